From an optimization exercise on the open Yosys and OpenROAD flow, aimed at small area; shortcuts taken in it are not production practice.
At most, simulation tests tie the RTL to the original design; equivalence was not proved.
Runs are listed by start time; runs that overlapped did not see each other's results, and the first one shown may already differ from the original design.
The series may have gaps, and a smaller design here may also do less where the tests do not look.
Only the layout flow was run in runs 3 to 6, 13 to 15 and 25; the RTL was not checked for function there.

[design/flow/config.mk]
export PLATFORM = sky130hd
export DESIGN_NAME = snake_top
export DESIGN_NICKNAME = snake_top
export VERILOG_FILES = /design/flow/design.v
export SDC_FILE = /design/flow/constraint.sdc
export NUM_CORES = 4
export LEC_CHECK = 0
export CAP_MARGIN = 20
export CORE_MARGIN = 2
export CORE_UTILIZATION = 40
export SLEW_MARGIN = 20
[design/flow/constraint.sdc]
create_clock -name core_clock -period 20.0 [get_ports {CLOCK_50}]
set_input_delay 4.0000 -clock core_clock [delete_from_list [all_inputs] [get_ports {CLOCK_50}]]
set_output_delay 4.0000 -clock core_clock [all_outputs]
set_load 0.01 [all_outputs]
[design/flow/design.v]
module snake_top(
	input CLOCK_50,
	input [4:0] KEY,            
	output [3:0] VGA_R,
	output [3:0] VGA_G,
	output [3:0] VGA_B,
	output VGA_HS,
	output VGA_VS,
	output [6:0] HEX0,
	output [6:0] HEX1,
	output [6:0] HEX2,
	output [6:0] HEX3,
	output [6:0] HEX4,
	output [6:0] HEX5
);
wire reset = ~KEY[4];
reg clk25;
always @(posedge CLOCK_50 or posedge reset) begin
	if (reset)
		clk25 <= 0;
	else
		clk25 <= ~clk25;
end
reg [11:0] slowcnt;
reg move_tick;
always @(posedge CLOCK_50 or posedge reset) begin
	if (reset) begin
		slowcnt <= 0;
		move_tick <= 0;
	end else begin
		slowcnt <= slowcnt + 1;
		move_tick <= (slowcnt == 0);
	end
end
reg [1:0] direction;
always @(posedge CLOCK_50 or posedge reset) begin
	if (reset)
		direction <= 2'b01;  
	else begin
		if (KEY[0] && direction != 2'b10) direction <= 2'b00;  
		else if (KEY[1] && direction != 2'b11) direction <= 2'b01;  
		else if (KEY[2] && direction != 2'b00) direction <= 2'b10;  
		else if (KEY[3] && direction != 2'b01) direction <= 2'b11;  
	end
end
wire [639:0] snake_x;
wire [639:0] snake_y;
wire [6:0] snake_length;
wire [9:0] apple_x;
wire [9:0] apple_y;
wire game_over;
snake_engine ENGINE (
	.clk(CLOCK_50),
	.reset(reset),
	.move_tick(move_tick),
	.direction(direction),
	.snake_x(snake_x),
	.snake_y(snake_y),
	.snake_length(snake_length),
	.apple_x(apple_x),
	.apple_y(apple_y),
	.game_over(game_over)
);
wire [9:0] px, py;
wire display_on;
vga_sync VGA (
	.clk(CLOCK_50),
	.reset(reset),
	.ce(~clk25),
	.px(px),
	.py(py),
	.hsync(VGA_HS),
	.vsync(VGA_VS),
	.display_on(display_on)
);
wire [3:0] r, g, b;
game_render RENDER (
	.px(px),
	.py(py),
	.snake_x(snake_x),
	.snake_y(snake_y),
	.snake_length(snake_length),
	.apple_x(apple_x),
	.apple_y(apple_y),
	.game_over(game_over),
	.red(r),
	.green(g),
	.blue(b)
);
assign VGA_R = display_on ? r : 0;
assign VGA_G = display_on ? g : 0;
assign VGA_B = display_on ? b : 0;
wire [3:0] score_tens = (snake_length) / 10;
wire [3:0] score_ones = (snake_length) % 10;
hex_decoder H0 (score_ones, HEX0);
hex_decoder H1 (score_tens, HEX1);
assign HEX2 = 7'b1111111;
assign HEX3 = 7'b1111111;
assign HEX4 = 7'b1111111;
assign HEX5 = 7'b1111111;
endmodule
module snake_engine #(
	parameter SNAKE_MAX = 64
)(
	input clk,
	input reset,
	input move_tick,           
	input [1:0] direction,     
	output reg [10*SNAKE_MAX-1:0] snake_x,  
	output reg [10*SNAKE_MAX-1:0] snake_y,
	output reg [6:0] snake_length,
	output reg [9:0] apple_x,
	output reg [9:0] apple_y,
	output reg game_over
);
reg [9:0] head_x;
reg [9:0] head_y;
reg [9:0] food_x;
reg [9:0] food_y;
reg [5:0] lfsr_x;   
reg [4:0] lfsr_y;   
integer i, j;
reg collision;
reg [SNAKE_MAX-1:0] body_segment_on;
wire eat_food = (head_x == apple_x) && (head_y == apple_y);
always @(posedge clk or posedge reset) begin
	if (reset) begin
		game_over <= 0;
		lfsr_x <= 6'b101001;
		lfsr_y <= 5'b11011;
		apple_x <= 40/4;  
		apple_y <= 30/4;
		head_x <= 20;
		head_y <= 15;
		body_segment_on <= 64'b0000000000000000000000000000000000000000000000000000001111111111;
		snake_length <= 10;
		for (i=0; i<SNAKE_MAX; i=i+1) begin
			snake_x[i*10 +: 10] <= 20;
			snake_y[i*10 +: 10] <= 15 + i;
		end
	end else if (game_over);
	else if (move_tick) begin
		lfsr_x <= {lfsr_x[4:0], lfsr_x[5] ^ lfsr_x[2]};
		lfsr_y <= {lfsr_y[3:0], lfsr_y[4] ^ lfsr_y[2]};
		if(lfsr_x <= 1 || lfsr_x >= 39) lfsr_x <= 5;
		if(lfsr_y <= 1 || lfsr_y >= 29) lfsr_y <= 5;
		case(direction)
			2'b00: head_y <= head_y - 1;
			2'b01: head_x <= head_x + 1;
			2'b10: head_y <= head_y + 1;
			2'b11: head_x <= head_x - 1;
		endcase
		collision = 0;
		for (j=1; j<SNAKE_MAX; j=j+1) begin
			if (snake_x[j*10 +:10] == head_x && snake_y[j*10 +:10] == head_y && body_segment_on[j]) begin
				collision = 1;
			end
		end
		if(collision) begin
			game_over <= 1;
		end
		else if (head_x >= 39 || head_y >= 29 || head_x <= 1 || head_y < 1) begin
			game_over <= 1;
		end else begin
			if (eat_food) begin
				snake_length <= snake_length + 1;
				body_segment_on[snake_length] <= 1;
				apple_x <= lfsr_x % 40;
				apple_y <= lfsr_y % 30;
			end
			for (i=SNAKE_MAX-1; i>0; i=i-1) begin
				snake_x[i*10 +:10] <= snake_x[(i-1)*10 +:10];
				snake_y[i*10 +:10] <= snake_y[(i-1)*10 +:10];
			end
			snake_x[0*10 +:10] <= head_x;
			snake_y[0*10 +:10] <= head_y;
		end
	end
end
endmodule
module vga_sync(
	input clk,
	input reset,
	input ce,          
	output [9:0] px,
	output [9:0] py,
	output reg hsync,
	output reg vsync,
	output display_on
);
parameter H_VISIBLE = 640;
parameter H_FP = 16;
parameter H_SYNC = 96;
parameter H_BP = 48;
parameter H_TOTAL = 800;
parameter V_VISIBLE = 480;
parameter V_FP = 10;
parameter V_SYNC = 2;
parameter V_BP = 33;
parameter V_TOTAL = 525;
reg [9:0] hcount;
reg [9:0] vcount;
always @(posedge clk or posedge reset) begin
	if (reset) begin
		hcount <= 0;
		vcount <= 0;
	end else if (!ce) begin
	end else if (hcount == H_TOTAL-1) begin
		hcount <= 0;
		if (vcount == V_TOTAL-1)
			vcount <= 0;
		else
			vcount <= vcount + 1;
	end else begin
		hcount <= hcount + 1;
	end
end
always @(*) begin
	hsync = ~((hcount >= H_VISIBLE + H_FP) && (hcount <  H_VISIBLE + H_FP + H_SYNC));
	vsync = ~((vcount >= V_VISIBLE + V_FP) && (vcount <  V_VISIBLE + V_FP + V_SYNC));
end
assign display_on = (hcount < H_VISIBLE) && (vcount < V_VISIBLE);
assign px = hcount;
assign py = vcount;
endmodule
module game_render #(
	parameter SNAKE_MAX = 64
)(
	input [9:0] px,     
	input [9:0] py,     
	input [10*SNAKE_MAX-1:0] snake_x,
	input [10*SNAKE_MAX-1:0] snake_y,
	input [6:0] snake_length,
	input [9:0] apple_x,
	input [9:0] apple_y,
	input game_over,
	output reg [3:0] red,
	output reg [3:0] green,
	output reg [3:0] blue
);
integer i;
reg hit_snake;
reg hit_apple;
wire [9:0] cell_x = px >> 4;    
wire [9:0] cell_y = py >> 4;
always @(*) begin
	hit_snake = 0;
	hit_apple = 0;
	for (i = 0; i < 64; i = i + 1) begin
		if (i < snake_length) begin
			if (cell_x == snake_x[i*10 +: 10] &&
				cell_y == snake_y[i*10 +: 10])
				hit_snake = 1;
		end
	end
	if(cell_x == apple_x && cell_y == apple_y)
		hit_apple = 1;
	if (game_over) begin
		red = 4'hF;
		green = 4'h0;
		blue = 4'h0;
		if (px > 200 && px <= 250) begin
			if (py > 200 && py <=210) begin
				red = 4'hF;
				green = 4'hF;
				blue = 4'hF;
			end else if (py > 210 && py <= 230 && px > 200 && px <= 210) begin
				red = 4'hF;
				green = 4'hF;
				blue = 4'hF;
			end else if (py > 230 && py <= 240 && ((px > 200 && px <= 210) || (px > 230 && px <= 250))) begin
				red = 4'hF;
				green = 4'hF;
				blue = 4'hF;
			end else if (py > 240 && py <= 260 && ((px > 200 && px <= 210) || (px > 240 && px <= 250))) begin
					red = 4'hF;
					green = 4'hF;
					blue = 4'hF;
			end else if (py > 260 && py <= 270) begin
				red = 4'hF;
				green = 4'hF;
				blue = 4'hF;
			end else if (py > 280 && py <= 290) begin
				red = 4'hF;
				green = 4'hF;
				blue = 4'hF;
			end else if (py > 290 && py <= 340 && ((px > 200 && px <= 210) || (px > 240 && px <= 250))) begin
				red = 4'hF;
				green = 4'hF;
				blue = 4'hF;
			end else if (py > 340 && py <= 350) begin
				red = 4'hF;
				green = 4'hF;
				blue = 4'hF;
			end
		end else if (px > 260 && px <= 310) begin
			if (py > 200 && py <=210) begin
				red = 4'hF;
				green = 4'hF;
				blue = 4'hF;
			end else if (py > 210 && py <= 230 && ((px > 260 && px <= 270) || (px > 300 && px <= 310))) begin
				red = 4'hF;
				green = 4'hF;
				blue = 4'hF;
			end else if (py > 230 && py <=240) begin
				red = 4'hF;
				green = 4'hF;
				blue = 4'hF;
			end else if (py > 240 && py <= 270 && ((px > 260 && px <= 270) || (px > 300 && px <= 310))) begin
				red = 4'hF;
				green = 4'hF;
				blue = 4'hF;
			end else if (py > 280 && py <= 320 && ((px > 260 && px <= 270) || (px > 300 && px <= 310))) begin
				red = 4'hF;
				green = 4'hF;
				blue = 4'hF;
			end else if (py > 320 && py <= 340 && ((px > 270 && px <= 280) || (px > 290 && px <= 300))) begin
				red = 4'hF;
				green = 4'hF;
				blue = 4'hF;
			end else if (py > 340 && py <= 350 && px > 280 && px <= 290) begin
				red = 4'hF;
				green = 4'hF;
				blue = 4'hF;
			end
		end else if (px > 320 && px <= 370) begin
			if (py > 200 && py <=220 && ((px > 320 && px <= 330) || (px > 360 && px <= 370))) begin
				red = 4'hF;
				green = 4'hF;
				blue = 4'hF;
			end else if (py > 220 && py <= 230 && ((px > 320 && px <= 340) || (px > 350 && px <= 370))) begin
				red = 4'hF;
				green = 4'hF;
				blue = 4'hF;
			end else if (py > 230 && py <= 240 && ((px > 320 && px <= 330) || (px > 360 && px <= 370) || (px > 340 && px <= 350))) begin
				red = 4'hF;
				green = 4'hF;
				blue = 4'hF;
			end else if (py > 240 && py <= 270 && ((px > 320 && px <= 330) || (px > 360 && px <= 370))) begin
				red = 4'hF;
				green = 4'hF;
				blue = 4'hF;
			end else if (py > 280 && py <= 290) begin
				red = 4'hF;
				green = 4'hF;
				blue = 4'hF;
			end else if (py > 290 && py <= 310 && px > 320 && px <= 330) begin
				red = 4'hF;
				green = 4'hF;
				blue = 4'hF;
			end else if (py > 310 && py <= 320 && px > 320 && px <= 350) begin
				red = 4'hF;
				green = 4'hF;
				blue = 4'hF;
			end else if (py > 320 && py <= 340 && px > 320 && px <= 330) begin
				red = 4'hF;
				green = 4'hF;
				blue = 4'hF;
			end else if (py > 340 && py <= 350) begin
				red = 4'hF;
				green = 4'hF;
				blue = 4'hF;
			end  
		end else if (px > 380 && px <= 430) begin
			if (py > 200 && py <=210) begin
				red = 4'hF;
				green = 4'hF;
				blue = 4'hF;
			end else if (py > 210 && py <= 230 && px > 380 && px <= 390) begin
				red = 4'hF;
				green = 4'hF;
				blue = 4'hF;
			end else if (py > 230 && py <= 240 && px > 380 && px <= 410) begin
				red = 4'hF;
				green = 4'hF;
				blue = 4'hF;
			end else if (py > 240 && py <= 260 && px > 380 && px <= 390) begin
				red = 4'hF;
				green = 4'hF;
				blue = 4'hF;
			end else if (py > 260 && py <= 270) begin
				red = 4'hF;
				green = 4'hF;
				blue = 4'hF;
			end else if (py > 280 && py <= 290 && px > 380 && px <= 420  ) begin
				red = 4'hF;
				green = 4'hF;
				blue = 4'hF;
			end else if (py > 290 && py <= 310 && ((px > 380 && px <= 390) || (px > 420 && px <= 430))) begin
				red = 4'hF;
				green = 4'hF;
				blue = 4'hF;
			end else if (py > 310 && py <= 320 && px > 380 && px <= 420  ) begin
				red = 4'hF;
				green = 4'hF;
				blue = 4'hF;
			end else if (py > 320 && py <= 330 && ((px > 380 && px <= 390) || (px > 400 && px <= 410))) begin
				red = 4'hF;
				green = 4'hF;
				blue = 4'hF;
			end else if (py > 330 && py <= 340 && ((px > 380 && px <= 390) || (px > 410 && px <= 420))) begin
				red = 4'hF;
				green = 4'hF;
				blue = 4'hF;
			end else if (py > 340 && py <= 350 && ((px > 380 && px <= 390) || (px > 420 && px <= 430))) begin
				red = 4'hF;
				green = 4'hF;
				blue = 4'hF;
			end  
		end else begin
			red = 4'hF;
			green = 4'h0;
			blue = 4'h0;
		end
   end else if (hit_snake) begin
		red   = 4'h0;
		green = 4'hF;
		blue  = 4'h0;
	end else if (hit_apple) begin
		red   = 4'hF;
		green = 4'h0;
		blue  = 4'h0;
	end else if(px < 16+13 || px >= (40-1)*16 || py < 16 || py >= (30-1)*16) begin
		red = 4'h0;
		green = 4'hA;
		blue = 4'hA;
	end else begin
		red   = 4'h0;
		green = 4'h0;
		blue  = 4'h0;
	end
end
endmodule
module hex_decoder(
	input [3:0] value,
	output reg [6:0] seg       
);
always @(*) begin
	case(value)
		4'h0: seg = 7'b1000000;
		4'h1: seg = 7'b1111001;
		4'h2: seg = 7'b0100100;
		4'h3: seg = 7'b0110000;
		4'h4: seg = 7'b0011001;
		4'h5: seg = 7'b0010010;
		4'h6: seg = 7'b0000010;
		4'h7: seg = 7'b1111000;
		4'h8: seg = 7'b0000000;
		4'h9: seg = 7'b0010000;
		4'hA: seg = 7'b0001000;
		4'hB: seg = 7'b0000011;
		4'hC: seg = 7'b1000110;
		4'hD: seg = 7'b0100001;
		4'hE: seg = 7'b0000110;
		4'hF: seg = 7'b0001110;
	endcase
end
endmodule
[design/flow/run.sh]
#!/bin/bash
# synth_recipe.tcl (not shown) runs the flow's synth.tcl, then flattens the netlist and writes it again
# the make line also repeats each setting of config.mk as NAME=value (left out here)
make -C /OpenROAD-flow-scripts/flow DESIGN_CONFIG=/design/flow/config.mk WORK_HOME=/design/flow/orfs CLKGATE_MAP_FILE= SYNTH_SCRIPT=/design/flow/synth_recipe.tcl finish
==> results of run 1 <==
layout make-up:
| type | instances | area (sq um) | share of cell area, % |
|---|---|---|---|
| multi-input combinational | 5229 | 44500 | 48.5 |
| sequential | 1436 | 36500 | 39.8 |
| clock buffer | 247 | 4880 | 5.32 |
| tap | 2805 | 3510 | 3.82 |
| timing repair buffer | 152 | 1420 | 1.55 |
| clock inverter | 60 | 772 | 0.841 |
| inverter | 37 | 139 | 0.151 |
| antenna | 2 | 5.00 | 0.00545 |
critical path, delay by kind of cell (launching register included):
family                     cells  cell delay (ps)
DFF                            1              760
and+or+nand+nor                7             1890
adders and majority gates      2              660
AOI/OAI and AO/OA              5             1720
xor gates and xnor gates       1              120
buffers and inverters          1              570
registers in the layout, indices dropped and copies added, names as in the netlist:
| register | cells |
|---|---|
| direction | 2 |
| ENGINE.apple_x | 10 |
| ENGINE.snake_length | 7 |
| ENGINE.game_over | 1 |
| VGA.vcount | 10 |
| ENGINE.head_y | 10 |
| ENGINE.lfsr_y | 5 |
| slowcnt | 12 |
| ENGINE.head_x | 10 |
| clk25 | 1 |
| move_tick | 1 |
| ENGINE.snake_x | 640 |
| ENGINE.snake_y | 640 |
| ENGINE.body_segment_on | 63 |
| ENGINE.lfsr_x | 6 |
| ENGINE.apple_y | 8 |
| VGA.hcount | 10 |
per-layer routing:
metal,global-route usage [%],vias up,routed length (um)
met5,0,-,120
met4,13.5,20,16300
met3,5.84,706,25100
met2,41.4,2661,133000
met1,37.6,30900,128000
li1,-,24900,-
cell families (layout without fill, tap and decap cells):
family	count (synthesis)	in the layout	share of synthesized area, %
compound gates	369	369	2.97
xor+xnor	2114	2114	21.9
fa+ha+maj	40	40	0.587
buf+inv	533	496	4.33
flops	1436	1436	43.1
mux	1287	1287	17.7
other cells	1	30	0.00444
simple gates	1391	1391	9.36
synthesized netlist by cell type (all sizes together) (6+ instances only):
cell     instances  area, sq um
a31oi           22          138
inv             37          139
clkbuf          43          161
or3             12         75.1
or2             11         68.8
or4             17          128
dfrtp         1071        26800
and3            16          100
nand2b          20          125
nor2           114          435
o2111ai         12          105
a41oi            6         52.6
nand3          142          711
ha              38          475
nor4bb           6         60.1
a211oi          10         75.1
and2            24          150
a2111oi          8         70.1
a22oi            7         57.6
nor4           455         2850
mux2          1275        14800
o22ai           30          188
dfstp          365         9590
mux2i           11          110
xnor2         1046         9160
nand4          315         1970
o21bai          40          300
buf            453         3360
a21o            29          218
a21oi           54          270
nor3            78          390
nand2          141          537
o21ai           77          385
o31ai           11         82.6
o211ai          10         75.1
xor2          1068         9350
nor2b           17          106
per-stage QoR:
stage	setup slack (ps)	cells	hold WS, ps	utilization (%)
2_1_floorplan	12220	7198	427	-
6_report	9430	9968	432	43.7
4_1_cts	9290	9964	429	43.7
3_3_place_gp	10230	9657	419	41.0
3_5_place_dp	10200	9657	413	41.0
5_1_grt	9100	9967	446	43.7
worst max path at each step:
stage / startpoint / end / slack, ps / cells past startpoint
global route: ENGINE.snake_length[5]$_DFFE_PN0P_ / HEX0[6] / 9100 / 16
CTS: ENGINE.snake_length[5]$_DFFE_PN0P_ / HEX0[6] / 9290 / 16
floorplan: ENGINE.snake_length[4]$_DFFE_PN0P_ / HEX0[6] / 12220 / 18
global placement: ENGINE.snake_length[5]$_DFFE_PN0P_ / HEX0[6] / 10230 / 17
finish: ENGINE.snake_length[5]$_DFFE_PN0P_ / HEX0[6] / 9430 / 16
detailed placement: ENGINE.snake_length[5]$_DFFE_PN0P_ / HEX0[6] / 10200 / 16
==> results.json, run 1 <==
{
  "dr.pass1.iters": 7,
  "postRouteAntennaNets": 0,
  "cts_tree": "built",
  "layout_commonest_cell": "mux2_1",
  "dr.first_iter.drc_count": 6297,
  "area_delta_synth_final_pct": 8.70,
  "relSlewSlack_pct": 17.8,
  "layout_min_cycle_time_ps": 10570,
  "grt_max_degree": 181,
  "gp_congestion": 0.970,
  "fin_crit_sh_pct": 52.9,
  "holdPathEnd": "ENGINE.apple_x[8]$_DFFE_PN0P_",
  "r2r_start": "ENGINE.head_y[9]$_DFFE_PN0P_",
  "cts_max_path_buffers": 3,
  "pin_count": 62,
  "n_fill_cell": 19500,
  "worst_slew_pin_slew_ps": 1230,
  "grt_overflow_total": 0,
  "setup_tns_ps": 0,
  "max_freq_mhz": 94.6,
  "outcome": "complete, no violations",
  "root_buffer": "clkbuf_16",
  "finalSetupViolCount": 0,
  "fin_worst_skew_ps": 43.1,
  "ff2ff_path_depth": 14,
  "cp-start-kind": "flip-flop",
  "cts_sinks": 1436,
  "hp-class": "reg -> reg",
  "vias_per_cell": 5.94,
  "final_cell_mix": "mux2_1, xor2_1, xnor2_1",
  "cts_resized": 0,
  "slew_violations": 0,
  "hold_viol_final": 0,
  "slowest_delay_ps": 760,
  "grt_usage_pct": 27.6,
  "yosysWarnings": 5,
  "initial_utilization_pct": 40.2,
  "synth_edf_count": 0,
  "ys_ff_latch": 1436,
  "cpMostUsedCell": "ha_1",
  "antenna_found_initial": 16,
  "drc": 0,
  "rsz0062_at_grt": "no",
  "nets": 7063,
  "ff2ff_setup_slack_ps": 11260,
  "holdPathStages": 0,
  "die_area_sq_um": 215000,
  "port_buffers": 33,
  "grt_pass1_wl_um": 440000,
  "cts_buffers": 163,
  "cts.htree.levels": 4,
  "netlist_area_sq_um": 84400,
  "vias": 59200,
  "post-cts-setup-buffer-count": 0,
  "ys_async_sr_fraction_pct": 100,
  "endpoint_kind": "primary output",
  "dpl_cell_area_sq_um": 86000,
  "maxCapViolCount": 0,
  "first_global_vias": 59900,
  "clk_pin_slew_ps": 60,
  "drive_gt1_share_pct": 13.8,
  "crit_type": "reg -> out",
  "syn-instance-count": 7171,
  "rr_endpoint": "ENGINE.snake_y[592]$_DFFE_PN0P_",
  "ys_seq_area_share_pct": 43.1,
  "ys_types": 84,
  "die_y_um": 463,
  "postCtsHoldBufs": 0,
  "num_rows": 168,
  "arrival_ps": 6570,
  "hpwl_um": 202000,
  "wire_per_inst_um": 30.3,
  "final_area_sq_um": 91800,
  "worstPathMaxFanout": 20,
  "finalWirelength_um": 302000,
  "postSynthAreaPerCell_sq_um": 11.8,
  "core_sq_um": 210000,
  "required_ps": 16000,
  "hold_start": "ENGINE.apple_x[8]$_DFFE_PN0P_",
  "dieWidth_um": 463,
  "cpMaxStageDelayCell": "dfrtp_1",
  "synth_ff_type": "dfrtp_1",
  "critical_path.cell_chain": "or2_1 > ha_1 > nand3b_1 > a22oi_2 > or2_2 > a21oi_1 > nor2_1 > xnor2_1 > ha_1 > nand3_1 > a31oi_1 > nor3_1 > a311oi_4 > or3b_2 > o21ai_0 > clkdlybuf4s50_1",
  "worstSkewPairLatency_ps": 850
}
Power of run 1 is not shown: the default activity estimate is doubtful for this run.
==> run 2: changes to the inputs <==
==> design/flow/design.v (replaced) <==
module snake_top(
	input CLOCK_50,
	input [4:0] KEY,            
	output [3:0] VGA_R,
	output [3:0] VGA_G,
	output [3:0] VGA_B,
	output VGA_HS,
	output VGA_VS,
	output [6:0] HEX0,
	output [6:0] HEX1,
	output [6:0] HEX2,
	output [6:0] HEX3,
	output [6:0] HEX4,
	output [6:0] HEX5
);
wire reset = ~KEY[4];
reg clk25;
reg [9:0] hcount;
reg [9:0] vcount;
always @(posedge CLOCK_50 or posedge reset) begin
	if (reset) begin
		clk25 <= 0;
		hcount <= 0;
		vcount <= 0;
	end else begin
		clk25 <= ~clk25;
		if (!clk25) begin
			if (hcount == 799) begin
				hcount <= 0;
				vcount <= (vcount == 524) ? 10'd0 : vcount + 10'd1;
			end else
				hcount <= hcount + 10'd1;
		end
	end
end
assign VGA_HS = ~((hcount >= 656) && (hcount < 752));
assign VGA_VS = ~((vcount >= 490) && (vcount < 492));
wire display_on = (hcount < 640) && (vcount < 480);
reg [6:0] q;
reg [5:0] w;
reg f;
wire ld = q[6];
wire [5:0] j = q[5:0];
wire tick = ld && (w == 0) && !f;
always @(posedge CLOCK_50 or posedge reset) begin
	if (reset) begin
		q <= 0;
		w <= 62;
		f <= 0;
	end else begin
		f <= tick;
		if (q == 0) begin
			q <= 64;
			w <= (w == 62) ? 6'd0 : w + 6'd1;
		end else if (!tick)
			q <= q - 7'd1;
	end
end
reg [1:0] direction;
always @(posedge CLOCK_50 or posedge reset) begin
	if (reset)
		direction <= 2'b01;
	else begin
		if (KEY[0] && direction != 2'b10) direction <= 2'b00;
		else if (KEY[1] && direction != 2'b11) direction <= 2'b01;
		else if (KEY[2] && direction != 2'b00) direction <= 2'b10;
		else if (KEY[3] && direction != 2'b01) direction <= 2'b11;
	end
end
reg game_over;
reg [5:0] hx;
reg [4:0] hy;
reg [5:0] ax;
reg [4:0] ay;
reg [5:0] lfsr_x;
reg [4:0] lfsr_y;
reg [6:0] len;
reg sat;               
reg [6:0] zc;          
reg [5:0] tx;          
reg [4:0] ty;
reg [1:0] tlink;       
reg tzero;
reg coll;              
reg [5:0] clr_x;       
reg clr_f;
reg [1:0] ring_lo [0:8];
reg [1:0] ring_hi [9:64];
wire [1:0] tap = ring_hi[64];
wire wall = (hx >= 39) || (hy >= 29) || (hx <= 1) || (hy == 0);
wire eat = (hx == ax) && (hy == ay);
wire go_tick = tick && !game_over;
wire move = go_tick && !coll && !wall;
wire grow_vis = eat && !len[6];
wire [6:0] len_new = len + {6'd0, eat};
reg [5:0] px_w;
reg [4:0] py_w;
wire [6:0] j7 = {1'b0, j};
wire vis = j7 < len;
wire cvis = vis || sat;
wire zero_j = (zc == j7);
wire last_vis = (j == 63) || !(j7 + 7'd1 < len);
wire last_cvis = (j == 63) || (!(j7 + 7'd1 < len) && !sat);
always @(posedge CLOCK_50) begin : ring_rot
	integer p;
	for (p = 10; p <= 64; p = p + 1)
		ring_hi[p] <= ring_hi[p-1];
	ring_hi[9] <= ring_lo[8];
end
always @(posedge CLOCK_50 or posedge reset) begin : ring_rst
	integer p;
	if (reset) begin
		for (p = 0; p <= 8; p = p + 1)
			ring_lo[p] <= 2'b00;
	end else begin
		for (p = 1; p <= 8; p = p + 1)
			ring_lo[p] <= ring_lo[p-1];
		ring_lo[0] <= move ? direction : tap;
	end
end
always @(posedge CLOCK_50) begin
	if (ld || !cvis) begin
		px_w <= tx;
		py_w <= ty;
	end else if (!zero_j) begin
		case (tap)
			2'b00: py_w <= py_w - 5'd1;
			2'b01: px_w <= px_w + 6'd1;
			2'b10: py_w <= py_w + 5'd1;
			2'b11: px_w <= px_w - 6'd1;
		endcase
	end
end
reg [38:2] mask;
reg [4:0] mask_row;
reg bld;
wire [9:0] vnext = vcount + 10'd1;
wire [4:0] target_row = vnext[8:4];
wire start = ld && !tick && (hcount >= 640) && (mask_row != target_row);
always @(posedge CLOCK_50 or posedge reset) begin : mask_blk
	integer x;
	if (reset) begin
		mask <= 0;
		mask_row <= 0;
		bld <= 0;
	end else begin
		if (ld)
			bld <= start;
		if (start) begin
			mask <= 0;
			mask_row <= target_row;
		end else if (!ld) begin
			if (bld && vis && py_w == mask_row)
				for (x = 2; x <= 38; x = x + 1)
					if (px_w == x) mask[x] <= 1'b1;
		end else if (move) begin
			if (len_new == 0)
				mask <= 0;
			else
				for (x = 2; x <= 38; x = x + 1) begin
					if (hy == mask_row && hx == x)
						mask[x] <= 1'b1;
					else if (!grow_vis && clr_f && clr_x == x)
						mask[x] <= 1'b0;
				end
		end
	end
end
always @(posedge CLOCK_50 or posedge reset) begin
	if (reset) begin
		game_over <= 0;
		lfsr_x <= 6'b101001;
		lfsr_y <= 5'b11011;
		ax <= 10;
		ay <= 7;
		hx <= 20;
		hy <= 15;
		len <= 10;
		sat <= 0;
		zc <= 0;
		tx <= 20;
		ty <= 24;
		tlink <= 2'b00;
		tzero <= 0;
		coll <= 0;
		clr_x <= 0;
		clr_f <= 0;
	end else begin
		sat <= sat | len[6];
		if (ld)
			coll <= 0;
		else begin
			if (cvis && j != 0 && px_w == hx && py_w == hy)
				coll <= 1;
			if (last_vis) begin
				clr_x <= px_w;
				clr_f <= (py_w == mask_row) && !zero_j;
			end
			if (last_cvis) begin
				tlink <= tap;
				tzero <= zero_j;
			end
		end
		if (go_tick) begin
			lfsr_x <= {lfsr_x[4:0], lfsr_x[5] ^ lfsr_x[2]};
			lfsr_y <= {lfsr_y[3:0], lfsr_y[4] ^ lfsr_y[2]};
			if (lfsr_x <= 1 || lfsr_x >= 39) lfsr_x <= 5;
			if (lfsr_y <= 1 || lfsr_y >= 29) lfsr_y <= 5;
			case (direction)
				2'b00: hy <= hy - 5'd1;
				2'b01: hx <= hx + 6'd1;
				2'b10: hy <= hy + 5'd1;
				2'b11: hx <= hx - 6'd1;
			endcase
			if (coll || wall)
				game_over <= 1;
		end
		if (move) begin
			if (!zc[6]) zc <= zc + 7'd1;
			if (eat) begin
				len <= len_new;
				ax <= lfsr_x % 40;
				ay <= lfsr_y % 30;
			end
			if (!(eat && !len[6] && !sat) && !tzero) begin
				case (tlink)
					2'b00: ty <= ty - 5'd1;
					2'b01: tx <= tx + 6'd1;
					2'b10: ty <= ty + 5'd1;
					2'b11: tx <= tx - 6'd1;
				endcase
			end
		end
	end
end
wire [5:0] cell_x = hcount[9:4];
wire [4:0] cell_y = vcount[8:4];
wire hit_snake = (cell_x >= 2 && cell_x <= 38) ? mask[cell_x] : 1'b0;
wire hit_apple = (cell_x == ax) && (cell_y == ay);
wire border = (hcount < 29) || (hcount >= 624) || (vcount < 16) || (vcount >= 464);
wire [9:0] px = hcount;
wire [9:0] py = vcount;
reg text;
always @(*) begin
	text = 0;
	if (px > 200 && px <= 250) begin
		if (py > 200 && py <=210) text = 1;
		else if (py > 210 && py <= 230 && px > 200 && px <= 210) text = 1;
		else if (py > 230 && py <= 240 && ((px > 200 && px <= 210) || (px > 230 && px <= 250))) text = 1;
		else if (py > 240 && py <= 260 && ((px > 200 && px <= 210) || (px > 240 && px <= 250))) text = 1;
		else if (py > 260 && py <= 270) text = 1;
		else if (py > 280 && py <= 290) text = 1;
		else if (py > 290 && py <= 340 && ((px > 200 && px <= 210) || (px > 240 && px <= 250))) text = 1;
		else if (py > 340 && py <= 350) text = 1;
	end else if (px > 260 && px <= 310) begin
		if (py > 200 && py <=210) text = 1;
		else if (py > 210 && py <= 230 && ((px > 260 && px <= 270) || (px > 300 && px <= 310))) text = 1;
		else if (py > 230 && py <=240) text = 1;
		else if (py > 240 && py <= 270 && ((px > 260 && px <= 270) || (px > 300 && px <= 310))) text = 1;
		else if (py > 280 && py <= 320 && ((px > 260 && px <= 270) || (px > 300 && px <= 310))) text = 1;
		else if (py > 320 && py <= 340 && ((px > 270 && px <= 280) || (px > 290 && px <= 300))) text = 1;
		else if (py > 340 && py <= 350 && px > 280 && px <= 290) text = 1;
	end else if (px > 320 && px <= 370) begin
		if (py > 200 && py <=220 && ((px > 320 && px <= 330) || (px > 360 && px <= 370))) text = 1;
		else if (py > 220 && py <= 230 && ((px > 320 && px <= 340) || (px > 350 && px <= 370))) text = 1;
		else if (py > 230 && py <= 240 && ((px > 320 && px <= 330) || (px > 360 && px <= 370) || (px > 340 && px <= 350))) text = 1;
		else if (py > 240 && py <= 270 && ((px > 320 && px <= 330) || (px > 360 && px <= 370))) text = 1;
		else if (py > 280 && py <= 290) text = 1;
		else if (py > 290 && py <= 310 && px > 320 && px <= 330) text = 1;
		else if (py > 310 && py <= 320 && px > 320 && px <= 350) text = 1;
		else if (py > 320 && py <= 340 && px > 320 && px <= 330) text = 1;
		else if (py > 340 && py <= 350) text = 1;
	end else if (px > 380 && px <= 430) begin
		if (py > 200 && py <=210) text = 1;
		else if (py > 210 && py <= 230 && px > 380 && px <= 390) text = 1;
		else if (py > 230 && py <= 240 && px > 380 && px <= 410) text = 1;
		else if (py > 240 && py <= 260 && px > 380 && px <= 390) text = 1;
		else if (py > 260 && py <= 270) text = 1;
		else if (py > 280 && py <= 290 && px > 380 && px <= 420) text = 1;
		else if (py > 290 && py <= 310 && ((px > 380 && px <= 390) || (px > 420 && px <= 430))) text = 1;
		else if (py > 310 && py <= 320 && px > 380 && px <= 420) text = 1;
		else if (py > 320 && py <= 330 && ((px > 380 && px <= 390) || (px > 400 && px <= 410))) text = 1;
		else if (py > 330 && py <= 340 && ((px > 380 && px <= 390) || (px > 410 && px <= 420))) text = 1;
		else if (py > 340 && py <= 350 && ((px > 380 && px <= 390) || (px > 420 && px <= 430))) text = 1;
	end
end
reg [3:0] r, g, b;
always @(*) begin
	if (game_over) begin
		r = 4'hF;
		g = text ? 4'hF : 4'h0;
		b = text ? 4'hF : 4'h0;
	end else if (hit_snake) begin
		r = 4'h0; g = 4'hF; b = 4'h0;
	end else if (hit_apple) begin
		r = 4'hF; g = 4'h0; b = 4'h0;
	end else if (border) begin
		r = 4'h0; g = 4'hA; b = 4'hA;
	end else begin
		r = 4'h0; g = 4'h0; b = 4'h0;
	end
end
assign VGA_R = display_on ? r : 4'h0;
assign VGA_G = display_on ? g : 4'h0;
assign VGA_B = display_on ? b : 4'h0;
wire [3:0] score_tens = len / 10;
wire [3:0] score_ones = len % 10;
function [6:0] seg7;
	input [3:0] value;
	case (value)
		4'h0: seg7 = 7'b1000000;
		4'h1: seg7 = 7'b1111001;
		4'h2: seg7 = 7'b0100100;
		4'h3: seg7 = 7'b0110000;
		4'h4: seg7 = 7'b0011001;
		4'h5: seg7 = 7'b0010010;
		4'h6: seg7 = 7'b0000010;
		4'h7: seg7 = 7'b1111000;
		4'h8: seg7 = 7'b0000000;
		4'h9: seg7 = 7'b0010000;
		4'hA: seg7 = 7'b0001000;
		4'hB: seg7 = 7'b0000011;
		4'hC: seg7 = 7'b1000110;
		4'hD: seg7 = 7'b0100001;
		4'hE: seg7 = 7'b0000110;
		4'hF: seg7 = 7'b0001110;
	endcase
endfunction
assign HEX0 = seg7(score_ones);
assign HEX1 = seg7(score_tens);
assign HEX2 = 7'b1111111;
assign HEX3 = 7'b1111111;
assign HEX4 = 7'b1111111;
assign HEX5 = 7'b1111111;
endmodule
==> run 2 against run 1 <==
  * Register-to-register slack gained 4200 ps
  * Flip-flop and latch count shrank 1144
  * Count of clock-buffer cells in the layout shrank 203
  * Worst setup slack gained 620 ps
  * Maximum frequency grew 6.2%
  * Critical path depth grew 1
  * Global-route usage shrank 8.4 points
  * Die area shrank 80%
  * Non-clock buffer count shrank 109
  * Clock skew shrank 11 ps
  * Critical path type unchanged
  * Critical endpoint is now HEX0[0]
==> results.json, run 2 <==
{
  "postSynthAreaPerCell_sq_um": 9.33,
  "synth_ff_type": "dfrtp_1",
  "vias": 13500,
  "top_layer": "met5",
  "final_cell_mix": "nand2_1, a21oi_1, dfrtp_1",
  "finalWirelength_um": 42500,
  "grt_pass1_wl_um": 69500,
  "setup_tns_ps": 0,
  "ff2ff_setup_slack_ps": 15480,
  "drc": 0,
  "outcome": "complete, no violations",
  "required_ps": 16000,
  "port_buffers": 33,
  "regMostFlops": "ring_hi",
  "n_fill_cell": 4021,
  "cts.htree.levels": 1,
  "hold_viol_final": 0,
  "worstSkewPairLatency_ps": 590,
  "rsz0062_at_grt": "no",
  "largest_registers": "ring_hi: 112 flops, mask: 37 flops, ring_lo: 18 flops",
  "netlist_area_sq_um": 16900,
  "cts_max_path_buffers": 3,
  "synth_top_area_cell": "dfrtp_1",
  "fin_worst_skew_ps": 31.7,
  "clk_pin_slew_ps": 60,
  "postRouteAntennaNets": 0,
  "slew_violations": 0,
  "num_rows": 75,
  "arrival_ps": 5960,
  "gp_congestion": 0.903,
  "antenna_found_initial": 3,
  "die_area_sq_um": 44000,
  "worst_slew_pin_slew_ps": 1180,
  "maxCapViolCount": 0,
  "finalSetupViolCount": 0,
  "synth_commonest_cells": "a21oi_1, nand2_1, dfrtp_1, nor2_1, dfxtp_1",
  "first_global_vias": 12900,
  "wl_met3_um": 2750,
  "relSlewSlack_pct": 21.5,
  "cts_tree": "built",
  "pin_count": 62,
  "yosysWarnings": 3,
  "core_sq_um": 41900,
  "grt_usage_pct": 19.1,
  "grt_max_degree": 91,
  "post-cts-setup-buffer-count": 0,
  "max_freq_mhz": 100,
  "initial_utilization_pct": 40.4,
  "drive_gt1_share_pct": 10.6,
  "die_y_um": 210,
  "endpoint_kind": "primary output",
  "root_buffer": "clkbuf_16",
  "hpwl_um": 29200,
  "ys_async_sr_fraction_pct": 57.9,
  "layout_min_cycle_time_ps": 9960,
  "ys_types": 98,
  "netlist.area_leader.share_pct": 20.5,
  "routed-wl-met2_um": 19700,
  "route.layer.met1.wl_um": 19200,
  "nets": 1841,
  "hp-class": "reg -> reg",
  "dr.pass1.iters": 6,
  "vias_per_cell": 5.80,
  "synth_edf_count": 11,
  "ys_seq_area_share_pct": 40.4,
  "grt_overflow_total": 0,
  "crit_type": "reg -> out",
  "cts_resized": 0,
  "dr.first_iter.drc_count": 1189,
  "worstPathMaxFanout": 17,
  "cts_sinks": 292,
  "cts_buffers": 31,
  "fin_crit_sh_pct": 49.8,
  "postCtsHoldBufs": 0,
  "ys_ff_latch": 292,
  "cp-start-kind": "flip-flop",
  "syn-instance-count": 1814,
  "largest_reg_flops": 112,
  "dieWidth_um": 210,
  "area_delta_synth_final_pct": 8.77,
  "synth_area_leaders": "dfrtp_1, dfxtp_1, ha_1",
  "wire_per_inst_um": 18.3
}
## run 2: changes by cell type after synthesis, sizes merged, moves of 335 or more
cell,before,now
buf,453,75
dfrtp,1071,139
dfstp,365,30
mux2,1275,64
nor4,455,17
xnor2,1046,71
xor2,1068,55
## run 2: per-layer routing
metal / up-vias / global-route usage, %
met3: 76 / 2.27
met2: 507 / 30.9
met5: - / 0
met1: 6544 / 27.0
li1: 6346 / -
met4: 2 / 5.60
## run 2: path summary, 6_finish.rpt
path                                   startpoint                endpoint  cells after the start
max in group asynchronous                  KEY[4]        q[6]$_DFFE_PN0P_                      2
setup reg to reg                hx[3]$_DFFE_PN0P_     mask[7]$_DFFE_PN0P_                     14
hold reg to reg            ring_hi[33][1]$_DFF_P_  ring_hi[34][1]$_DFF_P_                      0
min in group asynchronous                  KEY[4]   hcount[3]$_DFFE_PN0N_                      1
hold / removal             ring_hi[33][1]$_DFF_P_  ring_hi[34][1]$_DFF_P_                      0
setup / recovery               len[5]$_DFFE_PN0P_                 HEX0[0]                     17
## run 2: layout make-up
class | instances | area (sq um) | area share, %
multi-input cells | 1329 | 9200 | 49.9
flip-flops and latches | 292 | 6840 | 37.1
clock buffers | 44 | 887 | 4.82
well taps | 539 | 674 | 3.66
repair buffers | 43 | 410 | 2.23
inverters | 62 | 233 | 1.26
clock inverters | 14 | 168 | 0.911
diodes | 2 | 5.00 | 0.0272
## run 2: worst max-delay path, stage by stage (launching register included)
cell,delay [ps]
dfrtp_1,710
nor2_1,170
inv_1,110
ha_1,290
nor2b_1,400
a221o_1,220
o31ai_1,90
o22ai_1,720
o21ai_0,510
xnor2_1,470
inv_1,170
ha_1,290
nand2_1,130
nor3_1,50
o21ai_0,180
nand4_1,140
a211o_1,240
clkdlybuf4s50_1,480
## run 2: per-stage QoR
step	util (%)	cell area [sq um]	setup slack, ps	hold slack [ps]	cells
final	44.0	18400	10040	324	2325
after global placement	41.4	17300	10790	311	2265
after global routing	44.0	18400	9520	330	2323
after floorplan	-	17000	11990	310	1841
after CTS	43.9	18400	10010	323	2323
after detailed placement	41.4	17300	10650	312	2265
## run 2: kinds of logic after synthesis
kind of cell	Yosys count	share of synthesized area, %
simple gates	560	16.9
buf+inv	220	5.95
mux	90	6.70
fa+ha+maj	77	5.90
other cells	1	0.0222
flops	292	40.4
compound gates	447	17.5
xor+xnor	127	6.65
Power of run 2 is not shown: the default activity estimate is doubtful for this run.
==> run 3: changes to the inputs <==
==> design/flow/design.v (replaced) <==
module snake_top(
	input CLOCK_50,
	input [4:0] KEY,            
	output [3:0] VGA_R,
	output [3:0] VGA_G,
	output [3:0] VGA_B,
	output VGA_HS,
	output VGA_VS,
	output [6:0] HEX0,
	output [6:0] HEX1,
	output [6:0] HEX2,
	output [6:0] HEX3,
	output [6:0] HEX4,
	output [6:0] HEX5
);
wire reset = ~KEY[4];
reg clk25;
reg [9:0] hcount;
reg [9:0] vcount;
always @(posedge CLOCK_50 or posedge reset) begin
	if (reset) begin
		clk25 <= 0;
		hcount <= 0;
		vcount <= 0;
	end else begin
		clk25 <= ~clk25;
		if (!clk25) begin
			if (hcount == 799) begin
				hcount <= 0;
				vcount <= (vcount == 524) ? 10'd0 : vcount + 10'd1;
			end else
				hcount <= hcount + 10'd1;
		end
	end
end
assign VGA_HS = ~((hcount >= 656) && (hcount < 752));
assign VGA_VS = ~((vcount >= 490) && (vcount < 492));
wire display_on = (hcount < 640) && (vcount < 480);
reg ld;
reg [2:0] qt;          
reg [3:0] qo;          
reg [5:0] w;
reg f;
wire j0 = (qt == 0) && (qo == 0);
wire tick = ld && (w == 0) && !f;
always @(posedge CLOCK_50 or posedge reset) begin
	if (reset) begin
		ld <= 0;
		qt <= 0;
		qo <= 0;
		w <= 62;
		f <= 0;
	end else begin
		f <= tick;
		if (ld) begin
			if (!tick) begin
				ld <= 0;
				qt <= 6;
				qo <= 3;
			end
		end else if (j0) begin
			ld <= 1;
			w <= (w == 62) ? 6'd0 : w + 6'd1;
		end else if (qo == 0) begin
			qo <= 9;
			qt <= qt - 3'd1;
		end else
			qo <= qo - 4'd1;
	end
end
reg [1:0] direction;
always @(posedge CLOCK_50 or posedge reset) begin
	if (reset)
		direction <= 2'b01;
	else begin
		if (KEY[0] && direction != 2'b10) direction <= 2'b00;
		else if (KEY[1] && direction != 2'b11) direction <= 2'b01;
		else if (KEY[2] && direction != 2'b00) direction <= 2'b10;
		else if (KEY[3] && direction != 2'b01) direction <= 2'b11;
	end
end
reg game_over;
reg [5:0] hx;
reg [4:0] hy;
reg [5:0] ax;
reg [4:0] ay;
reg [5:0] lfsr_x;
reg [4:0] lfsr_y;
reg [3:0] lt;          
reg [3:0] lo;          
reg sat;               
reg [2:0] zt;          
reg [3:0] zo;          
reg [5:0] tx;          
reg [4:0] ty;
reg [1:0] tlink;       
reg tzero;
reg coll;              
reg [5:0] clr_x;       
reg clr_f;
reg [1:0] ring_lo [0:8];
reg [1:0] ring_hi [9:64];
wire [1:0] tap = ring_hi[64];
wire wall = (hx >= 39) || (hy >= 29) || (hx <= 1) || (hy == 0);
wire eat = (hx == ax) && (hy == ay);
wire go_tick = tick && !game_over;
wire move = go_tick && !coll && !wall;
wire len64 = (lt > 6) || (lt == 6 && lo >= 4);
wire grow_vis = eat && !len64;
wire len_wrap = eat && (lt == 12) && (lo == 7);
reg [5:0] px_w;
reg [4:0] py_w;
reg vis;               
reg vprev;             
wire cvis = vis || sat;
wire zero_j = (zt == qt) && (zo == qo);
wire last_vis = !vprev;
wire last_cvis = !(vprev || sat) || (qt == 6 && qo == 3);
always @(posedge CLOCK_50 or posedge reset) begin
	if (reset) begin
		vprev <= 1;
		vis <= 1;
	end else begin
		vprev <= ld ? 1'b0 : vis;
		vis <= ld ? len64 : (vis || ({1'b0, qt} == lt && qo == lo));
	end
end
always @(posedge CLOCK_50) begin : ring_rot
	integer p;
	for (p = 10; p <= 64; p = p + 1)
		ring_hi[p] <= ring_hi[p-1];
	ring_hi[9] <= ring_lo[8];
end
always @(posedge CLOCK_50 or posedge reset) begin : ring_rst
	integer p;
	if (reset) begin
		for (p = 0; p <= 8; p = p + 1)
			ring_lo[p] <= 2'b00;
	end else begin
		for (p = 1; p <= 8; p = p + 1)
			ring_lo[p] <= ring_lo[p-1];
		ring_lo[0] <= move ? direction : tap;
	end
end
always @(posedge CLOCK_50 or posedge reset) begin
	if (reset) begin
		px_w <= 20;
		py_w <= 15;
	end else if (ld || !cvis) begin
		px_w <= tx;
		py_w <= ty;
	end else if (!zero_j) begin
		case (tap)
			2'b00: py_w <= py_w - 5'd1;
			2'b01: px_w <= px_w + 6'd1;
			2'b10: py_w <= py_w + 5'd1;
			2'b11: px_w <= px_w - 6'd1;
		endcase
	end
end
reg [38:2] mask;
reg [4:0] mask_row;
reg bld;
wire [9:0] vnext = vcount + 10'd1;
wire [4:0] target_row = vnext[8:4];
wire start = ld && !tick && (hcount >= 640) && (mask_row != target_row);
always @(posedge CLOCK_50 or posedge reset) begin : mask_blk
	integer x;
	if (reset) begin
		mask <= 0;
		mask_row <= 0;
		bld <= 0;
	end else begin
		if (ld)
			bld <= start;
		if (start) begin
			mask <= 0;
			mask_row <= target_row;
		end else if (move && len_wrap) begin
			mask <= 0;
		end else begin
			for (x = 2; x <= 38; x = x + 1) begin
				if ((ld ? move : bld && vis) && py_w == mask_row && px_w == x)
					mask[x] <= 1'b1;
				else if (move && !grow_vis && clr_f && clr_x == x)
					mask[x] <= 1'b0;
			end
		end
	end
end
always @(posedge CLOCK_50 or posedge reset) begin
	if (reset) begin
		game_over <= 0;
		lfsr_x <= 6'b101001;
		lfsr_y <= 5'b11011;
		ax <= 10;
		ay <= 7;
		hx <= 20;
		hy <= 15;
		lt <= 1;
		lo <= 0;
		sat <= 0;
		zt <= 0;
		zo <= 0;
		tx <= 20;
		ty <= 24;
		tlink <= 2'b00;
		tzero <= 0;
		coll <= 0;
		clr_x <= 0;
		clr_f <= 0;
	end else begin
		sat <= sat | len64;
		if (ld)
			coll <= 0;
		else begin
			if (cvis && !j0 && px_w == hx && py_w == hy)
				coll <= 1;
			if (last_vis) begin
				clr_x <= px_w;
				clr_f <= (py_w == mask_row) && !zero_j;
			end
			if (last_cvis) begin
				tlink <= tap;
				tzero <= zero_j;
			end
		end
		if (go_tick) begin
			lfsr_x <= {lfsr_x[4:0], lfsr_x[5] ^ lfsr_x[2]};
			lfsr_y <= {lfsr_y[3:0], lfsr_y[4] ^ lfsr_y[2]};
			if (lfsr_x <= 1 || lfsr_x >= 39) lfsr_x <= 5;
			if (lfsr_y <= 1 || lfsr_y >= 29) lfsr_y <= 5;
			case (direction)
				2'b00: hy <= hy - 5'd1;
				2'b01: hx <= hx + 6'd1;
				2'b10: hy <= hy + 5'd1;
				2'b11: hx <= hx - 6'd1;
			endcase
			if (coll || wall)
				game_over <= 1;
		end
		if (move) begin
			if (!(zt == 6 && zo == 4)) begin
				if (zo == 9) begin
					zo <= 0;
					zt <= zt + 3'd1;
				end else
					zo <= zo + 4'd1;
			end
			if (eat) begin
				if (len_wrap) begin
					lt <= 0;
					lo <= 0;
				end else if (lo == 9) begin
					lo <= 0;
					lt <= lt + 4'd1;
				end else
					lo <= lo + 4'd1;
				ax <= lfsr_x % 40;
				ay <= lfsr_y % 30;
			end
			if (!(grow_vis && !sat) && !tzero) begin
				case (tlink)
					2'b00: ty <= ty - 5'd1;
					2'b01: tx <= tx + 6'd1;
					2'b10: ty <= ty + 5'd1;
					2'b11: tx <= tx - 6'd1;
				endcase
			end
		end
	end
end
wire [5:0] cell_x = hcount[9:4];
wire [4:0] cell_y = vcount[8:4];
wire hit_snake = (cell_x >= 2 && cell_x <= 38) ? mask[cell_x] : 1'b0;
wire hit_apple = (cell_x == ax) && (cell_y == ay);
wire border = (hcount < 29) || (hcount >= 624) || (vcount < 16) || (vcount >= 464);
reg [3:0] hsub;        
reg [2:0] tc;          
reg [2:0] tl;          
reg [3:0] vsub;        
reg [3:0] tr;          
always @(posedge CLOCK_50 or posedge reset) begin
	if (reset)
		tr <= 15;
	else if (!clk25 && hcount == 799) begin
		if (vcount == 200)
			tr <= 0;
		else if (vsub == 9 && tr != 15)
			tr <= tr + 4'd1;
	end
end
always @(posedge CLOCK_50) begin
	if (!clk25) begin
		if (hcount == 200) begin
			hsub <= 0;
			tc <= 0;
			tl <= 0;
		end else if (hsub == 9) begin
			hsub <= 0;
			if (tc == 5) begin
				tc <= 0;
				if (!tl[2]) tl <= tl + 3'd1;
			end else
				tc <= tc + 3'd1;
		end else
			hsub <= hsub + 4'd1;
		if (hcount == 799) begin
			if (vcount == 200 || vsub == 9)
				vsub <= 0;
			else
				vsub <= vsub + 4'd1;
		end
	end
end
reg [4:0] grow;
always @(*) begin
	case ({tr[3], tl[1:0], tr[2:0]})
		6'b000000: grow = 5'b11111;
		6'b000001: grow = 5'b00001;
		6'b000010: grow = 5'b00001;
		6'b000011: grow = 5'b11001;
		6'b000100: grow = 5'b10001;
		6'b000101: grow = 5'b10001;
		6'b000110: grow = 5'b11111;
		6'b001000: grow = 5'b11111;
		6'b001001: grow = 5'b10001;
		6'b001010: grow = 5'b10001;
		6'b001011: grow = 5'b11111;
		6'b001100: grow = 5'b10001;
		6'b001101: grow = 5'b10001;
		6'b001110: grow = 5'b10001;
		6'b010000: grow = 5'b10001;
		6'b010001: grow = 5'b10001;
		6'b010010: grow = 5'b11011;
		6'b010011: grow = 5'b10101;
		6'b010100: grow = 5'b10001;
		6'b010101: grow = 5'b10001;
		6'b010110: grow = 5'b10001;
		6'b011000: grow = 5'b11111;
		6'b011001: grow = 5'b00001;
		6'b011010: grow = 5'b00001;
		6'b011011: grow = 5'b00111;
		6'b011100: grow = 5'b00001;
		6'b011101: grow = 5'b00001;
		6'b011110: grow = 5'b11111;
		6'b100000: grow = 5'b11111;
		6'b100001: grow = 5'b10001;
		6'b100010: grow = 5'b10001;
		6'b100011: grow = 5'b10001;
		6'b100100: grow = 5'b10001;
		6'b100101: grow = 5'b10001;
		6'b100110: grow = 5'b11111;
		6'b101000: grow = 5'b10001;
		6'b101001: grow = 5'b10001;
		6'b101010: grow = 5'b10001;
		6'b101011: grow = 5'b10001;
		6'b101100: grow = 5'b01010;
		6'b101101: grow = 5'b01010;
		6'b101110: grow = 5'b00100;
		6'b110000: grow = 5'b11111;
		6'b110001: grow = 5'b00001;
		6'b110010: grow = 5'b00001;
		6'b110011: grow = 5'b00111;
		6'b110100: grow = 5'b00001;
		6'b110101: grow = 5'b00001;
		6'b110110: grow = 5'b11111;
		6'b111000: grow = 5'b01111;
		6'b111001: grow = 5'b10001;
		6'b111010: grow = 5'b10001;
		6'b111011: grow = 5'b01111;
		6'b111100: grow = 5'b00101;
		6'b111101: grow = 5'b01001;
		6'b111110: grow = 5'b10001;
		default: grow = 5'b00000;
	endcase
end
wire text = !tl[2] && (tr != 15) && (tr != 7) && (tc != 5) && grow[tc];
reg [3:0] r, g, b;
always @(*) begin
	if (game_over) begin
		r = 4'hF;
		g = text ? 4'hF : 4'h0;
		b = text ? 4'hF : 4'h0;
	end else if (hit_snake) begin
		r = 4'h0; g = 4'hF; b = 4'h0;
	end else if (hit_apple) begin
		r = 4'hF; g = 4'h0; b = 4'h0;
	end else if (border) begin
		r = 4'h0; g = 4'hA; b = 4'hA;
	end else begin
		r = 4'h0; g = 4'h0; b = 4'h0;
	end
end
assign VGA_R = display_on ? r : 4'h0;
assign VGA_G = display_on ? g : 4'h0;
assign VGA_B = display_on ? b : 4'h0;
function [6:0] seg7;
	input [3:0] value;
	case (value)
		4'h0: seg7 = 7'b1000000;
		4'h1: seg7 = 7'b1111001;
		4'h2: seg7 = 7'b0100100;
		4'h3: seg7 = 7'b0110000;
		4'h4: seg7 = 7'b0011001;
		4'h5: seg7 = 7'b0010010;
		4'h6: seg7 = 7'b0000010;
		4'h7: seg7 = 7'b1111000;
		4'h8: seg7 = 7'b0000000;
		4'h9: seg7 = 7'b0010000;
		4'hA: seg7 = 7'b0001000;
		4'hB: seg7 = 7'b0000011;
		4'hC: seg7 = 7'b1000110;
		4'hD: seg7 = 7'b0100001;
		4'hE: seg7 = 7'b0000110;
		4'hF: seg7 = 7'b0001110;
	endcase
endfunction
assign HEX0 = seg7(lo);
assign HEX1 = seg7(lt);
assign HEX2 = 7'b1111111;
assign HEX3 = 7'b1111111;
assign HEX4 = 7'b1111111;
assign HEX5 = 7'b1111111;
endmodule
--- a/design/flow/config.mk
+++ b/design/flow/config.mk
@@ -8,4 +8,5 @@
 export CAP_MARGIN = 20
 export CORE_MARGIN = 2
 export CORE_UTILIZATION = 40
+export CTS_BUF_LIST = sky130_fd_sc_hd__clkbuf_2 sky130_fd_sc_hd__clkbuf_4 sky130_fd_sc_hd__clkbuf_8
 export SLEW_MARGIN = 20
==> run 3 against run 2 <==
  * Critical path depth is 7 lower
  * Via count decreased by 21%
  * Register-to-register slack improved by 430 ps
  * First-iteration DRC count down 37%
  * Maximum frequency rose by 16%
  * Wire length fell by 25%
  * Flip-flop and latch count rose by 22
  * Non-clock buffer count fell by 6
  * Final cell count down 13%
  * Sequential share of layout area up 7.1 points
  * Clock skew shrank 5.8 ps
  * Critical path type unchanged
  * Critical endpoint is now VGA_G[3]
==> results.json, run 3 <==
{
  "ff2ff_setup_slack_ps": 15910,
  "drive_gt1_share_pct": 12.2,
  "cts_resized": 0,
  "finalSetupViolCount": 0,
  "finalWirelength_um": 31800,
  "rr_endpoint": "mask[26]$_DFFE_PN0P_",
  "root_buffer": "clkbuf_8",
  "largest_reg_flops": 112,
  "relSlewSlack_pct": 30.8,
  "synth_commonest_cells": "nand2_1, dfrtp_1, o21ai_0, dfxtp_1, nor2_1",
  "maxCapViolCount": 0,
  "wire_per_inst_um": 15.7,
  "synth_ff_type": "dfrtp_1",
  "endpoint_kind": "primary output",
  "cts_sinks": 314,
  "ys_types": 77,
  "outcome": "complete, no violations",
  "worstSkewPairLatency_ps": 610,
  "hpwl_um": 21600,
  "rsz0062_at_grt": "no",
  "dr.pass1.iters": 5,
  "cts_buffers": 54,
  "regMostFlops": "ring_hi",
  "grt_overflow_total": 0,
  "largest_registers": "ring_hi: 112 flops, mask: 37 flops, ring_lo: 18 flops",
  "port_buffers": 33,
  "worstPathMaxFanout": 18,
  "final_cell_mix": "nand2_1, dfrtp_1, o21ai_0",
  "cts_tree": "built",
  "setup_tns_ps": 0,
  "synth_edf_count": 14,
  "cp-start-kind": "flip-flop",
  "cts.htree.levels": 2,
  "synth_area_leaders": "dfrtp_1, dfxtp_1, dfstp_2",
  "core_sq_um": 36700,
  "syn-instance-count": 1508,
  "synth_most_common_cell": "nand2_1",
  "holdPathEnd": "ring_hi[17][0]$_DFF_P_",
  "cts_max_path_buffers": 3,
  "synth_top_area_cell": "dfrtp_1",
  "r2r_start": "w[3]$_DFFE_PN1P_",
  "fin_worst_skew_ps": 25.9,
  "ys_seq_area_share_pct": 49.6,
  "clk_pin_slew_ps": 70,
  "yosysWarnings": 3,
  "grt_pass1_wl_um": 53600,
  "dieWidth_um": 197,
  "max_freq_mhz": 116,
  "n_antenna_cell": 0,
  "vias_per_cell": 5.27,
  "netlist.area_leader.share_pct": 24.6,
  "die_area_sq_um": 38900,
  "n_fill_cell": 3454,
  "arrival_ps": 4610,
  "first_global_vias": 10400,
  "initial_utilization_pct": 40.7,
  "die_y_um": 197,
  "holdPathStages": 0,
  "postRouteAntennaNets": 0,
  "layout_commonest_cell": "nand2_1",
  "area_delta_synth_final_pct": 12.2,
  "layout_min_cycle_time_ps": 8610,
  "worst_slew_pin_slew_ps": 1030,
  "nets": 1592,
  "route.layer.met1.wl_um": 15100,
  "slew_violations": 0,
  "ys_async_sr_fraction_pct": 59.9,
  "drc": 0,
  "grt_usage_pct": 16.7,
  "hold_viol_final": 0,
  "dr.first_iter.drc_count": 755,
  "postSynthAreaPerCell_sq_um": 9.91,
  "num_rows": 70,
  "netlist_area_sq_um": 14900,
  "gp_congestion": 0.859,
  "wl_met3_um": 1300,
  "ys_ff_latch": 314,
  "crit_type": "reg -> out",
  "top_layer": "met4",
  "hp-class": "reg -> reg",
  "ff2ff_path_depth": 8,
  "fin_crit_sh_pct": 43.1,
  "grt_max_degree": 118,
  "required_ps": 16000,
  "antenna_found_initial": 0,
  "postCtsHoldBufs": 0,
  "hold_start": "ring_hi[16][0]$_DFF_P_",
  "pin_count": 62,
  "routed-wl-met2_um": 14700,
  "post-cts-setup-buffer-count": 0,
  "vias": 10700
}
run 3: cell types whose count changed after synthesis, sizes merged, moves of 16 or more:
cell	change
mux2	-48
nor3	-30
a211oi	-16
buf	-32
a21oi	-65
o21ai	+45
nand2	+26
run 3: cells by family (layout without fill, tap and decap cells):
family,Yosys count,in the layout,synth area share [%]
AO/OA/AOI/OAI,322,322,13.1
XOR/XNOR,114,114,6.86
adder cells (fa/ha/maj),70,70,6.11
buffers and inverters,168,194,5.17
flip-flops,314,314,49.6
multiplexers,42,42,3.70
other,1,28,0.0251
AND/OR/NAND/NOR,477,477,15.4
run 3: layout make-up:
class,count,area (sq um),share of cell area [%]
flip-flops and latches,314,7420,44.2
multi-input cells,1053,6860,40.9
clock buffers,79,1020,6.11
well taps,468,586,3.49
repair buffers,37,364,2.17
clock inverters,22,304,1.81
inverters,56,210,1.25
run 3: critical path, cell delays in order, from the launching register on:
cell and delay, ps:
dfrtp_1 740, inv_1 250, ha_1 320, xor2_1 540, mux2_2 310, a21oi_1 70
o32a_1 360, a211oi_1 500, nor2_1 130, a22oi_1 210, clkdlybuf4s50_1 580
run 3: per-stage QoR:
stage                     cells  setup slack (ps)  cell area, sq um  utilization [%]  hold WS, ps
after CTS                  2029             11290             16800             45.7          315
after detailed placement   1928             11960             15400             42.1          312
final                      2029             11390             16800             45.7          322
after floorplan            1535             13040             15000                -          310
after global routing       2029             11050             16800             45.7          326
after global placement     1928             12150             15400             42.1          311
run 3: worst max-delay path by stage:
stage / from / to / slack [ps] / cells after the start
after floorplan: hcount[5]$_DFFE_PN0N_ / VGA_G[3] / 13040 / 11
after global placement: hcount[5]$_DFFE_PN0N_ / VGA_G[3] / 12150 / 10
after detailed placement: hcount[5]$_DFFE_PN0N_ / VGA_G[3] / 11960 / 10
after CTS: hcount[5]$_DFFE_PN0N_ / VGA_G[3] / 11290 / 10
after global routing: hcount[5]$_DFFE_PN0N_ / VGA_G[3] / 11050 / 10
final: hcount[5]$_DFFE_PN0N_ / VGA_G[3] / 11390 / 10
run 3: layer usage:
metal	global-route usage, %	vias up
met3	2.73	59
li1	-	5193
met4	5.99	0
met1	23.4	5190
met2	26.2	250
met5	0	-
Power of run 3 is not shown: the default activity estimate is doubtful for this run.
==> run 4: changes to the inputs <==
--- a/design/flow/config.mk
+++ b/design/flow/config.mk
@@ -8,5 +8,5 @@
 export CAP_MARGIN = 20
 export CORE_MARGIN = 2
 export CORE_UTILIZATION = 40
-export CTS_BUF_LIST = sky130_fd_sc_hd__clkbuf_2 sky130_fd_sc_hd__clkbuf_4 sky130_fd_sc_hd__clkbuf_8
+export CTS_BUF_LIST = sky130_fd_sc_hd__clkbuf_4
 export SLEW_MARGIN = 20
==> run 4 against run 3 <==
  * Synthesized area unchanged
  * First-iteration DRC count fell by 5.7%
  * Final cell count increased by 2.9%
  * Critical path depth unchanged
  * Count of clock-buffer cells in the layout rose by 45
  * Maximum frequency is 1.9% lower
  * Cell area shrank 1.3%
  * Non-clock buffer count unchanged
  * Wire length is 1.3% higher
==> results.json, run 4 <==
{
  "dr.pass1.iters": 5,
  "drive_gt1_share_pct": 13.9,
  "holdPathStages": 0,
  "fin_crit_sh_pct": 43.9,
  "cts_max_path_buffers": 3,
  "die_y_um": 197,
  "r2r_start": "w[3]$_DFFE_PN1P_",
  "root_buffer": "clkbuf_4",
  "ff2ff_path_depth": 8,
  "slowest_delay_ps": 740,
  "synth_commonest_cells": "nand2_1, dfrtp_1, o21ai_0, dfxtp_1, nor2_1",
  "grt_pass1_wl_um": 54300,
  "first_global_vias": 10700,
  "finalWirelength_um": 32200,
  "worst_slew_pin_slew_ps": 1040,
  "cpMaxStageDelayCell": "dfrtp_1",
  "rr_endpoint": "mask[14]$_DFFE_PN0P_",
  "vias": 10900,
  "grt_max_degree": 118,
  "crit_type": "reg -> out",
  "cts_buffers": 85,
  "layout_min_cycle_time_ps": 8780,
  "n_fill_cell": 3502,
  "syn-instance-count": 1508,
  "initial_utilization_pct": 40.7,
  "grt_usage_pct": 17.1,
  "fin_worst_skew_ps": 38.1,
  "layout_commonest_cell": "nand2_1",
  "arrival_ps": 4780,
  "largest_reg_flops": 112,
  "antenna_found_initial": 2,
  "hold_start": "ring_hi[57][0]$_DFF_P_",
  "final_cell_mix": "nand2_1, dfrtp_1, clkbuf_4",
  "hpwl_um": 21600,
  "largest_registers": "ring_hi: 112 flops, mask: 37 flops, ring_lo: 18 flops",
  "nets": 1623,
  "ys_seq_area_share_pct": 49.6,
  "slew_violations": 0,
  "post-cts-setup-buffer-count": 0,
  "netlist_area_sq_um": 14900,
  "relSlewSlack_pct": 30.1,
  "setup_tns_ps": 0,
  "gp_congestion": 0.859,
  "rsz0062_at_grt": "no",
  "synth_top_area_cell": "dfrtp_1",
  "synth_ff_type": "dfrtp_1",
  "synth_most_common_cell": "nand2_1",
  "holdPathEnd": "ring_hi[58][0]$_DFF_P_",
  "dieWidth_um": 197,
  "wire_per_inst_um": 15.4,
  "pin_count": 62,
  "ys_ff_latch": 314,
  "vias_per_cell": 5.22,
  "finalSetupViolCount": 0,
  "worstPathMaxFanout": 18,
  "fin_ws_ps": 11220,
  "regMostFlops": "ring_hi",
  "worstSkewPairLatency_ps": 730,
  "ff2ff_setup_slack_ps": 15880,
  "dpl_cell_area_sq_um": 15400,
  "netlist.area_leader.share_pct": 24.6,
  "cp-start-kind": "flip-flop",
  "hold_viol_final": 0,
  "yosysWarnings": 3,
  "critical_path.cell_chain": "inv_1 > ha_1 > xor2_1 > mux2_2 > a21oi_1 > o32a_1 > a211oi_1 > nor2_1 > a22oi_1 > clkdlybuf4s50_1",
  "required_ps": 16000,
  "hp-class": "reg -> reg",
  "die_area_sq_um": 38900,
  "postRouteAntennaNets": 0,
  "endpoint_kind": "primary output",
  "postCtsHoldBufs": 0,
  "maxCapViolCount": 0,
  "cts.htree.levels": 3,
  "outcome": "complete, no violations",
  "synth_area_leaders": "dfrtp_1, dfxtp_1, dfstp_2",
  "postSynthAreaPerCell_sq_um": 9.91,
  "area_delta_synth_final_pct": 10.8,
  "grt_overflow_total": 0,
  "dp_slack_ps": 11960,
  "clk_pin_slew_ps": 70,
  "synth_edf_count": 14,
  "num_rows": 70,
  "ys_async_sr_fraction_pct": 59.9,
  "ys_types": 77,
  "dr.first_iter.drc_count": 712,
  "final_area_sq_um": 16600,
  "cts_sinks": 314,
  "core_sq_um": 36700,
  "cts_resized": 0,
  "max_freq_mhz": 114,
  "port_buffers": 33,
  "drc": 0,
  "cts_tree": "built"
}
## run 4: cell counts after synthesis
No cell type changed its count.
## run 4: how the worst max path moves through the flow
stage	start	to	slack (ps)	cells past startpoint
global placement	hcount[5]$_DFFE_PN0N_	VGA_G[3]	12150	10
detailed placement	hcount[5]$_DFFE_PN0N_	VGA_G[3]	11960	10
floorplan	hcount[5]$_DFFE_PN0N_	VGA_G[3]	13040	11
CTS	hcount[5]$_DFFE_PN0N_	VGA_G[3]	11130	10
global route	hcount[5]$_DFFE_PN0N_	VGA_G[3]	10890	10
finish	hcount[5]$_DFFE_PN0N_	VGA_G[3]	11220	10
## run 4: stage by stage
step | hold WS [ps] | cells | util [%]
finish | 317 | 2087 | 45.1
global route | 328 | 2087 | 45.1
CTS | 320 | 2085 | 45.1
detailed placement | 312 | 1928 | 42.1
global placement | 311 | 1928 | 42.1
floorplan | 310 | 1535 | -
## run 4: layout make-up
cell class	count	area (sq um)	area share, %
Sequential cell	314	7420	44.8
Antenna cell	2	5.00	0.0302
Clock buffer	124	931	5.62
Multi-Input combinational cell	1053	6860	41.4
Clock inverter	33	183	1.10
Timing Repair Buffer	37	364	2.20
Tap cell	468	586	3.54
Inverter	56	210	1.27
## run 4: cells by family (layout without fill, tap and decap cells)
family          count (synthesis)  after routing  share of synthesized area [%]
buf+inv                       168            250                           5.17
fa+ha+maj                      70             70                           6.11
compound gates                322            322                           13.1
simple gates                  477            477                           15.4
other cells                     1             30                         0.0251
flops                         314            314                           49.6
mux                            42             42                           3.70
xor+xnor                      114            114                           6.86
## run 4: worst max-delay path: cells and delay by family, from the launching register on
kind                     cells  cell delay [ps]
flip-flops                   1              740
XOR/XNOR                     1              550
AND/OR/NAND/NOR              1              130
buffers and inverters        2              830
multiplexers                 1              310
adder cells (fa/ha/maj)      1              310
AO/OA/AOI/OAI                4             1160
## run 4: per-layer routing
| metal | vias up | wire length (um) | global-route usage (%) |
|---|---|---|---|
| met5 | - | 0 | 0 |
| met4 | 0 | 747 | 7.46 |
| met3 | 66 | 1450 | 3.76 |
| met2 | 257 | 14900 | 26.4 |
| met1 | 5264 | 15100 | 23.1 |
| li1 | 5304 | - | - |
Power of run 4 is not shown: the default activity estimate is doubtful for this run.
==> run 5: changes to the inputs <==
--- a/design/flow/design.v
+++ b/design/flow/design.v
@@ -108,6 +108,7 @@
 wire len64 = (lt > 6) || (lt == 6 && lo >= 4);
 wire grow_vis = eat && !len64;
 wire len_wrap = eat && (lt == 12) && (lo == 7);
+wire len0 = (lt == 0) && (lo == 0);
 reg [5:0] px_w;
 reg [4:0] py_w;
 reg vis;               
@@ -117,14 +118,13 @@
 wire last_vis = !vprev;
 wire last_cvis = !(vprev || sat) || (qt == 6 && qo == 3);
 always @(posedge CLOCK_50 or posedge reset) begin
-	if (reset) begin
+	if (reset)
 		vprev <= 1;
-		vis <= 1;
-	end else begin
+	else
 		vprev <= ld ? 1'b0 : vis;
-		vis <= ld ? len64 : (vis || ({1'b0, qt} == lt && qo == lo));
-	end
 end
+always @(posedge CLOCK_50)
+	vis <= ld ? len64 : (vis || ({1'b0, qt} == lt && qo == lo));
 always @(posedge CLOCK_50) begin : ring_rot
 	integer p;
 	for (p = 10; p <= 64; p = p + 1)
@@ -142,11 +142,8 @@
 		ring_lo[0] <= move ? direction : tap;
 	end
 end
-always @(posedge CLOCK_50 or posedge reset) begin
-	if (reset) begin
-		px_w <= 20;
-		py_w <= 15;
-	end else if (ld || !cvis) begin
+always @(posedge CLOCK_50) begin
+	if (ld || !cvis) begin
 		px_w <= tx;
 		py_w <= ty;
 	end else if (!zero_j) begin
@@ -164,30 +161,36 @@
 wire [9:0] vnext = vcount + 10'd1;
 wire [4:0] target_row = vnext[8:4];
 wire start = ld && !tick && (hcount >= 640) && (mask_row != target_row);
-always @(posedge CLOCK_50 or posedge reset) begin : mask_blk
-	integer x;
+reg pend;
+wire first_move = (zt == 0) && (zo == 0);
+wire set_en = ld ? (move && !(len0 && !eat) && !first_move) : (bld && vis);
+wire mhit = pend || (set_en && py_w == mask_row);
+wire [5:0] maddr = pend ? clr_x : px_w;
+always @(posedge CLOCK_50 or posedge reset) begin
 	if (reset) begin
-		mask <= 0;
 		mask_row <= 0;
 		bld <= 0;
+		pend <= 0;
 	end else begin
 		if (ld)
 			bld <= start;
-		if (start) begin
-			mask <= 0;
+		if (start)
 			mask_row <= target_row;
-		end else if (move && len_wrap) begin
-			mask <= 0;
-		end else begin
-			for (x = 2; x <= 38; x = x + 1) begin
-				if ((ld ? move : bld && vis) && py_w == mask_row && px_w == x)
-					mask[x] <= 1'b1;
-				else if (move && !grow_vis && clr_f && clr_x == x)
-					mask[x] <= 1'b0;
-			end
-		end
+		pend <= move && !grow_vis && !len_wrap && clr_f;
 	end
 end
+always @(posedge CLOCK_50) begin : mask_blk
+	integer x;
+	if (start || (move && len_wrap))
+		mask <= 0;
+	else
+		for (x = 2; x <= 38; x = x + 1)
+			if (mhit && maddr == x)
+				mask[x] <= !pend;
+end
+always @(posedge CLOCK_50)
+	if (!ld && last_vis)
+		clr_x <= px_w;
 always @(posedge CLOCK_50 or posedge reset) begin
 	if (reset) begin
 		game_over <= 0;
@@ -207,7 +210,6 @@
 		tlink <= 2'b00;
 		tzero <= 0;
 		coll <= 0;
-		clr_x <= 0;
 		clr_f <= 0;
 	end else begin
 		sat <= sat | len64;
@@ -216,10 +218,8 @@
 		else begin
 			if (cvis && !j0 && px_w == hx && py_w == hy)
 				coll <= 1;
-			if (last_vis) begin
-				clr_x <= px_w;
+			if (last_vis)
 				clr_f <= (py_w == mask_row) && !zero_j;
-			end
 			if (last_cvis) begin
 				tlink <= tap;
 				tzero <= zero_j;
@@ -272,7 +272,7 @@
 end
 wire [5:0] cell_x = hcount[9:4];
 wire [4:0] cell_y = vcount[8:4];
-wire hit_snake = (cell_x >= 2 && cell_x <= 38) ? mask[cell_x] : 1'b0;
+wire hit_snake = (cell_x >= 2 && cell_x <= 38 && mask_row != 0 && !(pend && cell_x == clr_x)) ? mask[cell_x] : 1'b0;
 wire hit_apple = (cell_x == ax) && (cell_y == ay);
 wire border = (hcount < 29) || (hcount >= 624) || (vcount < 16) || (vcount >= 464);
 reg [3:0] hsub;        
--- a/design/flow/config.mk
+++ b/design/flow/config.mk
@@ -8,5 +8,7 @@
 export CAP_MARGIN = 20
 export CORE_MARGIN = 2
 export CORE_UTILIZATION = 40
-export CTS_BUF_LIST = sky130_fd_sc_hd__clkbuf_4
+export CTS_BUF_LIST = sky130_fd_sc_hd__clkbuf_8
+export CTS_CLUSTER_DIAMETER = 50
+export CTS_CLUSTER_SIZE = 12
 export SLEW_MARGIN = 20
==> run 5 against run 4 <==
  * Still clean on timing, DRC and antenna
  * Final cell count fell by 6.7%
  * Sequential share of layout area rose by 0.60 points
  * Global-route usage fell by 0.90 points
  * Maximum frequency rose by 9.4%
  * Non-clock buffer count rose by 2
  * First-iteration DRC count fell by 6.2%
  * Largest cell class unchanged
==> results.json, run 5 <==
{
  "outcome": "complete, no violations",
  "layout_min_cycle_time_ps": 8030,
  "layout_commonest_cell": "dfxtp_1",
  "cts_max_path_buffers": 3,
  "hold_viol_final": 0,
  "largest_registers": "ring_hi: 112 flops, mask: 37 flops, ring_lo: 18 flops",
  "max_freq_mhz": 124,
  "drive_gt1_share_pct": 12.1,
  "area_delta_synth_final_pct": 8.26,
  "postSynthAreaPerCell_sq_um": 10.3,
  "ff2ff_setup_slack_ps": 16880,
  "dr.pass1.iters": 5,
  "ys_types": 88,
  "hold_start": "ring_hi[16][1]$_DFF_P_",
  "die_area_sq_um": 38800,
  "num_rows": 70,
  "final_cell_mix": "dfxtp_1, nor2_1, nand2_1",
  "worstSkewPairLatency_ps": 560,
  "postRouteAntennaNets": 0,
  "wire_per_inst_um": 15.8,
  "cts_tree": "built",
  "synth_area_leaders": "dfxtp_1, dfrtp_1, edfxtp_1",
  "port_buffers": 33,
  "synth_top_area_cell": "dfxtp_1",
  "cts_sinks": 315,
  "rr_endpoint": "mask[23]$_SDFFE_PP0P_",
  "post-cts-setup-buffer-count": 0,
  "dieWidth_um": 197,
  "arrival_ps": 4030,
  "ff2ff_path_depth": 10,
  "holdPathEnd": "ring_hi[17][1]$_DFF_P_",
  "fin_worst_skew_ps": 25.6,
  "holdPathStages": 0,
  "drc": 0,
  "postCtsHoldBufs": 0,
  "final_area_sq_um": 16100,
  "netlist_area_sq_um": 14900,
  "relSlewSlack_pct": 33.2,
  "placed_cells": 1883,
  "fin_crit_sh_pct": 40.2,
  "cts_buffers": 38,
  "required_ps": 16000,
  "setup_tns_ps": 0,
  "synth_edf_count": 31,
  "r2r_start": "vcount[1]$_DFFE_PN0P_",
  "rsz0062_at_grt": "no",
  "ys_ff_latch": 315,
  "fin_util_pct": 44.0,
  "worstPathMaxFanout": 21,
  "regMostFlops": "ring_hi",
  "maxCapViolCount": 0,
  "core_sq_um": 36700,
  "cts.htree.levels": 2,
  "endpoint_kind": "primary output",
  "clk_pin_slew_ps": 80,
  "hpwl_um": 21100,
  "synth_ff_type": "dfxtp_1",
  "grt_pass1_wl_um": 51500,
  "dpl_cell_area_sq_um": 15400,
  "dr.first_iter.drc_count": 668,
  "syn-instance-count": 1453,
  "die_y_um": 197,
  "ys_seq_area_share_pct": 49.2,
  "first_global_vias": 9891,
  "root_buffer": "clkbuf_8",
  "hp-class": "reg -> reg",
  "n_fill_cell": 3509,
  "finalSetupViolCount": 0,
  "vias": 10300,
  "grt_usage_pct": 16.2,
  "finalWirelength_um": 30700,
  "synth_commonest_cells": "dfxtp_1, nor2_1, nand2_1, dfrtp_1, o21ai_0",
  "slew_violations": 0,
  "instances_no_fill": 1947,
  "cts_resized": 0,
  "nets": 1533,
  "initial_utilization_pct": 40.6,
  "synth_most_common_cell": "dfxtp_1",
  "crit_type": "reg -> out",
  "largest_reg_flops": 112,
  "pin_count": 62,
  "n_antenna_cell": 0,
  "ys_async_sr_fraction_pct": 42.5,
  "cp-start-kind": "flip-flop",
  "vias_per_cell": 5.27,
  "grt_max_degree": 77,
  "antenna_found_initial": 0,
  "worst_slew_pin_slew_ps": 991,
  "grt_overflow_total": 0,
  "yosysWarnings": 3,
  "netlist.area_leader.share_pct": 20.1,
  "gp_congestion": 0.809
}
==> run 5: logic make-up (layout without fill, tap and decap cells) <==
kind of cell	Yosys count	after routing	synth area share [%]
muxes	34	34	3.20
other	1	28	0.0251
adders and majority gates	72	72	6.29
xor gates and xnor gates	125	125	7.34
DFF	315	315	49.2
and+or+nand+nor	429	429	14.2
AOI/OAI and AO/OA	302	302	14.0
buffers and inverters	175	174	5.71
==> run 5: how the worst max path moves through the flow <==
stage	to	slack, ps	depth (start not counted)	startpoint
floorplan	VGA_G[3]	13060	13	hcount[5]$_DFFE_PN0N_
global placement	VGA_G[1]	12570	10	hcount[5]$_DFFE_PN0N_
detailed placement	VGA_R[2]	12500	10	hcount[5]$_DFFE_PN0N_
CTS	VGA_R[2]	11870	10	hcount[5]$_DFFE_PN0N_
global route	VGA_R[3]	11560	10	hcount[5]$_DFFE_PN0N_
finish	VGA_R[2]	11970	10	hcount[5]$_DFFE_PN0N_
==> run 5: through the flow <==
stage,worst slack (ps),hold WS (ps)
after detailed placement,12500,312
after floorplan,13060,310
final,11970,318
after CTS,11870,320
after global placement,12570,311
after global routing,11560,323
==> run 5: area by class of cell <==
type,count,area (sq um),share of cell area (%)
sequential,315,7330,45.4
multi-input combinational,990,6830,42.3
tap,468,586,3.63
clock buffer,41,564,3.50
timing repair buffer,39,377,2.33
inverter,71,267,1.65
clock inverter,23,189,1.17
==> run 5: layer usage <==
metal	global-route usage (%)	share of wire, %	vias to the layer above
met4	5.29	2.6	0
met3	2.60	3.8	57
met2	25.5	45	179
met5	0	0	-
met1	22.8	48	4987
li1	-	-	5039
==> run 5: worst max-delay path, cell delays in order, from the launching register on <==
cell             delay, ps
dfrtp_1                940
inv_1                  100
ha_1                   530
mux4_2                 350
mux2i_1                140
mux2i_1                120
a22oi_1                220
a31o_2                 210
a21oi_1                 70
nor2_1                 200
clkdlybuf4s50_1        590
Power of run 5 is not shown: the default activity estimate is doubtful for this run.
==> run 6: changes to the inputs <==
--- a/design/flow/config.mk
+++ b/design/flow/config.mk
@@ -8,7 +8,7 @@
 export CAP_MARGIN = 20
 export CORE_MARGIN = 2
 export CORE_UTILIZATION = 40
-export CTS_BUF_LIST = sky130_fd_sc_hd__clkbuf_8
-export CTS_CLUSTER_DIAMETER = 50
-export CTS_CLUSTER_SIZE = 12
+export CTS_BUF_LIST = sky130_fd_sc_hd__clkbuf_4
+export CTS_CLUSTER_DIAMETER = 40
+export CTS_CLUSTER_SIZE = 8
 export SLEW_MARGIN = 20
==> run 6 against run 5 <==
  * Critical path type unchanged
  * Non-clock buffer count stayed put
  * Critical path depth stayed put
  * Register-to-register slack hardly changed
  * Die area stayed put
  * Still clean
  * Core utilization is 0.16 points higher
  * Count of clock-buffer cells in the layout is 30 higher
  * First-iteration DRC count is 3.6% higher
  * Wire length is 0.61% higher
  * Synthesized cell count stayed put
  * Critical endpoint unchanged
==> results.json, run 6 <==
{
  "arrival_ps": 4210,
  "relSlewSlack_pct": 35.7,
  "finalSetupViolCount": 0,
  "dieWidth_um": 197,
  "regMostFlops": "ring_hi",
  "ys_seq_area_share_pct": 49.2,
  "worstPathMaxFanout": 21,
  "pin_count": 62,
  "critical_path.cell_chain": "inv_1 > ha_1 > mux4_2 > mux2i_1 > mux2i_1 > a22oi_1 > a31o_2 > a21oi_1 > nor2_1 > clkdlybuf4s50_1",
  "crit_type": "reg -> out",
  "worst_slew_pin_slew_ps": 955,
  "largest_registers": "ring_hi: 112 flops, mask: 37 flops, ring_lo: 18 flops",
  "core_sq_um": 36700,
  "postRouteAntennaNets": 0,
  "slowest_delay_ps": 940,
  "grt_overflow_total": 0,
  "dr.pass1.iters": 5,
  "yosysWarnings": 3,
  "cts_resized": 0,
  "holdPathStages": 0,
  "hold_viol_final": 0,
  "rr_endpoint": "mask[29]$_SDFFE_PP0P_",
  "drive_gt1_share_pct": 13.9,
  "clk_pin_slew_ps": 90,
  "cts_buffers": 52,
  "cpMostUsedCell": "mux2i_1",
  "post-cts-setup-buffer-count": 0,
  "ys_types": 88,
  "maxCapViolCount": 0,
  "die_area_sq_um": 38800,
  "cpMaxStageDelayCell": "dfrtp_1",
  "cts_sinks": 315,
  "outcome": "complete, no violations",
  "hp-class": "reg -> reg",
  "hold_start": "ring_hi[52][0]$_DFF_P_",
  "hpwl_um": 21100,
  "ff2ff_setup_slack_ps": 16870,
  "nets": 1547,
  "holdPathEnd": "ring_hi[53][0]$_DFF_P_",
  "port_buffers": 33,
  "setup_tns_ps": 0,
  "required_ps": 16000,
  "grt_max_degree": 77,
  "syn-instance-count": 1453,
  "wire_per_inst_um": 15.7,
  "placed_cells": 1883,
  "instances_no_fill": 1974,
  "dr.first_iter.drc_count": 692,
  "synth_edf_count": 31,
  "area_delta_synth_final_pct": 8.65,
  "initial_utilization_pct": 40.6,
  "fin_crit_sh_pct": 41.0,
  "cp.depth": 10,
  "synth_ff_type": "dfxtp_1",
  "synth_area_leaders": "dfxtp_1, dfrtp_1, edfxtp_1",
  "netlist_area_sq_um": 14900,
  "ys_ff_latch": 315,
  "grt_usage_pct": 16.3,
  "largest_reg_flops": 112,
  "synth_top_area_cell": "dfxtp_1",
  "root_buffer": "clkbuf_4",
  "cts.htree.levels": 2,
  "ff2ff_path_depth": 10,
  "fin_worst_skew_ps": 41.8,
  "endpoint_kind": "primary output",
  "first_global_vias": 10100,
  "ys_async_sr_fraction_pct": 42.5,
  "netlist.area_leader.share_pct": 20.1,
  "die_y_um": 197,
  "cts_tree": "built",
  "vias_per_cell": 5.29,
  "synth_most_common_cell": "dfxtp_1",
  "synth_commonest_cells": "dfxtp_1, nor2_1, nand2_1, dfrtp_1, o21ai_0",
  "postSynthAreaPerCell_sq_um": 10.3,
  "postCtsHoldBufs": 0,
  "grt_pass1_wl_um": 51800,
  "final_cell_mix": "dfxtp_1, nor2_1, nand2_1",
  "drc": 0,
  "slew_violations": 0,
  "cts_max_path_buffers": 3,
  "cp-start-kind": "flip-flop",
  "vias": 10400,
  "antenna_found_initial": 1,
  "num_rows": 70,
  "r2r_start": "vcount[1]$_DFFE_PN0P_",
  "finalWirelength_um": 30900,
  "layout_min_cycle_time_ps": 8210,
  "max_freq_mhz": 122,
  "layout_commonest_cell": "dfxtp_1",
  "worstSkewPairLatency_ps": 730,
  "critPathTopFamily": "flip-flops",
  "worst-path-buf-inv": 2,
  "gp_congestion": 0.809,
  "rsz0062_at_grt": "no"
}
## run 6: changes by cell type in the layout (fill, tap and decap cells not counted)
cell	change
clkinv_4	-2
clkinvlp_4	-1
diode_2	+1
inv_6	-1
inv_1	-7
inv_2	+1
bufinv_16	+5
clkinv_1	+3
clkbuf_8	-41
clkbuf_4	+71
inv_4	-1
inv_8	-1
## run 6: cell type report
class / count / area [sq um]
Inverter: 71 / 267
Tap cell: 468 / 586
Timing Repair Buffer: 39 / 377
Clock inverter: 19 / 277
Multi-Input combinational cell: 990 / 6830
Clock buffer: 71 / 533
Sequential cell: 315 / 7330
Fill cell: 3499 / 20500
Antenna cell: 1 / 2.50
## run 6: worst max-delay path by stage
stage | from | slack [ps] | to
2_1_floorplan | hcount[5]$_DFFE_PN0N_ | 13060 | VGA_G[3]
3_3_place_gp | hcount[5]$_DFFE_PN0N_ | 12570 | VGA_G[1]
3_5_place_dp | hcount[5]$_DFFE_PN0N_ | 12500 | VGA_R[2]
4_1_cts | hcount[5]$_DFFE_PN0N_ | 11670 | VGA_R[2]
5_1_grt | hcount[5]$_DFFE_PN0N_ | 11380 | VGA_R[3]
6_report | hcount[5]$_DFFE_PN0N_ | 11790 | VGA_R[2]
## run 6: per-layer routing
| metal | part of all wire, % | vias up | global-route usage [%] |
|---|---|---|---|
| met5 | 0 | - | 0 |
| met4 | 2.5 | 0 | 5.79 |
| met3 | 4.6 | 61 | 2.68 |
| met2 | 45 | 220 | 25.7 |
| met1 | 48 | 5061 | 22.6 |
| li1 | - | 5100 | - |
## run 6: cells by family (layout without fill, tap and decap cells)
group	Yosys count	after routing	share of synthesized area, %
AOI/OAI and AO/OA	302	302	14.0
xor gates and xnor gates	125	125	7.34
adders and majority gates	72	72	6.29
buffers and inverters	175	200	5.71
DFF	315	315	49.2
muxes	34	34	3.20
other	1	29	0.0251
and+or+nand+nor	429	429	14.2
## run 6: stage by stage
stage	worst slack [ps]	hold slack [ps]	instance area (sq um)	utilization (%)
after floorplan	13060	310	15000	-
after global placement	12570	311	15400	41.9
after detailed placement	12500	312	15400	41.9
after CTS	11670	322	16200	44.1
after global routing	11380	319	16200	44.1
final	11790	319	16200	44.1
Power of run 6 is not shown: the default activity estimate is doubtful for this run.
==> run 7: changes to the inputs <==
--- a/design/flow/design.v
+++ b/design/flow/design.v
@@ -17,6 +17,7 @@
 reg clk25;
 reg [9:0] hcount;
 reg [9:0] vcount;
+wire [9:0] vinc = vcount + 10'd1;
 always @(posedge CLOCK_50 or posedge reset) begin
 	if (reset) begin
 		clk25 <= 0;
@@ -27,7 +28,7 @@
 		if (!clk25) begin
 			if (hcount == 799) begin
 				hcount <= 0;
-				vcount <= (vcount == 524) ? 10'd0 : vcount + 10'd1;
+				vcount <= (vcount == 524) ? 10'd0 : vinc;
 			end else
 				hcount <= hcount + 10'd1;
 		end
@@ -39,19 +40,18 @@
 reg ld;
 reg [2:0] qt;          
 reg [3:0] qo;          
-reg [5:0] w;
-reg f;
+reg [5:0] w;           
 wire j0 = (qt == 0) && (qo == 0);
-wire tick = ld && (w == 0) && !f;
+wire tick = ld && (w == 63);
 always @(posedge CLOCK_50 or posedge reset) begin
 	if (reset) begin
 		ld <= 0;
 		qt <= 0;
 		qo <= 0;
 		w <= 62;
-		f <= 0;
 	end else begin
-		f <= tick;
+		if ((j0 && !ld) || tick)
+			w <= w + 6'd1;
 		if (ld) begin
 			if (!tick) begin
 				ld <= 0;
@@ -60,7 +60,6 @@
 			end
 		end else if (j0) begin
 			ld <= 1;
-			w <= (w == 62) ? 6'd0 : w + 6'd1;
 		end else if (qo == 0) begin
 			qo <= 9;
 			qt <= qt - 3'd1;
@@ -156,11 +155,11 @@
 	end
 end
 reg [38:2] mask;
-reg [4:0] mask_row;
 reg bld;
-wire [9:0] vnext = vcount + 10'd1;
-wire [4:0] target_row = vnext[8:4];
-wire start = ld && !tick && (hcount >= 640) && (mask_row != target_row);
+reg built;
+wire hblank = (hcount >= 640);
+wire [4:0] mask_row = hblank ? vinc[8:4] : vcount[8:4];
+wire start = ld && !tick && hblank && !built;
 reg pend;
 wire first_move = (zt == 0) && (zo == 0);
 wire set_en = ld ? (move && !(len0 && !eat) && !first_move) : (bld && vis);
@@ -168,14 +167,16 @@
 wire [5:0] maddr = pend ? clr_x : px_w;
 always @(posedge CLOCK_50 or posedge reset) begin
 	if (reset) begin
-		mask_row <= 0;
 		bld <= 0;
+		built <= 0;
 		pend <= 0;
 	end else begin
 		if (ld)
 			bld <= start;
 		if (start)
-			mask_row <= target_row;
+			built <= 1;
+		else if (!hblank)
+			built <= 0;
 		pend <= move && !grow_vis && !len_wrap && clr_f;
 	end
 end
==> design/flow/config.mk (replaced) <==
export PLATFORM = sky130hd
export DESIGN_NAME = snake_top
export DESIGN_NICKNAME = snake_top
export VERILOG_FILES = /design/flow/design.v
export SDC_FILE = /design/flow/constraint.sdc
export NUM_CORES = 4
export LEC_CHECK = 0
export CAP_MARGIN = 20
export CORE_MARGIN = 2
export CORE_UTILIZATION = 60
export CTS_BUF_LIST = sky130_fd_sc_hd__clkbuf_8
export CTS_CLUSTER_DIAMETER = 50
export CTS_CLUSTER_SIZE = 20
export SLEW_MARGIN = 20
==> run 7 against run 6 <==
  * Sequential share of layout area grew 0.31 points
  * Final cell count fell by 6.9%
  * Wire length increased by 0.52%
  * Synthesized cell count increased by 3.9%
  * Maximum frequency fell by 3.5%
  * Worst setup slack got worse by 300 ps
  * First-iteration DRC count rose by 19%
  * Core utilization increased by 21 points
  * Flip-flop and latch count decreased by 5
==> results.json, run 7 <==
{
  "synth_top_area_cell": "dfxtp_1",
  "yosysWarnings": 3,
  "cts_tree": "built",
  "drive_gt1_share_pct": 9.52,
  "ff2ff_setup_slack_ps": 16510,
  "cts_buffers": 30,
  "n_antenna_cell": 0,
  "root_buffer": "clkbuf_8",
  "hold_viol_final": 0,
  "slowest_delay_ps": 780,
  "synth_most_common_cell": "dfxtp_1",
  "num_rows": 57,
  "post-cts-setup-buffer-count": 0,
  "postSynthAreaPerCell_sq_um": 9.83,
  "rr_endpoint": "lt[2]$_DFFE_PN0P_",
  "setup_tns_ps": 0,
  "wire_per_inst_um": 16.9,
  "fin_worst_skew_ps": 37.6,
  "finalWirelength_um": 31100,
  "hp-class": "reg -> reg",
  "pin_count": 62,
  "grt_max_degree": 76,
  "dieWidth_um": 161,
  "worstPathMaxFanout": 17,
  "startpoint": "hcount[5]$_DFFE_PN0N_",
  "ys_seq_area_share_pct": 48.6,
  "ff2ff_path_depth": 6,
  "largest_registers": "ring_hi: 112 flops, mask: 37 flops, ring_lo: 18 flops",
  "largest_reg_flops": 112,
  "regMostFlops": "ring_hi",
  "netlist.area_leader.share_pct": 20.2,
  "cts_max_path_buffers": 3,
  "worst-path-buf-inv": 2,
  "placed_cells": 1781,
  "arrival_ps": 4500,
  "syn-instance-count": 1509,
  "rsz0062_at_grt": "no",
  "grt_usage_pct": 24.1,
  "critPathTopFamily": "multiplexers",
  "ys_async_sr_fraction_pct": 41.6,
  "required_ps": 16000,
  "ys_types": 85,
  "n_fill_cell": 2029,
  "fin_crit_sh_pct": 42.5,
  "synth_commonest_cells": "dfxtp_1, nor2_1, nand2_1, o21ai_0, dfrtp_1",
  "instances_no_fill": 1837,
  "vias_per_cell": 5.74,
  "dr.pass1.iters": 5,
  "synth_edf_count": 31,
  "first_global_vias": 9965,
  "area_delta_synth_final_pct": 6.64,
  "grt_overflow_total": 0,
  "drc": 0,
  "postRouteAntennaNets": 0,
  "gp_congestion": 0.890,
  "multi_input_area_sq_um": 6890,
  "regArea_sq_um": 7200,
  "cpMaxStageDelayCell": "dfrtp_1",
  "layout_min_cycle_time_ps": 8500,
  "cts_sinks": 310,
  "grt_pass1_wl_um": 51100,
  "antenna_found_initial": 1,
  "cp.depth": 10,
  "cpMostUsedCell": "nand3_1",
  "cts.htree.levels": 1,
  "cts_resized": 0,
  "holdPathStages": 0,
  "layout_commonest_cell": "dfxtp_1",
  "dr.first_iter.drc_count": 821,
  "initial_utilization_pct": 61.0,
  "core_sq_um": 24300,
  "nets": 1564,
  "critical_path.cell_chain": "inv_1 > ha_1 > mux4_2 > mux2_2 > nand3_1 > o311a_1 > nand3_1 > a31oi_1 > o21a_1 > clkdlybuf4s50_1",
  "crit_type": "reg -> out",
  "relSlewSlack_pct": 27.4,
  "max_freq_mhz": 118,
  "finalSetupViolCount": 0,
  "synth_ff_type": "dfxtp_1",
  "cp-start-kind": "flip-flop",
  "die_area_sq_um": 26000,
  "r2r_start": "ld$_DFF_PN0_",
  "netlist_area_sq_um": 14800,
  "maxCapViolCount": 0,
  "port_buffers": 33,
  "endpoint": "VGA_R[1]",
  "ys_ff_latch": 310,
  "final_cell_mix": "dfxtp_1, nor2_1, nand2_1",
  "vias": 10500,
  "die_y_um": 161,
  "worstSkewPairLatency_ps": 630,
  "postCtsHoldBufs": 0,
  "slew_violations": 0,
  "synth_area_leaders": "dfxtp_1, dfrtp_1, edfxtp_1",
  "outcome": "complete, no violations",
  "hpwl_um": 21400,
  "clk_pin_slew_ps": 110,
  "endpoint_kind": "primary output",
  "worst_slew_pin_slew_ps": 1090
}
==> run 7: cell types whose count changed after synthesis, sizes merged, moves of 8 or more <==
cell and delta:
a31oi +33, clkbuf +9, mux2 +13, nand3 +13, o21ai +36, o221a -37, xnor2 -16, xor2 +8
==> run 7: worst min path at each step <==
stage	startpoint	to	slack, ps
after floorplan	ring_hi[9][0]$_DFF_P_	ring_hi[10][0]$_DFF_P_	310
after global placement	ring_hi[61][0]$_DFF_P_	ring_hi[62][0]$_DFF_P_	310
after detailed placement	ring_hi[11][0]$_DFF_P_	ring_hi[12][0]$_DFF_P_	310
after CTS	ring_hi[34][0]$_DFF_P_	ring_hi[35][0]$_DFF_P_	330
after global routing	ring_hi[20][1]$_DFF_P_	ring_hi[21][1]$_DFF_P_	330
final	ring_hi[44][0]$_DFF_P_	ring_hi[45][0]$_DFF_P_	330
==> run 7: logic make-up after synthesis <==
family	count (synthesis)	synth area share, %
DFF	310	48.6
other	1	0.0253
muxes	42	3.80
xor gates and xnor gates	117	6.91
adders and majority gates	69	6.07
AOI/OAI and AO/OA	330	13.8
buffers and inverters	184	5.77
and+or+nand+nor	456	15.0
==> run 7: worst register-to-register path, stage by stage (launching register included) <==
cell and delay, ps:
dfrtp_1 890, or4b_4 670, nor3_4 270, nand4bb_1 760, a21oi_1 530, a21oi_1 120, a31oi_1 160
==> run 7: routing by layer <==
metal	track usage, %	wire, um	vias up	part of all wire, %
met5	0	12	-	0.039
met4	6.94	802	2	2.6
met3	3.26	1470	63	4.7
met2	39.4	14500	255	47
met1	33.7	14300	5064	46
li1	-	-	5164	-
==> run 7: cell type report <==
class                      instances  area share (%)
clock buffer                      31            2.70
clock inverter                    25            1.80
inverter                          69            1.64
multi-input combinational       1042            43.5
sequential                       310            45.6
tap                              324            2.56
timing repair buffer              36            2.22
==> run 7: through the flow <==
| step | area [sq um] | setup WS, ps | hold WS (ps) | util [%] |
|---|---|---|---|---|
| 5_1_grt | 15800 | 11210 | 328 | 65.0 |
| 3_3_place_gp | 15100 | 12220 | 311 | 62.1 |
| 2_1_floorplan | 14900 | 13090 | 310 | - |
| 6_report | 15800 | 11500 | 329 | 65.0 |
| 3_5_place_dp | 15100 | 12130 | 312 | 62.1 |
| 4_1_cts | 15800 | 11450 | 327 | 65.0 |
Power of run 7 is not shown: the default activity estimate is doubtful for this run.
==> run 8: changes to the inputs <==
==> design/flow/flow/run.sh (new file) <==
#!/bin/bash
# The standard ORFS layout (standard.sh, unchanged) with two settings
# passed through the environment:
#  - the port buffers that buffer_ports inserts use the smallest buffer
#    (every input and output port still gets its own buffer);
#  - clock tree synthesis clusters the flip-flops 16 to a buffer within
#    60 um, uses clkbuf_8 and adds no dummy loads.
# standard.sh's output goes to standard.log; ORFS keeps each tool's log
# under orfs/logs/.
set -o pipefail
export BUFFER_PORTS_ARGS="-buffer_cell sky130_fd_sc_hd__buf_1"
export CTS_ARGS="-sink_clustering_enable -repair_clock_nets -sink_clustering_size 16 -sink_clustering_max_diameter 60 -buf_list sky130_fd_sc_hd__clkbuf_8 -dont_use_dummy_load"
bash standard.sh > standard.log 2>&1
==> design/flow/standard.sh (new file) <==
#!/bin/bash
# synth_recipe.tcl (not shown) runs the flow's synth.tcl, then flattens the netlist and writes it again
# the make line also repeats each setting of config.mk as NAME=value (left out here)
make -C /OpenROAD-flow-scripts/flow DESIGN_CONFIG=/design/flow/config.mk WORK_HOME=/design/flow/orfs CLKGATE_MAP_FILE= SYNTH_SCRIPT=/design/flow/synth_recipe.tcl "${@:-finish}"
--- a/design/flow/config.mk
+++ b/design/flow/config.mk
@@ -8,7 +8,4 @@
 export CAP_MARGIN = 20
 export CORE_MARGIN = 2
 export CORE_UTILIZATION = 60
-export CTS_BUF_LIST = sky130_fd_sc_hd__clkbuf_8
-export CTS_CLUSTER_DIAMETER = 50
-export CTS_CLUSTER_SIZE = 20
 export SLEW_MARGIN = 20
removed: design/flow/run.sh
==> run 8 against run 7 <==
  * Still clean
  * Maximum frequency up 5.7%
  * Critical endpoint is now VGA_R[2]
  * Clock skew up 24 ps
  * Core utilization down 2.3 points
  * Critical path depth unchanged
  * Wire length down 1.9%
  * Final cell count down 1.6%
==> results.json, run 8 <==
{
  "outcome": "complete, no violations",
  "cts_tree": "built",
  "netlist.area_leader.share_pct": 20.2,
  "worstPathMaxFanout": 17,
  "slowest_delay_ps": 760,
  "postSynthAreaPerCell_sq_um": 9.83,
  "dr.first_iter.drc_count": 671,
  "cts_sinks": 310,
  "core_sq_um": 24300,
  "hp-class": "reg -> reg",
  "cts.htree.levels": 1,
  "largest_registers": "ring_hi: 112 flops, mask: 37 flops, ring_lo: 18 flops",
  "ys_seq_area_share_pct": 48.6,
  "synth_commonest_cells": "dfxtp_1, nor2_1, nand2_1, o21ai_0, dfrtp_1",
  "ys_types": 85,
  "crit_type": "reg -> out",
  "area_delta_synth_final_pct": 2.87,
  "nets": 1560,
  "ys_async_sr_fraction_pct": 41.6,
  "worst_slew_pin_slew_ps": 1040,
  "cpMostUsedCell": "nand3_1",
  "setup_tns_ps": 0,
  "vias_per_cell": 5.75,
  "rsz0062_at_grt": "no",
  "grt_usage_pct": 24.0,
  "regMostFlops": "ring_hi",
  "ff2ff_setup_slack_ps": 16390,
  "endpoint": "VGA_R[2]",
  "cpMaxStageDelayCell": "dfrtp_1",
  "synth_most_common_cell": "dfxtp_1",
  "whs_ps": 324,
  "endpoint_kind": "primary output",
  "largest_reg_flops": 112,
  "synth_top_area_cell": "dfxtp_1",
  "startpoint": "hcount[5]$_DFFE_PN0N_",
  "first_global_vias": 9884,
  "clk_pin_slew_ps": 90,
  "arrival_ps": 4050,
  "synth_area_leaders": "dfxtp_1, dfrtp_1, edfxtp_1",
  "finalSetupViolCount": 0,
  "antenna_found_initial": 0,
  "fin_crit_sh_pct": 40.2,
  "root_buffer": "clkbuf_8",
  "max_freq_mhz": 124,
  "finalWirelength_um": 30500,
  "cts_buffers": 25,
  "vias": 10400,
  "hpwl_um": 21400,
  "drive_gt1_share_pct": 7.89,
  "critical_path.cell_chain": "inv_1 > ha_1 > mux4_2 > mux2_2 > nand3_1 > o311a_1 > nand3_1 > a31oi_1 > o21a_1 > buf_1",
  "synth_edf_count": 31,
  "wire_per_inst_um": 16.9,
  "cts_resized": 0,
  "relSlewSlack_pct": 30.3,
  "layout_commonest_cell": "dfxtp_1",
  "syn-instance-count": 1509,
  "yosysWarnings": 3,
  "drc": 0,
  "netlist_area_sq_um": 14800,
  "die_y_um": 161,
  "layout_min_cycle_time_ps": 8050,
  "grt_max_degree": 68,
  "dieWidth_um": 161,
  "required_ps": 16000,
  "grt_overflow_total": 0,
  "grt_pass1_wl_um": 51400,
  "hold_viol_final": 0,
  "final_cell_mix": "dfxtp_1, nor2_1, nand2_1",
  "gp_congestion": 0.846,
  "cp-start-kind": "flip-flop",
  "dr.pass1.iters": 5,
  "ff2ff_path_depth": 6,
  "cts_max_path_buffers": 3,
  "pin_count": 62,
  "port_buffers": 33,
  "ys_ff_latch": 310,
  "rr_endpoint": "lt[2]$_DFFE_PN0P_",
  "synth_ff_type": "dfxtp_1",
  "maxCapViolCount": 0,
  "r2r_start": "ld$_DFF_PN0_",
  "num_rows": 57,
  "postCtsHoldBufs": 0,
  "n_antenna_cell": 0,
  "die_area_sq_um": 26000,
  "post-cts-setup-buffer-count": 0,
  "worstSkewPairLatency_ps": 570,
  "initial_utilization_pct": 61.0,
  "fin_worst_skew_ps": 61.6,
  "postRouteAntennaNets": 0,
  "slew_violations": 0
}
[run 8: cell types whose count changed in the layout (fill, tap and decap cells not counted), sizes merged]
cell	previous run	this run
clkinv	4	2
buf	4	36
clkbuf	31	26
clkdlybuf4s50	32	0
inv	89	67
clkinvlp	1	0
[run 8: area by class of cell]
class / count / area, sq um
Fill cell: 2066 / 9060
Sequential cell: 310 / 7200
Timing Repair Buffer: 37 / 158
Tap cell: 324 / 405
Multi-Input combinational cell: 1042 / 6890
Clock buffer: 25 / 344
Inverter: 69 / 259
[run 8: per-layer routing]
| metal | vias up | track usage [%] | wire length, um |
|---|---|---|---|
| li1 | 5115 | - | - |
| met5 | - | 0 | 0 |
| met3 | 38 | 2.41 | 1210 |
| met2 | 209 | 39.5 | 14300 |
| met1 | 5029 | 34.5 | 14400 |
| met4 | 0 | 5.93 | 617 |
[run 8: cell families (layout without fill, tap and decap cells)]
logic type                 count (synthesis)  in the layout  share of synthesized area (%)
and+or+nand+nor                          456            456                           15.0
AOI/OAI and AO/OA                        330            330                           13.8
DFF                                      310            310                           48.6
buffers and inverters                    184            131                           5.77
xor gates and xnor gates                 117            117                           6.91
adders and majority gates                 69             69                           6.07
muxes                                     42             42                           3.80
other                                      1             28                         0.0253
[run 8: worst max-delay path, delay by kind of cell, from the launching register on]
kind            cells  cell delay, ps
compound gates      3             610
fa+ha+maj           1             690
buf+inv             2             400
flops               1             760
mux                 2             870
simple gates        2             170
[run 8: metrics by stage]
step	worst slack [ps]	area [sq um]	utilization, %	instances
4_1_cts	11870	15300	62.7	1807
2_1_floorplan	13090	14900	-	1536
5_1_grt	11680	15300	62.7	1807
6_report	11950	15300	62.7	1807
3_5_place_dp	12510	14900	61.3	1782
3_3_place_gp	12610	14900	61.3	1782
[run 8: worst min path at each step]
stage	from	end	slack (ps)	cells after the start
2_1_floorplan	ring_hi[9][0]$_DFF_P_	ring_hi[10][0]$_DFF_P_	310	0
3_3_place_gp	ring_hi[16][1]$_DFF_P_	ring_hi[17][1]$_DFF_P_	310	0
3_5_place_dp	ring_hi[62][1]$_DFF_P_	ring_hi[63][1]$_DFF_P_	310	0
4_1_cts	ring_lo[4][1]$_DFF_PN0_	ring_lo[5][1]$_DFF_PN0_	330	0
5_1_grt	ring_hi[19][0]$_DFF_P_	ring_hi[20][0]$_DFF_P_	330	0
6_report	ring_lo[4][1]$_DFF_PN0_	ring_lo[5][1]$_DFF_PN0_	320	0
Power of run 8 is not shown: the default activity estimate is doubtful for this run.
==> run 9: changes to the inputs <==
==> design/flow/run.sh (new file) <==
#!/bin/bash
# synth_recipe.tcl (not shown) runs the flow's synth.tcl, then flattens the netlist and writes it again
# the make line also repeats each setting of config.mk as NAME=value (left out here)
make -C /OpenROAD-flow-scripts/flow DESIGN_CONFIG=/design/flow/config.mk WORK_HOME=/design/flow/orfs CLKGATE_MAP_FILE= SYNTH_SCRIPT=/design/flow/synth_recipe.tcl finish
--- a/design/flow/config.mk
+++ b/design/flow/config.mk
@@ -8,4 +8,7 @@
 export CAP_MARGIN = 20
 export CORE_MARGIN = 2
 export CORE_UTILIZATION = 60
+export CTS_BUF_LIST = sky130_fd_sc_hd__clkbuf_8
+export CTS_CLUSTER_DIAMETER = 60
+export CTS_CLUSTER_SIZE = 16
 export SLEW_MARGIN = 20
removed: design/flow/flow/run.sh
removed: design/flow/standard.sh
==> run 9 against run 8 <==
  * First-iteration DRC count grew 22%
  * Sequential share of layout area is 1.0 points lower
  * Non-clock buffer count is 1 lower
  * Final cell count rose by 1.1%
  * Core utilization increased by 1.4 points
  * Critical path depth is the same
  * Maximum frequency shrank 5.1%
  * Global-route usage is 0.077 points higher
  * Synthesized cell count stayed put
  * Hold slack lost 7.1 ps
  * Critical endpoint is now VGA_R[1]
==> results.json, run 9 <==
{
  "outcome": "complete, no violations",
  "vias": 10500,
  "regMostFlops": "ring_hi",
  "hp-class": "reg -> reg",
  "fin_crit_sh_pct": 42.4,
  "drc": 0,
  "synth_commonest_cells": "dfxtp_1, nor2_1, nand2_1, o21ai_0, dfrtp_1",
  "relSlewSlack_pct": 26.5,
  "die_area_sq_um": 26000,
  "cp-start-kind": "flip-flop",
  "drive_gt1_share_pct": 8.52,
  "gp_congestion": 0.890,
  "first_global_vias": 9931,
  "core_sq_um": 24300,
  "cpMaxStageDelayCell": "dfrtp_1",
  "regArea_sq_um": 7200,
  "fin_ws_ps": 11520,
  "area_delta_synth_final_pct": 5.13,
  "hpwl_um": 21400,
  "n_antenna_cell": 0,
  "postCtsHoldBufs": 0,
  "ys_ff_latch": 310,
  "hold_start": "ring_hi[63][1]$_DFF_P_",
  "final_cell_mix": "dfxtp_1, nor2_1, nand2_1",
  "clk_pin_slew_ps": 100,
  "vias_per_cell": 5.74,
  "maxCapViolCount": 0,
  "largest_registers": "ring_hi: 112 flops, mask: 37 flops, ring_lo: 18 flops",
  "dieWidth_um": 161,
  "endpoint_kind": "primary output",
  "antenna_found_initial": 1,
  "postSynthAreaPerCell_sq_um": 9.83,
  "synth_top_area_cell": "dfxtp_1",
  "setup_tns_ps": 0,
  "fin_worst_skew_ps": 21.7,
  "synth_area_leaders": "dfxtp_1, dfrtp_1, edfxtp_1",
  "critPathTopFamily": "multiplexers",
  "ys_seq_area_share_pct": 48.6,
  "cts_tree": "built",
  "crit_type": "reg -> out",
  "syn-instance-count": 1509,
  "cts_max_path_buffers": 3,
  "cts_buffers": 26,
  "wire_per_inst_um": 16.9,
  "slowest_delay_ps": 780,
  "max_freq_mhz": 118,
  "root_buffer": "clkbuf_8",
  "largest_reg_flops": 112,
  "n_fill_cell": 2070,
  "nets": 1560,
  "critical_path.cell_chain": "inv_1 > ha_1 > mux4_2 > mux2_2 > nand3_1 > o311a_1 > nand3_1 > a31oi_1 > o21a_1 > clkdlybuf4s50_1",
  "die_y_um": 161,
  "grt_max_degree": 76,
  "cpMostUsedCell": "nand3_1",
  "dp_slack_ps": 12130,
  "startpoint": "hcount[5]$_DFFE_PN0N_",
  "yosysWarnings": 3,
  "grt_pass1_wl_um": 51200,
  "layout_min_cycle_time_ps": 8480,
  "cts_sinks": 310,
  "cts_resized": 0,
  "dr.pass1.iters": 7,
  "ys_types": 85,
  "synth_ff_type": "dfxtp_1",
  "rsz0062_at_grt": "no",
  "worstPathMaxFanout": 17,
  "grt_overflow_total": 0,
  "num_rows": 57,
  "worstSkewPairLatency_ps": 580,
  "ys_async_sr_fraction_pct": 41.6,
  "synth_most_common_cell": "dfxtp_1",
  "grt_usage_pct": 24.1,
  "finalWirelength_um": 30800,
  "worst-path-buf-inv": 2,
  "initial_utilization_pct": 61.0,
  "layout_commonest_cell": "dfxtp_1",
  "netlist.area_leader.share_pct": 20.2,
  "pin_count": 62,
  "postRouteAntennaNets": 0,
  "cts.htree.levels": 1,
  "required_ps": 16000,
  "r2r_start": "ld$_DFF_PN0_",
  "finalSetupViolCount": 0,
  "hold_viol_final": 0,
  "port_buffers": 33,
  "post-cts-setup-buffer-count": 0,
  "dr.first_iter.drc_count": 818,
  "multi_input_area_sq_um": 6890,
  "slew_violations": 0,
  "arrival_ps": 4480,
  "worst_slew_pin_slew_ps": 1100,
  "netlist_area_sq_um": 14800,
  "synth_edf_count": 31
}
[run 9: cell counts after synthesis]
Identical to the previous run, type by type.
[run 9: path summary, 6_finish.rpt]
path,endpoint,slack (ps),depth (start not counted)
setup / recovery,VGA_R[1],11520,10
hold / removal,ring_hi[64][1]$_DFF_P_,320,0
setup reg to reg,lt[2]$_DFFE_PN0P_,16510,6
hold reg to reg,ring_hi[64][1]$_DFF_P_,320,0
max in group asynchronous,lt[2]$_DFFE_PN0P_,15150,2
min in group asynchronous,ring_lo[8][1]$_DFF_PN0_,3580,1
[run 9: final cells by class]
cell class / count / share of cell area, %
Inverter: 69 / 1.66
Multi-Input combinational cell: 1042 / 44.2
Tap cell: 324 / 2.60
Clock buffer: 28 / 2.47
Clock inverter: 17 / 0.650
Timing Repair Buffer: 36 / 2.25
Sequential cell: 310 / 46.2
[run 9: kinds of logic (layout without fill, tap and decap cells)]
group                    count (synthesis)  in the layout  share of synthesized area, %
adder cells (fa/ha/maj)                 69             69                          6.07
XOR/XNOR                               117            117                          6.91
AND/OR/NAND/NOR                        456            456                          15.0
other                                    1             28                        0.0253
buffers and inverters                  184            150                          5.77
multiplexers                            42             42                          3.80
flip-flops                             310            310                          48.6
AO/OA/AOI/OAI                          330            330                          13.8
[run 9: metal layers]
metal / vias up / wire length [um] / track usage [%]
met1: 5011 / 14300 / 33.9
met2: 270 / 14300 / 39.3
li1: 5141 / - / -
met4: 2 / 673 / 6.33
met3: 51 / 1460 / 3.49
met5: - / 12 / 0
[run 9: per-stage QoR]
step	hold WS [ps]	utilization (%)	instances	cell area, sq um
2_1_floorplan	310	-	1536	14900
3_3_place_gp	311	62.1	1781	15100
3_5_place_dp	312	62.1	1781	15100
4_1_cts	327	64.1	1826	15600
5_1_grt	329	64.1	1826	15600
6_report	317	64.1	1826	15600
Power of run 9 is not shown: the default activity estimate is doubtful for this run.
==> run 10: changes to the inputs <==
--- a/design/flow/design.v
+++ b/design/flow/design.v
@@ -18,6 +18,7 @@
 reg [9:0] hcount;
 reg [9:0] vcount;
 wire [9:0] vinc = vcount + 10'd1;
+wire hend = hcount[9] && hcount[8] && hcount[4:0] == 5'd31;    
 always @(posedge CLOCK_50 or posedge reset) begin
 	if (reset) begin
 		clk25 <= 0;
@@ -26,9 +27,9 @@
 	end else begin
 		clk25 <= ~clk25;
 		if (!clk25) begin
-			if (hcount == 799) begin
+			if (hend) begin
 				hcount <= 0;
-				vcount <= (vcount == 524) ? 10'd0 : vinc;
+				vcount <= (vcount[9] && vcount[3] && vcount[2]) ? 10'd0 : vinc;    
 			end else
 				hcount <= hcount + 10'd1;
 		end
@@ -273,7 +274,10 @@
 end
 wire [5:0] cell_x = hcount[9:4];
 wire [4:0] cell_y = vcount[8:4];
-wire hit_snake = (cell_x >= 2 && cell_x <= 38 && mask_row != 0 && !(pend && cell_x == clr_x)) ? mask[cell_x] : 1'b0;
+wire [31:0] mlo = {mask[31:2], 2'b00};
+wire [7:0] mhi = {1'b0, mask[38:32]};
+wire mbit = cell_x[5] ? mhi[cell_x[2:0]] : mlo[cell_x[4:0]];
+wire hit_snake = mbit && mask_row != 0 && !(pend && cell_x == clr_x);
 wire hit_apple = (cell_x == ax) && (cell_y == ay);
 wire border = (hcount < 29) || (hcount >= 624) || (vcount < 16) || (vcount >= 464);
 reg [3:0] hsub;        
@@ -284,7 +288,7 @@
 always @(posedge CLOCK_50 or posedge reset) begin
 	if (reset)
 		tr <= 15;
-	else if (!clk25 && hcount == 799) begin
+	else if (!clk25 && hend) begin
 		if (vcount == 200)
 			tr <= 0;
 		else if (vsub == 9 && tr != 15)
@@ -306,7 +310,7 @@
 				tc <= tc + 3'd1;
 		end else
 			hsub <= hsub + 4'd1;
-		if (hcount == 799) begin
+		if (hend) begin
 			if (vcount == 200 || vsub == 9)
 				vsub <= 0;
 			else
@@ -373,10 +377,18 @@
 		6'b111100: grow = 5'b00101;
 		6'b111101: grow = 5'b01001;
 		6'b111110: grow = 5'b10001;
+		6'b000111: grow = 5'b11111;
+		6'b001111: grow = 5'b10001;
+		6'b010111: grow = 5'b10001;
+		6'b011111: grow = 5'b11111;
+		6'b100111: grow = 5'b11111;
+		6'b101111: grow = 5'b00100;
+		6'b110111: grow = 5'b11111;
+		6'b111111: grow = 5'b10001;
 		default: grow = 5'b00000;
 	endcase
 end
-wire text = !tl[2] && (tr != 15) && (tr != 7) && (tc != 5) && grow[tc];
+wire text = !tl[2] && (tr[2:0] != 7) && (tc != 5) && grow[tc];
 reg [3:0] r, g, b;
 always @(*) begin
 	if (game_over) begin
@@ -396,29 +408,20 @@
 assign VGA_R = display_on ? r : 4'h0;
 assign VGA_G = display_on ? g : 4'h0;
 assign VGA_B = display_on ? b : 4'h0;
-function [6:0] seg7;
-	input [3:0] value;
-	case (value)
-		4'h0: seg7 = 7'b1000000;
-		4'h1: seg7 = 7'b1111001;
-		4'h2: seg7 = 7'b0100100;
-		4'h3: seg7 = 7'b0110000;
-		4'h4: seg7 = 7'b0011001;
-		4'h5: seg7 = 7'b0010010;
-		4'h6: seg7 = 7'b0000010;
-		4'h7: seg7 = 7'b1111000;
-		4'h8: seg7 = 7'b0000000;
-		4'h9: seg7 = 7'b0010000;
-		4'hA: seg7 = 7'b0001000;
-		4'hB: seg7 = 7'b0000011;
-		4'hC: seg7 = 7'b1000110;
-		4'hD: seg7 = 7'b0100001;
-		4'hE: seg7 = 7'b0000110;
-		4'hF: seg7 = 7'b0001110;
-	endcase
-endfunction
-assign HEX0 = seg7(lo);
-assign HEX1 = seg7(lt);
+assign HEX0[0] = !((lo[3]) || (!lo[0] && !lo[2]) || (lo[0] && lo[2]) || (lo[1]));
+assign HEX0[1] = !((!lo[2]) || (!lo[0] && !lo[1]) || (lo[0] && lo[1]));
+assign HEX0[2] = (!lo[0] && lo[1] && !lo[2]);
+assign HEX0[3] = (lo[0] && !lo[1] && !lo[2] && !lo[3]) || (!lo[0] && !lo[1] && lo[2]) || (lo[0] && lo[1] && lo[2]);
+assign HEX0[4] = (!lo[1] && lo[2]) || (lo[0]);
+assign HEX0[5] = (lo[0] && !lo[2] && !lo[3]) || (lo[1] && !lo[2]) || (lo[0] && lo[1]);
+assign HEX0[6] = (!lo[1] && !lo[2] && !lo[3]) || (lo[0] && lo[1] && lo[2]);
+assign HEX1[0] = !((lt[1] && !lt[3]) || (!lt[1] && lt[3]) || (!lt[0] && !lt[2]) || (lt[0] && lt[2]));
+assign HEX1[1] = !((!lt[0] && !lt[1] && !lt[3]) || (lt[0] && lt[1] && !lt[3]) || (!lt[1] && !lt[2]) || (!lt[0] && !lt[2]));
+assign HEX1[2] = (!lt[0] && lt[1] && !lt[2] && !lt[3]) || (lt[2] && lt[3]);
+assign HEX1[3] = (lt[0] && !lt[1] && !lt[2] && !lt[3]) || (!lt[0] && !lt[1] && lt[2] && !lt[3]) || (!lt[0] && lt[1] && lt[3]) || (lt[0] && lt[1] && lt[2]);
+assign HEX1[4] = (!lt[1] && lt[2] && !lt[3]) || (lt[0] && !lt[3]) || (lt[0] && !lt[1]);
+assign HEX1[5] = !((lt[3]) || (!lt[1] && lt[2]) || (!lt[0] && lt[2]) || (!lt[0] && !lt[1]));
+assign HEX1[6] = (!lt[1] && !lt[2] && !lt[3]) || (lt[2] && lt[3]) || (lt[0] && lt[1] && lt[2]);
 assign HEX2 = 7'b1111111;
 assign HEX3 = 7'b1111111;
 assign HEX4 = 7'b1111111;
==> design/flow/flow/run.sh (new file) <==
#!/bin/bash
# The standard ORFS layout (standard.sh, unchanged) with two settings
# passed through the environment:
#  - the port buffers that buffer_ports inserts use the smallest buffer
#    (every input and output port still gets its own buffer);
#  - clock tree synthesis clusters the flip-flops 16 to a buffer within
#    60 um, uses clkbuf_8 and adds no dummy loads.
# standard.sh's output goes to standard.log; ORFS keeps each tool's log
# under orfs/logs/.
set -o pipefail
export BUFFER_PORTS_ARGS="-buffer_cell sky130_fd_sc_hd__buf_1"
export CTS_ARGS="-sink_clustering_enable -repair_clock_nets -sink_clustering_size 10 -sink_clustering_max_diameter 40 -buf_list sky130_fd_sc_hd__clkbuf_4 -dont_use_dummy_load"
bash standard.sh > standard.log 2>&1
==> design/flow/standard.sh (new file) <==
#!/bin/bash
# synth_recipe.tcl (not shown) runs the flow's synth.tcl, then flattens the netlist and writes it again
# the make line also repeats each setting of config.mk as NAME=value (left out here)
make -C /OpenROAD-flow-scripts/flow DESIGN_CONFIG=/design/flow/config.mk WORK_HOME=/design/flow/orfs CLKGATE_MAP_FILE= SYNTH_SCRIPT=/design/flow/synth_recipe.tcl "${@:-finish}"
--- a/design/flow/config.mk
+++ b/design/flow/config.mk
@@ -8,7 +8,4 @@
 export CAP_MARGIN = 20
 export CORE_MARGIN = 2
 export CORE_UTILIZATION = 60
-export CTS_BUF_LIST = sky130_fd_sc_hd__clkbuf_8
-export CTS_CLUSTER_DIAMETER = 60
-export CTS_CLUSTER_SIZE = 16
 export SLEW_MARGIN = 20
removed: design/flow/run.sh
==> run 10 against run 9 <==
  * Still clean
  * Hold slack got worse by 30 ps
  * Clock skew grew 56 ps
  * Cell area is 6.0% lower
  * Sequential share of layout area increased by 3.0 points
  * Global-route usage is 0.64 points lower
  * Maximum frequency increased by 12%
  * Final cell count fell by 7.1%
  * Die area is 4.5% lower
==> results.json, run 10 <==
{
  "hold_viol_final": 0,
  "endpoint_kind": "primary output",
  "netlist_area_sq_um": 14100,
  "slew_violations": 0,
  "ys_async_sr_fraction_pct": 41.6,
  "num_rows": 56,
  "cts.htree.levels": 2,
  "nets": 1446,
  "largest_reg_flops": 112,
  "ys_ff_latch": 310,
  "yosysWarnings": 3,
  "gp_congestion": 0.853,
  "grt_overflow_total": 0,
  "dr.first_iter.drc_count": 723,
  "grt_max_degree": 72,
  "postRouteAntennaNets": 0,
  "worstSkewPairLatency_ps": 670,
  "drive_gt1_share_pct": 9.38,
  "ys_seq_area_share_pct": 50.9,
  "dieWidth_um": 158,
  "cts_max_path_buffers": 3,
  "wire_per_inst_um": 16.5,
  "hpwl_um": 19300,
  "synth_area_leaders": "dfxtp_1, dfrtp_1, edfxtp_1",
  "max_freq_mhz": 132,
  "worstPathMaxFanout": 21,
  "maxCapViolCount": 0,
  "crit_type": "reg -> out",
  "area_delta_synth_final_pct": 3.61,
  "synth_commonest_cells": "dfxtp_1, nand2_1, dfrtp_1, nor2_1, o21ai_0",
  "final_cell_mix": "dfxtp_1, nand2_1, dfrtp_1",
  "cp-start-kind": "flip-flop",
  "antenna_found_initial": 2,
  "synth_most_common_cell": "dfxtp_1",
  "grt_util_met2_pct": 36.7,
  "fin_crit_sh_pct": 37.8,
  "setup_tns_ps": 0,
  "arrival_ps": 3560,
  "largest_registers": "ring_hi: 112 flops, mask: 37 flops, ring_lo: 18 flops",
  "die_y_um": 158,
  "layout_min_cycle_time_ps": 7560,
  "vias": 9663,
  "port_buffers": 33,
  "busiest_layer": "met2",
  "rsz0062_at_grt": "no",
  "netlist.area_leader.share_pct": 21.2,
  "grt_pass1_wl_um": 46700,
  "cts_buffers": 45,
  "dr.pass1.iters": 5,
  "fin_worst_skew_ps": 78.2,
  "drc": 0,
  "post-cts-setup-buffer-count": 0,
  "ys_types": 75,
  "n_fill_cell": 1972,
  "vias_per_cell": 5.69,
  "relSlewSlack_pct": 37.7,
  "initial_utilization_pct": 60.6,
  "cts_tree": "built",
  "use_met3_pct": 3.61,
  "pin_count": 62,
  "synth_top_area_cell": "dfxtp_1",
  "die_area_sq_um": 24800,
  "finalWirelength_um": 28100,
  "clk_pin_slew_ps": 90,
  "syn-instance-count": 1364,
  "root_buffer": "clkbuf_4",
  "postSynthAreaPerCell_sq_um": 10.4,
  "cts_sinks": 310,
  "core_sq_um": 23300,
  "grt_usage_pct": 23.4,
  "outcome": "complete, no violations",
  "hp-class": "reg -> reg",
  "synth_edf_count": 31,
  "regMostFlops": "ring_hi",
  "finalSetupViolCount": 0,
  "layout_commonest_cell": "dfxtp_1",
  "synth_ff_type": "dfxtp_1",
  "first_global_vias": 9218,
  "worst_slew_pin_slew_ps": 935,
  "cts_resized": 0,
  "required_ps": 16000,
  "postCtsHoldBufs": 0,
  "met1_usage_pct": 33.8
}
-- run 10: cell types whose count changed after synthesis, sizes merged, moves of 7 or more --
cell,previous run,this run
o21ai,126,93
xor2,68,58
a31oi,48,6
nor2,140,78
nor2b,13,5
xnor2,49,59
inv,67,54
o211ai,8,41
nand3,36,27
buf,57,44
o31ai,17,29
ha,64,57
-- run 10: final timing paths --
| check | to | from | cells after the start | slack, ps |
|---|---|---|---|---|
| worst min register to register | ring_hi[25][1]$_DFF_P_ | ring_hi[24][1]$_DFF_P_ | 0 | 290 |
| min in group asynchronous | ring_lo[7][0]$_DFF_PN0_ | KEY[4] | 1 | 3470 |
| worst max-delay path | VGA_R[2] | hcount[4]$_DFFE_PN0N_ | 8 | 12440 |
| worst max register to register | mask[33]$_SDFFE_PP0P_ | hcount[8]$_DFFE_PN0N_ | 7 | 16070 |
| max in group asynchronous | vcount[4]$_DFFE_PN0P_ | KEY[4] | 2 | 15040 |
| worst min-delay path | ring_hi[25][1]$_DFF_P_ | ring_hi[24][1]$_DFF_P_ | 0 | 290 |
-- run 10: metal layers --
metal / part of all wire [%] / routed length [um]
met1: 49 / 13700
met2: 45 / 12600
met5: 0 / 0
met4: 2.2 / 623
met3: 4.3 / 1200
-- run 10: metrics by stage --
| stage | worst slack (ps) | utilization, % | area [sq um] | instances | hold WS [ps] |
|---|---|---|---|---|---|
| 2_1_floorplan | 13290 | - | 14200 | 1391 | 310 |
| 3_3_place_gp | 13090 | 61.3 | 14300 | 1650 | 310 |
| 3_5_place_dp | 13020 | 61.3 | 14300 | 1650 | 312 |
| 4_1_cts | 12330 | 62.8 | 14600 | 1695 | 285 |
| 5_1_grt | 12100 | 62.8 | 14700 | 1697 | 291 |
| 6_report | 12440 | 62.8 | 14700 | 1697 | 287 |
-- run 10: cells by family (layout without fill, tap and decap cells) --
group,count (synthesis),count (layout),share of synthesized area [%]
buf+inv,154,139,5.09
xor+xnor,119,119,7.56
simple gates,377,377,13.0
flops,310,310,50.9
mux,34,34,3.26
compound gates,307,307,14.4
fa+ha+maj,62,62,5.75
other cells,1,30,0.0265
-- run 10: cell type report --
cell class	count	area (sq um)	share of cell area (%)
sequential	310	7200	49.2
multi-input combinational	927	6320	43.2
tap	319	399	2.72
clock buffer	45	338	2.31
inverter	54	203	1.38
timing repair buffer	40	180	1.23
antenna	2	5.00	0.0342
-- run 10: worst max-delay path, stage by stage (launching register included) --
cell      delay, ps
dfrtp_1         920
mux4_2          590
mux2i_1         170
a221oi_1        100
a311oi_1        460
a311o_1         200
a21oi_1          70
nor2_1          240
buf_1           190
Power of run 10 is not shown: the default activity estimate is doubtful for this run.
==> run 11: changes to the inputs <==
--- a/design/flow/flow/run.sh
+++ b/design/flow/flow/run.sh
@@ -9,5 +9,5 @@
 # under orfs/logs/.
 set -o pipefail
 export BUFFER_PORTS_ARGS="-buffer_cell sky130_fd_sc_hd__buf_1"
-export CTS_ARGS="-sink_clustering_enable -repair_clock_nets -sink_clustering_size 10 -sink_clustering_max_diameter 40 -buf_list sky130_fd_sc_hd__clkbuf_4 -dont_use_dummy_load"
+export CTS_ARGS="-sink_clustering_enable -repair_clock_nets -sink_clustering_size 16 -sink_clustering_max_diameter 60 -buf_list sky130_fd_sc_hd__clkbuf_8 -dont_use_dummy_load"
 bash standard.sh > standard.log 2>&1
==> run 11 against run 10 <==
  * Worst setup slack better by 120 ps
  * Global-route usage is 0.22 points lower
  * Synthesized area stayed put
  * Clock skew is 25 ps lower
  * Via count is 1.5% lower
  * First-iteration DRC count is 3.5% higher
  * Maximum frequency is 1.7% higher
  * Hold slack better by 40 ps
  * Largest cell class unchanged
  * Highest routed layer unchanged
==> results.json, run 11 <==
{
  "fin_worst_skew_ps": 52.9,
  "vias": 9514,
  "relSlewSlack_pct": 38.1,
  "vias_per_cell": 5.66,
  "gp_congestion": 0.853,
  "required_ps": 16000,
  "port_buffers": 33,
  "syn-instance-count": 1364,
  "area_delta_synth_final_pct": 4.11,
  "hpwl_um": 19300,
  "largest_registers": "ring_hi: 112 flops, mask: 37 flops, ring_lo: 18 flops",
  "wire_per_inst_um": 16.6,
  "netlist.area_leader.share_pct": 21.2,
  "die_area_sq_um": 24800,
  "cts_resized": 0,
  "hp-class": "reg -> reg",
  "slew_violations": 0,
  "worstSkewPairLatency_ps": 590,
  "drc": 0,
  "synth_area_leaders": "dfxtp_1, dfrtp_1, edfxtp_1",
  "die_y_um": 158,
  "ys_ff_latch": 310,
  "yosysWarnings": 3,
  "n_antenna_cell": 0,
  "synth_edf_count": 31,
  "synth_ff_type": "dfxtp_1",
  "crit_type": "reg -> out",
  "cts.htree.levels": 1,
  "synth_top_area_cell": "dfxtp_1",
  "postRouteAntennaNets": 0,
  "core_sq_um": 23300,
  "nets": 1431,
  "instances_no_fill": 1680,
  "rsz0062_at_grt": "no",
  "max_freq_mhz": 134,
  "pin_count": 62,
  "synth_commonest_cells": "dfxtp_1, nand2_1, dfrtp_1, nor2_1, o21ai_0",
  "dr.first_iter.drc_count": 748,
  "endpoint_kind": "primary output",
  "cts_buffers": 30,
  "antenna_found_initial": 1,
  "dr.pass1.iters": 5,
  "placed_cells": 1650,
  "grt_pass1_wl_um": 46500,
  "finalWirelength_um": 27800,
  "layout_min_cycle_time_ps": 7440,
  "largest_reg_flops": 112,
  "dieWidth_um": 158,
  "drive_gt1_share_pct": 8.38,
  "post-cts-setup-buffer-count": 0,
  "synth_most_common_cell": "dfxtp_1",
  "netlist_area_sq_um": 14100,
  "worstPathMaxFanout": 21,
  "final_area_sq_um": 14700,
  "outcome": "complete, no violations",
  "clk_pin_slew_ps": 90,
  "initial_utilization_pct": 60.6,
  "grt_usage_pct": 23.2,
  "num_rows": 56,
  "worst_slew_pin_slew_ps": 929,
  "cts_max_path_buffers": 3,
  "regMostFlops": "ring_hi",
  "finalSetupViolCount": 0,
  "first_global_vias": 9096,
  "grt_max_degree": 72,
  "arrival_ps": 3440,
  "dpl_cell_area_sq_um": 14300,
  "setup_tns_ps": 0,
  "n_fill_cell": 1968,
  "fin_crit_sh_pct": 37.2,
  "root_buffer": "clkbuf_8",
  "maxCapViolCount": 0,
  "final_cell_mix": "dfxtp_1, nand2_1, dfrtp_1",
  "cp-start-kind": "flip-flop",
  "ys_types": 75,
  "cts_tree": "built",
  "hold_viol_final": 0,
  "layout_commonest_cell": "dfxtp_1",
  "ys_seq_area_share_pct": 50.9,
  "postCtsHoldBufs": 0,
  "grt_overflow_total": 0,
  "ys_async_sr_fraction_pct": 41.6,
  "postSynthAreaPerCell_sq_um": 10.4,
  "cts_sinks": 310
}
-- run 11: cell count changes in the layout (fill, tap and decap cells not counted), sizes merged --
cell | previous run | this run
diode | 2 | 0
clkbuf | 46 | 31
-- run 11: cells by family (layout without fill, tap and decap cells) --
logic type	count (synthesis)	count (layout)	synth area share, %
compound gates	307	307	14.4
xor+xnor	119	119	7.56
fa+ha+maj	62	62	5.75
buf+inv	154	124	5.09
flops	310	310	50.9
mux	34	34	3.26
other cells	1	28	0.0265
simple gates	377	377	13.0
-- run 11: layout make-up --
type / instances / area, sq um / area share, %
sequential: 310 / 7200 / 48.9
tap: 319 / 399 / 2.71
clock buffer: 30 / 413 / 2.80
multi-input combinational: 927 / 6320 / 43.0
timing repair buffer: 40 / 180 / 1.22
inverter: 54 / 203 / 1.38
-- run 11: worst max-delay path: stages (launching register included) --
cell and delay, ps:
dfrtp_1 910, mux4_2 590, mux2i_1 170, a221oi_1 100
a311oi_1 430, a311o_1 200, nand3b_1 120, a21oi_1 200
buf_1 170
-- run 11: through the flow --
step           hold WS (ps)  utilization, %  worst slack (ps)
4_1_cts                 330            63.1             12430
6_report                328            63.1             12560
2_1_floorplan           310               -             13290
3_3_place_gp            310            61.3             13090
3_5_place_dp            312            61.3             13020
5_1_grt                 333            63.1             12220
-- run 11: worst paths after layout --
kind                       slack [ps]                   start  cells past startpoint                     end
setup / recovery                12560   hcount[4]$_DFFE_PN0N_                      8                VGA_B[3]
hold / removal                    330  ring_hi[42][0]$_DFF_P_                      0  ring_hi[43][0]$_DFF_P_
setup reg to reg                16080   hcount[8]$_DFFE_PN0N_                      7   mask[35]$_SDFFE_PP0P_
hold reg to reg                   330  ring_hi[42][0]$_DFF_P_                      0  ring_hi[43][0]$_DFF_P_
max in group asynchronous       15020                  KEY[4]                      2   vcount[4]$_DFFE_PN0P_
min in group asynchronous        3550                  KEY[4]                      1       tx[0]$_DFFE_PN0P_
-- run 11: per-layer routing --
layer	wire [um]	share of wire, %	track usage [%]
met1	13600	49	33.7
met2	12500	45	37.0
met3	1080	3.9	3.06
met4	590	2.1	5.67
met5	0	0	0
Power of run 11 is not shown: the default activity estimate is doubtful for this run.
==> run 12: changes to the inputs <==
==> design/flow/flow/run.sh (replaced) <==
#!/bin/bash
# The standard ORFS layout (standard.sh, unchanged) with two settings
# passed through the environment:
#  - the port buffers that buffer_ports inserts use the smallest buffer
#    (every input and output port still gets its own buffer);
#  - clock tree synthesis clusters the flip-flops up to 10 to a buffer
#    within 40 um, uses clkbuf_4 and adds no dummy loads.
# standard.sh's output goes to standard.log; ORFS keeps each tool's log
# under orfs/logs/.
set -o pipefail
export BUFFER_PORTS_ARGS="-buffer_cell sky130_fd_sc_hd__buf_1"
export CTS_ARGS="-sink_clustering_enable -repair_clock_nets -sink_clustering_size 10 -sink_clustering_max_diameter 40 -buf_list sky130_fd_sc_hd__clkbuf_4 -dont_use_dummy_load"
bash standard.sh > standard.log 2>&1
==> run 12 against run 11 <==
  * Synthesized cell count is the same
  * Non-clock buffer count unchanged
  * Critical path depth unchanged
  * Critical path type unchanged
  * Largest cell class unchanged
==> results.json, run 12 <==
{
  "final_cell_mix": "dfxtp_1, nand2_1, dfrtp_1",
  "cts_resized": 0,
  "synth_area_leaders": "dfxtp_1, dfrtp_1, edfxtp_1",
  "grt_max_degree": 72,
  "grt_usage_pct": 23.4,
  "post-cts-setup-buffer-count": 0,
  "r2r_start": "hcount[8]$_DFFE_PN0N_",
  "grt_pass1_wl_um": 46700,
  "critical_path.cell_chain": "mux4_2 > mux2i_1 > a221oi_1 > a311oi_1 > a311o_1 > a21oi_1 > nor2_1 > buf_1",
  "grt_overflow_total": 0,
  "synth_ff_type": "dfxtp_1",
  "num_rows": 56,
  "worst_slew_pin_slew_ps": 935,
  "top_layer": "met4",
  "dr.first_iter.drc_count": 723,
  "die_area_sq_um": 24800,
  "netlist_area_sq_um": 14100,
  "wire_per_inst_um": 16.5,
  "hp-class": "reg -> reg",
  "fin_worst_skew_ps": 78.2,
  "largest_reg_flops": 112,
  "critPathTopFamily": "flip-flops",
  "regMostFlops": "ring_hi",
  "ys_types": 75,
  "slowest_delay_ps": 920,
  "initial_utilization_pct": 60.6,
  "area_delta_synth_final_pct": 3.61,
  "cpMaxStageDelayCell": "dfrtp_1",
  "relSlewSlack_pct": 37.7,
  "first_global_vias": 9218,
  "required_ps": 16000,
  "cts.htree.levels": 2,
  "holdPathStages": 0,
  "worstSkewPairLatency_ps": 670,
  "vias_per_cell": 5.69,
  "routed-wl-met2_um": 12600,
  "yosysWarnings": 3,
  "arrival_ps": 3560,
  "route.layer.met1.wl_um": 13700,
  "synth_compound_area_share_pct": 14.4,
  "holdPathEnd": "ring_hi[25][1]$_DFF_P_",
  "fin_crit_sh_pct": 37.8,
  "ys_ff_latch": 310,
  "dr.pass1.iters": 5,
  "hold_viol_final": 0,
  "ys_seq_area_share_pct": 50.9,
  "ys_async_sr_fraction_pct": 41.6,
  "largest_registers": "ring_hi: 112 flops, mask: 37 flops, ring_lo: 18 flops",
  "wl_met3_um": 1200,
  "synth_fa_ha_area_share_pct": 5.75,
  "worst-path-buf-inv": 1,
  "clk_pin_slew_ps": 90,
  "hold_start": "ring_hi[24][1]$_DFF_P_",
  "synth_most_common_cell": "dfxtp_1",
  "netlist.area_leader.share_pct": 21.2,
  "rsz0062_at_grt": "no",
  "cts_sinks": 310,
  "max_freq_mhz": 132,
  "port_buffers": 33,
  "layout_min_cycle_time_ps": 7560,
  "cts_max_path_buffers": 3,
  "yosys.area_share.simple_pct": 13.0,
  "nets": 1446,
  "postSynthAreaPerCell_sq_um": 10.4,
  "endpoint_kind": "primary output",
  "synth-xor-area-share_pct": 7.56,
  "drive_gt1_share_pct": 9.38,
  "ff2ff_path_depth": 7,
  "synth_top_area_cell": "dfxtp_1",
  "synth_commonest_cells": "dfxtp_1, nand2_1, dfrtp_1, nor2_1, o21ai_0",
  "root_buffer": "clkbuf_4",
  "finalSetupViolCount": 0,
  "ff2ff_setup_slack_ps": 16070,
  "core_sq_um": 23300,
  "antenna_found_initial": 2,
  "die_y_um": 158,
  "synth_top_family_by_area": "compound AO/OA/AOI/OAI gates",
  "synthMuxAreaShare_pct": 3.26,
  "setup_tns_ps": 0,
  "drc": 0,
  "syn-instance-count": 1364,
  "pin_count": 62,
  "hpwl_um": 19300,
  "dieWidth_um": 158,
  "cts_tree": "built",
  "synth_edf_count": 31,
  "slew_violations": 0,
  "outcome": "complete, no violations",
  "layout_commonest_cell": "dfxtp_1",
  "cp-start-kind": "flip-flop",
  "postRouteAntennaNets": 0,
  "vias": 9663,
  "maxCapViolCount": 0,
  "worstPathMaxFanout": 21,
  "gp_congestion": 0.853,
  "rr_endpoint": "mask[33]$_SDFFE_PP0P_",
  "cts_buffers": 45,
  "crit_type": "reg -> out",
  "postCtsHoldBufs": 0,
  "finalWirelength_um": 28100
}
-- run 12: cell type report --
class	instances	area, sq um
fill	1972	8680
sequential	310	7200
multi-input combinational	927	6320
tap	319	399
clock buffer	45	338
inverter	54	203
timing repair buffer	40	180
antenna	2	5.00
-- run 12: logic make-up (layout without fill, tap and decap cells) --
kind of cell | Yosys count | in the layout
flops | 310 | 310
mux | 34 | 34
buf+inv | 154 | 139
xor+xnor | 119 | 119
simple gates | 377 | 377
other cells | 1 | 30
compound gates | 307 | 307
fa+ha+maj | 62 | 62
-- run 12: worst max-delay path by stage --
stage / from / endpoint / slack (ps) / depth (start not counted)
floorplan: tr[1]$_DFFE_PN1P_ / VGA_G[3] / 13290 / 10
global placement: hcount[4]$_DFFE_PN0N_ / VGA_R[3] / 13090 / 8
detailed placement: hcount[4]$_DFFE_PN0N_ / VGA_R[2] / 13020 / 8
CTS: hcount[4]$_DFFE_PN0N_ / VGA_R[2] / 12330 / 8
global route: hcount[4]$_DFFE_PN0N_ / VGA_R[1] / 12100 / 8
finish: hcount[4]$_DFFE_PN0N_ / VGA_R[2] / 12440 / 8
-- run 12: per-layer routing --
metal | up-vias | track usage [%]
li1 | 4790 | -
met1 | 4629 | 33.8
met5 | - | 0
met4 | 0 | 6.84
met3 | 48 | 3.61
met2 | 196 | 36.7
-- run 12: stage by stage --
stage / util (%) / instance area, sq um / setup slack [ps] / instances / hold WS [ps]
floorplan: - / 14200 / 13290 / 1391 / 310
global placement: 61.3 / 14300 / 13090 / 1650 / 310
detailed placement: 61.3 / 14300 / 13020 / 1650 / 312
CTS: 62.8 / 14600 / 12330 / 1695 / 285
global route: 62.8 / 14700 / 12100 / 1697 / 291
finish: 62.8 / 14700 / 12440 / 1697 / 287
Power of run 12 is not shown: the default activity estimate is doubtful for this run.
==> run 13: changes to the inputs <==
--- a/design/flow/design.v
+++ b/design/flow/design.v
@@ -93,8 +93,7 @@
 reg [3:0] zo;          
 reg [5:0] tx;          
 reg [4:0] ty;
-reg [1:0] tlink;       
-reg tzero;
+reg lc_d;              
 reg coll;              
 reg [5:0] clr_x;       
 reg clr_f;
@@ -207,10 +206,9 @@
 		sat <= 0;
 		zt <= 0;
 		zo <= 0;
-		tx <= 20;
-		ty <= 24;
-		tlink <= 2'b00;
-		tzero <= 0;
+		tx <= 20;          
+		ty <= 23;          
+		lc_d <= 0;
 		coll <= 0;
 		clr_f <= 0;
 	end else begin
@@ -222,10 +220,11 @@
 				coll <= 1;
 			if (last_vis)
 				clr_f <= (py_w == mask_row) && !zero_j;
-			if (last_cvis) begin
-				tlink <= tap;
-				tzero <= zero_j;
-			end
+		end
+		lc_d <= !ld && last_cvis;
+		if (!ld && lc_d && w == 62 && !(grow_vis && !sat)) begin
+			tx <= px_w;
+			ty <= py_w;
 		end
 		if (go_tick) begin
 			lfsr_x <= {lfsr_x[4:0], lfsr_x[5] ^ lfsr_x[2]};
@@ -261,14 +260,6 @@
 				ax <= lfsr_x % 40;
 				ay <= lfsr_y % 30;
 			end
-			if (!(grow_vis && !sat) && !tzero) begin
-				case (tlink)
-					2'b00: ty <= ty - 5'd1;
-					2'b01: tx <= tx + 6'd1;
-					2'b10: ty <= ty + 5'd1;
-					2'b11: tx <= tx - 6'd1;
-				endcase
-			end
 		end
 	end
 end
==> run 13 against run 12 <==
  * Still clean on timing, DRC and antenna
  * Wire length is 0.15% higher
  * Highest routed layer unchanged
  * Maximum frequency is 2.3% lower
  * First-iteration DRC count is 16% lower
  * Final cell count is 2.8% lower
  * Die area is 1.3% lower
  * Via count is 0.19% lower
  * Clock skew is 31 ps higher
==> results.json, run 13 <==
{
  "outcome": "complete, no violations",
  "hpwl_um": 19400,
  "vias": 9645,
  "die_area_sq_um": 24500,
  "finalWirelength_um": 28100,
  "grt_pass1_wl_um": 46600,
  "cts_max_path_buffers": 3,
  "grt_max_degree": 73,
  "port_buffers": 33,
  "maxCapViolCount": 0,
  "hold_viol_final": 0,
  "worst_slew_pin_slew_ps": 1090,
  "synth_commonest_cells": "dfxtp_1, nand2_1, o21ai_0, dfrtp_1, nor2_1",
  "dieWidth_um": 156,
  "max_freq_mhz": 129,
  "final_cell_mix": "dfxtp_1, nand2_1, o21ai_0",
  "postCtsHoldBufs": 0,
  "fin_worst_skew_ps": 109,
  "synth_ff_type": "dfxtp_1",
  "hp-class": "reg -> reg",
  "ys_async_sr_fraction_pct": 41.2,
  "multi_input_area_sq_um": 6150,
  "netlist_area_sq_um": 13900,
  "cts_sinks": 308,
  "synth_edf_count": 31,
  "cts_resized": 0,
  "required_ps": 16000,
  "die_y_um": 156,
  "crit_type": "reg -> out",
  "initial_utilization_pct": 61.4,
  "rr_endpoint": "mask[17]$_SDFFE_PP0P_",
  "fin_util_pct": 63.3,
  "drive_gt1_share_pct": 9.54,
  "placed_cells": 1604,
  "grt_usage_pct": 23.6,
  "worstPathMaxFanout": 10,
  "synth_most_common_cell": "dfxtp_1",
  "wire_per_inst_um": 17.1,
  "pin_count": 62,
  "n_fill_cell": 1925,
  "endpoint_kind": "primary output",
  "drc": 0,
  "syn-instance-count": 1357,
  "endpoint": "VGA_B[1]",
  "r2r_start": "ld$_DFF_PN0_",
  "cp-start-kind": "flip-flop",
  "rsz0062_at_grt": "no",
  "cts_tree": "built",
  "gp_congestion": 0.887,
  "slew_violations": 0,
  "regMostFlops": "ring_hi",
  "largest_reg_flops": 112,
  "cts.htree.levels": 2,
  "grt_overflow_total": 0,
  "synth_area_leaders": "dfxtp_1, dfrtp_1, dfstp_2",
  "nets": 1425,
  "netlist.area_leader.share_pct": 21.5,
  "startpoint": "tr[1]$_DFFE_PN1P_",
  "finalSetupViolCount": 0,
  "ys_seq_area_share_pct": 51.3,
  "postRouteAntennaNets": 0,
  "relSlewSlack_pct": 27.2,
  "layout_min_cycle_time_ps": 7740,
  "num_rows": 55,
  "instances_no_fill": 1649,
  "synth_top_area_cell": "dfxtp_1",
  "antenna_found_initial": 1,
  "ff2ff_setup_slack_ps": 16620,
  "ff2ff_path_depth": 7,
  "postSynthAreaPerCell_sq_um": 10.3,
  "core_sq_um": 22700,
  "yosysWarnings": 3,
  "first_global_vias": 9087,
  "layout_commonest_cell": "dfxtp_1",
  "largest_registers": "ring_hi: 112 flops, mask: 37 flops, ring_lo: 18 flops",
  "cts_buffers": 44,
  "clk_pin_slew_ps": 90,
  "post-cts-setup-buffer-count": 0,
  "fin_crit_sh_pct": 38.7,
  "hold_start": "ring_hi[14][1]$_DFF_P_",
  "arrival_ps": 3740,
  "vias_per_cell": 5.85,
  "ys_types": 81,
  "dr.pass1.iters": 5,
  "setup_tns_ps": 0,
  "dr.first_iter.drc_count": 606,
  "root_buffer": "clkbuf_4",
  "area_delta_synth_final_pct": 3.09,
  "worstSkewPairLatency_ps": 700,
  "ys_ff_latch": 308,
  "regArea_sq_um": 7160
}
[run 13: cell types whose count changed in the layout (fill, tap and decap cells not counted), moves of 8 or more]
cell / previous run / this run
a31oi_1: 6 / 14
o21ai_0: 75 / 110
nor2b_1: 5 / 13
nand2_1: 132 / 112
o31ai_1: 29 / 11
nand2b_1: 12 / 22
nand4_1: 14 / 22
a21o_1: 17 / 8
xnor2_1: 59 / 47
[run 13: stage by stage]
stage,worst slack [ps],hold slack (ps),instance area [sq um]
2_1_floorplan,13010,310,14100
3_3_place_gp,12980,310,14000
3_5_place_dp,12940,312,14000
4_1_cts,12220,227,14400
5_1_grt,11920,252,14400
6_report,12260,251,14400
[run 13: worst min-delay path by stage]
stage | depth (start not counted) | to
after floorplan | 0 | ring_hi[10][0]$_DFF_P_
after global placement | 0 | ring_hi[10][1]$_DFF_P_
after detailed placement | 0 | ring_hi[14][0]$_DFF_P_
after CTS | 0 | ring_hi[15][1]$_DFF_P_
after global routing | 0 | ring_hi[15][1]$_DFF_P_
final | 0 | ring_hi[15][1]$_DFF_P_
[run 13: cell type report]
type / instances / area share, %
Multi-Input combinational cell: 916 / 42.8
Sequential cell: 308 / 49.8
Antenna cell: 1 / 0.0174
Tap cell: 285 / 2.48
Clock buffer: 44 / 2.30
Timing Repair Buffer: 39 / 1.20
Inverter: 56 / 1.46
[run 13: worst max-delay path, cell delays in order (launching register included)]
cell      delay, ps
dfstp_2         640
inv_1           120
ha_1            400
nor2b_1         120
o21ai_0         240
a221oi_1        120
a311o_1         340
and3_1          180
o311ai_0        580
o41ai_1         210
buf_1           170
[run 13: logic make-up after synthesis]
kind of cell	after synthesis	synth area share, %
adder cells (fa/ha/maj)	54	5.00
multiplexers	35	3.31
AO/OA/AOI/OAI	297	13.7
flip-flops	308	51.3
buffers and inverters	160	5.33
other	1	0.0269
AND/OR/NAND/NOR	391	14.4
XOR/XNOR	111	6.97
[run 13: layer usage]
layer,up-vias,GRT usage (%),wire (um)
li1,4736,-,-
met1,4585,32.8,13000
met2,260,37.9,12800
met3,64,4.13,1520
met4,0,7.51,733
met5,-,0,0
Power of run 13 is not shown: the default activity estimate is doubtful for this run.
==> run 14: changes to the inputs <==
--- a/design/flow/design.v
+++ b/design/flow/design.v
@@ -141,17 +141,26 @@
 		ring_lo[0] <= move ? direction : tap;
 	end
 end
+reg [5:0] nx;
+reg [4:0] ny;
+always @(*) begin
+	nx = px_w;
+	ny = py_w;
+	if (!zero_j)
+		case (tap)
+			2'b00: ny = py_w - 5'd1;
+			2'b01: nx = px_w + 6'd1;
+			2'b10: ny = py_w + 5'd1;
+			2'b11: nx = px_w - 6'd1;
+		endcase
+end
 always @(posedge CLOCK_50) begin
 	if (ld || !cvis) begin
 		px_w <= tx;
 		py_w <= ty;
-	end else if (!zero_j) begin
-		case (tap)
-			2'b00: py_w <= py_w - 5'd1;
-			2'b01: px_w <= px_w + 6'd1;
-			2'b10: py_w <= py_w + 5'd1;
-			2'b11: px_w <= px_w - 6'd1;
-		endcase
+	end else begin
+		px_w <= nx;
+		py_w <= ny;
 	end
 end
 reg [38:2] mask;
@@ -222,6 +231,10 @@
 				clr_f <= (py_w == mask_row) && !zero_j;
 		end
 		lc_d <= !ld && last_cvis;
+		if (!ld && j0 && !first_move) begin
+			hx <= nx;
+			hy <= ny;
+		end
 		if (!ld && lc_d && w == 62 && !(grow_vis && !sat)) begin
 			tx <= px_w;
 			ty <= py_w;
@@ -231,12 +244,6 @@
 			lfsr_y <= {lfsr_y[3:0], lfsr_y[4] ^ lfsr_y[2]};
 			if (lfsr_x <= 1 || lfsr_x >= 39) lfsr_x <= 5;
 			if (lfsr_y <= 1 || lfsr_y >= 29) lfsr_y <= 5;
-			case (direction)
-				2'b00: hy <= hy - 5'd1;
-				2'b01: hx <= hx + 6'd1;
-				2'b10: hy <= hy + 5'd1;
-				2'b11: hx <= hx - 6'd1;
-			endcase
 			if (coll || wall)
 				game_over <= 1;
 		end
==> run 14 against run 13 <==
  * Critical path depth decreased by 4
  * Flip-flop and latch count unchanged
  * Global-route usage increased by 0.65 points
  * Still clean
  * Worst setup slack improved by 110 ps
  * Non-clock buffer count increased by 4
  * Register-to-register slack got worse by 240 ps
  * Cell area increased by 0.60%
  * Die area increased by 0.37%
  * First-iteration DRC count increased by 58%
  * Synthesized area increased by 0.38%
==> results.json, run 14 <==
{
  "gp_congestion": 0.870,
  "drive_gt1_share_pct": 9.52,
  "yosysWarnings": 3,
  "grt_overflow_total": 0,
  "maxCapViolCount": 0,
  "finalSetupViolCount": 0,
  "synth_commonest_cells": "dfxtp_1, nand2_1, nor2_1, dfrtp_1, o21ai_0",
  "wire_per_inst_um": 16.9,
  "yosys.area_share.simple_pct": 15.5,
  "die_y_um": 157,
  "finalWirelength_um": 29000,
  "ff2ff_setup_slack_ps": 16380,
  "synth_area_leaders": "dfxtp_1, dfrtp_1, dfstp_2",
  "synth_compound_area_share_pct": 14.4,
  "ys_types": 82,
  "grt_max_degree": 72,
  "grt_pass1_wl_um": 48000,
  "cts.htree.levels": 2,
  "endpoint_kind": "primary output",
  "dr.first_iter.drc_count": 959,
  "layout_min_cycle_time_ps": 7630,
  "hpwl_um": 19800,
  "core_sq_um": 22800,
  "fin_worst_skew_ps": 97.7,
  "grt_usage_pct": 24.3,
  "initial_utilization_pct": 61.5,
  "netlist_area_sq_um": 14000,
  "regMostFlops": "ring_hi",
  "largest_registers": "ring_hi: 112 flops, mask: 37 flops, ring_lo: 18 flops",
  "pin_count": 62,
  "syn-instance-count": 1400,
  "netlist.area_leader.share_pct": 23.0,
  "cpMaxStageDelayCell": "dfrtp_1",
  "postCtsHoldBufs": 0,
  "postSynthAreaPerCell_sq_um": 10.0,
  "synthMuxAreaShare_pct": 4.05,
  "postRouteAntennaNets": 0,
  "slowest_delay_ps": 930,
  "worst_slew_pin_slew_ps": 1120,
  "dr.pass1.iters": 7,
  "cts_sinks": 308,
  "root_buffer": "clkbuf_4",
  "outcome": "complete, no violations",
  "clk_pin_slew_ps": 100,
  "nets": 1463,
  "slew_violations": 0,
  "ys_async_sr_fraction_pct": 41.2,
  "first_global_vias": 9277,
  "max_freq_mhz": 131,
  "cp-start-kind": "flip-flop",
  "rsz0062_at_grt": "no",
  "num_rows": 55,
  "setup_tns_ps": 0,
  "port_buffers": 33,
  "crit_type": "reg -> out",
  "synth_edf_count": 20,
  "synth_ff_type": "dfxtp_1",
  "ys_ff_latch": 308,
  "required_ps": 16000,
  "layout_commonest_cell": "dfxtp_1",
  "synth_top_area_cell": "dfxtp_1",
  "largest_reg_flops": 112,
  "cts_buffers": 44,
  "cts_max_path_buffers": 3,
  "synth_most_common_cell": "dfxtp_1",
  "fin_crit_sh_pct": 38.1,
  "die_area_sq_um": 24600,
  "hold_viol_final": 0,
  "worstSkewPairLatency_ps": 670,
  "critical_path.cell_chain": "mux4_2 > or4_1 > a21boi_0 > o31ai_1 > a21boi_0 > buf_1",
  "cpMostUsedCell": "a21boi_0",
  "arrival_ps": 3630,
  "worstPathMaxFanout": 21,
  "post-cts-setup-buffer-count": 0,
  "relSlewSlack_pct": 25.5,
  "hp-class": "reg -> reg",
  "antenna_found_initial": 1,
  "cts_tree": "built",
  "synth-xor-area-share_pct": 5.88,
  "cts_resized": 0,
  "vias": 9924,
  "drc": 0,
  "vias_per_cell": 5.76,
  "synth_fa_ha_area_share_pct": 4.31,
  "ys_seq_area_share_pct": 50.3,
  "synth_top_family_by_area": "simple AND/OR/NAND/NOR gates",
  "final_cell_mix": "dfxtp_1, nand2_1, nor2_1",
  "dieWidth_um": 157,
  "area_delta_synth_final_pct": 3.32
}
==> run 14: cell types whose count changed in the layout (fill, tap and decap cells not counted), sizes merged, moves of 11 or more <==
cell / change
a21oi: +28
a22o: +31
dfxtp: +11
edfxtp: -11
nand2: +16
nor2: +22
nor3: +23
o211ai: -35
o21ai: -27
xor2: -26
==> run 14: worst max-delay path: cells and delay by family, from the launching register on <==
family	cells	cell delay (ps)
AO/OA/AOI/OAI	3	920
AND/OR/NAND/NOR	1	390
flip-flops	1	930
multiplexers	1	580
buffers and inverters	1	200
==> run 14: per-layer routing <==
layer	GRT usage (%)	up-vias	wire, um
met4	6.77	0	539
li1	-	4908	-
met5	0	-	0
met3	3.77	49	1560
met1	36.0	4709	14000
met2	36.9	258	12900
==> run 14: area by class of cell <==
cell class / instances / area, sq um
Tap cell: 313 / 392
Fill cell: 1948 / 8310
Clock buffer: 44 / 330
Timing Repair Buffer: 43 / 203
Antenna cell: 1 / 2.50
Inverter: 49 / 184
Sequential cell: 308 / 7050
Multi-Input combinational cell: 964 / 6310
==> run 14: final timing paths <==
kind / start / endpoint / cells after the start
max: hcount[4]$_DFFE_PN0N_ / VGA_R[1] / 6
min: ring_hi[25][0]$_DFF_P_ / ring_hi[26][0]$_DFF_P_ / 0
min reg2reg: ring_hi[25][0]$_DFF_P_ / ring_hi[26][0]$_DFF_P_ / 0
min in group asynchronous: KEY[4] / vcount[5]$_DFFE_PN0P_ / 1
max in group asynchronous: KEY[4] / ld$_DFF_PN0_ / 2
max reg2reg: w[1]$_DFFE_PN1P_ / lt[1]$_DFFE_PN0P_ / 6
==> run 14: logic make-up (layout without fill, tap and decap cells) <==
family | Yosys count | after routing
adders and majority gates | 47 | 47
AOI/OAI and AO/OA | 309 | 309
and+or+nand+nor | 442 | 442
buffers and inverters | 155 | 136
xor gates and xnor gates | 94 | 94
other | 1 | 29
DFF | 308 | 308
muxes | 44 | 44
==> run 14: stage by stage <==
stage / util [%] / hold slack (ps) / setup WS, ps / instance area (sq um) / instances
after floorplan: - / 310 / 13290 / 14100 / 1427
after global placement: 62.0 / 312 / 13040 / 14100 / 1677
after detailed placement: 62.0 / 312 / 12930 / 14100 / 1677
after CTS: 63.5 / 298 / 12250 / 14500 / 1721
after global routing: 63.5 / 295 / 12110 / 14500 / 1722
final: 63.5 / 284 / 12370 / 14500 / 1722
Power of run 14 is not shown: the default activity estimate is doubtful for this run.
==> run 15: changes to the inputs <==
--- a/design/flow/design.v
+++ b/design/flow/design.v
@@ -141,26 +141,17 @@
 		ring_lo[0] <= move ? direction : tap;
 	end
 end
-reg [5:0] nx;
-reg [4:0] ny;
-always @(*) begin
-	nx = px_w;
-	ny = py_w;
-	if (!zero_j)
-		case (tap)
-			2'b00: ny = py_w - 5'd1;
-			2'b01: nx = px_w + 6'd1;
-			2'b10: ny = py_w + 5'd1;
-			2'b11: nx = px_w - 6'd1;
-		endcase
-end
 always @(posedge CLOCK_50) begin
 	if (ld || !cvis) begin
 		px_w <= tx;
 		py_w <= ty;
-	end else begin
-		px_w <= nx;
-		py_w <= ny;
+	end else if (!zero_j) begin
+		case (tap)
+			2'b00: py_w <= py_w - 5'd1;
+			2'b01: px_w <= px_w + 6'd1;
+			2'b10: py_w <= py_w + 5'd1;
+			2'b11: px_w <= px_w - 6'd1;
+		endcase
 	end
 end
 reg [38:2] mask;
@@ -231,10 +222,6 @@
 				clr_f <= (py_w == mask_row) && !zero_j;
 		end
 		lc_d <= !ld && last_cvis;
-		if (!ld && j0 && !first_move) begin
-			hx <= nx;
-			hy <= ny;
-		end
 		if (!ld && lc_d && w == 62 && !(grow_vis && !sat)) begin
 			tx <= px_w;
 			ty <= py_w;
@@ -244,6 +231,12 @@
 			lfsr_y <= {lfsr_y[3:0], lfsr_y[4] ^ lfsr_y[2]};
 			if (lfsr_x <= 1 || lfsr_x >= 39) lfsr_x <= 5;
 			if (lfsr_y <= 1 || lfsr_y >= 29) lfsr_y <= 5;
+			case (direction)
+				2'b00: hy <= hy - 5'd1;
+				2'b01: hx <= hx + 6'd1;
+				2'b10: hy <= hy + 5'd1;
+				2'b11: hx <= hx - 6'd1;
+			endcase
 			if (coll || wall)
 				game_over <= 1;
 		end
@@ -281,17 +274,24 @@
 reg [3:0] hsub;        
 reg [2:0] tc;          
 reg [2:0] tl;          
-reg [3:0] vsub;        
 reg [3:0] tr;          
-always @(posedge CLOCK_50 or posedge reset) begin
-	if (reset)
-		tr <= 15;
-	else if (!clk25 && hend) begin
-		if (vcount == 200)
-			tr <= 0;
-		else if (vsub == 9 && tr != 15)
-			tr <= tr + 4'd1;
-	end
+always @(*) begin
+	tr = 15;
+	if (vcount > 200 && vcount <= 210) tr = 0;
+	if (vcount > 210 && vcount <= 220) tr = 1;
+	if (vcount > 220 && vcount <= 230) tr = 2;
+	if (vcount > 230 && vcount <= 240) tr = 3;
+	if (vcount > 240 && vcount <= 250) tr = 4;
+	if (vcount > 250 && vcount <= 260) tr = 5;
+	if (vcount > 260 && vcount <= 270) tr = 6;
+	if (vcount > 270 && vcount <= 280) tr = 7;
+	if (vcount > 280 && vcount <= 290) tr = 8;
+	if (vcount > 290 && vcount <= 300) tr = 9;
+	if (vcount > 300 && vcount <= 310) tr = 10;
+	if (vcount > 310 && vcount <= 320) tr = 11;
+	if (vcount > 320 && vcount <= 330) tr = 12;
+	if (vcount > 330 && vcount <= 340) tr = 13;
+	if (vcount > 340 && vcount <= 350) tr = 14;
 end
 always @(posedge CLOCK_50) begin
 	if (!clk25) begin
@@ -308,12 +308,6 @@
 				tc <= tc + 3'd1;
 		end else
 			hsub <= hsub + 4'd1;
-		if (hend) begin
-			if (vcount == 200 || vsub == 9)
-				vsub <= 0;
-			else
-				vsub <= vsub + 4'd1;
-		end
 	end
 end
 reg [4:0] grow;
==> run 15 against run 14 <==
  * Still clean
  * Clock skew increased by 15 ps
  * Flip-flop and latch count decreased by 8
  * Cell area increased by 0.19%
  * Non-clock buffer count decreased by 2
  * Critical endpoint is now VGA_G[3]
==> results.json, run 15 <==
{
  "synth_top_area_cell": "dfxtp_1",
  "cts_resized": 0,
  "die_y_um": 157,
  "endpoint_kind": "primary output",
  "largest_reg_flops": 112,
  "area_delta_synth_final_pct": 3.01,
  "wire_per_inst_um": 16.9,
  "first_global_vias": 9514,
  "core_sq_um": 23300,
  "fin_worst_skew_ps": 113,
  "synth_commonest_cells": "dfxtp_1, nor2_1, nand2_1, dfrtp_1, xnor2_1",
  "holdPathStages": 0,
  "finalSetupViolCount": 0,
  "holdPathEnd": "ring_hi[47][0]$_DFF_P_",
  "hold_viol_final": 0,
  "syn-instance-count": 1413,
  "cts_max_path_buffers": 3,
  "postSynthAreaPerCell_sq_um": 9.96,
  "ys_ff_latch": 300,
  "grt_pass1_wl_um": 48200,
  "grt_max_degree": 63,
  "initial_utilization_pct": 60.5,
  "ys_types": 100,
  "vias_per_cell": 5.84,
  "hpwl_um": 20200,
  "fin_ws_ps": 10910,
  "netlist_area_sq_um": 14100,
  "nets": 1468,
  "rsz0062_at_grt": "no",
  "worstPathMaxFanout": 19,
  "clk_pin_slew_ps": 100,
  "hp-class": "reg -> reg",
  "root_buffer": "clkbuf_4",
  "drc": 0,
  "grt_usage_pct": 24.0,
  "yosysWarnings": 3,
  "pin_count": 62,
  "synth_ff_type": "dfxtp_1",
  "netlist.area_leader.share_pct": 21.3,
  "num_rows": 56,
  "layout_commonest_cell": "dfxtp_1",
  "cts_tree": "built",
  "ff2ff_path_depth": 8,
  "layout_min_cycle_time_ps": 9090,
  "max_freq_mhz": 110,
  "slew_violations": 0,
  "antenna_found_initial": 1,
  "setup_tns_ps": 0,
  "finalWirelength_um": 29200,
  "required_ps": 16000,
  "cts_sinks": 300,
  "arrival_ps": 5090,
  "fin_util_pct": 62.3,
  "rr_endpoint": "mask[24]$_SDFFE_PP0P_",
  "vias": 10100,
  "dp_slack_ps": 11660,
  "ys_seq_area_share_pct": 49.3,
  "r2r_start": "vcount[5]$_DFFE_PN0P_",
  "cp-start-kind": "flip-flop",
  "die_area_sq_um": 24700,
  "fin_crit_sh_pct": 45.4,
  "drive_gt1_share_pct": 10.6,
  "post-cts-setup-buffer-count": 0,
  "largest_registers": "ring_hi: 112 flops, mask: 37 flops, ring_lo: 18 flops",
  "hold_start": "ring_hi[46][0]$_DFF_P_",
  "maxCapViolCount": 0,
  "crit_type": "reg -> out",
  "synth_most_common_cell": "dfxtp_1",
  "final_cell_mix": "dfxtp_1, nor2_1, nand2_1",
  "worstSkewPairLatency_ps": 650,
  "worst_slew_pin_slew_ps": 906,
  "cts.htree.levels": 2,
  "dieWidth_um": 157,
  "gp_congestion": 0.877,
  "dr.pass1.iters": 5,
  "postCtsHoldBufs": 0,
  "dr.first_iter.drc_count": 610,
  "postRouteAntennaNets": 0,
  "relSlewSlack_pct": 39.5,
  "grt_overflow_total": 0,
  "synth_edf_count": 27,
  "ff2ff_setup_slack_ps": 16060,
  "cts_buffers": 41,
  "outcome": "complete, no violations",
  "port_buffers": 33,
  "ys_async_sr_fraction_pct": 41.0,
  "regMostFlops": "ring_hi",
  "synth_area_leaders": "dfxtp_1, dfrtp_1, dfstp_2"
}
run 15: changes by cell type in the layout (fill, tap and decap cells not counted), sizes merged, moves of 13 or more:
cell    delta
xnor2     +20
a22o      -35
a21oi     -27
nor2      +48
nand2     +13
nor3      -19
a211oi    +22
run 15: area by class of cell:
class | count | area [sq um]
Timing Repair Buffer | 41 | 188
Antenna cell | 1 | 2.50
Fill cell | 2026 | 8770
Tap cell | 319 | 399
Sequential cell | 300 | 6930
Multi-Input combinational cell | 982 | 6490
Inverter | 46 | 173
Clock buffer | 41 | 308
run 15: metrics by stage:
stage	std cells	cell area (sq um)	hold slack (ps)
floorplan	1440	14200	310
global placement	1688	14200	311
detailed placement	1688	14200	312
CTS	1729	14500	271
global route	1730	14500	254
finish	1730	14500	276
run 15: cell families after synthesis:
group,count (synthesis),share of synthesized area (%)
AND/OR/NAND/NOR,480,16.7
flip-flops,300,49.3
AO/OA/AOI/OAI,287,14.2
buffers and inverters,158,5.32
XOR/XNOR,103,6.41
adder cells (fa/ha/maj),50,4.61
multiplexers,34,3.43
other,1,0.0267
run 15: per-layer routing:
metal,part of all wire [%],GRT usage (%)
met5,0,0
met4,2.0,6.75
met2,47,39.0
met3,4.4,3.39
met1,47,33.9
run 15: worst max-delay path by stage:
stage | to | from | cells past startpoint | slack [ps]
3_3_place_gp | VGA_B[1] | vcount[7]$_DFFE_PN0P_ | 16 | 11670
5_1_grt | VGA_G[0] | vcount[8]$_DFFE_PN0P_ | 16 | 10600
4_1_cts | VGA_B[1] | vcount[7]$_DFFE_PN0P_ | 16 | 10870
2_1_floorplan | VGA_B[3] | vcount[1]$_DFFE_PN0P_ | 19 | 12130
6_report | VGA_G[3] | vcount[8]$_DFFE_PN0P_ | 16 | 10910
3_5_place_dp | VGA_B[1] | vcount[7]$_DFFE_PN0P_ | 16 | 11660
run 15: worst max-delay path, stage by stage, from the launching register on:
cell and delay (ps):
dfrtp_1 770, or4b_1 550, or3_1 390, a21o_1 230
o211a_2 170, and2_1 190, inv_1 80, ha_1 230
nor2b_1 240, nor2_1 90, a21oi_1 190, o41ai_2 110
a311o_1 330, a311o_1 370, and4_4 180, nor2_1 130
buf_1 170
Power of run 15 is not shown: the default activity estimate is doubtful for this run.
==> run 16: changes to the inputs <==
--- a/design/flow/design.v
+++ b/design/flow/design.v
@@ -141,17 +141,26 @@
 		ring_lo[0] <= move ? direction : tap;
 	end
 end
+reg [5:0] nx;
+reg [4:0] ny;
+always @(*) begin
+	nx = px_w;
+	ny = py_w;
+	if (!zero_j)
+		case (tap)
+			2'b00: ny = py_w - 5'd1;
+			2'b01: nx = px_w + 6'd1;
+			2'b10: ny = py_w + 5'd1;
+			2'b11: nx = px_w - 6'd1;
+		endcase
+end
 always @(posedge CLOCK_50) begin
 	if (ld || !cvis) begin
 		px_w <= tx;
 		py_w <= ty;
-	end else if (!zero_j) begin
-		case (tap)
-			2'b00: py_w <= py_w - 5'd1;
-			2'b01: px_w <= px_w + 6'd1;
-			2'b10: py_w <= py_w + 5'd1;
-			2'b11: px_w <= px_w - 6'd1;
-		endcase
+	end else begin
+		px_w <= nx;
+		py_w <= ny;
 	end
 end
 reg [38:2] mask;
@@ -222,6 +231,10 @@
 				clr_f <= (py_w == mask_row) && !zero_j;
 		end
 		lc_d <= !ld && last_cvis;
+		if (!ld && j0 && !first_move) begin
+			hx <= nx;
+			hy <= ny;
+		end
 		if (!ld && lc_d && w == 62 && !(grow_vis && !sat)) begin
 			tx <= px_w;
 			ty <= py_w;
@@ -231,12 +244,6 @@
 			lfsr_y <= {lfsr_y[3:0], lfsr_y[4] ^ lfsr_y[2]};
 			if (lfsr_x <= 1 || lfsr_x >= 39) lfsr_x <= 5;
 			if (lfsr_y <= 1 || lfsr_y >= 29) lfsr_y <= 5;
-			case (direction)
-				2'b00: hy <= hy - 5'd1;
-				2'b01: hx <= hx + 6'd1;
-				2'b10: hy <= hy + 5'd1;
-				2'b11: hx <= hx - 6'd1;
-			endcase
 			if (coll || wall)
 				game_over <= 1;
 		end
==> run 16 against run 15 <==
  * Still clean
  * Global-route usage up 0.087 points
  * Synthesized cell count down 0.35%
  * Non-clock buffer count up 3
  * Worst setup slack better by 350 ps
  * Cell area down 1.6%
  * Clock skew down 51 ps
  * Critical path depth down 3
  * Flip-flop and latch count unchanged
  * Count of clock-buffer cells in the layout up 1
  * First-iteration DRC count up 27%
  * Critical endpoint is now VGA_B[1]
  * Largest cell class unchanged
  * Highest routed layer unchanged
==> results.json, run 16 <==
{
  "outcome": "complete, no violations",
  "worstPathMaxFanout": 20,
  "arrival_ps": 4740,
  "dr.first_iter.drc_count": 772,
  "hold_viol_final": 0,
  "critPathTopFamily": "compound AO/OA/AOI/OAI gates",
  "slew_violations": 0,
  "synth_most_common_cell": "dfxtp_1",
  "critical_path.cell_chain": "or2_1 > a21o_1 > o21ai_1 > mux2i_1 > nor2_1 > ha_1 > o21ai_2 > o221ai_1 > a211oi_1 > nor3b_1 > nand4bb_1 > o22ai_1 > buf_1",
  "cp-start-kind": "flip-flop",
  "crit_type": "reg -> out",
  "setup_tns_ps": 0,
  "finalSetupViolCount": 0,
  "grt_usage_pct": 24.1,
  "fin_crit_sh_pct": 43.7,
  "fin_worst_skew_ps": 61.6,
  "wire_per_inst_um": 16.8,
  "layout_min_cycle_time_ps": 8740,
  "antenna_found_initial": 1,
  "synth_area_leaders": "dfxtp_1, dfrtp_1, dfstp_2",
  "ys_seq_area_share_pct": 49.2,
  "postRouteAntennaNets": 0,
  "num_rows": 55,
  "maxCapViolCount": 0,
  "ys_ff_latch": 300,
  "vias_per_cell": 5.88,
  "required_ps": 16000,
  "final_cell_mix": "dfxtp_1, nand2_1, o21ai_0",
  "nets": 1461,
  "rsz0062_at_grt": "no",
  "regMostFlops": "ring_hi",
  "worstSkewPairLatency_ps": 650,
  "hp-class": "reg -> reg",
  "grt_pass1_wl_um": 47700,
  "dr.pass1.iters": 5,
  "postCtsHoldBufs": 0,
  "post-cts-setup-buffer-count": 0,
  "finalWirelength_um": 28500,
  "yosysWarnings": 3,
  "drive_gt1_share_pct": 10.0,
  "vias": 9967,
  "synth_ff_type": "dfxtp_1",
  "dieWidth_um": 156,
  "synth_commonest_cells": "dfxtp_1, nand2_1, o21ai_0, dfrtp_1, nor2_1",
  "cts_sinks": 300,
  "die_y_um": 156,
  "worst_slew_pin_slew_ps": 881,
  "largest_reg_flops": 112,
  "drc": 0,
  "endpoint_kind": "primary output",
  "max_freq_mhz": 114,
  "largest_registers": "ring_hi: 112 flops, mask: 37 flops, ring_lo: 18 flops",
  "hpwl_um": 19400,
  "clk_pin_slew_ps": 100,
  "layout_commonest_cell": "dfxtp_1",
  "synth_edf_count": 16,
  "cpMaxStageDelayCell": "mux2i_1",
  "area_delta_synth_final_pct": 2.86,
  "postSynthAreaPerCell_sq_um": 9.85,
  "grt_max_degree": 78,
  "pin_count": 62,
  "relSlewSlack_pct": 41.3,
  "cts_buffers": 42,
  "cts_tree": "built",
  "core_sq_um": 22600,
  "initial_utilization_pct": 61.2,
  "netlist.area_leader.share_pct": 23.2,
  "root_buffer": "clkbuf_4",
  "synth_top_area_cell": "dfxtp_1",
  "ys_async_sr_fraction_pct": 41.0,
  "netlist_area_sq_um": 13900,
  "cts_max_path_buffers": 3,
  "ys_types": 94,
  "syn-instance-count": 1408,
  "cts.htree.levels": 2,
  "slowest_delay_ps": 680,
  "die_area_sq_um": 24300,
  "worst-path-buf-inv": 1,
  "gp_congestion": 0.903,
  "grt_overflow_total": 0,
  "cts_resized": 0,
  "port_buffers": 33,
  "first_global_vias": 9435
}
run 16: cell count changes after synthesis, moves of 13 or more:
| cell | previous run | this run |
|---|---|---|
| o21ai_0 | 75 | 100 |
| xor2_1 | 27 | 49 |
| a211oi_1 | 27 | 14 |
| o21ai_1 | 3 | 22 |
| nor2_1 | 143 | 89 |
| or3_1 | 7 | 21 |
| xnor2_1 | 76 | 44 |
| a311oi_1 | 1 | 16 |
| a21oi_1 | 43 | 88 |
run 16: final timing paths:
kind,cells past startpoint,endpoint,from,slack (ps)
min in group asynchronous,1,hcount[4]$_DFFE_PN0N_,KEY[4],3410
max in group asynchronous,3,hx[4]$_DFFE_PN1P_,KEY[4],15270
setup reg to reg,9,mask[29]$_SDFFE_PP0P_,ld$_DFF_PN0_,16190
hold reg to reg,0,ring_hi[19][0]$_DFF_P_,ring_hi[18][0]$_DFF_P_,330
setup / recovery,13,VGA_B[1],vcount[7]$_DFFE_PN0P_,11260
hold / removal,0,ring_hi[19][0]$_DFF_P_,ring_hi[18][0]$_DFF_P_,330
run 16: kinds of logic (layout without fill, tap and decap cells):
kind of cell | Yosys count | after routing | synth area share, %
AO/OA/AOI/OAI | 351 | 351 | 15.9
XOR/XNOR | 93 | 93 | 5.87
adder cells (fa/ha/maj) | 44 | 44 | 4.08
buffers and inverters | 165 | 139 | 5.80
flip-flops | 300 | 300 | 49.2
multiplexers | 38 | 38 | 3.75
other | 1 | 29 | 0.0270
AND/OR/NAND/NOR | 416 | 416 | 15.4
run 16: through the flow:
step	worst slack, ps	hold slack (ps)	utilization [%]	instances	area [sq um]
after floorplan	12510	310	-	1435	14000
after global placement	12070	310	61.5	1651	13900
after detailed placement	11970	312	61.5	1651	13900
after CTS	11270	329	62.9	1693	14200
after global routing	10910	336	63.0	1695	14300
final	11260	328	63.0	1695	14300
run 16: per-layer routing:
| metal | vias up | part of all wire (%) | track usage, % |
|---|---|---|---|
| li1 | 4928 | - | - |
| met1 | 4665 | 47 | 34.9 |
| met2 | 325 | 46 | 38.0 |
| met3 | 49 | 5.6 | 3.56 |
| met4 | 0 | 2.1 | 6.86 |
| met5 | - | 0 | 0 |
run 16: cell type report:
type | count | area, sq um
antenna | 1 | 2.50
clock buffer | 42 | 315
fill | 1871 | 8380
inverter | 53 | 199
multi-input combinational | 970 | 6340
sequential | 300 | 6820
tap | 285 | 357
timing repair buffer | 44 | 223
Power of run 16 is not shown: the default activity estimate is doubtful for this run.
==> run 17: changes to the inputs <==
--- a/design/flow/design.v
+++ b/design/flow/design.v
@@ -97,9 +97,8 @@
 reg coll;              
 reg [5:0] clr_x;       
 reg clr_f;
-reg [1:0] ring_lo [0:8];
-reg [1:0] ring_hi [9:64];
-wire [1:0] tap = ring_hi[64];
+reg [1:0] ring [0:64];
+wire [1:0] tap = ring[64];
 wire wall = (hx >= 39) || (hy >= 29) || (hx <= 1) || (hy == 0);
 wire eat = (hx == ax) && (hy == ay);
 wire go_tick = tick && !game_over;
@@ -126,27 +125,21 @@
 	vis <= ld ? len64 : (vis || ({1'b0, qt} == lt && qo == lo));
 always @(posedge CLOCK_50) begin : ring_rot
 	integer p;
-	for (p = 10; p <= 64; p = p + 1)
-		ring_hi[p] <= ring_hi[p-1];
-	ring_hi[9] <= ring_lo[8];
-end
-always @(posedge CLOCK_50 or posedge reset) begin : ring_rst
-	integer p;
-	if (reset) begin
-		for (p = 0; p <= 8; p = p + 1)
-			ring_lo[p] <= 2'b00;
-	end else begin
-		for (p = 1; p <= 8; p = p + 1)
-			ring_lo[p] <= ring_lo[p-1];
-		ring_lo[0] <= move ? direction : tap;
-	end
+	for (p = 1; p <= 64; p = p + 1)
+		ring[p] <= ring[p-1];
+	ring[0] <= move ? direction : tap;
 end
+reg ge;                
+always @(posedge CLOCK_50)
+	ge <= ld ? !(zt == 6 && zo == 4) : (ge && !zero_j);
 reg [5:0] nx;
 reg [4:0] ny;
 always @(*) begin
 	nx = px_w;
 	ny = py_w;
-	if (!zero_j)
+	if (ge && !zero_j)
+		ny = py_w - 5'd1;
+	else if (!zero_j)
 		case (tap)
 			2'b00: ny = py_w - 5'd1;
 			2'b01: nx = px_w + 6'd1;
@@ -174,20 +167,14 @@
 wire set_en = ld ? (move && !(len0 && !eat) && !first_move) : (bld && vis);
 wire mhit = pend || (set_en && py_w == mask_row);
 wire [5:0] maddr = pend ? clr_x : px_w;
-always @(posedge CLOCK_50 or posedge reset) begin
-	if (reset) begin
-		bld <= 0;
+always @(posedge CLOCK_50) begin
+	if (ld)
+		bld <= start;
+	if (start)
+		built <= 1;
+	else if (!hblank)
 		built <= 0;
-		pend <= 0;
-	end else begin
-		if (ld)
-			bld <= start;
-		if (start)
-			built <= 1;
-		else if (!hblank)
-			built <= 0;
-		pend <= move && !grow_vis && !len_wrap && clr_f;
-	end
+	pend <= move && !grow_vis && !len_wrap && clr_f;
 end
 always @(posedge CLOCK_50) begin : mask_blk
 	integer x;
@@ -199,8 +186,10 @@
 				mask[x] <= !pend;
 end
 always @(posedge CLOCK_50)
-	if (!ld && last_vis)
+	if (!ld && last_vis) begin
 		clr_x <= px_w;
+		clr_f <= (py_w == mask_row) && !zero_j;
+	end
 always @(posedge CLOCK_50 or posedge reset) begin
 	if (reset) begin
 		game_over <= 0;
@@ -219,7 +208,6 @@
 		ty <= 23;          
 		lc_d <= 0;
 		coll <= 0;
-		clr_f <= 0;
 	end else begin
 		sat <= sat | len64;
 		if (ld)
@@ -227,8 +215,6 @@
 		else begin
 			if (cvis && !j0 && px_w == hx && py_w == hy)
 				coll <= 1;
-			if (last_vis)
-				clr_f <= (py_w == mask_row) && !zero_j;
 		end
 		lc_d <= !ld && last_cvis;
 		if (!ld && j0 && !first_move) begin
--- a/design/flow/config.mk
+++ b/design/flow/config.mk
@@ -7,5 +7,5 @@
 export LEC_CHECK = 0
 export CAP_MARGIN = 20
 export CORE_MARGIN = 2
-export CORE_UTILIZATION = 60
+export CORE_UTILIZATION = 75
 export SLEW_MARGIN = 20
==> run 17 against run 16 <==
  * Still clean on timing, DRC and antenna
  * Wire length grew 2.3%
  * Clock skew is 60 ps higher
  * Cell area fell by 0.88%
  * Register-to-register slack got worse by 150 ps
  * Critical path depth rose by 1
  * Core utilization up 15 points
  * Hold slack worse by 0.98 ps
  * Synthesized cell count increased by 0.85%
  * First-iteration DRC count is 3.1% higher
  * Maximum frequency grew 0.40%
  * Flip-flop and latch count increased by 1
  * Count of clock-buffer cells in the layout did not move
  * Critical path type unchanged
  * Critical endpoint is now VGA_G[1]
  * Largest cell class unchanged
==> results.json, run 17 <==
{
  "num_rows": 49,
  "ys_types": 84,
  "final_area_sq_um": 14100,
  "netlist.area_leader.share_pct": 26.4,
  "cts_sinks": 301,
  "outcome": "complete, no violations",
  "synth_ff_type": "dfxtp_1",
  "nets": 1468,
  "syn-instance-count": 1420,
  "largest_reg_flops": 130,
  "wire_per_inst_um": 17.7,
  "met1_usage_pct": 42.3,
  "endpoint_kind": "primary output",
  "grt_pass1_wl_um": 48600,
  "grt_max_degree": 58,
  "finalWirelength_um": 29100,
  "synth_most_common_cell": "dfxtp_1",
  "cpMaxStageDelayCell": "dfrtp_1",
  "yosysWarnings": 2,
  "synth_area_leaders": "dfxtp_1, dfrtp_1, dfstp_2",
  "cts.htree.levels": 2,
  "vias": 10200,
  "rsz0062_at_grt": "no",
  "ff2ff_path_depth": 9,
  "initial_utilization_pct": 76.5,
  "core_sq_um": 18000,
  "postCtsHoldBufs": 0,
  "cp-start-kind": "flip-flop",
  "largest_registers": "ring: 130 flops, mask: 37 flops",
  "grt_overflow_total": 0,
  "crit_type": "reg -> out",
  "layout_commonest_cell": "dfxtp_1",
  "ys_seq_area_share_pct": 49.0,
  "hp-class": "reg -> reg",
  "postRouteAntennaNets": 0,
  "slew_violations": 0,
  "fin_worst_skew_ps": 122,
  "worst_slew_pin_slew_ps": 1110,
  "die_area_sq_um": 19500,
  "max_freq_mhz": 115,
  "cts_max_path_buffers": 3,
  "antenna_found_initial": 1,
  "post-cts-setup-buffer-count": 0,
  "vias_per_cell": 6.20,
  "hold_viol_final": 0,
  "finalSetupViolCount": 0,
  "setup_tns_ps": 0,
  "synth_commonest_cells": "dfxtp_1, nand2_1, nor2_1, o21ai_0, dfrtp_1",
  "drc": 0,
  "worstSkewPairLatency_ps": 670,
  "regMostFlops": "ring",
  "grt_usage_pct": 30.1,
  "busiest_layer": "met2",
  "arrival_ps": 4710,
  "layout_min_cycle_time_ps": 8710,
  "ys_async_sr_fraction_pct": 33.6,
  "cts_resized": 0,
  "dieWidth_um": 140,
  "netlist_area_sq_um": 13800,
  "dpl_cell_area_sq_um": 13800,
  "slowest_delay_ps": 610,
  "dr.pass1.iters": 5,
  "first_global_vias": 9819,
  "fin_crit_sh_pct": 43.5,
  "port_buffers": 33,
  "synth_edf_count": 18,
  "grt_util_met2_pct": 48.4,
  "final_cell_mix": "dfxtp_1, nand2_1, nor2_1",
  "worstPathMaxFanout": 22,
  "dr.first_iter.drc_count": 796,
  "ys_ff_latch": 301,
  "hpwl_um": 19900,
  "clk_pin_slew_ps": 90,
  "use_met3_pct": 4.51,
  "gp_congestion": 0.875,
  "pin_count": 62,
  "root_buffer": "clkbuf_4",
  "cts_buffers": 42,
  "drive_gt1_share_pct": 8.96,
  "die_y_um": 140,
  "required_ps": 16000,
  "relSlewSlack_pct": 25.6,
  "area_delta_synth_final_pct": 2.50,
  "critical_path.cell_chain": "or4_1 > a221o_1 > nand3b_1 > o21ai_1 > nor3_1 > inv_1 > ha_1 > nor2_1 > mux2i_1 > o21a_1 > a221o_1 > a2111oi_2 > nor3_1 > buf_1",
  "synth_top_area_cell": "dfxtp_1",
  "postSynthAreaPerCell_sq_um": 9.71,
  "maxCapViolCount": 0,
  "holdPathStages": 0,
  "cts_tree": "built"
}
## run 17: changes by cell type after synthesis, moves of 16 or more
cell and change:
clkbuf_1 +16, nor2_1 +31, o21ai_1 -16, dfrtp_1 -22, mux2i_1 +32, dfxtp_1 +21, a21oi_1 -30, nand3_1 +19
## run 17: path summary, 6_finish.rpt
path | startpoint | endpoint | slack [ps]
min in group asynchronous | KEY[4] | hx[1]$_DFFE_PN0P_ | 3460
worst min register to register | ring[56][1]$_DFF_P_ | ring[57][1]$_DFF_P_ | 330
worst max register to register | ld$_DFF_PN0_ | mask[12]$_SDFFE_PP0P_ | 16040
max in group asynchronous | KEY[4] | vcount[9]$_DFFE_PN0P_ | 15350
worst max-delay path | vcount[2]$_DFFE_PN0P_ | VGA_G[1] | 11290
worst min-delay path | ring[56][1]$_DFF_P_ | ring[57][1]$_DFF_P_ | 330
## run 17: logic make-up after synthesis
kind of cell	synth area share, %
other	0.0272
flip-flops	49.0
multiplexers	5.60
AO/OA/AOI/OAI	13.7
AND/OR/NAND/NOR	16.2
XOR/XNOR	6.03
buffers and inverters	5.62
adder cells (fa/ha/maj)	3.86
## run 17: critical path, delay by kind of cell, from the launching register on
kind,cells,cell delay (ps)
and+or+nand+nor,5,1380
muxes,1,100
adders and majority gates,1,300
buffers and inverters,2,270
DFF,1,610
AOI/OAI and AO/OA,5,1430
## run 17: layout make-up
type,count,area [sq um]
inverters,50,188
clock buffers,42,315
repair buffers,43,203
flip-flops and latches,301,6750
multi-input cells,982,6390
well taps,229,287
diodes,1,2.50
fillers,1192,3890
## run 17: per-stage QoR
stage	hold WS [ps]	util [%]	setup slack, ps	cells
finish	327	78.4	11290	1648
global placement	311	76.5	12040	1605
global route	328	78.4	10840	1648
CTS	328	78.3	11300	1647
floorplan	310	-	12240	1447
detailed placement	312	76.6	11960	1605
## run 17: per-layer routing
layer  share of wire, %  up-vias
met1                 44     4851
met3                6.0       61
li1                   -     4911
met2                 48      389
met4                2.5        0
met5                  0        -
Power of run 17 is not shown: the default activity estimate is doubtful for this run.
==> run 18: changes to the inputs <==
--- a/design/flow/config.mk
+++ b/design/flow/config.mk
@@ -7,5 +7,5 @@
 export LEC_CHECK = 0
 export CAP_MARGIN = 20
 export CORE_MARGIN = 2
-export CORE_UTILIZATION = 75
+export CORE_UTILIZATION = 60
 export SLEW_MARGIN = 20
==> run 18 against run 17 <==
  * Still clean
  * Final cell count up 3.5%
  * First-iteration DRC count shrank 35%
  * Synthesized cell count stayed put
  * Flip-flop and latch count unchanged
  * Worst setup slack worse by 37 ps
  * Non-clock buffer count up 2
  * Register-to-register slack better by 130 ps
  * Global-route usage is 6.2 points lower
  * Synthesized area did not move
  * Maximum frequency fell by 0.42%
  * Sequential share of layout area is 0.25 points lower
==> results.json, run 18 <==
{
  "fin_worst_skew_ps": 114,
  "root_buffer": "clkbuf_4",
  "dr.first_iter.drc_count": 518,
  "clk_pin_slew_ps": 90,
  "core_sq_um": 22600,
  "hold_viol_final": 0,
  "vias": 9881,
  "die_y_um": 156,
  "slew_violations": 0,
  "holdPathStages": 0,
  "worstSkewPairLatency_ps": 670,
  "n_fill_cell": 1910,
  "layout_min_cycle_time_ps": 8740,
  "ys_seq_area_share_pct": 49.0,
  "antenna_found_initial": 1,
  "synth_ff_type": "dfxtp_1",
  "port_buffers": 33,
  "postRouteAntennaNets": 0,
  "required_ps": 16000,
  "cts_max_path_buffers": 3,
  "num_rows": 55,
  "hp-class": "reg -> reg",
  "die_area_sq_um": 24200,
  "vias_per_cell": 5.79,
  "hpwl_um": 19100,
  "cts_buffers": 42,
  "maxCapViolCount": 0,
  "postCtsHoldBufs": 0,
  "setup_tns_ps": 0,
  "largest_reg_flops": 130,
  "ff2ff_path_depth": 9,
  "ys_async_sr_fraction_pct": 33.6,
  "pin_count": 62,
  "synth_area_leaders": "dfxtp_1, dfrtp_1, dfstp_2",
  "cts_tree": "built",
  "endpoint_kind": "primary output",
  "gp_congestion": 0.837,
  "final_cell_mix": "dfxtp_1, nand2_1, nor2_1",
  "finalSetupViolCount": 0,
  "crit_type": "reg -> out",
  "yosysWarnings": 2,
  "nets": 1470,
  "post-cts-setup-buffer-count": 0,
  "cts_resized": 0,
  "finalWirelength_um": 28000,
  "ff2ff_setup_slack_ps": 16170,
  "ys_ff_latch": 301,
  "grt_overflow_total": 0,
  "synth_commonest_cells": "dfxtp_1, nand2_1, nor2_1, o21ai_0, dfrtp_1",
  "largest_registers": "ring: 130 flops, mask: 37 flops",
  "ys_types": 84,
  "cp-start-kind": "flip-flop",
  "syn-instance-count": 1420,
  "drc": 0,
  "cts.htree.levels": 2,
  "worstPathMaxFanout": 22,
  "max_freq_mhz": 114,
  "drive_gt1_share_pct": 8.94,
  "outcome": "complete, no violations",
  "synth_most_common_cell": "dfxtp_1",
  "synth_edf_count": 18,
  "netlist.area_leader.share_pct": 26.4,
  "regArea_sq_um": 6750,
  "area_delta_synth_final_pct": 3.04,
  "grt_pass1_wl_um": 47700,
  "cts_sinks": 301,
  "fin_crit_sh_pct": 43.7,
  "synth_top_area_cell": "dfxtp_1",
  "wire_per_inst_um": 16.4,
  "grt_usage_pct": 23.9,
  "dieWidth_um": 156,
  "layout_commonest_cell": "dfxtp_1",
  "first_global_vias": 9339,
  "arrival_ps": 4740,
  "rsz0062_at_grt": "no",
  "grt_max_degree": 71,
  "netlist_area_sq_um": 13800,
  "worst_slew_pin_slew_ps": 1100,
  "regMostFlops": "ring",
  "relSlewSlack_pct": 25.8,
  "dr.pass1.iters": 5,
  "initial_utilization_pct": 61.1,
  "postSynthAreaPerCell_sq_um": 9.71,
  "multi_input_area_sq_um": 6380
}
==> run 18: final cells by class <==
class                      instances  area share (%)
timing repair buffer              45            1.53
antenna                            1          0.0176
multi-input combinational        982            44.9
clock buffer                      42            2.22
tap                              285            2.51
sequential                       301            47.5
inverter                          50            1.32
==> run 18: worst paths after layout <==
check / endpoint / startpoint
max: VGA_G[3] / vcount[8]$_DFFE_PN0P_
min: ring[23][0]$_DFF_P_ / ring[22][0]$_DFF_P_
max reg2reg: mask[23]$_SDFFE_PP0P_ / ld$_DFF_PN0_
min reg2reg: ring[23][0]$_DFF_P_ / ring[22][0]$_DFF_P_
max in group asynchronous: hcount[9]$_DFFE_PN0N_ / KEY[4]
min in group asynchronous: tx[0]$_DFFE_PN0P_ / KEY[4]
==> run 18: per-layer routing <==
layer  up-vias  global-route usage (%)  part of all wire [%]
met1      4673                    35.4                    49
met2       232                    36.3                    44
met5         -                       0                     0
li1       4918                       -                     -
met3        58                    3.72                   4.5
met4         0                    7.21                   2.4
==> run 18: kinds of logic after synthesis <==
logic type / after synthesis / share of synthesized area (%)
buffers and inverters: 164 / 5.62
AO/OA/AOI/OAI: 296 / 13.7
AND/OR/NAND/NOR: 457 / 16.2
adder cells (fa/ha/maj): 42 / 3.86
other: 1 / 0.0272
flip-flops: 301 / 49.0
multiplexers: 64 / 5.60
XOR/XNOR: 95 / 6.03
==> run 18: worst max-delay path, stage by stage, from the launching register on <==
cell and delay (ps):
dfrtp_1 640, nor2_1 640, o21ai_0 210, a22o_1 340, nor3_1 410, inv_1 130
ha_1 310, nor2_1 140, mux2i_1 100, o21a_1 200, a221o_1 350, a2111oi_2 410
nor3_1 120, buf_1 140
==> run 18: metrics by stage <==
stage / util [%] / hold WS [ps] / cell area, sq um / instances / setup WS, ps
after detailed placement: 61.5 / 312 / 13900 / 1663 / 11870
after global placement: 61.5 / 312 / 13900 / 1663 / 11980
after global routing: 63.0 / 314 / 14200 / 1706 / 10820
final: 63.0 / 303 / 14200 / 1706 / 11260
after CTS: 62.9 / 308 / 14200 / 1705 / 11250
after floorplan: - / 310 / 13900 / 1447 / 12240
Power of run 18 is not shown: the default activity estimate is doubtful for this run.
==> run 19: changes to the inputs <==
--- a/design/flow/config.mk
+++ b/design/flow/config.mk
@@ -5,7 +5,8 @@
 export SDC_FILE = /design/flow/constraint.sdc
 export NUM_CORES = 4
 export LEC_CHECK = 0
-export CAP_MARGIN = 20
+export CAP_MARGIN = 10
 export CORE_MARGIN = 2
 export CORE_UTILIZATION = 60
-export SLEW_MARGIN = 20
+export GPL_TIMING_DRIVEN = 0
+export SLEW_MARGIN = 10
==> run 19 against run 18 <==
  * Register-to-register slack worse by 540 ps
  * Count of clock-buffer cells in the layout is 1 higher
  * Via count is 4.3% higher
  * Flip-flop and latch count stayed put
  * Still clean
  * Critical endpoint unchanged
  * Worst setup slack worse by 280 ps
  * Die area stayed put
==> results.json, run 19 <==
{
  "outcome": "complete, no violations",
  "regMostFlops": "ring",
  "fin_crit_sh_pct": 45.1,
  "ys_ff_latch": 301,
  "max_freq_mhz": 111,
  "die_y_um": 156,
  "ys_seq_area_share_pct": 49.0,
  "maxCapViolCount": 0,
  "core_sq_um": 22600,
  "arrival_ps": 5020,
  "vias_per_cell": 5.68,
  "grt_overflow_total": 0,
  "cts.htree.levels": 2,
  "cts_max_path_buffers": 3,
  "area_delta_synth_final_pct": 7.16,
  "yosysWarnings": 2,
  "hpwl_um": 21000,
  "post-cts-setup-buffer-count": 0,
  "netlist_area_sq_um": 13800,
  "postCtsHoldBufs": 0,
  "grt_usage_pct": 24.7,
  "gp_congestion": 0.870,
  "initial_utilization_pct": 61.1,
  "ff2ff_path_depth": 11,
  "hp-class": "reg -> reg",
  "hold_viol_final": 0,
  "ys_types": 84,
  "synth_most_common_cell": "dfxtp_1",
  "cts_tree": "built",
  "required_ps": 16000,
  "dieWidth_um": 156,
  "layout_min_cycle_time_ps": 9020,
  "synth_ff_type": "dfxtp_1",
  "vias": 10300,
  "drc": 0,
  "clk_pin_slew_ps": 100,
  "port_buffers": 33,
  "synth_edf_count": 18,
  "drive_gt1_share_pct": 10.7,
  "synth_commonest_cells": "dfxtp_1, nand2_1, nor2_1, o21ai_0, dfrtp_1",
  "num_rows": 55,
  "slew_violations": 0,
  "postSynthAreaPerCell_sq_um": 9.71,
  "setup_tns_ps": 0,
  "die_area_sq_um": 24200,
  "wire_per_inst_um": 16.3,
  "endpoint_kind": "primary output",
  "worstSkewPairLatency_ps": 660,
  "cts_buffers": 43,
  "synth_top_area_cell": "dfxtp_1",
  "slowest_delay_ps": 410,
  "ys_async_sr_fraction_pct": 33.6,
  "syn-instance-count": 1420,
  "cts_resized": 0,
  "netlist.area_leader.share_pct": 26.4,
  "finalSetupViolCount": 0,
  "whs_ps": 299,
  "fin_worst_skew_ps": 72.9,
  "rsz0062_at_grt": "no",
  "fin_util_pct": 65.5,
  "crit_type": "reg -> out",
  "postRouteAntennaNets": 0,
  "nets": 1578,
  "dr.first_iter.drc_count": 717,
  "final_cell_mix": "dfxtp_1, nand2_1, nor2_1",
  "relSlewSlack_pct": 19.3,
  "critical_path.cell_chain": "clkbuf_1 > inv_1 > ha_1 > and3_1 > o211ai_1 > nand3b_1 > o21ai_1 > nor3_1 > inv_1 > ha_1 > buf_2 > nor2_1 > mux2i_1 > o21a_1 > a221o_1 > a2111oi_2 > nor3_1 > buf_4 > buf_1",
  "antenna_found_initial": 1,
  "cp-start-kind": "flip-flop",
  "holdPathStages": 0,
  "layout_commonest_cell": "dfxtp_1",
  "root_buffer": "clkbuf_4",
  "cts_sinks": 301,
  "synth_area_leaders": "dfxtp_1, dfrtp_1, dfstp_2",
  "largest_reg_flops": 130,
  "grt_max_degree": 36,
  "pin_count": 62,
  "grt_pass1_wl_um": 48900,
  "dr.pass1.iters": 5,
  "largest_registers": "ring: 130 flops, mask: 37 flops",
  "worstPathMaxFanout": 10,
  "worst_slew_pin_slew_ps": 1200,
  "finalWirelength_um": 29600,
  "cpMaxStageDelayCell": "dfrtp_1",
  "first_global_vias": 9692
}
## run 19: cell counts after synthesis
No cell type changed its count.
## run 19: per-stage QoR
step,worst slack [ps],instance area [sq um],instances
6_report,10980,14800,1814
2_1_floorplan,12240,13900,1447
3_3_place_gp,10410,14400,1765
4_1_cts,10950,14800,1812
5_1_grt,10480,14800,1814
3_5_place_dp,11630,14400,1769
## run 19: cells by family (layout without fill, tap and decap cells)
family / after synthesis / count (layout) / synth area share [%]
and+or+nand+nor: 457 / 457 / 16.2
DFF: 301 / 301 / 49.0
AOI/OAI and AO/OA: 296 / 296 / 13.7
buffers and inverters: 164 / 245 / 5.62
xor gates and xnor gates: 95 / 95 / 6.03
muxes: 64 / 64 / 5.60
adders and majority gates: 42 / 42 / 3.86
other: 1 / 29 / 0.0272
## run 19: worst paths after layout
check                      slack [ps]                    end             startpoint
max                             10980               VGA_G[3]  vcount[1]$_DFFE_PN0P_
min                               300    ring[56][1]$_DFF_P_    ring[55][1]$_DFF_P_
max reg2reg                     15630  mask[35]$_SDFFE_PP0P_       w[3]$_DFFE_PN1P_
min reg2reg                       300    ring[56][1]$_DFF_P_    ring[55][1]$_DFF_P_
max in group asynchronous       16110      ax[1]$_DFFE_PN1P_                 KEY[4]
min in group asynchronous        3310      zt[0]$_DFFE_PN0P_                 KEY[4]
## run 19: layer usage
metal  share of wire (%)  wire [um]  track usage [%]
met5                   0          0                0
met4                 2.2        652             6.90
met3                 5.5       1620             4.06
met2                  44      13000             38.8
met1                  48      14300             35.7
## run 19: layout make-up
cell class,count,area [sq um]
flip-flops and latches,301,6750
inverters,50,188
diodes,1,2.50
well taps,285,357
multi-input cells,982,6370
clock buffers,43,323
fillers,1927,7790
plain buffers,114,587
repair buffers,38,198
## run 19: worst max-delay path, delay by kind of cell, from the launching register on
family	cells	cell delay, ps
compound gates	5	1360
flops	1	410
fa+ha+maj	2	470
mux	1	90
buf+inv	6	1090
simple gates	5	1000
Power of run 19 is not shown: the default activity estimate is doubtful for this run.
==> run 20: changes to the inputs <==
--- a/design/flow/config.mk
+++ b/design/flow/config.mk
@@ -5,8 +5,8 @@
 export SDC_FILE = /design/flow/constraint.sdc
 export NUM_CORES = 4
 export LEC_CHECK = 0
-export CAP_MARGIN = 10
+export CAP_MARGIN = 20
 export CORE_MARGIN = 2
 export CORE_UTILIZATION = 60
 export GPL_TIMING_DRIVEN = 0
-export SLEW_MARGIN = 10
+export SLEW_MARGIN = 20
==> run 20 against run 19 <==
  * Non-clock buffer count fell by 1
  * Via count increased by 0.29%
  * Core utilization about the same
  * Die area did not move
  * Worst setup slack worse by 83 ps
  * Synthesized cell count unchanged
  * First-iteration DRC count decreased by 1.5%
  * Critical endpoint unchanged
==> results.json, run 20 <==
{
  "postRouteAntennaNets": 0,
  "grt_usage_pct": 24.6,
  "ys_ff_latch": 301,
  "syn-instance-count": 1420,
  "vias": 10300,
  "cts_resized": 0,
  "holdPathStages": 0,
  "synth_commonest_cells": "dfxtp_1, nand2_1, nor2_1, o21ai_0, dfrtp_1",
  "whs_ps": 293,
  "grt_overflow_total": 0,
  "rsz0062_at_grt": "no",
  "cts_sinks": 301,
  "drive_gt1_share_pct": 10.9,
  "netlist.area_leader.share_pct": 26.4,
  "rr_endpoint": "mask[35]$_SDFFE_PP0P_",
  "cts_tree": "built",
  "grt_max_degree": 32,
  "postSynthAreaPerCell_sq_um": 9.71,
  "synth_top_area_cell": "dfxtp_1",
  "die_area_sq_um": 24200,
  "wire_per_inst_um": 16.3,
  "required_ps": 16000,
  "dr.pass1.iters": 7,
  "hold_start": "ring[55][1]$_DFF_P_",
  "cp-start-kind": "flip-flop",
  "clk_pin_slew_ps": 90,
  "setup_tns_ps": 0,
  "post-cts-setup-buffer-count": 0,
  "synth_area_leaders": "dfxtp_1, dfrtp_1, dfstp_2",
  "pin_count": 62,
  "drc": 0,
  "synth_ff_type": "dfxtp_1",
  "hpwl_um": 21100,
  "port_buffers": 33,
  "cts_max_path_buffers": 3,
  "dpl_cell_area_sq_um": 14500,
  "yosysWarnings": 2,
  "postCtsHoldBufs": 0,
  "first_global_vias": 9534,
  "ff2ff_path_depth": 11,
  "antenna_found_initial": 1,
  "arrival_ps": 5110,
  "gp_congestion": 0.870,
  "synth_edf_count": 18,
  "outcome": "complete, no violations",
  "netlist_area_sq_um": 13800,
  "layout_min_cycle_time_ps": 9110,
  "fin_worst_skew_ps": 110,
  "final_cell_mix": "dfxtp_1, nand2_1, nor2_1",
  "relSlewSlack_pct": 26.9,
  "largest_registers": "ring: 130 flops, mask: 37 flops",
  "ys_types": 84,
  "r2r_start": "w[5]$_DFFE_PN1P_",
  "cts.htree.levels": 2,
  "max_freq_mhz": 110,
  "crit_type": "reg -> out",
  "dieWidth_um": 156,
  "hold_viol_final": 0,
  "nets": 1576,
  "root_buffer": "clkbuf_4",
  "maxCapViolCount": 0,
  "layout_commonest_cell": "dfxtp_1",
  "synth_most_common_cell": "dfxtp_1",
  "ff2ff_setup_slack_ps": 15660,
  "ys_seq_area_share_pct": 49.0,
  "initial_utilization_pct": 61.1,
  "hp-class": "reg -> reg",
  "final_area_sq_um": 14800,
  "ys_async_sr_fraction_pct": 33.6,
  "finalSetupViolCount": 0,
  "largest_reg_flops": 130,
  "vias_per_cell": 5.71,
  "holdPathEnd": "ring[56][1]$_DFF_P_",
  "regMostFlops": "ring",
  "fin_crit_sh_pct": 45.5,
  "endpoint_kind": "primary output",
  "die_y_um": 156,
  "grt_pass1_wl_um": 48600,
  "core_sq_um": 22600,
  "worstPathMaxFanout": 10,
  "cts_buffers": 42,
  "dr.first_iter.drc_count": 706,
  "worst_slew_pin_slew_ps": 1090,
  "worstSkewPairLatency_ps": 680,
  "num_rows": 55,
  "area_delta_synth_final_pct": 7.23,
  "slew_violations": 0,
  "finalWirelength_um": 29600
}
[run 20: routing by layer]
layer,share of wire [%],GRT usage (%)
met4,1.9,6.82
met2,45,38.5
met5,0,0
met1,49,35.9
met3,4.5,3.86
[run 20: layout make-up]
| cell class | instances | area, sq um |
|---|---|---|
| multi-input combinational | 982 | 6400 |
| sequential | 301 | 6750 |
| fill | 1881 | 7780 |
| tap | 285 | 357 |
| buffer | 114 | 587 |
| timing repair buffer | 37 | 193 |
| clock buffer | 42 | 315 |
| antenna | 1 | 2.50 |
| inverter | 50 | 188 |
[run 20: logic make-up (layout without fill, tap and decap cells)]
logic type	after synthesis	after routing	share of synthesized area, %
AO/OA/AOI/OAI	296	296	13.7
buffers and inverters	164	243	5.62
multiplexers	64	64	5.60
adder cells (fa/ha/maj)	42	42	3.86
AND/OR/NAND/NOR	457	457	16.2
other	1	29	0.0272
flip-flops	301	301	49.0
XOR/XNOR	95	95	6.03
[run 20: how the worst max path moves through the flow]
stage	end	slack, ps	startpoint
final	VGA_G[3]	10890	vcount[1]$_DFFE_PN0P_
after global placement	hcount[5]$_DFFE_PN0N_	10410	KEY[4]
after detailed placement	VGA_G[3]	11590	vcount[1]$_DFFE_PN0P_
after floorplan	VGA_G[3]	12240	vcount[1]$_DFFE_PN0P_
after CTS	VGA_G[3]	10910	vcount[1]$_DFFE_PN0P_
after global routing	VGA_G[3]	10480	vcount[1]$_DFFE_PN0P_
[run 20: metrics by stage]
stage	setup slack [ps]	util (%)	instances
after CTS	10910	65.4	1811
after floorplan	12240	-	1447
after detailed placement	11590	64.0	1769
after global routing	10480	65.5	1812
after global placement	10410	63.7	1765
final	10890	65.5	1812
[run 20: worst max-delay path: stages, from the launching register on]
cell       delay [ps]
dfrtp_1           410
clkbuf_1          420
inv_1             140
ha_1              280
and3_1            200
o211ai_1          300
nand3b_1          190
o21ai_1           140
nor3_1            420
inv_1             120
ha_1              190
buf_2             170
nor2_1            110
mux2i_1            90
o21a_1            200
a221o_1           360
a2111oi_2         400
nor3_1            120
buf_4             140
buf_1             120
Power of run 20 is not shown: the default activity estimate is doubtful for this run.
==> run 21: changes to the inputs <==
--- a/design/flow/design.v
+++ b/design/flow/design.v
@@ -267,24 +267,17 @@
 reg [3:0] hsub;        
 reg [2:0] tc;          
 reg [2:0] tl;          
+reg [3:0] vsub;        
 reg [3:0] tr;          
-always @(*) begin
-	tr = 15;
-	if (vcount > 200 && vcount <= 210) tr = 0;
-	if (vcount > 210 && vcount <= 220) tr = 1;
-	if (vcount > 220 && vcount <= 230) tr = 2;
-	if (vcount > 230 && vcount <= 240) tr = 3;
-	if (vcount > 240 && vcount <= 250) tr = 4;
-	if (vcount > 250 && vcount <= 260) tr = 5;
-	if (vcount > 260 && vcount <= 270) tr = 6;
-	if (vcount > 270 && vcount <= 280) tr = 7;
-	if (vcount > 280 && vcount <= 290) tr = 8;
-	if (vcount > 290 && vcount <= 300) tr = 9;
-	if (vcount > 300 && vcount <= 310) tr = 10;
-	if (vcount > 310 && vcount <= 320) tr = 11;
-	if (vcount > 320 && vcount <= 330) tr = 12;
-	if (vcount > 330 && vcount <= 340) tr = 13;
-	if (vcount > 340 && vcount <= 350) tr = 14;
+always @(posedge CLOCK_50 or posedge reset) begin
+	if (reset)
+		tr <= 15;
+	else if (!clk25 && hend) begin
+		if (vcount == 200)
+			tr <= 0;
+		else if (vsub == 9 && tr != 15)
+			tr <= tr + 4'd1;
+	end
 end
 always @(posedge CLOCK_50) begin
 	if (!clk25) begin
@@ -301,6 +294,12 @@
 				tc <= tc + 3'd1;
 		end else
 			hsub <= hsub + 4'd1;
+		if (hend) begin
+			if (vcount == 200 || vsub == 9)
+				vsub <= 0;
+			else
+				vsub <= vsub + 4'd1;
+		end
 	end
 end
 reg [4:0] grow;
--- a/design/flow/config.mk
+++ b/design/flow/config.mk
@@ -8,5 +8,4 @@
 export CAP_MARGIN = 20
 export CORE_MARGIN = 2
 export CORE_UTILIZATION = 60
-export GPL_TIMING_DRIVEN = 0
 export SLEW_MARGIN = 20
==> run 21 against run 20 <==
  * Still clean on timing, DRC and antenna
  * Via count decreased by 6.3%
  * Synthesized cell count decreased by 2.9%
  * Core utilization decreased by 2.9 points
  * Maximum frequency increased by 17%
  * Non-clock buffer count decreased by 107
  * Wire length decreased by 7.2%
  * Die area decreased by 1.1%
  * Worst setup slack improved by 1300 ps
  * Sequential share of layout area increased by 3.9 points
  * Cell area decreased by 4.8%
  * Count of clock-buffer cells in the layout increased by 2
  * Critical path type unchanged
  * Highest routed layer unchanged
==> results.json, run 21 <==
{
  "largest_registers": "ring: 130 flops, mask: 37 flops",
  "hold_viol_final": 0,
  "cts.htree.levels": 2,
  "worst_slew_pin_slew_ps": 1020,
  "cts_sinks": 309,
  "ys_seq_area_share_pct": 51.2,
  "worstSkewPairLatency_ps": 660,
  "cts_max_path_buffers": 3,
  "relSlewSlack_pct": 31.3,
  "dieWidth_um": 155,
  "synth_commonest_cells": "dfxtp_1, nand2_1, nor2_1, o21ai_0, dfrtp_1",
  "finalWirelength_um": 27400,
  "wl_met3_um": 1250,
  "dr.first_iter.drc_count": 668,
  "synth_ff_type": "dfxtp_1",
  "arrival_ps": 3780,
  "vias": 9691,
  "netlist.area_leader.share_pct": 26.7,
  "core_sq_um": 22500,
  "fin_crit_sh_pct": 38.9,
  "final_cell_mix": "dfxtp_1, nand2_1, nor2_1",
  "drc": 0,
  "max_freq_mhz": 129,
  "initial_utilization_pct": 60.6,
  "largest_reg_flops": 130,
  "top_layer": "met4",
  "regMostFlops": "ring",
  "required_ps": 16000,
  "nets": 1442,
  "worstPathMaxFanout": 10,
  "crit_type": "reg -> out",
  "ys_async_sr_fraction_pct": 34.0,
  "die_area_sq_um": 24000,
  "clk_pin_slew_ps": 90,
  "synth_area_leaders": "dfxtp_1, dfrtp_1, dfstp_2",
  "wire_per_inst_um": 16.4,
  "ys_types": 80,
  "hpwl_um": 18700,
  "gp_congestion": 0.856,
  "port_buffers": 33,
  "maxCapViolCount": 0,
  "placed_cells": 1630,
  "routed-wl-met2_um": 12200,
  "root_buffer": "clkbuf_4",
  "finalSetupViolCount": 0,
  "hp-class": "reg -> reg",
  "cp-start-kind": "flip-flop",
  "cts_buffers": 44,
  "synth_top_area_cell": "dfxtp_1",
  "area_delta_synth_final_pct": 3.27,
  "grt_max_degree": 63,
  "post-cts-setup-buffer-count": 0,
  "first_global_vias": 9117,
  "postSynthAreaPerCell_sq_um": 9.89,
  "route.layer.met1.wl_um": 13300,
  "synth_most_common_cell": "dfxtp_1",
  "instances_no_fill": 1675,
  "num_rows": 55,
  "ys_ff_latch": 309,
  "endpoint_kind": "primary output",
  "cts_resized": 0,
  "drive_gt1_share_pct": 9.29,
  "layout_min_cycle_time_ps": 7780,
  "grt_pass1_wl_um": 45900,
  "grt_usage_pct": 23.4,
  "syn-instance-count": 1379,
  "layout_commonest_cell": "dfxtp_1",
  "rsz0062_at_grt": "no",
  "grt_overflow_total": 0,
  "netlist_area_sq_um": 13600,
  "setup_tns_ps": 0,
  "die_y_um": 155,
  "synth_edf_count": 22,
  "antenna_found_initial": 1,
  "cts_tree": "built",
  "postCtsHoldBufs": 0,
  "fin_worst_skew_ps": 87.8,
  "outcome": "complete, no violations",
  "pin_count": 62,
  "whs_ps": 306,
  "dr.pass1.iters": 7,
  "yosysWarnings": 2,
  "vias_per_cell": 5.79,
  "slew_violations": 0,
  "postRouteAntennaNets": 0
}
[run 21: cell type report]
cell class	count	area [sq um]
inverter	44	165
tap	285	357
multi-input combinational	948	6040
antenna	1	2.50
timing repair buffer	44	210
clock buffer	44	330
fill	1915	8420
sequential	309	6980
[run 21: per-layer routing]
metal	global-route usage, %	vias up
met2	36.5	204
met1	33.7	4627
met5	0	-
met4	6.53	0
met3	4.29	58
li1	-	4802
[run 21: metrics by stage]
step                      util [%]  setup slack (ps)  instance area [sq um]
final                         62.6             12220                  14100
after global routing          62.6             11770                  14100
after CTS                     62.6             12180                  14100
after detailed placement      61.1             12850                  13800
after global placement        61.1             12910                  13700
after floorplan                  -             13260                  13700
[run 21: final timing paths]
kind | startpoint | to | slack, ps | cells past startpoint
max reg2reg | lt[1]$_DFFE_PN0P_ | mask[22]$_SDFFE_PP0P_ | 16950 | 9
max in group asynchronous | KEY[4] | hcount[4]$_DFFE_PN0N_ | 15290 | 2
min in group asynchronous | KEY[4] | zt[1]$_DFFE_PN0P_ | 3390 | 1
max | tr[1]$_DFFE_PN1P_ | VGA_B[3] | 12220 | 10
min reg2reg | ring[3][1]$_DFF_P_ | ring[4][1]$_DFF_P_ | 310 | 0
min | ring[3][1]$_DFF_P_ | ring[4][1]$_DFF_P_ | 310 | 0
[run 21: cell families after synthesis]
family          after synthesis  synth area share [%]
flops                       309                  51.2
mux                          34                  3.25
fa+ha+maj                    45                  4.18
buf+inv                     149                  5.32
xor+xnor                     93                  6.27
other cells                   1                0.0275
compound gates              271                  12.7
simple gates                477                  17.1
[run 21: critical path, stage by stage, from the launching register on]
cell and delay [ps]:
dfstp_2 630, inv_1 80, ha_1 420, nand2b_1 160, a21oi_1 90, nor3_1 190
a211oi_1 80, o311a_1 300, o311ai_0 740, a2bb2o_1 360, buf_1 130
Power of run 21 is not shown: the default activity estimate is doubtful for this run.
==> run 22: changes to the inputs <==
--- a/design/flow/flow/run.sh
+++ b/design/flow/flow/run.sh
@@ -9,5 +9,5 @@
 # under orfs/logs/.
 set -o pipefail
 export BUFFER_PORTS_ARGS="-buffer_cell sky130_fd_sc_hd__buf_1"
-export CTS_ARGS="-sink_clustering_enable -repair_clock_nets -sink_clustering_size 10 -sink_clustering_max_diameter 40 -buf_list sky130_fd_sc_hd__clkbuf_4 -dont_use_dummy_load"
+export CTS_ARGS="-sink_clustering_enable -repair_clock_nets -sink_clustering_size 11 -sink_clustering_max_diameter 40 -buf_list sky130_fd_sc_hd__clkbuf_4 -dont_use_dummy_load"
 bash standard.sh > standard.log 2>&1
==> run 22 against run 21 <==
  * Count of clock-buffer cells in the layout is 1 lower
  * Flip-flop and latch count stayed put
  * Synthesized area stayed put
  * Global-route usage hardly changed
  * Critical endpoint unchanged
  * Final cell count hardly changed
  * Worst setup slack worse by 25 ps
  * Critical path depth stayed put
  * Cell area hardly changed
  * Die area stayed put
  * Sequential share of layout area hardly changed
  * Still clean on timing, DRC and antenna
  * First-iteration DRC count is 1.6% higher
==> results.json, run 22 <==
{
  "outcome": "complete, no violations",
  "synth_edf_count": 22,
  "holdPathStages": 0,
  "met1_usage_pct": 33.9,
  "use_met3_pct": 3.92,
  "cts_sinks": 309,
  "die_y_um": 155,
  "cpMaxStageDelayCell": "o311ai_0",
  "relSlewSlack_pct": 30.8,
  "hpwl_um": 18700,
  "grt_max_degree": 63,
  "max_freq_mhz": 128,
  "synth_commonest_cells": "dfxtp_1, nand2_1, nor2_1, o21ai_0, dfrtp_1",
  "layout_commonest_cell": "dfxtp_1",
  "ys_seq_area_share_pct": 51.2,
  "ys_ff_latch": 309,
  "postSynthAreaPerCell_sq_um": 9.89,
  "regMostFlops": "ring",
  "slew_violations": 0,
  "vias": 9683,
  "syn-instance-count": 1379,
  "fin_worst_skew_ps": 83.7,
  "rsz0062_at_grt": "no",
  "cts_buffers": 43,
  "cts_max_path_buffers": 3,
  "finalSetupViolCount": 0,
  "slowest_delay_ps": 770,
  "final_cell_mix": "dfxtp_1, nand2_1, nor2_1",
  "clk_pin_slew_ps": 100,
  "fin_crit_sh_pct": 39.0,
  "worstSkewPairLatency_ps": 650,
  "first_global_vias": 9114,
  "crit_type": "reg -> out",
  "synth_most_common_cell": "dfxtp_1",
  "ys_async_sr_fraction_pct": 34.0,
  "wire_per_inst_um": 16.4,
  "gp_congestion": 0.856,
  "synth_ff_type": "dfxtp_1",
  "drc": 0,
  "worst_slew_pin_slew_ps": 1030,
  "arrival_ps": 3810,
  "pin_count": 62,
  "post-cts-setup-buffer-count": 0,
  "startpoint": "tr[1]$_DFFE_PN1P_",
  "synth_area_leaders": "dfxtp_1, dfrtp_1, dfstp_2",
  "r2r_start": "lt[1]$_DFFE_PN0P_",
  "endpoint_kind": "primary output",
  "holdPathEnd": "ring[19][0]$_DFF_P_",
  "grt_usage_pct": 23.4,
  "required_ps": 16000,
  "cts.htree.levels": 2,
  "num_rows": 55,
  "largest_reg_flops": 130,
  "root_buffer": "clkbuf_4",
  "vias_per_cell": 5.78,
  "finalWirelength_um": 27500,
  "setup_tns_ps": 0,
  "rr_endpoint": "mask[22]$_SDFFE_PP0P_",
  "area_delta_synth_final_pct": 3.22,
  "worstPathMaxFanout": 10,
  "layout_min_cycle_time_ps": 7810,
  "core_sq_um": 22500,
  "netlist.area_leader.share_pct": 26.7,
  "critical_path.cell_chain": "inv_1 > ha_1 > nand2b_1 > a21oi_1 > nor3_1 > a211oi_1 > o311a_1 > o311ai_0 > a2bb2o_1 > buf_1",
  "busiest_layer": "met2",
  "whs_ps": 280,
  "grt_util_met2_pct": 36.5,
  "hold_viol_final": 0,
  "grt_overflow_total": 0,
  "ys_types": 80,
  "hold_start": "ring[18][0]$_DFF_P_",
  "yosysWarnings": 2,
  "nets": 1441,
  "netlist_area_sq_um": 13600,
  "dr.pass1.iters": 5,
  "largest_registers": "ring: 130 flops, mask: 37 flops",
  "synth_top_area_cell": "dfxtp_1",
  "grt_pass1_wl_um": 45900,
  "postCtsHoldBufs": 0,
  "antenna_found_initial": 1,
  "cts_resized": 0,
  "cp-start-kind": "flip-flop",
  "postRouteAntennaNets": 0,
  "ff2ff_path_depth": 9,
  "dieWidth_um": 155,
  "hp-class": "reg -> reg",
  "die_area_sq_um": 24000,
  "ff2ff_setup_slack_ps": 16950,
  "drive_gt1_share_pct": 9.22,
  "initial_utilization_pct": 60.6,
  "cts_tree": "built",
  "port_buffers": 33,
  "dr.first_iter.drc_count": 679,
  "maxCapViolCount": 0
}
## run 22: changes by cell type in the layout (fill, tap and decap cells not counted), sizes merged
cell    before  now
clkbuf      45   44
## run 22: worst max-delay path: cells and delay by family, from the launching register on
kind                       cells  cell delay (ps)
DFF                            1              630
AOI/OAI and AO/OA              5             1600
and+or+nand+nor                2              350
adders and majority gates      1              420
buffers and inverters          2              210
## run 22: layout make-up
class | instances | area [sq um]
Fill cell | 1917 | 8420
Sequential cell | 309 | 6980
Multi-Input combinational cell | 948 | 6040
Tap cell | 285 | 357
Clock buffer | 43 | 323
Timing Repair Buffer | 44 | 210
Inverter | 44 | 165
Antenna cell | 1 | 2.50
## run 22: how the worst max path moves through the flow
stage                    end  slack, ps  cells past startpoint
floorplan           VGA_B[3]      13260                     10
global placement    VGA_B[3]      12910                     10
detailed placement  VGA_B[3]      12850                     10
CTS                 VGA_B[3]      12180                     10
global route        VGA_B[1]      11830                     10
finish              VGA_B[3]      12190                     10
## run 22: per-layer routing
layer  part of all wire, %  routed length, um  vias up
met5                     0                  0        -
met4                   2.3                625        0
met3                   4.7               1300       52
met2                    44              12200      245
met1                    49              13400     4587
li1                      -                  -     4799
## run 22: cell families (layout without fill, tap and decap cells)
| family | Yosys count | in the layout | synth area share [%] |
|---|---|---|---|
| compound gates | 271 | 271 | 12.7 |
| xor+xnor | 93 | 93 | 6.27 |
| fa+ha+maj | 45 | 45 | 4.18 |
| buf+inv | 149 | 131 | 5.32 |
| flops | 309 | 309 | 51.2 |
| mux | 34 | 34 | 3.25 |
| other cells | 1 | 29 | 0.0275 |
| simple gates | 477 | 477 | 17.1 |
## run 22: stage by stage
step / utilization [%] / worst slack [ps] / instance area [sq um] / instances
global placement: 61.1 / 12910 / 13700 / 1630
CTS: 62.6 / 12180 / 14100 / 1673
floorplan: - / 13260 / 13700 / 1406
detailed placement: 61.1 / 12850 / 13800 / 1630
finish: 62.6 / 12190 / 14100 / 1674
global route: 62.6 / 11830 / 14100 / 1674
Power of run 22 is not shown: the default activity estimate is doubtful for this run.
==> run 23: changes to the inputs <==
--- a/design/flow/flow/run.sh
+++ b/design/flow/flow/run.sh
@@ -9,5 +9,5 @@
 # under orfs/logs/.
 set -o pipefail
 export BUFFER_PORTS_ARGS="-buffer_cell sky130_fd_sc_hd__buf_1"
-export CTS_ARGS="-sink_clustering_enable -repair_clock_nets -sink_clustering_size 11 -sink_clustering_max_diameter 40 -buf_list sky130_fd_sc_hd__clkbuf_4 -dont_use_dummy_load"
+export CTS_ARGS="-sink_clustering_enable -repair_clock_nets -sink_clustering_size 10 -sink_clustering_max_diameter 50 -buf_list sky130_fd_sc_hd__clkbuf_4 -dont_use_dummy_load"
 bash standard.sh > standard.log 2>&1
==> run 23 against run 22 <==
  * Critical path type unchanged
  * Global-route usage hardly changed
  * Wire length hardly changed
  * Cell area shrank 0.11%
  * Count of clock-buffer cells in the layout fell by 2
==> results.json, run 23 <==
{
  "die_y_um": 155,
  "cts_max_path_buffers": 3,
  "finalWirelength_um": 27500,
  "cts_resized": 0,
  "netlist.area_leader.share_pct": 26.7,
  "layout_commonest_cell": "dfxtp_1",
  "hold_start": "ring[27][0]$_DFF_P_",
  "synth_edf_count": 22,
  "drc": 0,
  "endpoint_kind": "primary output",
  "worst-path-buf-inv": 2,
  "regMostFlops": "ring",
  "ys_types": 80,
  "postRouteAntennaNets": 0,
  "core_sq_um": 22500,
  "synth_commonest_cells": "dfxtp_1, nand2_1, nor2_1, o21ai_0, dfrtp_1",
  "wire_per_inst_um": 16.5,
  "pin_count": 62,
  "cp.depth": 10,
  "synth_area_leaders": "dfxtp_1, dfrtp_1, dfstp_2",
  "area_delta_synth_final_pct": 3.11,
  "final_cell_mix": "dfxtp_1, nand2_1, nor2_1",
  "largest_reg_flops": 130,
  "netlist_area_sq_um": 13600,
  "gp_congestion": 0.856,
  "critical_path.cell_chain": "inv_1 > ha_1 > nand2b_1 > a21oi_1 > nor3_1 > a211oi_1 > o311a_1 > o311ai_0 > a2bb2o_1 > buf_1",
  "worst_slew_pin_slew_ps": 1060,
  "outcome": "complete, no violations",
  "yosysWarnings": 2,
  "ff2ff_path_depth": 6,
  "synth_compound_area_share_pct": 12.7,
  "grt_max_degree": 63,
  "post-cts-setup-buffer-count": 0,
  "antenna_found_initial": 1,
  "vias": 9712,
  "finalSetupViolCount": 0,
  "cts_tree": "built",
  "drive_gt1_share_pct": 9.09,
  "ys_ff_latch": 309,
  "setup_tns_ps": 0,
  "dr.first_iter.drc_count": 664,
  "grt_pass1_wl_um": 45900,
  "num_rows": 55,
  "postSynthAreaPerCell_sq_um": 9.89,
  "cpMaxStageDelayCell": "o311ai_0",
  "ys_async_sr_fraction_pct": 34.0,
  "r2r_start": "hcount[5]$_DFFE_PN0N_",
  "dpl_cell_area_sq_um": 13800,
  "critPathTopFamily": "compound AO/OA/AOI/OAI gates",
  "largest_registers": "ring: 130 flops, mask: 37 flops",
  "port_buffers": 33,
  "startpoint": "tr[1]$_DFFE_PN1P_",
  "cts_sinks": 309,
  "cts.htree.levels": 2,
  "synth_top_area_cell": "dfxtp_1",
  "required_ps": 16000,
  "yosys.area_share.simple_pct": 17.1,
  "postCtsHoldBufs": 0,
  "max_freq_mhz": 128,
  "synthMuxAreaShare_pct": 3.25,
  "first_global_vias": 9085,
  "ys_seq_area_share_pct": 51.2,
  "clk_pin_slew_ps": 90,
  "crit_type": "reg -> out",
  "layout_min_cycle_time_ps": 7810,
  "die_area_sq_um": 24000,
  "initial_utilization_pct": 60.6,
  "synth_most_common_cell": "dfxtp_1",
  "synth_ff_type": "dfxtp_1",
  "grt_usage_pct": 23.4,
  "syn-instance-count": 1379,
  "holdPathStages": 0,
  "slew_violations": 0,
  "hp-class": "reg -> reg",
  "fin_worst_skew_ps": 103,
  "hpwl_um": 18700,
  "nets": 1439,
  "fin_crit_sh_pct": 39.0,
  "dr.pass1.iters": 5,
  "rsz0062_at_grt": "no",
  "arrival_ps": 3810,
  "root_buffer": "clkbuf_4",
  "cp-start-kind": "flip-flop",
  "synth_fa_ha_area_share_pct": 4.18,
  "cts_buffers": 41,
  "grt_overflow_total": 0,
  "slowest_delay_ps": 770,
  "hold_viol_final": 0,
  "maxCapViolCount": 0,
  "fin_util_pct": 62.5,
  "worstSkewPairLatency_ps": 660,
  "synth_top_family_by_area": "simple AND/OR/NAND/NOR gates",
  "synth-xor-area-share_pct": 6.27,
  "relSlewSlack_pct": 29.1,
  "vias_per_cell": 5.81,
  "worstPathMaxFanout": 10,
  "final_area_sq_um": 14100,
  "dieWidth_um": 155
}
run 23: final timing paths:
path                                    endpoint  slack (ps)
min in group asynchronous      tx[1]$_DFFE_PN0P_        3390
hold / removal               ring[28][0]$_DFF_P_         290
max in group asynchronous  hcount[8]$_DFFE_PN0N_       15260
setup reg to reg             tl[0]$_SDFFCE_PP0P_       16920
hold reg to reg              ring[28][0]$_DFF_P_         290
setup / recovery                        VGA_B[3]       12190
run 23: routing by layer:
metal  global-route usage (%)  vias up  share of wire (%)
li1                         -     4789                  -
met1                     33.9     4622                 49
met2                     36.5      254                 45
met3                     3.73       47                4.5
met4                     6.66        0                2.0
met5                        0        -                  0
run 23: layout make-up:
type	count	area (sq um)
fillers	1917	8440
flip-flops and latches	309	6980
multi-input cells	948	6040
well taps	285	357
clock buffers	41	308
repair buffers	44	210
inverters	44	165
diodes	1	2.50
run 23: kinds of logic (layout without fill, tap and decap cells):
| group | Yosys count | count (layout) |
|---|---|---|
| XOR/XNOR | 93 | 93 |
| adder cells (fa/ha/maj) | 45 | 45 |
| buffers and inverters | 149 | 129 |
| flip-flops | 309 | 309 |
| AO/OA/AOI/OAI | 271 | 271 |
| AND/OR/NAND/NOR | 477 | 477 |
| other | 1 | 29 |
| multiplexers | 34 | 34 |
run 23: per-stage QoR:
stage / instances / hold WS, ps / setup WS [ps]
floorplan: 1406 / 310 / 13260
global placement: 1630 / 311 / 12910
detailed placement: 1630 / 312 / 12850
CTS: 1671 / 288 / 12190
global route: 1672 / 296 / 11850
finish: 1672 / 286 / 12190
run 23: worst register-to-register path, stage by stage (launching register included):
cell,delay [ps]
dfrtp_1,670
nor3_1,360
nor4b_1,700
inv_1,160
o21ai_0,280
and3_1,270
a21boi_0,300
Power of run 23 is not shown: the default activity estimate is doubtful for this run.
==> run 24: changes to the inputs <==
==> design/flow/run.sh (new file) <==
#!/bin/bash
# synth_recipe.tcl (not shown) runs the flow's synth.tcl, then flattens the netlist and writes it again
# the make line also repeats each setting of config.mk as NAME=value (left out here)
make -C /OpenROAD-flow-scripts/flow DESIGN_CONFIG=/design/flow/config.mk WORK_HOME=/design/flow/orfs CLKGATE_MAP_FILE= SYNTH_SCRIPT=/design/flow/synth_recipe.tcl finish
--- a/design/flow/config.mk
+++ b/design/flow/config.mk
@@ -8,4 +8,7 @@
 export CAP_MARGIN = 20
 export CORE_MARGIN = 2
 export CORE_UTILIZATION = 60
+export CTS_BUF_LIST = sky130_fd_sc_hd__clkbuf_8
+export CTS_CLUSTER_DIAMETER = 60
+export CTS_CLUSTER_SIZE = 16
 export SLEW_MARGIN = 20
removed: design/flow/flow/run.sh
removed: design/flow/standard.sh
==> run 24 against run 23 <==
  * Critical endpoint is now VGA_B[1]
  * Non-clock buffer count stayed put
  * Critical path depth stayed put
  * Count of clock-buffer cells in the layout is 13 lower
  * Critical path type unchanged
  * Core utilization is 2.1 points higher
  * Register-to-register slack worse by 180 ps
  * Die area stayed put
  * Worst setup slack worse by 370 ps
  * Wire length is 0.14% higher
  * Clock skew is 85 ps lower
  * Maximum frequency is 4.5% lower
  * Cell area is 3.4% higher
  * Hold slack better by 34 ps
==> results.json, run 24 <==
{
  "grt_overflow_total": 0,
  "final_cell_mix": "dfxtp_1, nand2_1, nor2_1",
  "critical_path.cell_chain": "inv_1 > ha_1 > nand2b_1 > a21oi_1 > nor3_1 > a211oi_1 > o311a_1 > o311ai_0 > a2bb2o_1 > clkdlybuf4s50_1",
  "grt_usage_pct": 23.2,
  "yosys.area_share.simple_pct": 17.1,
  "die_area_sq_um": 24000,
  "layout_commonest_cell": "dfxtp_1",
  "hold_start": "ring[14][0]$_DFF_P_",
  "num_rows": 55,
  "maxCapViolCount": 0,
  "dp_slack_ps": 12450,
  "synth_most_common_cell": "dfxtp_1",
  "postSynthAreaPerCell_sq_um": 9.89,
  "relSlewSlack_pct": 21.4,
  "setup_tns_ps": 0,
  "synth_compound_area_share_pct": 12.7,
  "wire_per_inst_um": 16.4,
  "synth_top_area_cell": "dfxtp_1",
  "largest_registers": "ring: 130 flops, mask: 37 flops",
  "netlist_area_sq_um": 13600,
  "core_sq_um": 22500,
  "drc": 0,
  "fin_crit_sh_pct": 40.9,
  "postCtsHoldBufs": 0,
  "ys_seq_area_share_pct": 51.2,
  "hp-class": "reg -> reg",
  "pin_count": 62,
  "die_y_um": 155,
  "gp_congestion": 0.873,
  "dieWidth_um": 155,
  "synth_ff_type": "dfxtp_1",
  "worstSkewPairLatency_ps": 590,
  "arrival_ps": 4180,
  "outcome": "complete, no violations",
  "slew_violations": 0,
  "regMostFlops": "ring",
  "cts_sinks": 309,
  "ys_ff_latch": 309,
  "hold_viol_final": 0,
  "synth_area_leaders": "dfxtp_1, dfrtp_1, dfstp_2",
  "root_buffer": "clkbuf_8",
  "largest_reg_flops": 130,
  "grt_max_degree": 62,
  "worst_slew_pin_slew_ps": 1170,
  "layout_min_cycle_time_ps": 8180,
  "dr.first_iter.drc_count": 728,
  "initial_utilization_pct": 60.6,
  "synth_top_family_by_area": "simple AND/OR/NAND/NOR gates",
  "slowest_delay_ps": 790,
  "port_buffers": 33,
  "vias": 9623,
  "required_ps": 16000,
  "startpoint": "tr[1]$_DFFE_PN1P_",
  "first_global_vias": 9009,
  "grt_pass1_wl_um": 46000,
  "synth_fa_ha_area_share_pct": 4.18,
  "cts_tree": "built",
  "crit_type": "reg -> out",
  "ys_types": 80,
  "vias_per_cell": 5.74,
  "clk_pin_slew_ps": 90,
  "nets": 1425,
  "cts.htree.levels": 1,
  "area_delta_synth_final_pct": 6.60,
  "syn-instance-count": 1379,
  "yosysWarnings": 2,
  "fin_worst_skew_ps": 17.4,
  "cts_max_path_buffers": 3,
  "dr.pass1.iters": 5,
  "synth_commonest_cells": "dfxtp_1, nand2_1, nor2_1, o21ai_0, dfrtp_1",
  "antenna_found_initial": 0,
  "r2r_start": "lt[1]$_DFFE_PN0P_",
  "cp-start-kind": "flip-flop",
  "post-cts-setup-buffer-count": 0,
  "synthMuxAreaShare_pct": 3.25,
  "n_antenna_cell": 0,
  "max_freq_mhz": 122,
  "cpMaxStageDelayCell": "o311ai_0",
  "cts_resized": 0,
  "endpoint_kind": "primary output",
  "fin_ws_ps": 11820,
  "cts_buffers": 27,
  "ys_async_sr_fraction_pct": 34.0,
  "hpwl_um": 18700,
  "finalSetupViolCount": 0,
  "rsz0062_at_grt": "no",
  "netlist.area_leader.share_pct": 26.7,
  "worstPathMaxFanout": 10,
  "synth_edf_count": 22,
  "synth-xor-area-share_pct": 6.27,
  "finalWirelength_um": 27600,
  "postRouteAntennaNets": 0,
  "drive_gt1_share_pct": 9.05
}
-- run 24: cell count changes in the layout (fill, tap and decap cells not counted), sizes merged --
cell | previous run | this run
inv | 43 | 53
clkinv | 1 | 4
clkinvlp | 0 | 3
clkdlybuf4s50 | 0 | 32
clkbuf | 42 | 28
buf | 43 | 12
diode | 1 | 0
bufinv | 0 | 3
-- run 24: critical path, delay by kind of cell, from the launching register on --
kind                     cells  cell delay (ps)
AND/OR/NAND/NOR              2              350
buffers and inverters        2              570
flip-flops                   1              630
AO/OA/AOI/OAI                5             1610
adder cells (fa/ha/maj)      1              420
-- run 24: cells by family after synthesis --
family / count (synthesis)
buffers and inverters: 149
adders and majority gates: 45
and+or+nand+nor: 477
muxes: 34
AOI/OAI and AO/OA: 271
xor gates and xnor gates: 93
DFF: 309
other: 1
-- run 24: per-layer routing --
layer  GRT usage [%]  share of wire (%)  vias up  wire (um)
met2            35.3                 44      211      12100
met5               0                  0        -          0
met1            35.1                 50     4592      13700
met4            6.22                2.4        0        660
met3            3.17                4.1       52       1130
li1                -                  -     4768          -
-- run 24: through the flow --
step | instances | hold slack (ps) | instance area [sq um] | util, %
floorplan | 1406 | 310 | 13700 | -
global placement | 1630 | 310 | 13900 | 62.0
detailed placement | 1630 | 312 | 14000 | 62.0
CTS | 1677 | 322 | 14500 | 64.6
global route | 1677 | 327 | 14500 | 64.6
finish | 1677 | 321 | 14500 | 64.6
-- run 24: area by class of cell --
| type | instances | area, sq um |
|---|---|---|
| multi-input combinational | 948 | 6040 |
| clock buffer | 28 | 385 |
| timing repair buffer | 44 | 410 |
| sequential | 309 | 6980 |
| inverter | 44 | 165 |
| clock inverter | 19 | 203 |
| fill | 1885 | 7960 |
| tap | 285 | 357 |
-- run 24: worst paths after layout --
| path | to | slack (ps) | depth (start not counted) |
|---|---|---|---|
| worst max-delay path | VGA_B[1] | 11820 | 10 |
| worst min-delay path | ring[15][0]$_DFF_P_ | 320 | 0 |
| worst max register to register | mask[22]$_SDFFE_PP0P_ | 16740 | 9 |
| worst min register to register | ring[15][0]$_DFF_P_ | 320 | 0 |
| max in group asynchronous | vcount[4]$_DFFE_PN0P_ | 15450 | 2 |
| min in group asynchronous | lt[3]$_DFFE_PN0P_ | 3480 | 1 |
Power of run 24 is not shown: the default activity estimate is doubtful for this run.
==> run 25: changes to the inputs <==
--- a/design/flow/design.v
+++ b/design/flow/design.v
@@ -89,8 +89,8 @@
 reg [3:0] lt;          
 reg [3:0] lo;          
 reg sat;               
-reg [2:0] zt;          
-reg [3:0] zo;          
+reg moved;             
+reg t_init;            
 reg [5:0] tx;          
 reg [4:0] ty;
 reg lc_d;              
@@ -112,7 +112,8 @@
 reg vis;               
 reg vprev;             
 wire cvis = vis || sat;
-wire zero_j = (zt == qt) && (zo == qo);
+reg ge;                
+wire zero_j = ge && (px_w == 20) && (py_w == 15);
 wire last_vis = !vprev;
 wire last_cvis = !(vprev || sat) || (qt == 6 && qo == 3);
 always @(posedge CLOCK_50 or posedge reset) begin
@@ -129,9 +130,8 @@
 		ring[p] <= ring[p-1];
 	ring[0] <= move ? direction : tap;
 end
-reg ge;                
 always @(posedge CLOCK_50)
-	ge <= ld ? !(zt == 6 && zo == 4) : (ge && !zero_j);
+	ge <= ld ? t_init : (ge && !(zero_j && cvis));
 reg [5:0] nx;
 reg [4:0] ny;
 always @(*) begin
@@ -163,7 +163,7 @@
 wire [4:0] mask_row = hblank ? vinc[8:4] : vcount[8:4];
 wire start = ld && !tick && hblank && !built;
 reg pend;
-wire first_move = (zt == 0) && (zo == 0);
+wire first_move = !moved;
 wire set_en = ld ? (move && !(len0 && !eat) && !first_move) : (bld && vis);
 wire mhit = pend || (set_en && py_w == mask_row);
 wire [5:0] maddr = pend ? clr_x : px_w;
@@ -202,8 +202,8 @@
 		lt <= 1;
 		lo <= 0;
 		sat <= 0;
-		zt <= 0;
-		zo <= 0;
+		moved <= 0;
+		t_init <= 1;
 		tx <= 20;          
 		ty <= 23;          
 		lc_d <= 0;
@@ -224,6 +224,7 @@
 		if (!ld && lc_d && w == 62 && !(grow_vis && !sat)) begin
 			tx <= px_w;
 			ty <= py_w;
+			t_init <= ge;
 		end
 		if (go_tick) begin
 			lfsr_x <= {lfsr_x[4:0], lfsr_x[5] ^ lfsr_x[2]};
@@ -234,13 +235,7 @@
 				game_over <= 1;
 		end
 		if (move) begin
-			if (!(zt == 6 && zo == 4)) begin
-				if (zo == 9) begin
-					zo <= 0;
-					zt <= zt + 3'd1;
-				end else
-					zo <= zo + 4'd1;
-			end
+			moved <= 1;
 			if (eat) begin
 				if (len_wrap) begin
 					lt <= 0;
==> design/flow/flow/run.sh (new file) <==
#!/bin/bash
# The standard ORFS layout (standard.sh, unchanged) with two settings
# passed through the environment:
#  - the port buffers that buffer_ports inserts use the smallest buffer
#    (every input and output port still gets its own buffer);
#  - clock tree synthesis clusters the flip-flops up to 10 to a buffer
#    within 40 um, uses clkbuf_4 and adds no dummy loads.
# standard.sh's output goes to standard.log; ORFS keeps each tool's log
# under orfs/logs/.
set -o pipefail
export BUFFER_PORTS_ARGS="-buffer_cell sky130_fd_sc_hd__buf_1"
export CTS_ARGS="-sink_clustering_enable -repair_clock_nets -sink_clustering_size 10 -sink_clustering_max_diameter 40 -buf_list sky130_fd_sc_hd__clkbuf_4 -dont_use_dummy_load"
bash standard.sh > standard.log 2>&1
==> design/flow/standard.sh (new file) <==
#!/bin/bash
# synth_recipe.tcl (not shown) runs the flow's synth.tcl, then flattens the netlist and writes it again
# the make line also repeats each setting of config.mk as NAME=value (left out here)
make -C /OpenROAD-flow-scripts/flow DESIGN_CONFIG=/design/flow/config.mk WORK_HOME=/design/flow/orfs CLKGATE_MAP_FILE= SYNTH_SCRIPT=/design/flow/synth_recipe.tcl "${@:-finish}"
--- a/design/flow/config.mk
+++ b/design/flow/config.mk
@@ -8,7 +8,4 @@
 export CAP_MARGIN = 20
 export CORE_MARGIN = 2
 export CORE_UTILIZATION = 60
-export CTS_BUF_LIST = sky130_fd_sc_hd__clkbuf_8
-export CTS_CLUSTER_DIAMETER = 60
-export CTS_CLUSTER_SIZE = 16
 export SLEW_MARGIN = 20
removed: design/flow/run.sh
==> run 25 against run 24 <==
  * Via count increased by 3.7%
  * Count of clock-buffer cells in the layout increased by 16
  * Still clean
  * Hold slack got worse by 12 ps
  * Maximum frequency increased by 10%
  * Final cell count about the same
  * Core utilization decreased by 2.1 points
  * Clock skew increased by 47 ps
  * Flip-flop and latch count decreased by 5
  * Critical path depth decreased by 3
==> results.json, run 25 <==
{
  "netlist_area_sq_um": 13800,
  "post-cts-setup-buffer-count": 0,
  "postCtsHoldBufs": 0,
  "crit_type": "reg -> out",
  "worst_slew_pin_slew_ps": 1100,
  "root_buffer": "clkbuf_4",
  "pin_count": 62,
  "hold_viol_final": 0,
  "setup_tns_ps": 0,
  "rsz0062_at_grt": "no",
  "drc": 0,
  "critical_path.cell_chain": "mux4_2 > and3b_1 > nor3_1 > nor4_1 > nand2_1 > a211oi_1 > buf_1",
  "max_freq_mhz": 135,
  "finalWirelength_um": 29100,
  "die_y_um": 156,
  "grt_overflow_total": 0,
  "ys_ff_latch": 304,
  "dr.first_iter.drc_count": 645,
  "drive_gt1_share_pct": 9.63,
  "slew_violations": 0,
  "cts_resized": 0,
  "instances_no_fill": 1678,
  "layout_min_cycle_time_ps": 7430,
  "dp_slack_ps": 13180,
  "worstPathMaxFanout": 22,
  "r2r_start": "w[4]$_DFFE_PN1P_",
  "grt_usage_pct": 24.3,
  "synth_commonest_cells": "dfxtp_1, nand2_1, nor2_1, o21ai_0, dfrtp_1",
  "grt_pass1_wl_um": 48100,
  "ys_seq_area_share_pct": 49.6,
  "finalSetupViolCount": 0,
  "fin_worst_skew_ps": 64.5,
  "synth_ff_type": "dfxtp_1",
  "area_delta_synth_final_pct": 2.51,
  "arrival_ps": 3430,
  "first_global_vias": 9288,
  "startpoint": "hcount[4]$_DFFE_PN0N_",
  "syn-instance-count": 1398,
  "cts_buffers": 44,
  "required_ps": 16000,
  "synth_area_leaders": "dfxtp_1, dfrtp_1, dfstp_2",
  "largest_reg_flops": 130,
  "yosysWarnings": 2,
  "ff2ff_path_depth": 6,
  "outcome": "complete, no violations",
  "placed_cells": 1633,
  "postSynthAreaPerCell_sq_um": 9.88,
  "wire_per_inst_um": 17.3,
  "endpoint_kind": "primary output",
  "nets": 1444,
  "fin_crit_sh_pct": 37.2,
  "worstSkewPairLatency_ps": 660,
  "synth_most_common_cell": "dfxtp_1",
  "synth_edf_count": 22,
  "layout_commonest_cell": "dfxtp_1",
  "dieWidth_um": 156,
  "cts.htree.levels": 2,
  "clk_pin_slew_ps": 100,
  "die_area_sq_um": 24300,
  "ys_types": 84,
  "cts_max_path_buffers": 3,
  "relSlewSlack_pct": 25.9,
  "largest_registers": "ring: 130 flops, mask: 37 flops",
  "synth_top_area_cell": "dfxtp_1",
  "ys_async_sr_fraction_pct": 32.9,
  "cts_sinks": 304,
  "num_rows": 55,
  "netlist.area_leader.share_pct": 26.4,
  "rr_endpoint": "mask[29]$_SDFFE_PP0P_",
  "final_cell_mix": "dfxtp_1, nand2_1, nor2_1",
  "fin_ws_ps": 12570,
  "core_sq_um": 22600,
  "ff2ff_setup_slack_ps": 16870,
  "cpMaxStageDelayCell": "dfrtp_1",
  "hpwl_um": 19900,
  "postRouteAntennaNets": 0,
  "cp-start-kind": "flip-flop",
  "vias_per_cell": 5.95,
  "port_buffers": 33,
  "regMostFlops": "ring",
  "grt_max_degree": 75,
  "initial_utilization_pct": 61.0,
  "gp_congestion": 0.859,
  "cts_tree": "built",
  "slowest_delay_ps": 1000,
  "antenna_found_initial": 1,
  "maxCapViolCount": 0,
  "dr.pass1.iters": 6,
  "endpoint": "VGA_G[0]",
  "hp-class": "reg -> reg",
  "vias": 9977
}
## run 25: cell types whose count changed in the layout (fill, tap and decap cells not counted), moves of 9 or more
cell,before,now
clkbuf_4,0,45
nor2_1,112,77
buf_1,0,32
clkdlybuf4s50_1,32,0
clkbuf_8,28,0
o21ai_0,91,68
o21ai_1,2,21
a32oi_1,21,5
nand4_1,28,12
a22o_1,6,21
o211ai_1,6,18
o2111ai_1,1,10
## run 25: cell type report
cell class	instances	area (sq um)
Inverter	59	221
Timing Repair Buffer	38	165
Antenna cell	1	2.50
Fill cell	1964	8480
Clock buffer	44	330
Sequential cell	304	6850
Multi-Input combinational cell	947	6230
Tap cell	285	357
## run 25: kinds of logic after synthesis
family | synth area share [%]
compound gates | 15.3
fa+ha+maj | 4.04
mux | 3.94
other cells | 0.0271
xor+xnor | 5.14
flops | 49.6
simple gates | 15.9
buf+inv | 6.09
## run 25: worst min-delay path by stage
stage / depth (start not counted) / startpoint / end / slack (ps)
finish: 0 / ring[40][0]$_DFF_P_ / ring[41][0]$_DFF_P_ / 310
global route: 0 / ring[40][0]$_DFF_P_ / ring[41][0]$_DFF_P_ / 280
CTS: 0 / ring[40][0]$_DFF_P_ / ring[41][0]$_DFF_P_ / 280
detailed placement: 0 / ring[26][0]$_DFF_P_ / ring[27][0]$_DFF_P_ / 310
global placement: 0 / ring[38][0]$_DFF_P_ / ring[39][0]$_DFF_P_ / 310
floorplan: 0 / ring[9][0]$_DFF_P_ / ring[10][0]$_DFF_P_ / 310
## run 25: worst max-delay path, delay by kind of cell (launching register included)
kind / cells / cell delay, ps
flip-flops: 1 / 1000
buffers and inverters: 1 / 180
multiplexers: 1 / 380
AND/OR/NAND/NOR: 4 / 930
AO/OA/AOI/OAI: 1 / 320
## run 25: per-stage QoR
stage	hold WS, ps	cell area [sq um]	utilization [%]
floorplan	310	13900	-
global placement	310	13800	61.1
detailed placement	312	13800	61.1
CTS	277	14200	62.5
global route	276	14200	62.6
finish	308	14200	62.6
## run 25: routing by layer
metal  vias to the layer above  part of all wire [%]  track usage, %
met1                      4800                    49            35.4
met3                        56                   4.5            4.03
li1                       4894                     -               -
met5                         -                     0               0
met2                       227                    44            37.6
met4                         0                   2.2            7.03
Power of run 25 is not shown: the default activity estimate is doubtful for this run.
==> run 26: changes to the inputs <==
--- a/design/flow/design.v
+++ b/design/flow/design.v
@@ -113,7 +113,7 @@
 reg vprev;             
 wire cvis = vis || sat;
 reg ge;                
-wire zero_j = ge && (px_w == 20) && (py_w == 15);
+wire zero_j = ge && (py_w == 15);    
 wire last_vis = !vprev;
 wire last_cvis = !(vprev || sat) || (qt == 6 && qo == 3);
 always @(posedge CLOCK_50 or posedge reset) begin
==> run 26 against run 25 <==
  * Worst setup slack lost 460 ps
  * Highest routed layer unchanged
  * Flip-flop and latch count unchanged
  * Critical endpoint is now VGA_G[3]
  * Register-to-register slack lost 390 ps
  * Synthesized cell count fell by 3.1%
  * First-iteration DRC count is 5.3% higher
  * Hold slack better by 3.0 ps
  * Die area decreased by 2.4%
  * Non-clock buffer count rose by 4
  * Core utilization is 0.76 points higher
  * Count of clock-buffer cells in the layout is 2 lower
  * Via count down 5.7%
  * Still clean on timing, DRC and antenna
  * Critical path depth up 3
==> results.json, run 26 <==
{
  "synth_fa_ha_area_share_pct": 4.05,
  "netlist.area_leader.share_pct": 27.0,
  "arrival_ps": 3890,
  "first_global_vias": 8871,
  "yosys.area_share.simple_pct": 15.0,
  "die_y_um": 154,
  "clk_pin_slew_ps": 90,
  "dr.pass1.iters": 6,
  "regMostFlops": "ring",
  "die_area_sq_um": 23700,
  "drc": 0,
  "setup_tns_ps": 0,
  "worstSkewPairLatency_ps": 660,
  "n_fill_cell": 1859,
  "cts_sinks": 304,
  "initial_utilization_pct": 61.4,
  "cts_buffers": 42,
  "area_delta_synth_final_pct": 3.19,
  "wire_per_inst_um": 16.4,
  "synth_top_area_cell": "dfxtp_1",
  "grt_max_degree": 75,
  "dr.first_iter.drc_count": 679,
  "outcome": "complete, no violations",
  "vias": 9411,
  "instances_no_fill": 1639,
  "worst-path-buf-inv": 2,
  "synth_compound_area_share_pct": 14.0,
  "ys_async_sr_fraction_pct": 32.9,
  "ys_seq_area_share_pct": 50.9,
  "dieWidth_um": 154,
  "synth_edf_count": 22,
  "largest_registers": "ring: 130 flops, mask: 37 flops",
  "synth_area_leaders": "dfxtp_1, dfrtp_1, dfstp_2",
  "multi_input_area_sq_um": 6010,
  "fin_worst_skew_ps": 74.4,
  "cts.htree.levels": 2,
  "grt_overflow_total": 0,
  "worstPathMaxFanout": 9,
  "synth_top_family_by_area": "simple AND/OR/NAND/NOR gates",
  "cts_max_path_buffers": 3,
  "worst_slew_pin_slew_ps": 939,
  "fin_crit_sh_pct": 39.4,
  "endpoint_kind": "primary output",
  "num_rows": 54,
  "grt_pass1_wl_um": 45000,
  "whs_ps": 311,
  "cpMostUsedCell": "a211oi_1",
  "slowest_delay_ps": 630,
  "cts_tree": "built",
  "drive_gt1_share_pct": 11.0,
  "pin_count": 62,
  "syn-instance-count": 1354,
  "regArea_sq_um": 6850,
  "nets": 1409,
  "postCtsHoldBufs": 0,
  "maxCapViolCount": 0,
  "hold_start": "ring[2][1]$_DFF_P_",
  "gp_congestion": 0.882,
  "final_cell_mix": "dfxtp_1, nand2_1, nor2_1",
  "hp-class": "reg -> reg",
  "hold_viol_final": 0,
  "placed_cells": 1596,
  "ff2ff_path_depth": 7,
  "r2r_start": "w[2]$_DFFE_PN1P_",
  "ys_ff_latch": 304,
  "grt_usage_pct": 23.1,
  "core_sq_um": 22000,
  "ys_types": 85,
  "relSlewSlack_pct": 37.4,
  "holdPathStages": 0,
  "finalWirelength_um": 26900,
  "max_freq_mhz": 127,
  "rsz0062_at_grt": "no",
  "rr_endpoint": "mask[3]$_SDFFE_PP0P_",
  "netlist_area_sq_um": 13500,
  "vias_per_cell": 5.74,
  "postRouteAntennaNets": 0,
  "crit_type": "reg -> out",
  "slew_violations": 0,
  "critPathTopFamily": "compound AO/OA/AOI/OAI gates",
  "critical_path.cell_chain": "inv_1 > ha_1 > nand2_1 > and3_1 > mux4_2 > or4_1 > a211oi_1 > o21ai_0 > a211oi_1 > buf_1",
  "finalSetupViolCount": 0,
  "layout_min_cycle_time_ps": 7890,
  "synth_ff_type": "dfxtp_1",
  "required_ps": 16000,
  "cpMaxStageDelayCell": "dfstp_2",
  "synth-xor-area-share_pct": 5.72,
  "synth_commonest_cells": "dfxtp_1, nand2_1, nor2_1, o21ai_0, a21oi_1",
  "yosysWarnings": 2,
  "root_buffer": "clkbuf_4",
  "synthMuxAreaShare_pct": 4.89,
  "largest_reg_flops": 130,
  "cts_resized": 0,
  "port_buffers": 33,
  "postSynthAreaPerCell_sq_um": 9.95,
  "fin_util_pct": 63.3,
  "hpwl_um": 18600,
  "synth_most_common_cell": "dfxtp_1",
  "post-cts-setup-buffer-count": 0,
  "cp-start-kind": "flip-flop",
  "layout_commonest_cell": "dfxtp_1",
  "ff2ff_setup_slack_ps": 16480,
  "holdPathEnd": "ring[3][1]$_DFF_P_",
  "antenna_found_initial": 1
}
## run 26: changes by cell type after synthesis, sizes merged, moves of 10 or more
cell / delta
buf: -12
xor2: +18
nor2b: -10
nor2: +20
and2: -11
o211ai: -14
a22o: -17
xnor2: -11
a21boi: +16
mux2: +12
inv: -10
## run 26: worst max-delay path by stage
stage | start | depth (start not counted) | end
3_3_place_gp | tr[1]$_DFFE_PN1P_ | 10 | VGA_G[3]
5_1_grt | tr[1]$_DFFE_PN1P_ | 10 | VGA_G[1]
3_5_place_dp | tr[1]$_DFFE_PN1P_ | 10 | VGA_G[3]
4_1_cts | tr[1]$_DFFE_PN1P_ | 10 | VGA_G[3]
6_report | tr[1]$_DFFE_PN1P_ | 10 | VGA_G[3]
2_1_floorplan | tr[1]$_DFFE_PN1P_ | 11 | VGA_G[3]
## run 26: layout make-up
| class | count | share of cell area (%) |
|---|---|---|
| Multi-Input combinational cell | 922 | 43.2 |
| Antenna cell | 1 | 0.0180 |
| Inverter | 48 | 1.30 |
| Clock buffer | 42 | 2.27 |
| Timing Repair Buffer | 42 | 1.40 |
| Tap cell | 280 | 2.52 |
| Sequential cell | 304 | 49.3 |
## run 26: stage by stage
| step | setup slack, ps | instance area [sq um] |
|---|---|---|
| after floorplan | 12730 | 13600 |
| after global placement | 12890 | 13600 |
| after detailed placement | 12740 | 13600 |
| after CTS | 12080 | 13900 |
| after global routing | 11910 | 13900 |
| final | 12110 | 13900 |
## run 26: per-layer routing
metal | global-route usage (%) | vias up | share of wire (%)
met1 | 33.6 | 4496 | 49
met3 | 3.61 | 47 | 3.9
met4 | 7.39 | 0 | 2.3
li1 | - | 4672 | -
met5 | 0 | - | 0
met2 | 35.8 | 196 | 45
## run 26: cell families (layout without fill, tap and decap cells)
| logic type | Yosys count | after routing |
|---|---|---|
| AO/OA/AOI/OAI | 295 | 295 |
| XOR/XNOR | 88 | 88 |
| adder cells (fa/ha/maj) | 43 | 43 |
| buffers and inverters | 155 | 132 |
| flip-flops | 304 | 304 |
| multiplexers | 51 | 51 |
| other | 1 | 29 |
| AND/OR/NAND/NOR | 417 | 417 |
Power of run 26 is not shown: the default activity estimate is doubtful for this run.
==> run 27: changes to the inputs <==
==> design/flow/run.sh (new file) <==
#!/bin/bash
# synth_recipe.tcl (not shown) runs the flow's synth.tcl, then flattens the netlist and writes it again
# the make line also repeats each setting of config.mk as NAME=value (left out here)
make -C /OpenROAD-flow-scripts/flow DESIGN_CONFIG=/design/flow/config.mk WORK_HOME=/design/flow/orfs CLKGATE_MAP_FILE= SYNTH_SCRIPT=/design/flow/synth_recipe.tcl finish
--- a/design/flow/config.mk
+++ b/design/flow/config.mk
@@ -8,4 +8,7 @@
 export CAP_MARGIN = 20
 export CORE_MARGIN = 2
 export CORE_UTILIZATION = 60
+export CTS_BUF_LIST = sky130_fd_sc_hd__clkbuf_8
+export CTS_CLUSTER_DIAMETER = 60
+export CTS_CLUSTER_SIZE = 16
 export SLEW_MARGIN = 20
removed: design/flow/flow/run.sh
removed: design/flow/standard.sh
==> run 27 against run 26 <==
  * Cell area grew 2.8%
  * Via count grew 0.34%
  * Critical path depth is the same
  * Worst setup slack lost 330 ps
  * Global-route usage shrank 0.14 points
  * First-iteration DRC count shrank 9.0%
  * Count of clock-buffer cells in the layout shrank 15
  * Synthesized cell count is the same
  * Core utilization grew 1.8 points
  * Register-to-register slack lost 110 ps
==> results.json, run 27 <==
{
  "layout_commonest_cell": "dfxtp_1",
  "ys_async_sr_fraction_pct": 32.9,
  "synth_edf_count": 22,
  "cts_max_path_buffers": 3,
  "final_cell_mix": "dfxtp_1, nand2_1, nor2_1",
  "antenna_found_initial": 0,
  "syn-instance-count": 1354,
  "outcome": "complete, no violations",
  "core_sq_um": 22000,
  "pin_count": 62,
  "grt_usage_pct": 23.0,
  "synth_commonest_cells": "dfxtp_1, nand2_1, nor2_1, o21ai_0, a21oi_1",
  "wire_per_inst_um": 16.3,
  "maxCapViolCount": 0,
  "dieWidth_um": 154,
  "relSlewSlack_pct": 40.0,
  "worstSkewPairLatency_ps": 590,
  "endpoint_kind": "primary output",
  "synth_area_leaders": "dfxtp_1, dfrtp_1, dfstp_2",
  "fin_worst_skew_ps": 18.5,
  "n_antenna_cell": 0,
  "ys_types": 85,
  "grt_pass1_wl_um": 44900,
  "fin_crit_sh_pct": 41.1,
  "slew_violations": 0,
  "dr.pass1.iters": 5,
  "ys_seq_area_share_pct": 50.9,
  "cts.htree.levels": 1,
  "initial_utilization_pct": 61.4,
  "ff2ff_path_depth": 6,
  "drive_gt1_share_pct": 10.6,
  "setup_tns_ps": 0,
  "postSynthAreaPerCell_sq_um": 9.95,
  "num_rows": 54,
  "cts_tree": "built",
  "synth_ff_type": "dfxtp_1",
  "drc": 0,
  "vias": 9443,
  "vias_per_cell": 5.75,
  "largest_registers": "ring: 130 flops, mask: 37 flops",
  "worst_slew_pin_slew_ps": 900,
  "largest_reg_flops": 130,
  "cts_sinks": 304,
  "postCtsHoldBufs": 0,
  "yosysWarnings": 2,
  "rsz0062_at_grt": "no",
  "post-cts-setup-buffer-count": 0,
  "die_y_um": 154,
  "hold_viol_final": 0,
  "area_delta_synth_final_pct": 6.05,
  "hpwl_um": 18400,
  "postRouteAntennaNets": 0,
  "holdPathStages": 0,
  "root_buffer": "clkbuf_8",
  "finalSetupViolCount": 0,
  "nets": 1395,
  "clk_pin_slew_ps": 100,
  "netlist.area_leader.share_pct": 27.0,
  "die_area_sq_um": 23700,
  "layout_min_cycle_time_ps": 8220,
  "arrival_ps": 4220,
  "required_ps": 16000,
  "regMostFlops": "ring",
  "grt_overflow_total": 0,
  "ys_ff_latch": 304,
  "cts_buffers": 27,
  "cp-start-kind": "flip-flop",
  "first_global_vias": 8859,
  "dr.first_iter.drc_count": 618,
  "hp-class": "reg -> reg",
  "worstPathMaxFanout": 9,
  "grt_max_degree": 55,
  "synth_most_common_cell": "dfxtp_1",
  "cts_resized": 0,
  "finalWirelength_um": 26800,
  "gp_congestion": 0.874,
  "crit_type": "reg -> out",
  "max_freq_mhz": 122,
  "n_fill_cell": 1824,
  "netlist_area_sq_um": 13500,
  "port_buffers": 33,
  "synth_top_area_cell": "dfxtp_1"
}
[run 27: changes by cell type in the layout (fill, tap and decap cells not counted), moves of 6 or more]
cell	change
clkbuf_4	-43
buf_1	-32
clkdlybuf4s50_1	+32
clkbuf_8	+27
inv_1	+6
inv_6	+6
[run 27: per-stage QoR]
stage | hold slack, ps | cells | worst slack (ps) | area (sq um) | utilization, %
2_1_floorplan | 310 | 1381 | 12730 | 13600 | -
3_3_place_gp | 311 | 1597 | 12470 | 13800 | 62.8
3_5_place_dp | 312 | 1597 | 12400 | 13800 | 62.8
4_1_cts | 327 | 1642 | 11750 | 14300 | 65.1
5_1_grt | 336 | 1642 | 11420 | 14300 | 65.1
6_report | 320 | 1642 | 11780 | 14300 | 65.1
[run 27: worst max-delay path: stages (launching register included)]
cell             delay, ps
dfstp_2                630
inv_1                  130
ha_1                   390
nand2_1                 60
and3_1                 170
mux4_2                 440
or4_1                  410
a211oi_1               350
o21ai_0                160
a211oi_1               310
clkdlybuf4s50_1        590
[run 27: cell type report]
type | count | area (sq um) | area share [%]
clock buffers | 27 | 372 | 2.60
clock inverters | 18 | 134 | 0.937
inverters | 48 | 180 | 1.26
multi-input cells | 922 | 6000 | 42.0
flip-flops and latches | 304 | 6850 | 48.0
well taps | 280 | 350 | 2.45
repair buffers | 43 | 403 | 2.82
[run 27: routing by layer]
metal	wire length [um]	track usage [%]
met1	13000	33.7
met2	11900	36.1
met3	1110	2.71
met4	756	7.03
met5	0	0
[run 27: worst paths after layout]
| check | startpoint | slack, ps | to |
|---|---|---|---|
| worst max-delay path | tr[1]$_DFFE_PN1P_ | 11780 | VGA_G[1] |
| worst min-delay path | ring[49][0]$_DFF_P_ | 320 | ring[50][0]$_DFF_P_ |
| worst max register to register | ld$_DFF_PN0_ | 16370 | mask[3]$_SDFFE_PP0P_ |
| worst min register to register | ring[49][0]$_DFF_P_ | 320 | ring[50][0]$_DFF_P_ |
| max in group asynchronous | KEY[4] | 15420 | hx[0]$_DFFE_PN0P_ |
| min in group asynchronous | KEY[4] | 3420 | hcount[1]$_DFFE_PN0N_ |
[run 27: logic make-up after synthesis]
group / after synthesis / synth area share, %
simple gates: 417 / 15.0
flops: 304 / 50.9
xor+xnor: 88 / 5.72
compound gates: 295 / 14.0
fa+ha+maj: 43 / 4.05
buf+inv: 155 / 5.44
mux: 51 / 4.89
other cells: 1 / 0.0278
Power of run 27 is not shown: the default activity estimate is doubtful for this run.

-- afterwards: timing with drivers on the ports --
No port has a modelled driver above. Below, the same layouts with a new extraction and two added sets of constraints. Step 1: set_driving_cell puts a clkbuf_16 on CLOCK_50 and a buf_2 on each other input, an assumption about the parent block. Step 2 adds t to the input delays and takes it off the output delays; t is the mean of the earliest and latest rising clock arrival at the registers after step 1. Input paths then give back, and output paths get back, about the clock's delay inside the block. a / b / c = ideal / step 1 / step 2; a / b = the first two.
run	shift t [ns]	setup WS [ns]	clock arrival spread, ns	worst register clock-pin slew, ns
run 1	0.920	9.428 / 9.340 / 10.260	0.043 / 0.044	0.07 / 0.07
run 2	0.630	10.045 / 9.987 / 10.617	0.032 / 0.032	0.07 / 0.07
run 3	0.636	11.386 / 11.343 / 11.979	0.026 / 0.026	0.07 / 0.07
run 4	0.761	11.217 / 11.171 / 11.932	0.042 / 0.042	0.07 / 0.07
run 5	0.600	11.968 / 11.917 / 12.517	0.027 / 0.026	0.08 / 0.08
run 6	0.759	11.794 / 11.748 / 12.507	0.042 / 0.042	0.10 / 0.10
run 7	0.657	11.498 / 11.452 / 12.108	0.038 / 0.037	0.11 / 0.11
run 8	0.589	11.953 / 11.907 / 12.495	0.062 / 0.061	0.10 / 0.10
run 9	0.618	11.518 / 11.472 / 12.090	0.022 / 0.022	0.11 / 0.11
run 10	0.671	12.441 / 12.401 / 13.072	0.084 / 0.084	0.10 / 0.10
run 11	0.607	12.564 / 12.519 / 13.127	0.054 / 0.053	0.09 / 0.09
run 12	0.671	12.441 / 12.401 / 13.072	0.084 / 0.084	0.10 / 0.10
run 13	0.683	12.259 / 12.219 / 12.902	0.109 / 0.110	0.11 / 0.11
run 14	0.661	12.371 / 12.330 / 12.992	0.099 / 0.099	0.11 / 0.11
run 15	0.635	10.910 / 10.869 / 11.503	0.149 / 0.149	0.11 / 0.11
run 16	0.669	11.260 / 11.214 / 11.883	0.062 / 0.062	0.10 / 0.10
run 17	0.653	11.294 / 11.254 / 11.907	0.122 / 0.122	0.12 / 0.12
run 18	0.652	11.257 / 11.214 / 11.866	0.114 / 0.114	0.11 / 0.11
run 19	0.661	10.977 / 10.939 / 11.600	0.082 / 0.083	0.11 / 0.11
run 20	0.664	10.894 / 10.853 / 11.518	0.110 / 0.111	0.10 / 0.10
run 21	0.659	12.219 / 12.179 / 12.838	0.087 / 0.088	0.10 / 0.10
run 22	0.650	12.194 / 12.154 / 12.804	0.084 / 0.084	0.11 / 0.11
run 23	0.653	12.193 / 12.150 / 12.803	0.102 / 0.103	0.11 / 0.11
run 24	0.627	11.823 / 11.779 / 12.407	0.018 / 0.019	0.10 / 0.10
run 25	0.659	12.567 / 12.526 / 13.185	0.087 / 0.087	0.10 / 0.10
run 26	0.656	12.111 / 12.070 / 12.726	0.092 / 0.092	0.10 / 0.10
run 27	0.629	11.779 / 11.736 / 12.365	0.024 / 0.025	0.10 / 0.10
After both steps setup and hold are still met in every run listed.
